Background: an optimization exercise with open tools, aiming at small area, a short achievable clock period and few clock cycles. Do not read the settings as production practice.
Where RTL was checked, it was by simulation tests only, not by an equivalence proof against the original.
The runs stand in the order in which they began. Some may have run side by side, so a run need not build on the results above it, and the first need not be the original design.
Not every run is shown, and edits may drop behaviour that the tests do not exercise.
Only the layout flow was run in runs 1 to 3; the RTL was not checked for function there.
No activity file was given, so power comes from the tool's default toggle rates.

[flow/config.mk]
export PLATFORM = sky130hd
export DESIGN_NAME = mips_pipeline
export DESIGN_NICKNAME = mips_pipeline
export VERILOG_FILES = /design/flow/design.v
export SDC_FILE = /design/flow/constraint.sdc
export NUM_CORES = 8
export LEC_CHECK = 0
export CAP_MARGIN = 20
export CORE_MARGIN = 2
export CORE_UTILIZATION = 40
export SLEW_MARGIN = 20
[flow/run.sh]
#!/bin/bash
# synth_recipe.tcl (not shown) runs the flow's synth.tcl, then flattens the netlist and writes it again
# the make line also repeats each setting of config.mk as NAME=value (left out here)
make -C /OpenROAD-flow-scripts/flow DESIGN_CONFIG=/design/flow/config.mk WORK_HOME=/design/flow/orfs CLKGATE_MAP_FILE= SYNTH_SCRIPT=/design/flow/synth_recipe.tcl finish
[flow/design.v]
module Adder (out ,in1, in2);
input wire signed [31:0] in1, in2;
output wire [31:0] out;
assign out = in1 + in2;
endmodule 
module ShiftLeft2(out, in);
input [31:0]in;
output [31:0]out;
assign out = in << 2;
endmodule
module SignExtend(in ,out);
input  [15:0] in;
output [31:0] out;
assign out =  (in[15] == 1)? {16'hffff , in} : 
              (in[15] == 0)? {16'h0000 ,in}  : 16'hxxxx;
endmodule
module mux_3input_out1 #(parameter integer LENGTH = 8) (
    input wire [LENGTH-1:0] in1,
    input wire [LENGTH-1:0] in2,
    input wire [LENGTH-1:0] in3,
    input wire [1:0] sel,
    output reg [LENGTH-1:0] out
);
    always @* begin
        case (sel)
            2'b00: out = in1;
            2'b01: out = in2;
            2'b10: out = in3;
            default: out = in1;  
        endcase
    end
endmodule  
module ALU32Bit(data1, data2, ALUControl, shiftAmount, ALUResult);
input wire signed [31:0] data1,data2;
input wire [3:0] ALUControl;
input wire [4:0] shiftAmount;
output reg signed [31:0] ALUResult;
wire [31:0] neg_data2;
assign neg_data2 = -data2;
parameter ADD = 4'b0000;
parameter SUB = 4'b0001;
parameter AND = 4'b0010;
parameter OR = 4'b0011;
parameter SHFT_L = 4'b0100;
parameter SHFT_R_L = 4'b0101;
parameter SHFT_R_A = 4'b0110;
parameter GREATER = 4'b0111;
parameter LESS = 4'b1000;
parameter NOR = 4'b1001;
always @(*)
begin
case(ALUControl)
ADD: 
	ALUResult = data1 + data2;
SUB:
	ALUResult = data1 + neg_data2;
AND:
	ALUResult = data1 & data2;
OR:
	ALUResult = data1 | data2;
SHFT_L:
	ALUResult = data2 << shiftAmount;
SHFT_R_L:
	ALUResult = data2 >> shiftAmount;
SHFT_R_A:
	ALUResult = data2 >>> shiftAmount;
GREATER:
	begin
	if(data1 > data2)
	ALUResult = 1;
	else
	ALUResult = 0;
	end
LESS:
	begin
	if(data1 < data2)
	ALUResult = 1;
	else
	ALUResult = 0;
	end
NOR:
	begin
	ALUResult = ~(data1 | data2);
	end
default:
	ALUResult = data1 + data2;
endcase
end
endmodule
module ALUControl(clk, ALUControl, ALUOp, funct);
input clk;
input [3:0] ALUOp;
input [5:0] funct;
output [3:0] ALUControl;
assign ALUControl = 	(ALUOp == 4'b0000) ? 4'b0000:
			(ALUOp == 4'b0001) ? 4'b0001:
			(ALUOp == 4'b0011) ? 4'b0010:
			(ALUOp == 4'b0100) ? 4'b0011:
			(ALUOp == 4'b0101) ? 4'b1000:
			(ALUOp == 4'b0010) ? 
				((funct == 6'b100000) ? 4'b0000:
				 (funct == 6'b100010) ? 4'b0001:
				 (funct == 6'b100100) ? 4'b0010:
				 (funct == 6'b100101) ? 4'b0011:
				 (funct == 6'b100111) ? 4'b1001:
				 (funct == 6'b101010) ? 4'b1000:
				 (funct == 6'b000000) ? 4'b0100:
				 (funct == 6'b000010) ? 4'b0101 : 4'b0000): 4'b0000;
endmodule
module PC (
    input wire clk,           
    input wire rst,           
    input wire hold,          
    input wire [31:0] pc_in,  
    output wire [31:0] pc_out  
);
    reg [31:0] current_pc;
    always @(posedge clk or posedge rst) begin
        if (rst)
            current_pc <= 32'h00000000;  
        else if (!hold)
            current_pc <= pc_in;         
    end
    assign pc_out = current_pc;
endmodule
module IF_ID_reg(PCplus4 ,instrIn ,instrOut ,clk ,hold,PCplus4Out,IF_flush,reset);
  input wire [31:0] instrIn,PCplus4;
  input clk ,hold,IF_flush,reset;
  output reg [31:0] instrOut, PCplus4Out;
  always @(posedge clk or posedge reset)
    begin
      if (reset)
        begin
      instrOut <= 32'b0;
        end
      else if (hold==1'b0)
        begin
          if (IF_flush==1'b1)
            instrOut <= 32'b0;
          else
            instrOut <= instrIn;
        end
    end
  always @(posedge clk)
    begin
      if (hold==1'b0)
        PCplus4Out<=PCplus4;
    end
endmodule
module ID_EX_reg (
    input wire clk,           
    input wire reset,         
    input wire RegWrite, MemtoReg, MemWrite, MemRead, ALUSrc, RegDst,
    input wire [3:0] ALUOp,
    input wire [31:0] rs,     
    input wire [31:0] rt,     
    input wire [31:0] imm,    
    input wire [14:0] regs,   
    output reg RegWriteOut, MemtoRegOut, MemWriteOut, MemReadOut, ALUSrcOut, RegDstOut,
    output reg [3:0] ALUOpOut,
    output reg [31:0] rs_out,
    output reg [31:0] rt_out,
    output reg [31:0] imm_out,
    output reg [4:0] rsNum, rtNum, rdNum
);
    always @(posedge clk or posedge reset) begin
        if (reset) begin
            RegWriteOut <= 1'b0;
            MemWriteOut <= 1'b0;
            MemReadOut <= 1'b0;
        end else begin
            RegWriteOut <= RegWrite;
            MemWriteOut <= MemWrite;
            MemReadOut <= MemRead;
        end
    end
    always @(posedge clk) begin
        MemtoRegOut <= MemtoReg;
        ALUSrcOut <= ALUSrc;
        RegDstOut <= RegDst;
        ALUOpOut <= ALUOp;
        rs_out <= rs;
        rt_out <= rt;
        imm_out <= imm;
        rsNum <= regs[14:10];
        rtNum <= regs[9:5];
        rdNum <= regs[4:0];
    end
endmodule
module EX_MemReg (clk,reset,RegWrite, MemtoReg,MemWrite, MemRead,ALUresult,writedata,writeReg,RegWriteOut, MemtoRegOut,MemWriteOut
			,MemReadOut,ALUresultOut,writedataOut,writeRegOut);
  input clk, reset;
  input RegWrite, MemtoReg;
  input MemWrite, MemRead; 
  input [31:0] ALUresult,writedata;
  input [4:0] writeReg;
  output reg RegWriteOut, MemtoRegOut ,MemWriteOut, MemReadOut;
  output reg [31:0] ALUresultOut,writedataOut;
  output reg [4:0] writeRegOut;
  always@(posedge clk or posedge reset)
    begin
      if (reset)
        begin
      RegWriteOut <= 1'b0;
      MemWriteOut <= 1'b0;
      MemReadOut <= 1'b0;
        end
      else
        begin
      RegWriteOut <= RegWrite;
      MemWriteOut <= MemWrite;
      MemReadOut <= MemRead;
        end
    end
  always@(posedge clk)
    begin
      MemtoRegOut <= MemtoReg;
      ALUresultOut<=ALUresult;
      writedataOut<=writedata;
      writeRegOut<=writeReg;
    end
endmodule
module Mem_WbReg (
    input wire clk,
    input wire reset,
    input wire RegWrite, MemtoReg,
    input wire [31:0] ALUresult,
    input wire [31:0] readData,
    input wire [4:0] writeReg,
    output reg RegWriteOut, MemtoRegOut,
    output reg [31:0] readDataOut,
    output reg [31:0] ALUresultOut,
    output reg [4:0] writeRegOut
);
    always @(posedge clk or posedge reset) begin
        if (reset)
            RegWriteOut <= 1'b0;
        else
            RegWriteOut <= RegWrite;
    end
    always @(posedge clk) begin
        MemtoRegOut <= MemtoReg;
        readDataOut <= readData;
        ALUresultOut <= ALUresult;
        writeRegOut <= writeReg;
    end
endmodule
module ForwardingUnit (EX_MemRegwrite,EX_MemWriteReg,EX_MemMemRead,Mem_WbRegwrite,Mem_WbWriteReg,ID_Ex_Rs,ID_Ex_Rt,IF_ID_Rs,IF_ID_Rt,upperMux_sel,lowerMux_sel, comparatorMux1Selector,comparatorMux2Selector);
  input EX_MemRegwrite, EX_MemMemRead, Mem_WbRegwrite;
  input [4:0] EX_MemWriteReg , Mem_WbWriteReg, ID_Ex_Rs, ID_Ex_Rt, IF_ID_Rs, IF_ID_Rt;
  output reg [1:0] upperMux_sel, lowerMux_sel;
  output reg comparatorMux1Selector,comparatorMux2Selector;
  always@(*)
    begin
      if (EX_MemRegwrite && (EX_MemWriteReg != 5'd0) && (EX_MemWriteReg == ID_Ex_Rs))
        upperMux_sel = 2'b10;
      else if (Mem_WbRegwrite && (Mem_WbWriteReg != 5'd0) && (Mem_WbWriteReg == ID_Ex_Rs))
        upperMux_sel = 2'b01;
      else  
        upperMux_sel = 2'b00;
      if (EX_MemRegwrite && (EX_MemWriteReg != 5'd0) && (EX_MemWriteReg == ID_Ex_Rt))
        lowerMux_sel = 2'b10;
      else if (Mem_WbRegwrite && (Mem_WbWriteReg != 5'd0) && (Mem_WbWriteReg == ID_Ex_Rt))
        lowerMux_sel = 2'b01;
      else  
        lowerMux_sel = 2'b00;
      comparatorMux1Selector = EX_MemRegwrite && !EX_MemMemRead && (EX_MemWriteReg != 5'd0) && (EX_MemWriteReg == IF_ID_Rs);
      comparatorMux2Selector = EX_MemRegwrite && !EX_MemMemRead && (EX_MemWriteReg != 5'd0) && (EX_MemWriteReg == IF_ID_Rt);
    end
endmodule
module HazardDetectionUnit(ID_ExMemRead,EX_MemMemRead,ID_Ex_Rt,EX_MemWriteReg,IF_ID_Instr,beqWaited,holdPC,holdIF_ID,muxSelector);
  input ID_ExMemRead,EX_MemMemRead,beqWaited;
  input [4:0] ID_Ex_Rt, EX_MemWriteReg;
  input [31:0] IF_ID_Instr;
  output reg holdPC, holdIF_ID, muxSelector;
  parameter beqOPcode=6'b000100;
  reg stall;
  always@(*)
    begin
      stall = 1'b0;
      if (ID_ExMemRead && (ID_Ex_Rt==IF_ID_Instr[25:21] || ID_Ex_Rt==IF_ID_Instr[20:16]))
        stall = 1'b1;
      if ((IF_ID_Instr[31:26]==beqOPcode) && !beqWaited)
        stall = 1'b1;
      if ((IF_ID_Instr[31:26]==beqOPcode) && EX_MemMemRead && (EX_MemWriteReg != 5'd0)
          && (EX_MemWriteReg==IF_ID_Instr[25:21] || EX_MemWriteReg==IF_ID_Instr[20:16]))
        stall = 1'b1;
      holdPC = stall;
      holdIF_ID = stall;
      muxSelector = stall;
    end
endmodule
module register_file (
    input wire [4:0] rs,  
    input wire [4:0] rt,  
    input wire [4:0] rd,  
    input wire [31:0] writeData,  
    input wire RegWrite,  
    input wire clk,  
    output wire [31:0] readData1,  
    output wire [31:0] readData2  
);
reg [31:0] registers [1:31];  
always @(posedge clk) begin
    if (RegWrite && (rd != 5'd0)) begin
        registers[rd] <= writeData;
    end
end
assign readData1 = (rs == 5'd0) ? 32'd0 : (RegWrite && (rd == rs)) ? writeData : registers[rs];
assign readData2 = (rt == 5'd0) ? 32'd0 : (RegWrite && (rd == rt)) ? writeData : registers[rt];
endmodule
module ControlUnit(
    input [5:0] Opcode,
    input [5:0] Funct,
    output reg RegDst, Branch, MemRead, MemtoReg,
    output reg [3:0] ALUOp,
    output reg MemWrite, ALUSrc, RegWrite
);
always @(*)
begin
    RegDst    = 1'b0;
    Branch    = 1'b0;
    MemRead   = 1'b0;
    MemtoReg  = 1'b0;
    ALUOp     = 4'b0000;
    MemWrite  = 1'b0;
    ALUSrc    = 1'b0;
    RegWrite  = 1'b0;
    case(Opcode)
        6'b000000: begin  
            RegDst    = 1'b1;
            ALUOp     = 4'b0010;
            case(Funct)
                6'b100000, 6'b100010, 6'b100100, 6'b100101,
                6'b100111, 6'b101010, 6'b000000, 6'b000010: RegWrite = 1'b1;
                default: RegWrite = 1'b0;
            endcase
        end
        6'b100011: begin  
            RegWrite  = 1'b1;
            ALUSrc    = 1'b1;
            MemtoReg  = 1'b1;
            MemRead   = 1'b1;
        end
        6'b101011: begin  
            ALUSrc    = 1'b1;
            MemWrite  = 1'b1;
        end
        6'b000100: begin  
            Branch    = 1'b1;
            ALUOp     = 4'b0001;
        end
        6'b001000: begin  
            RegWrite  = 1'b1;
            ALUSrc    = 1'b1;
        end
        6'b001100: begin  
            RegWrite  = 1'b1;
            ALUSrc    = 1'b1;
            ALUOp     = 4'b0011;
        end
        6'b001101: begin  
            RegWrite  = 1'b1;
            ALUSrc    = 1'b1;
            ALUOp     = 4'b0100;
        end
        6'b001010: begin  
            RegWrite  = 1'b1;
            ALUSrc    = 1'b1;
            ALUOp     = 4'b0101;
        end
        default: begin  
        end
    endcase
end
endmodule
module mips_pipeline (
    input  wire        clk,
    input  wire        reset,
    output wire [31:0] imem_addr,
    input  wire [31:0] imem_rdata,
    output wire [31:0] dmem_addr,
    output wire [31:0] dmem_wdata,
    output wire        dmem_we,
    output wire        dmem_re,
    input  wire [31:0] dmem_rdata
);
wire [31:0] nextPC, readPC, PCPlus4IF, PCPlus4ID;
wire [31:0] branchAddress;
wire [31:0] instructionID;
wire [31:0] registerData1ID, registerData2ID, registerData1EX, registerData2EX;
wire [31:0] signExtendOutID, signExtendOutEX;
wire [31:0] shiftOut;
wire [3:0] ALUOpID, ALUOpEX;
wire [4:0] rsEX ,rtEX ,rdEX;
wire [31:0] ALUData1, ALUData2;
wire [31:0] ALUData2Mux_1Out;
wire [4:0] regDstMuxOut;
wire [31:0] ALUResultEX, ALUResultMEM, ALUResultWB;
wire [31:0] memoryWriteDataMEM;
wire [4:0] writeRegMEM, writeRegWB;
wire [1:0] upperMux_sel, lowerMux_sel;
wire comparatorMux1Selector,comparatorMux2Selector;
wire [31:0] comparatorMux1Out, comparatorMux2Out;
wire [31:0] memoryReadDataWB;
wire [31:0] regWriteDataMEM;
wire [3:0] ALUControl;
wire holdPC, holdIF_ID, hazardMuxSelector;
wire RegDstID, branchID, MemReadID, MemtoRegID, MemWriteID, ALUSrcID, RegWriteID;
wire RegDstEX, MemReadEX, MemtoRegEX, MemWriteEX, ALUSrcEX, RegWriteEX;
wire RegWriteMEM, MemtoRegMEM, MemWriteMEM, MemReadMEM;
wire RegWriteWB, MemtoRegWB;
wire equalFlag, PCMuxSel;
reg beqWaited;
PC PCRegister(.clk(clk), .rst(reset), .hold(holdPC), .pc_in(nextPC), .pc_out(readPC));
assign imem_addr = readPC;
Adder PCAdder(PCPlus4IF ,readPC, 32'h00000004);
assign nextPC = PCMuxSel ? branchAddress : PCPlus4IF;
assign PCMuxSel = branchID & equalFlag & ~holdPC;
IF_ID_reg IF_ID(PCPlus4IF, imem_rdata, instructionID, clk, holdIF_ID, PCPlus4ID, PCMuxSel, reset);
ControlUnit controlUnit(.Opcode(instructionID[31:26]), .Funct(instructionID[5:0]), .RegDst(RegDstID), .Branch(branchID),
			.MemRead(MemReadID), .MemtoReg(MemtoRegID), .ALUOp(ALUOpID), .MemWrite(MemWriteID), .ALUSrc(ALUSrcID),
			.RegWrite(RegWriteID));
register_file registerFile(.rs(instructionID[25:21]), .rt(instructionID[20:16]), .rd(writeRegWB), .writeData(regWriteDataMEM),
			.RegWrite(RegWriteWB), .clk(clk), .readData1(registerData1ID), .readData2(registerData2ID));
assign comparatorMux1Out = comparatorMux1Selector ? ALUResultMEM : registerData1ID;
assign comparatorMux2Out = comparatorMux2Selector ? ALUResultMEM : registerData2ID;
assign equalFlag = (comparatorMux1Out == comparatorMux2Out);
SignExtend signExtend(instructionID[15:0], signExtendOutID);
ShiftLeft2 shiftLeft2(shiftOut, signExtendOutID);
Adder branchAdder(branchAddress, shiftOut, PCPlus4ID);
HazardDetectionUnit hazardUnit(.ID_ExMemRead(MemReadEX), .EX_MemMemRead(MemReadMEM), .ID_Ex_Rt(rtEX), .EX_MemWriteReg(writeRegMEM),
			.IF_ID_Instr(instructionID), .beqWaited(beqWaited), .holdPC(holdPC), .holdIF_ID(holdIF_ID),
			.muxSelector(hazardMuxSelector));
always @(posedge clk or posedge reset)
  if (reset)
    beqWaited <= 1'b0;
  else
    beqWaited <= holdIF_ID & branchID;
ID_EX_reg ID_EX(.clk(clk), .reset(reset),
		.RegWrite(RegWriteID & ~hazardMuxSelector), .MemtoReg(MemtoRegID), .MemWrite(MemWriteID & ~hazardMuxSelector),
		.MemRead(MemReadID & ~hazardMuxSelector), .ALUSrc(ALUSrcID), .RegDst(RegDstID), .ALUOp(ALUOpID),
		.rs(registerData1ID), .rt(registerData2ID), .imm(signExtendOutID), .regs(instructionID[25:11]),
		.RegWriteOut(RegWriteEX), .MemtoRegOut(MemtoRegEX), .MemWriteOut(MemWriteEX), .MemReadOut(MemReadEX),
		.ALUSrcOut(ALUSrcEX), .RegDstOut(RegDstEX), .ALUOpOut(ALUOpEX),
		.rs_out(registerData1EX), .rt_out(registerData2EX), .imm_out(signExtendOutEX),
		.rsNum(rsEX), .rtNum(rtEX), .rdNum(rdEX));
mux_3input_out1 #(32) ALUData1Mux(.in1(registerData1EX), .in2(regWriteDataMEM), .in3(ALUResultMEM), .sel(upperMux_sel), .out(ALUData1));
mux_3input_out1 #(32) ALUData2Mux_1(.in1(registerData2EX), .in2(regWriteDataMEM), .in3(ALUResultMEM), .sel(lowerMux_sel), .out(ALUData2Mux_1Out));
assign ALUData2 = ALUSrcEX ? signExtendOutEX : ALUData2Mux_1Out;
ALUControl AluControl(clk, ALUControl, ALUOpEX, signExtendOutEX[5:0]);
ALU32Bit ALU(.data1(ALUData1), .data2(ALUData2), .ALUControl(ALUControl), .shiftAmount(signExtendOutEX[10:6]), .ALUResult(ALUResultEX));
assign regDstMuxOut = RegDstEX ? rdEX : rtEX;
EX_MemReg EX_MEM(clk, reset, RegWriteEX, MemtoRegEX, MemWriteEX, MemReadEX, ALUResultEX, ALUData2Mux_1Out
		,regDstMuxOut, RegWriteMEM, MemtoRegMEM, MemWriteMEM, MemReadMEM, ALUResultMEM, memoryWriteDataMEM, writeRegMEM);
ForwardingUnit forwardingUnit(.EX_MemRegwrite(RegWriteMEM), .EX_MemWriteReg(writeRegMEM), .EX_MemMemRead(MemReadMEM),
			.Mem_WbRegwrite(RegWriteWB), .Mem_WbWriteReg(writeRegWB), .ID_Ex_Rs(rsEX), .ID_Ex_Rt(rtEX),
			.IF_ID_Rs(instructionID[25:21]), .IF_ID_Rt(instructionID[20:16]),
			.upperMux_sel(upperMux_sel), .lowerMux_sel(lowerMux_sel),
			.comparatorMux1Selector(comparatorMux1Selector), .comparatorMux2Selector(comparatorMux2Selector));
assign dmem_addr  = ALUResultMEM;
assign dmem_wdata = memoryWriteDataMEM;
assign dmem_we    = MemWriteMEM;
assign dmem_re    = MemReadMEM;
Mem_WbReg MEM_WB(.clk(clk), .reset(reset), .RegWrite(RegWriteMEM), .MemtoReg(MemtoRegMEM), .ALUresult(ALUResultMEM),
		.readData(dmem_rdata), .writeReg(writeRegMEM), .RegWriteOut(RegWriteWB), .MemtoRegOut(MemtoRegWB),
		.readDataOut(memoryReadDataWB), .ALUresultOut(ALUResultWB), .writeRegOut(writeRegWB));
assign regWriteDataMEM = MemtoRegWB ? memoryReadDataWB : ALUResultWB;
endmodule
[flow/constraint.sdc]
create_clock -name core_clock -period 7.5 [get_ports {clk}]
set_input_delay 1.5000 -clock core_clock [delete_from_list [all_inputs] [get_ports {clk}]]
set_output_delay 1.5000 -clock core_clock [all_outputs]
set_load 0.01 [all_outputs]
==> results of run 1 <==
[stage by stage]
step	hold slack (ps)	std cells	power [mW]	worst slack, ps	cell area [um2]
2_1_floorplan	310	5600	12.6	2010	72000
3_3_place_gp	312	7961	15.4	920	76800
3_5_place_dp	314	7961	15.4	816	76800
4_1_cts	326	8231	22.7	758	81600
5_1_grt	337	8237	23.4	213	81600
6_report	335	8246	22.8	362	81700
[layout make-up]
cell class              count  area (um2)  area share, %
clock buffers             185        3870           4.74
repair buffers            425        3860           4.73
well taps                2355        2950           3.61
multi-input cells        3652       31900           39.1
flip-flops and latches   1332       37300           45.7
inverters                 197         742          0.909
diodes                     15        37.5         0.0460
clock inverters            85         978           1.20
[layer usage]
layer	track usage, %	share of wire, %	up-vias
met2	47.0	45	3602
met1	40.0	38	27800
met5	0	0.034	-
met3	7.32	11	811
li1	-	-	22500
met4	17.3	6.2	14
[cells by family after synthesis]
logic type	count (synthesis)	synth area share (%)
XOR/XNOR	145	1.76
flip-flops	1332	51.8
adder cells (fa/ha/maj)	129	2.27
multiplexers	754	18.3
AO/OA/AOI/OAI	1328	12.8
buffers and inverters	616	4.44
AND/OR/NAND/NOR	1296	8.65
[Yosys cell counts (all sizes together), types with 57 or more instances]
master     n  area, um2
a31oi     82        513
dfxtp    236       4720
buf      223       1710
o211ai    58        440
nand3    104        521
dfrtp     72       1800
mux2i    237       2370
nand4     57        357
nand2    433       1630
xnor2    109        955
mux4     441       9940
inv      193        724
nor4      63        407
a211oi    87        671
nor2     301       1130
a21oi    204       1030
edfxtp  1024      30700
o22ai     73        457
nor3      73        370
o21ai    280       1430
mux2      76        856
ha       126       1580
clkbuf   195        734
[critical path: cells and delay by family, from the launching register on]
family | cells | cell delay (ps)
AOI/OAI and AO/OA | 10 | 2490
buffers and inverters | 3 | 1470
muxes | 2 | 1190
and+or+nand+nor | 3 | 1000
DFF | 1 | 520
adders and majority gates | 1 | 310
[power by group through the flow]
stage	Combinational (mW)	Clock [mW]	Sequential, mW
floorplan	3.09	0	9.53
global placement	5.66	0	9.71
detailed placement	5.70	0	9.71
CTS	5.72	7.43	9.56
global route	6.13	7.70	9.58
finish	5.89	7.37	9.56
[how the worst max path moves through the flow]
stage / startpoint / endpoint / slack, ps / depth (start not counted)
after floorplan: MEM_WB.writeRegOut[3]$_DFF_P_ / EX_MEM.ALUresultOut[23]$_DFF_P_ / 2010 / 22
after global placement: MEM_WB.writeRegOut[3]$_DFF_P_ / EX_MEM.ALUresultOut[0]$_DFF_P_ / 920 / 19
after detailed placement: MEM_WB.writeRegOut[2]$_DFF_P_ / EX_MEM.ALUresultOut[30]$_DFF_P_ / 820 / 18
after CTS: MEM_WB.writeRegOut[2]$_DFF_P_ / EX_MEM.ALUresultOut[30]$_DFF_P_ / 760 / 18
after global routing: MEM_WB.MemtoRegOut$_DFF_P_ / EX_MEM.ALUresultOut[23]$_DFF_P_ / 210 / 21
final: MEM_WB.MemtoRegOut$_DFF_P_ / EX_MEM.ALUresultOut[0]$_DFF_P_ / 360 / 19
==> impl_table.tex, run 1 <==
\begin{tabular}{lr}
\hline
Metric & Value \\
\hline
\multicolumn{2}{l}{\textbf{Worst setup path}} \\
Setup crit start kind & register \\
Most numerous cell on the critical path & sky130\_fd\_sc\_hd\_\_o21ai\_0 \\
Worst Reg-to-Reg Cells & 19 \\
Critical path capture point type & register \\
Origin of the critical flop-to-flop path & MEM\_WB.MemtoRegOut\$\_DFF\_P\_ \\
Critical path class & register to register \\
Worst endpoint required time & 8170 ps \\
Worst-path cell with the longest stage delay & sky130\_fd\_sc\_hd\_\_clkinv\_1 \\
Capture point of the worst reg-to-reg path & EX\_MEM.ALUresultOut[0]\$\_DFF\_P\_ \\
Max incr delay on CP & 1040 ps \\
Slack of the worst reg-to-reg path & 360 ps \\
CP Max Fanout & 34 \\
Arrival time of the worst setup path & 7810 ps \\
Cell Chain, Critical Path & buf\_4 -> mux2i\_1 -> clkinv\_1 -> nor4\_1 -> o31a\_1 -> inv\_1 -> mux2i\_1 -> ha\_1 -> o21ai\_0 -> nand2b\_1 -> o31ai\_1 -> o21ai\_0 -> a21oi\_1 -> o31a\_1 -> o21ai\_0 -> a31oi\_1 -> or3\_1 -> a41oi\_1 -> o211ai\_1 \\
\multicolumn{2}{l}{\textbf{Global routing}} \\
Pin count of the biggest net entering global routing & 73 \\
All-Layer GR Usage & 30.7\% \\
Gr ovfl total & 0 \\
First-pass GRT wire length & 402 mm \\
Number of global-route vias before repair & 52800 \\
Number of antenna violations at the first check in global routing & 22 \\
\multicolumn{2}{l}{\textbf{Clock tree}} \\
Clk slew on worst S/H paths & 60 ps \\
Total of hold buffers inserted after clock tree synthesis & 0 \\
CTS tree & built \\
Number of CTS-inserted buffers & 145 \\
Buffers from clock root to sink, at most & 3 \\
Setup Buffers After CTS & 0 \\
Clock tree sinks & 1332 \\
Clock H-tree levels & 4 \\
Cells resized by post-CTS repair & 0 \\
Clock latency on the worst-skew pair & 840 ps \\
CTS Root Buffer Type & sky130\_fd\_sc\_hd\_\_clkbuf\_16 \\
\multicolumn{2}{l}{\textbf{Placed design}} \\
I/O Buffers & 163 \\
RD Place Congestion & 1.00 \\
Detailed-placement wirelength estimate & 196 mm \\
\multicolumn{2}{l}{\textbf{Route}} \\
Per-cell routed wire length & 35.1 um \\
DRC violation count after routing & 0 \\
Initial DRC Count & 8093 \\
Drt pass-1 iters & 6 \\
Total Routed Length & 289 mm \\
Post-DR vias/cell & 6.63 \\
Residual antenna-violating net count after detailed routing & 0 \\
Vias after detailed routing & 54700 \\
\multicolumn{2}{l}{\textbf{STA}} \\
Time the final worst path needs with I/O delays and setup & 7140 ps \\
Max-slew violation count & 0 \\
Final period util & 95.2\% \\
Final setup violating endpoints & 0 \\
Slew at the pin closest to its max-slew limit & 1320 ps \\
Tightest slew margin relative to the limit & 11.6\% \\
Unrepaired setup endpoints after global routing & no \\
Number of hold violations in the final report & 0 \\
Highest clock rate & 0.140 GHz \\
Clock skew after layout & 55.9 ps \\
Total negative slack & 0 ps \\
\multicolumn{2}{l}{\textbf{Yosys}} \\
Cells after Synth & 5600 \\
Sequential-to-total area share from yosys stat & 51.8\% \\
Distinct cells, synth & 114 \\
Synthesized area per cell & 12.9 um2 \\
Number of synthesized flops with an enable pin & 1024 \\
Ys Warns & 12 \\
Async set-reset flop share out of synthesis & 5.41\% \\
Ys flop type & sky130\_fd\_sc\_hd\_\_edfxtp\_1 \\
Netlist area before placement & 0.0720 mm2 \\
Number of synthesized register bits & 1332 \\
\multicolumn{2}{l}{\textbf{Floorplanning}} \\
Die span in y & 428 um \\
I/O pin total & 164 \\
Starting utilization of the core area & 40.3\% \\
Placeable Area & 0.179 mm2 \\
Number of placement rows & 155 \\
Full die area & 0.183 mm2 \\
Width of the die & 428 um \\
\multicolumn{2}{l}{\textbf{Power}} \\
NetSw & 7.65 mW \\
Share of total power consumed by net switching & 33.5\% \\
Power density over the cells & 279 mW/mm2 \\
Share of total power in the clock network & 32.3\% \\
Portion of total power attributed to combinational logic & 25.8\% \\
Max rail drop VDD & 0.000259 V \\
Pint & 15.2 mW \\
Static leakage & 28.3 nW \\
Share of total power in sequential cells & 41.9\% \\
\multicolumn{2}{l}{\textbf{Worst hold path}} \\
Instance count along the most critical hold path & 0 \\
Worst Hold Path EP & MEM\_WB.MemtoRegOut\$\_DFF\_P\_ \\
Hold Path Origin & EX\_MEM.MemtoRegOut\$\_DFF\_P\_ \\
Worst Hold Class & register to register \\
\multicolumn{2}{l}{\textbf{Finish}} \\
Count of fill cells added during filler insertion & 15900 \\
Register with the most flip-flops & registerFile.registers \\
P\&R area growth vs syn & 13.4\% \\
Most common library cell in the layout ignoring fill and taps & sky130\_fd\_sc\_hd\_\_edfxtp\_1 \\
Most used cells in the layout excluding fill and tap cells & 1024 x sky130\_fd\_sc\_hd\_\_edfxtp\_1, 438 x sky130\_fd\_sc\_hd\_\_mux4\_2, 433 x sky130\_fd\_sc\_hd\_\_nand2\_1 \\
Share of post-route cells with drive strength above 1 & 19.3\% \\
Number of flip-flops in the largest register & 992 \\
Share of the core filled with cells in the final layout & 45.7\% \\
Number of nets in the final layout & 5948 \\
\multicolumn{2}{l}{\textbf{Outcome}} \\
Status & timing/DRC/antenna clean \\
\multicolumn{2}{l}{\textbf{Run}} \\
Max-cap check violation count & 0 \\
\hline
\end{tabular}
==> inputs of run 2 (changes only) <==
==> flow/design.v (replaced) <==
module mips_pipeline (
    input  wire        clk,
    input  wire        reset,
    output wire [31:0] imem_addr,
    input  wire [31:0] imem_rdata,
    output wire [31:0] dmem_addr,
    output wire [31:0] dmem_wdata,
    output wire        dmem_we,
    output wire        dmem_re,
    input  wire [31:0] dmem_rdata
);
reg  [9:0]  pc;
reg  [31:0] x_a, x_b;
reg  [15:0] x_imm;
reg  [9:0]  x_target;
reg  [4:0]  x_dst;
reg         x_fa, x_fb;
reg         x_alusrc;
reg         x_add, x_sub, x_and, x_or, x_nor, x_slt, x_sll, x_srl;
reg         x_regwrite, x_load, x_store, x_br;
reg  [31:0] m_res, m_wdata;
reg  [4:0]  m_dst;
reg         m_regwrite, m_load, m_we;
wire [31:0] ins = imem_rdata;
wire [5:0]  op  = ins[31:26];
wire [4:0]  rs  = ins[25:21];
wire [4:0]  rt  = ins[20:16];
wire [4:0]  rd  = ins[15:11];
wire [5:0]  fn  = ins[5:0];
wire f_r    = (op == 6'h00);
wire f_radd = f_r & (fn == 6'h20);
wire f_rsub = f_r & (fn == 6'h22);
wire f_rand = f_r & (fn == 6'h24);
wire f_ror  = f_r & (fn == 6'h25);
wire f_rnor = f_r & (fn == 6'h27);
wire f_rslt = f_r & (fn == 6'h2a);
wire f_rsll = f_r & (fn == 6'h00);
wire f_rsrl = f_r & (fn == 6'h02);
wire f_addi = (op == 6'h08);
wire f_andi = (op == 6'h0c);
wire f_ori  = (op == 6'h0d);
wire f_slti = (op == 6'h0a);
wire f_lw   = (op == 6'h23);
wire f_sw   = (op == 6'h2b);
wire f_beq  = (op == 6'h04);
wire f_same = (rs == rt);
wire f_rknown = f_radd | f_rsub | f_rand | f_ror | f_rnor | f_rslt | f_rsll | f_rsrl;
wire [4:0] f_dst = f_r ? rd : rt;
wire f_regwrite = (f_rknown | f_addi | f_andi | f_ori | f_slti | f_lw) & (f_dst != 5'd0);
wire [9:0] pc1      = pc + 10'd1;
wire [9:0] f_target = pc1 + ins[9:0];
wire       x_taken;
wire [9:0] pc_next  = x_taken ? x_target : (f_beq & f_same) ? f_target : pc1;
always @(posedge clk or posedge reset)
  if (reset) pc <= 10'd0;
  else       pc <= pc_next;
assign imem_addr = {20'd0, pc, 2'b00};
wire [31:0] m_val = m_load ? dmem_rdata : m_res;
wire [31:0] rf [0:31];
assign rf[0] = 32'd0;
genvar gi;
generate
  for (gi = 1; gi < 32; gi = gi + 1) begin : g_rf
    reg [31:0] r;
    always @(posedge clk)
      if (m_regwrite && (m_dst == gi)) r <= m_val;
    assign rf[gi] = r;
  end
endgenerate
wire byp_a = m_regwrite & (m_dst == rs);
wire byp_b = m_regwrite & (m_dst == rt);
reg [31:0] rd_a, rd_b;
integer k;
always @(*) begin
  rd_a = byp_a ? m_val : 32'd0;
  rd_b = byp_b ? m_val : 32'd0;
  for (k = 1; k < 32; k = k + 1) begin
    rd_a = rd_a | ({32{(rs == k) & ~byp_a}} & rf[k]);
    rd_b = rd_b | ({32{(rt == k) & ~byp_b}} & rf[k]);
  end
end
wire f_fa = x_regwrite & (x_dst == rs);
wire f_fb = x_regwrite & (x_dst == rt);
always @(posedge clk) begin
  x_a      <= rd_a;
  x_b      <= rd_b;
  x_imm    <= ins[15:0];
  x_target <= f_target;
  x_dst    <= f_dst;
  x_fa     <= f_fa;
  x_fb     <= f_fb;
  x_alusrc <= ~f_r;
  x_add    <= f_radd | f_addi | f_lw | f_sw;
  x_sub    <= f_rsub;
  x_and    <= f_rand | f_andi;
  x_or     <= f_ror | f_ori;
  x_nor    <= f_rnor;
  x_slt    <= f_rslt | f_slti;
  x_sll    <= f_rsll;
  x_srl    <= f_rsrl;
end
always @(posedge clk or posedge reset)
  if (reset) begin
    x_regwrite <= 1'b0;
    x_load     <= 1'b0;
    x_store    <= 1'b0;
    x_br       <= 1'b0;
  end else begin
    x_regwrite <= f_regwrite & ~x_taken;
    x_load     <= f_lw & ~x_taken;
    x_store    <= f_sw & ~x_taken;
    x_br       <= f_beq & ~f_same & ~x_taken;
  end
wire [31:0] a   = x_fa ? m_val : x_a;
wire [31:0] bv  = x_fb ? m_val : x_b;
wire [31:0] b   = x_alusrc ? {{16{x_imm[15]}}, x_imm} : bv;
wire        sub = x_sub | x_slt;
wire [31:0] sum = a + (sub ? ~b : b) + {31'd0, sub};
wire        lt  = (a[31] ^ b[31]) ? a[31] : sum[31];
wire [4:0]  sh  = x_imm[10:6];
reg [31:0] res;
always @(*) begin
  res = 32'd0;
  if (x_add | x_sub) res = res | sum;
  if (x_and)         res = res | (a & b);
  if (x_or)          res = res | (a | b);
  if (x_nor)         res = res | ~(a | b);
  if (x_slt)         res = res | {31'd0, lt};
  if (x_sll)         res = res | (bv << sh);
  if (x_srl)         res = res | (bv >> sh);
end
assign x_taken = x_br & (a == bv);
always @(posedge clk) begin
  m_res   <= res;
  m_wdata <= bv;
  m_dst   <= x_dst;
end
always @(posedge clk or posedge reset)
  if (reset) begin
    m_regwrite <= 1'b0;
    m_load     <= 1'b0;
    m_we       <= 1'b0;
  end else begin
    m_regwrite <= x_regwrite;
    m_load     <= x_load;
    m_we       <= x_store;
  end
assign dmem_addr  = m_res;
assign dmem_wdata = m_wdata;
assign dmem_we    = m_we;
assign dmem_re    = m_load;
endmodule
==> run 2 against run 1 <==
Synthesized area down 22%. Clock skew down 23 ps. Clock power down 8.4%. Register-to-register slack better by 1300 ps. Final area down 19%. Die area down 22%. Total power down 27%. Sequential power down 22%. Largest cell class unchanged.
==> impl_table.tex, run 2 <==
\begin{tabular}{lr}
\hline
Metric & Value \\
\hline
\multicolumn{2}{l}{\textbf{STA}} \\
Clock skew after layout & 32.9 ps (was 55.9 ps) \\
Final setup violating endpoints & 0 (unchanged) \\
Number of hold violations in the final report & 0 (unchanged) \\
Slew at the pin closest to its max-slew limit & 1340 ps (was 1320 ps) \\
Unrepaired setup endpoints after global routing & no (unchanged) \\
Highest clock rate & 0.168 GHz (was 0.140 GHz) \\
Total negative slack & 0 ps (unchanged) \\
Max-slew violation count & 0 (unchanged) \\
Tightest slew margin relative to the limit & 10.2\% (was 11.6\%) \\
Final period util & 79.2\% (was 95.2\%) \\
Time the final worst path needs with I/O delays and setup & 5940 ps (was 7140 ps) \\
\multicolumn{2}{l}{\textbf{Floorplanning}} \\
Width of the die & 379 um (was 428 um) \\
Full die area & 0.144 mm2 (was 0.183 mm2) \\
I/O pin total & 164 (unchanged) \\
Die span in y & 379 um (was 428 um) \\
Number of placement rows & 137 (was 155) \\
Starting utilization of the core area & 40.3\% (about the same) \\
Placeable Area & 0.140 mm2 (was 0.179 mm2) \\
\multicolumn{2}{l}{\textbf{Yosys}} \\
Ranking of synthesized cells by instance count & 992 x sky130\_fd\_sc\_hd\_\_edfxtp\_1, 513 x sky130\_fd\_sc\_hd\_\_a22oi\_1, 262 x sky130\_fd\_sc\_hd\_\_nor2\_1, 240 x sky130\_fd\_sc\_hd\_\_clkbuf\_1, 208 x sky130\_fd\_sc\_hd\_\_a221oi\_1 (was 1024 x sky130\_fd\_sc\_hd\_\_edfxtp\_1, 438 x sky130\_fd\_sc\_hd\_\_mux4\_2, 433 x sky130\_fd\_sc\_hd\_\_nand2\_1, 301 x sky130\_fd\_sc\_hd\_\_nor2\_1, 257 x sky130\_fd\_sc\_hd\_\_o21ai\_0) \\
Largest family of logic cells by synthesized area & compound AO/OA/AOI/OAI gates (was multiplexers) \\
Ys flop type & sky130\_fd\_sc\_hd\_\_edfxtp\_1 (unchanged) \\
Share of Yosys cell area claimed by the top area cell type & 53.0\% (was 42.7\%) \\
Synth Area in Compound Gates & 19.1\% (was 12.8\%) \\
Largest area contributor in the netlist & sky130\_fd\_sc\_hd\_\_edfxtp\_1 (unchanged) \\
Sequential-to-total area share from yosys stat & 60.0\% (was 51.8\%) \\
Synthesized area per cell & 12.8 um2 (was 12.9 um2) \\
Netlist area before placement & 0.0562 mm2 (was 0.0720 mm2) \\
Distinct cells, synth & 85 (was 114) \\
Ys Warns & 1 (was 12) \\
Synthesized-area fraction occupied by xor and xnor cells & 1.90\% (was 1.76\%) \\
Simple logic cell fraction of the synthesized area & 8.43\% (was 8.65\%) \\
Number of synthesized register bits & 1184 (was 1332) \\
Library cell with the highest instance count after synthesis & sky130\_fd\_sc\_hd\_\_edfxtp\_1 (unchanged) \\
Multiplexer fraction of the synthesized cell area & 6.33\% (was 18.3\%) \\
Post-Synth Adder-Cell Area & 1.02\% (was 2.27\%) \\
Dominant cells by area after synthesis & sky130\_fd\_sc\_hd\_\_edfxtp\_1 53\%, sky130\_fd\_sc\_hd\_\_a22oi\_1 6.9\%, sky130\_fd\_sc\_hd\_\_dfxtp\_1 6.2\% (was sky130\_fd\_sc\_hd\_\_edfxtp\_1 43\%, sky130\_fd\_sc\_hd\_\_mux4\_2 14\%, sky130\_fd\_sc\_hd\_\_dfxtp\_1 6.6\%) \\
Cells after Synth & 4406 (was 5600) \\
Async set-reset flop share out of synthesis & 1.44\% (was 5.41\%) \\
Number of synthesized flops with an enable pin & 992 (was 1024) \\
\multicolumn{2}{l}{\textbf{Finish}} \\
Number of flip-flops in the largest register & 992 (unchanged) \\
Final cell count without fillers & 6610 (was 8246) \\
Register with the most flip-flops & g\_rf.r (was registerFile.registers) \\
Footprint of the multi-input gates & 0.0216 mm2 (was 0.0319 mm2) \\
Count of fill cells added during filler insertion & 12400 (was 15900) \\
Sequential cell area & 0.0337 mm2 (was 0.0373 mm2) \\
Number of nets in the final layout & 4709 (was 5948) \\
P\&R area growth vs syn & 17.1\% (was 13.4\%) \\
Most common library cell in the layout ignoring fill and taps & sky130\_fd\_sc\_hd\_\_edfxtp\_1 (unchanged) \\
Share of post-route cells with drive strength above 1 & 14.8\% (was 19.3\%) \\
Most used cells in the layout excluding fill and tap cells & 992 x sky130\_fd\_sc\_hd\_\_edfxtp\_1, 513 x sky130\_fd\_sc\_hd\_\_a22oi\_1, 224 x sky130\_fd\_sc\_hd\_\_buf\_4 (was 1024 x sky130\_fd\_sc\_hd\_\_edfxtp\_1, 438 x sky130\_fd\_sc\_hd\_\_mux4\_2, 433 x sky130\_fd\_sc\_hd\_\_nand2\_1) \\
\multicolumn{2}{l}{\textbf{Worst setup path}} \\
Worst Path Buf+Inv & 1 (was 3) \\
Critical path class & input pin to register (was register to register) \\
CP Max Fanout & 36 (was 34) \\
Setup crit start kind & input pin (was register) \\
Worst endpoint required time & 8160 ps (was 8170 ps) \\
Most numerous cell on the critical path & sky130\_fd\_sc\_hd\_\_o21ai\_0 (unchanged) \\
Worst-path cell with the longest stage delay & sky130\_fd\_sc\_hd\_\_mux2\_2 (was sky130\_fd\_sc\_hd\_\_clkinv\_1) \\
Max incr delay on CP & 810 ps (was 1040 ps) \\
Arrival time of the worst setup path & 6600 ps (was 7810 ps) \\
Largest delay share family, worst path & compound AO/OA/AOI/OAI gates (unchanged) \\
Cell Chain, Critical Path & clkdlybuf4s50\_1 -> mux2\_2 -> mux2i\_4 -> o21ai\_0 -> xnor2\_1 -> ha\_1 -> and2\_1 -> a221o\_1 -> or3\_1 -> o221a\_2 -> a211o\_1 -> a21oi\_1 -> xor2\_1 -> o21ai\_0 (was buf\_4 -> mux2i\_1 -> clkinv\_1 -> nor4\_1 -> o31a\_1 -> inv\_1 -> mux2i\_1 -> ha\_1 -> o21ai\_0 -> nand2b\_1 -> o31ai\_1 -> o21ai\_0 -> a21oi\_1 -> o31a\_1 -> o21ai\_0 -> a31oi\_1 -> or3\_1 -> a41oi\_1 -> o211ai\_1) \\
Critical path capture point type & register (unchanged) \\
\multicolumn{2}{l}{\textbf{Run}} \\
Max-cap check violation count & 0 (unchanged) \\
\multicolumn{2}{l}{\textbf{Placed design}} \\
Detailed-placement wirelength estimate & 195 mm (was 196 mm) \\
Total placed cells including tap cells & 6338 (was 7961) \\
I/O Buffers & 141 (was 163) \\
RD Place Congestion & 1.05 (was 1.00) \\
\multicolumn{2}{l}{\textbf{Clock tree}} \\
Clk slew on worst S/H paths & 60 ps (about the same) \\
Buffers from clock root to sink, at most & 3 (unchanged) \\
Total of hold buffers inserted after clock tree synthesis & 0 (unchanged) \\
CTS Root Buffer Type & sky130\_fd\_sc\_hd\_\_clkbuf\_16 (unchanged) \\
Number of CTS-inserted buffers & 131 (was 145) \\
Clock tree sinks & 1184 (was 1332) \\
Clock latency on the worst-skew pair & 810 ps (was 840 ps) \\
Clock H-tree levels & 4 (unchanged) \\
Cells resized by post-CTS repair & 0 (unchanged) \\
Setup Buffers After CTS & 0 (unchanged) \\
CTS tree & built (unchanged) \\
\multicolumn{2}{l}{\textbf{Global routing}} \\
Pin count of the biggest net entering global routing & 42 (was 73) \\
Gr ovfl total & 0 (unchanged) \\
Number of global-route vias before repair & 46400 (was 52800) \\
All-Layer GR Usage & 41.6\% (was 30.7\%) \\
Number of antenna violations at the first check in global routing & 23 (was 22) \\
First-pass GRT wire length & 401 mm (was 402 mm) \\
\multicolumn{2}{l}{\textbf{Route}} \\
DRC violation count after routing & 0 (unchanged) \\
Per-cell routed wire length & 46.4 um (was 35.1 um) \\
Vias after detailed routing & 51000 (was 54700) \\
Total Routed Length & 306 mm (was 289 mm) \\
Residual antenna-violating net count after detailed routing & 0 (unchanged) \\
Post-DR vias/cell & 7.71 (was 6.63) \\
Drt pass-1 iters & 17 (was 6) \\
Initial DRC Count & 10900 (was 8093) \\
\multicolumn{2}{l}{\textbf{Power}} \\
Power density over the cells & 252 mW/mm2 (was 279 mW/mm2) \\
Max rail drop VDD & 0.000237 V (was 0.000259 V) \\
Static leakage & 22.2 nW (was 28.3 nW) \\
\multicolumn{2}{l}{\textbf{Worst hold path}} \\
Worst Hold Class & register to register (unchanged) \\
\multicolumn{2}{l}{\textbf{Outcome}} \\
Status & timing/DRC/antenna clean (unchanged) \\
\hline
\end{tabular}
run 2: metal layers:
layer	vias to the layer above	track usage [%]	share of wire, %
met3	2001	21.4	17
li1	18400	-	-
met5	-	1.03	0.069
met1	24500	47.4	32
met4	18	34.0	11
met2	5977	57.8	40
run 2: worst paths after layout:
kind,from,end,cells past startpoint,slack [ps]
worst max-delay path,dmem_rdata[11],m_res[23]$_DFF_P_,14,1560
min in group asynchronous,reset,pc[3]$_DFF_PP0_,2,1170
worst max register to register,m_load$_DFF_PP0_,m_res[7]$_DFF_P_,15,1700
worst min-delay path,x_store$_DFF_PP0_,m_we$_DFF_PP0_,0,360
worst min register to register,x_store$_DFF_PP0_,m_we$_DFF_PP0_,0,360
max in group asynchronous,reset,m_load$_DFF_PP0_,2,5760
run 2: where the power goes:
| group | internal (mW) | switching [mW] | total (mW) |
|---|---|---|---|
| registers | 7.29 | 0.206 | 7.50 |
| logic | 0.793 | 1.55 | 2.34 |
| clock network | 3.92 | 2.83 | 6.75 |
| total | 12.0 | 4.59 | 16.6 |
run 2: metrics by stage:
stage	setup slack (ps)	hold slack, ps	utilization [%]	power (mW)	cell area [um2]
floorplan	2210	331	-	8.77	56300
CTS	1710	366	47.0	16.4	65600
finish	1560	359	47.2	16.6	65800
global route	1420	369	47.1	16.9	65700
global placement	878	333	43.8	9.83	61200
detailed placement	890	351	43.9	9.82	61200
run 2: worst reg2reg max path, cell delays in order (launching register included):
cell	delay (ps)
sky130_fd_sc_hd__dfrtp_2	940
sky130_fd_sc_hd__buf_4	320
sky130_fd_sc_hd__mux2i_1	580
sky130_fd_sc_hd__inv_2	460
sky130_fd_sc_hd__mux2i_4	460
sky130_fd_sc_hd__o21ai_0	220
sky130_fd_sc_hd__xnor2_1	190
sky130_fd_sc_hd__ha_1	380
sky130_fd_sc_hd__nand3_1	150
sky130_fd_sc_hd__a211oi_1	70
sky130_fd_sc_hd__mux2_2	340
sky130_fd_sc_hd__nor3b_1	400
sky130_fd_sc_hd__o21ai_0	160
sky130_fd_sc_hd__xor2_1	240
sky130_fd_sc_hd__a221oi_1	540
sky130_fd_sc_hd__nand2_1	220
run 2: kinds of logic (layout without fill, tap and decap cells):
kind of cell,after synthesis,count (layout)
buffers and inverters,429,704
adders and majority gates,45,45
other,1,54
AOI/OAI and AO/OA,1396,1396
xor gates and xnor gates,122,122
DFF,1184,1184
and+or+nand+nor,959,959
muxes,270,270
run 2: area by class of cell:
class	instances	area share, %
flip-flops and latches	1184	51.3
multi-input cells	2814	32.8
clock buffers	160	5.31
repair buffers	377	5.06
well taps	1876	3.57
clock inverters	76	1.37
inverters	91	0.519
diodes	32	0.122
==> inputs of run 3 (changes only) <==
==> flow/design.v (replaced) <==
module mips_pipeline (
    input  wire        clk,
    input  wire        reset,
    output wire [31:0] imem_addr,
    input  wire [31:0] imem_rdata,
    output wire [31:0] dmem_addr,
    output wire [31:0] dmem_wdata,
    output wire        dmem_we,
    output wire        dmem_re,
    input  wire [31:0] dmem_rdata
);
reg  [9:0]  pc;
reg  [31:0] x_a;         
reg  [31:0] x_b;         
reg  [15:0] x_imm;       
reg  [9:0]  x_target;    
reg  [4:0]  x_dst;
reg         x_useimm, x_inv;
reg         x_sum, x_and, x_or, x_nor, x_slt, x_sll, x_srl;
reg         x_wr_alu, x_wr_ld, x_load, x_store, x_br;
reg  [31:0] m_res;       
reg  [31:0] m_addr;      
reg  [31:0] m_wdata;
reg  [4:0]  m_dst;
reg         m_regwrite;  
reg         m_load;      
reg         m_re, m_we;
wire [31:0] ins = imem_rdata;
wire [5:0]  op  = ins[31:26];
wire [4:0]  rs  = ins[25:21];
wire [4:0]  rt  = ins[20:16];
wire [4:0]  rd  = ins[15:11];
wire [5:0]  fn  = ins[5:0];
wire f_r    = (op == 6'h00);
wire f_radd = f_r & (fn == 6'h20);
wire f_rsub = f_r & (fn == 6'h22);
wire f_rand = f_r & (fn == 6'h24);
wire f_ror  = f_r & (fn == 6'h25);
wire f_rnor = f_r & (fn == 6'h27);
wire f_rslt = f_r & (fn == 6'h2a);
wire f_rsll = f_r & (fn == 6'h00);
wire f_rsrl = f_r & (fn == 6'h02);
wire f_addi = (op == 6'h08);
wire f_andi = (op == 6'h0c);
wire f_ori  = (op == 6'h0d);
wire f_slti = (op == 6'h0a);
wire f_lw   = (op == 6'h23);
wire f_sw   = (op == 6'h2b);
wire f_beq  = (op == 6'h04);
wire f_same = (rs == rt);
wire f_bc   = f_beq & ~f_same;               
wire f_ialu   = f_addi | f_andi | f_ori | f_slti;
wire f_rknown = f_radd | f_rsub | f_rand | f_ror | f_rnor | f_rslt | f_rsll | f_rsrl;
wire [4:0] f_dst = f_r ? rd : rt;
wire f_nz     = (f_dst != 5'd0);
wire f_wr_alu = (f_rknown | f_ialu) & f_nz;
wire f_wr_ld  = f_lw & f_nz;
wire stall = x_wr_ld & ((x_dst == rs) | (x_dst == rt));
wire [9:0] pc1      = pc + 10'd1;
wire [9:0] f_target = pc1 + ins[9:0];
wire       x_taken;
wire [9:0] pc_next  = x_taken ? x_target :
                      stall   ? pc :
                      (f_beq & f_same) ? f_target : pc1;
always @(posedge clk or posedge reset)
  if (reset) pc <= 10'd0;
  else       pc <= pc_next;
assign imem_addr = {20'd0, pc, 2'b00};
wire [31:0] m_val = m_load ? dmem_rdata : m_res;
wire [31:0] rf [0:31];
assign rf[0] = 32'd0;
genvar gi;
generate
  for (gi = 1; gi < 32; gi = gi + 1) begin : g_rf
    reg [31:0] r;
    always @(posedge clk)
      if (m_regwrite && (m_dst == gi)) r <= m_val;
    assign rf[gi] = r;
  end
endgenerate
wire [31:0] res;
wire fwd_a = x_wr_alu & (x_dst == rs);
wire fwd_b = x_wr_alu & (x_dst == rt);
wire byp_a = ~fwd_a & m_regwrite & (m_dst == rs);
wire byp_b = ~fwd_b & m_regwrite & (m_dst == rt);
reg [31:0] rd_a, rd_b;
integer k;
always @(*) begin
  rd_a = ({32{fwd_a}} & res) | ({32{byp_a}} & m_val);
  rd_b = ({32{fwd_b}} & res) | ({32{byp_b}} & m_val);
  for (k = 1; k < 32; k = k + 1) begin
    rd_a = rd_a | ({32{(rs == k) & ~fwd_a & ~byp_a}} & rf[k]);
    rd_b = rd_b | ({32{(rt == k) & ~fwd_b & ~byp_b}} & rf[k]);
  end
end
wire f_inv = f_rsub | f_rslt | f_slti;      
always @(posedge clk) begin
  x_a      <= rd_a;
  x_b      <= rd_b;
  x_imm    <= f_slti ? ~ins[15:0] : ins[15:0];
  x_target <= f_target;
  x_dst    <= f_dst;
  x_useimm <= ~f_r;
  x_inv    <= f_inv;
  x_sum    <= f_radd | f_rsub | f_addi | f_lw | f_sw;
  x_and    <= f_rand | f_andi;
  x_or     <= f_ror | f_ori;
  x_nor    <= f_rnor;
  x_slt    <= f_rslt | f_slti;
  x_sll    <= f_rsll;
  x_srl    <= f_rsrl;
end
wire f_ok = ~x_taken & ~stall;
always @(posedge clk or posedge reset)
  if (reset) begin
    x_wr_alu <= 1'b0;
    x_wr_ld  <= 1'b0;
    x_load   <= 1'b0;
    x_store  <= 1'b0;
    x_br     <= 1'b0;
  end else begin
    x_wr_alu <= f_wr_alu & f_ok;
    x_wr_ld  <= f_wr_ld & f_ok;
    x_load   <= f_lw & f_ok;
    x_store  <= f_sw & f_ok;
    x_br     <= f_bc & f_ok;
  end
wire [31:0] a = x_a;
wire [31:0] b = x_useimm ? {{16{x_imm[15]}}, x_imm} : (x_inv ? ~x_b : x_b);
wire [31:0] p0 = a ^ b;
wire [31:0] g0 = a & b;
reg  [31:0] gk, pk, gn, pn;
integer j, d;
always @(*) begin
  gk = g0; pk = p0;
  gk[0] = g0[0] | (p0[0] & x_inv);
  for (d = 1; d < 32; d = d * 2) begin
    gn = gk; pn = pk;
    for (j = d; j < 32; j = j + 1) begin
      gn[j] = gk[j] | (pk[j] & gk[j-d]);
      pn[j] = pk[j] & pk[j-d];
    end
    gk = gn; pk = pn;
  end
end
wire [31:0] c   = {gk[30:0], x_inv};
wire [31:0] sum = p0 ^ c;
wire        lt  = (a[31] == b[31]) ? a[31] : ~c[31];
function [31:0] rev(input [31:0] v);
  integer i;
  for (i = 0; i < 32; i = i + 1) rev[i] = v[31-i];
endfunction
wire [31:0] shin = x_sll ? rev(x_b) : x_b;
wire [31:0] shr  = shin >> x_imm[10:6];
reg [31:0] r;
always @(*) begin
  r = 32'd0;
  if (x_sum) r = r | sum;
  if (x_and) r = r | (a & b);
  if (x_or)  r = r | (a | b);
  if (x_nor) r = r | ~(a | b);
  if (x_slt) r = r | {31'd0, lt};
  if (x_sll) r = r | rev(shr);
  if (x_srl) r = r | shr;
end
assign res = r;
assign x_taken = x_br & (x_a == x_b);
always @(posedge clk) begin
  m_res   <= res;
  m_addr  <= sum;
  m_wdata <= x_b;
  m_dst   <= x_dst;
end
always @(posedge clk or posedge reset)
  if (reset) begin
    m_regwrite <= 1'b0;
    m_load     <= 1'b0;
    m_re       <= 1'b0;
    m_we       <= 1'b0;
  end else begin
    m_regwrite <= x_wr_alu | x_wr_ld;
    m_load     <= x_wr_ld;
    m_re       <= x_load;
    m_we       <= x_store;
  end
assign dmem_addr  = m_addr;
assign dmem_wdata = m_wdata;
assign dmem_we    = m_we;
assign dmem_re    = m_re;
endmodule
--- a/flow/config.mk
+++ b/flow/config.mk
@@ -7,5 +7,7 @@
 export LEC_CHECK = 0
 export CAP_MARGIN = 20
 export CORE_MARGIN = 2
-export CORE_UTILIZATION = 40
+export CORE_UTILIZATION = 35
+export SETUP_SLACK_MARGIN = 4.5
 export SLEW_MARGIN = 20
+export TNS_END_PERCENT = 0
==> run 3 against run 2 <==
Largest cell class unchanged. Final area rose by 4.7%. Highest routed layer unchanged. Register-to-register slack gained 1700 ps. Core utilization decreased by 4.1 points. Clock skew grew 6.9 ps. Clock power rose by 0.6%. Worst setup slack better by 1800 ps. Sequential share of layout area shrank 1.3 points. Sequential power increased by 5.2%.
==> impl_table.tex, run 3 <==
\begin{tabular}{lr}
\hline
Metric & Value \\
\hline
\multicolumn{2}{l}{\textbf{Worst setup path}} \\
Slack of the worst reg-to-reg path & 3360 ps (was 1700 ps) \\
Launch point of the critical path & x\_a[8]\$\_DFF\_P\_ (was dmem\_rdata[11]) \\
Critical path capture point type & register (unchanged) \\
Setup crit start kind & register (was input pin) \\
Origin of the critical flop-to-flop path & x\_a[8]\$\_DFF\_P\_ (was m\_load\$\_DFF\_PP0\_) \\
Cell Chain, Critical Path & inv\_1 -> ha\_4 -> o211ai\_1 -> or2\_4 -> or3\_1 -> o211ai\_1 -> buf\_4 -> nand2\_1 -> xnor2\_2 -> a211oi\_4 -> o211ai\_1 (was clkdlybuf4s50\_1 -> mux2\_2 -> mux2i\_4 -> o21ai\_0 -> xnor2\_1 -> ha\_1 -> and2\_1 -> a221o\_1 -> or3\_1 -> o221a\_2 -> a211o\_1 -> a21oi\_1 -> xor2\_1 -> o21ai\_0) \\
Arrival time of the worst setup path & 4710 ps (was 6600 ps) \\
Worst-path cell with the longest stage delay & sky130\_fd\_sc\_hd\_\_dfxtp\_1 (was sky130\_fd\_sc\_hd\_\_mux2\_2) \\
Worst Reg-to-Reg Cells & 11 (was 15) \\
Most numerous cell on the critical path & sky130\_fd\_sc\_hd\_\_o211ai\_1 (was sky130\_fd\_sc\_hd\_\_o21ai\_0) \\
Worst endpoint required time & 8060 ps (was 8160 ps) \\
CP Max Fanout & 6 (was 36) \\
Max incr delay on CP & 910 ps (was 810 ps) \\
Capture point of the worst reg-to-reg path & x\_b[23]\$\_DFF\_P\_ (was m\_res[7]\$\_DFF\_P\_) \\
Critical path class & register to register (was input pin to register) \\
\multicolumn{2}{l}{\textbf{Clock tree}} \\
CTS Root Buffer Type & sky130\_fd\_sc\_hd\_\_clkbuf\_16 (unchanged) \\
Clock tree sinks & 1216 (was 1184) \\
Number of CTS-inserted buffers & 133 (was 131) \\
Buffers from clock root to sink, at most & 3 (unchanged) \\
Clk slew on worst S/H paths & 60 ps (about the same) \\
Clock H-tree levels & 4 (unchanged) \\
CTS tree & built (unchanged) \\
Clock latency on the worst-skew pair & 820 ps (was 810 ps) \\
Total of hold buffers inserted after clock tree synthesis & 0 (unchanged) \\
\multicolumn{2}{l}{\textbf{Global routing}} \\
Met1 track demand over resource in global routing & 44.2\% (was 47.4\%) \\
Gr ovfl total & 0 (unchanged) \\
Met2 Resource Use GR & 52.5\% (was 57.8\%) \\
Number of global-route vias before repair & 47700 (was 46400) \\
Pin count of the biggest net entering global routing & 40 (was 42) \\
First-pass GRT wire length & 424 mm (was 401 mm) \\
All-Layer GR Usage & 38.3\% (was 41.6\%) \\
Number of antenna violations at the first check in global routing & 36 (was 23) \\
Met3 track demand over resource in global routing & 21.3\% (was 21.4\%) \\
Layer carrying the most global-route usage & met2 (unchanged) \\
\multicolumn{2}{l}{\textbf{Power}} \\
Power density over the cells & 251 mW/mm2 (was 252 mW/mm2) \\
Pint & 12.4 mW (was 12.0 mW) \\
Portion of total power attributed to combinational logic & 15.2\% (was 14.1\%) \\
Max rail drop VDD & 0.000260 V (was 0.000237 V) \\
Share of total power in sequential cells & 45.6\% (was 45.2\%) \\
Share of total power in the clock network & 39.2\% (was 40.7\%) \\
Overall Power & 17.3 mW (was 16.6 mW) \\
Static leakage & 23.7 nW (was 22.2 nW) \\
Share of total power consumed by net switching & 28.3\% (was 27.6\%) \\
NetSw & 4.90 mW (was 4.59 mW) \\
\multicolumn{2}{l}{\textbf{STA}} \\
Tightest slew margin relative to the limit & 17.6\% (was 10.2\%) \\
Time the final worst path needs with I/O delays and setup & 4140 ps (was 5940 ps) \\
Highest clock rate & 0.241 GHz (was 0.168 GHz) \\
Final setup violating endpoints & 0 (unchanged) \\
Total negative slack & 0 ps (unchanged) \\
Slew at the pin closest to its max-slew limit & 1230 ps (was 1340 ps) \\
Number of hold violations in the final report & 0 (unchanged) \\
Clock skew after layout & 39.8 ps (was 32.9 ps) \\
Final period util & 55.2\% (was 79.2\%) \\
Max-slew violation count & 0 (unchanged) \\
Unrepaired setup endpoints after global routing & yes (was no) \\
\multicolumn{2}{l}{\textbf{Floorplanning}} \\
Full die area & 0.164 mm2 (was 0.144 mm2) \\
Number of placement rows & 147 (was 137) \\
I/O pin total & 164 (unchanged) \\
Starting utilization of the core area & 35.2\% (was 40.3\%) \\
Die span in y & 405 um (was 379 um) \\
Placeable Area & 0.160 mm2 (was 0.140 mm2) \\
Width of the die & 405 um (was 379 um) \\
\multicolumn{2}{l}{\textbf{Finish}} \\
Most used cells in the layout excluding fill and tap cells & 992 x sky130\_fd\_sc\_hd\_\_edfxtp\_1, 725 x sky130\_fd\_sc\_hd\_\_a22oi\_1, 343 x sky130\_fd\_sc\_hd\_\_nand2\_1 (was 992 x sky130\_fd\_sc\_hd\_\_edfxtp\_1, 513 x sky130\_fd\_sc\_hd\_\_a22oi\_1, 224 x sky130\_fd\_sc\_hd\_\_buf\_4) \\
Share of post-route cells with drive strength above 1 & 19.9\% (was 14.8\%) \\
Number of nets in the final layout & 5016 (was 4709) \\
P\&R area growth vs syn & 22.3\% (was 17.1\%) \\
Register with the most flip-flops & g\_rf.r (unchanged) \\
Most common library cell in the layout ignoring fill and taps & sky130\_fd\_sc\_hd\_\_edfxtp\_1 (unchanged) \\
Number of flip-flops in the largest register & 992 (unchanged) \\
\multicolumn{2}{l}{\textbf{Worst hold path}} \\
Hold Path Origin & x\_load\$\_DFF\_PP0\_ (was x\_store\$\_DFF\_PP0\_) \\
Worst Hold Class & register to register (unchanged) \\
Instance count along the most critical hold path & 0 (unchanged) \\
Worst Hold Path EP & m\_re\$\_DFF\_PP0\_ (was m\_we\$\_DFF\_PP0\_) \\
\multicolumn{2}{l}{\textbf{Yosys}} \\
Sequential-to-total area share from yosys stat & 61.0\% (was 60.0\%) \\
Async set-reset flop share out of synthesis & 1.56\% (was 1.44\%) \\
Dominant cells by area after synthesis & sky130\_fd\_sc\_hd\_\_edfxtp\_1 53\%, sky130\_fd\_sc\_hd\_\_a22oi\_1 9.7\%, sky130\_fd\_sc\_hd\_\_dfxtp\_1 7.3\% (was sky130\_fd\_sc\_hd\_\_edfxtp\_1 53\%, sky130\_fd\_sc\_hd\_\_a22oi\_1 6.9\%, sky130\_fd\_sc\_hd\_\_dfxtp\_1 6.2\%) \\
Largest area contributor in the netlist & sky130\_fd\_sc\_hd\_\_edfxtp\_1 (unchanged) \\
Number of synthesized register bits & 1216 (was 1184) \\
Ys flop type & sky130\_fd\_sc\_hd\_\_edfxtp\_1 (unchanged) \\
Cells after Synth & 4516 (was 4406) \\
Synthesized area per cell & 12.5 um2 (was 12.8 um2) \\
Ranking of synthesized cells by instance count & 992 x sky130\_fd\_sc\_hd\_\_edfxtp\_1, 728 x sky130\_fd\_sc\_hd\_\_a22oi\_1, 351 x sky130\_fd\_sc\_hd\_\_nand2\_1, 225 x sky130\_fd\_sc\_hd\_\_nor2\_1 (was 992 x sky130\_fd\_sc\_hd\_\_edfxtp\_1, 513 x sky130\_fd\_sc\_hd\_\_a22oi\_1, 262 x sky130\_fd\_sc\_hd\_\_nor2\_1, 240 x sky130\_fd\_sc\_hd\_\_clkbuf\_1, 208 x sky130\_fd\_sc\_hd\_\_a221oi\_1) \\
Distinct cells, synth & 91 (was 85) \\
Library cell with the highest instance count after synthesis & sky130\_fd\_sc\_hd\_\_edfxtp\_1 (unchanged) \\
Ys Warns & 1 (unchanged) \\
Share of Yosys cell area claimed by the top area cell type & 52.9\% (was 53.0\%) \\
Number of synthesized flops with an enable pin & 992 (unchanged) \\
Netlist area before placement & 0.0564 mm2 (was 0.0562 mm2) \\
\multicolumn{2}{l}{\textbf{Placed design}} \\
I/O Buffers & 141 (unchanged) \\
RD Place Congestion & 1.04 (was 1.05) \\
Detailed-placement wirelength estimate & 193 mm (was 195 mm) \\
\multicolumn{2}{l}{\textbf{Run}} \\
Max-cap check violation count & 0 (unchanged) \\
\multicolumn{2}{l}{\textbf{Route}} \\
DRC violation count after routing & 0 (unchanged) \\
Post-DR vias/cell & 7.27 (was 7.71) \\
Vias after detailed routing & 52100 (was 51000) \\
Initial DRC Count & 11300 (was 10900) \\
Per-cell routed wire length & 45.0 um (was 46.4 um) \\
Total Routed Length & 322 mm (was 306 mm) \\
Residual antenna-violating net count after detailed routing & 0 (unchanged) \\
Drt pass-1 iters & 12 (was 17) \\
\multicolumn{2}{l}{\textbf{Outcome}} \\
Status & timing/DRC/antenna clean (unchanged) \\
\hline
\end{tabular}
-- run 3: routing by layer --
layer  vias up  wire, um
met3      1993     56600
met1     25500    106000
met2      5753    126000
li1      18900         -
met4        50     32000
met5         -      1150
-- run 3: layout make-up --
| class | count | area [um2] |
|---|---|---|
| tap | 2160 | 2700 |
| inverter | 119 | 447 |
| timing repair buffer | 523 | 5050 |
| sequential | 1216 | 34400 |
| fill | 14700 | 91300 |
| clock inverter | 65 | 723 |
| clock buffer | 179 | 3750 |
| multi-input combinational | 2880 | 21800 |
| antenna | 26 | 65.1 |
-- run 3: repair_timing --
item	in CTS	in global routing
pin swaps	106	14
setup buffers	171	2
endpoints found under the setup margin	264	307
gates resized for setup	341	13
cloned	14	0
-- run 3: stage by stage --
step | utilization [%] | cell area, um2 | worst slack (ps) | cells | hold WS (ps)
CTS | 42.9 | 68700 | 3670 | 7138 | 350
finish | 43.0 | 68900 | 3360 | 7168 | 347
global route | 43.0 | 68800 | 3430 | 7142 | 367
detailed placement | 38.3 | 61300 | 1640 | 6709 | 338
global placement | 38.3 | 61300 | 1670 | 6707 | 343
floorplan | - | 56600 | 3710 | 4537 | 329
-- run 3: worst max path at each step --
stage / to / depth (start not counted)
4_1_cts: x_b[28]$_DFF_P_ / 16
5_1_grt: x_b[25]$_DFF_P_ / 15
2_1_floorplan: x_a[5]$_DFF_P_ / 10
6_report: x_b[23]$_DFF_P_ / 11
3_3_place_gp: x_b[13]$_DFF_P_ / 11
3_5_place_dp: x_a[5]$_DFF_P_ / 10
-- run 3: kinds of logic (layout without fill, tap and decap cells) --
logic type,after synthesis,in the layout,synth area share [%]
buf+inv,450,886,3.37
compound gates,1346,1346,18.1
mux,162,162,3.80
flops,1216,1216,61.0
fa+ha+maj,77,77,1.75
simple gates,1117,1126,9.71
xor+xnor,147,147,2.32
other cells,1,48,0.00665
-- run 3: critical path, delay by kind of cell, from the launching register on --
family	cells	cell delay, ps
compound gates	4	1320
flops	1	910
simple gates	3	700
buf+inv	2	390
fa+ha+maj	1	360
xor+xnor	1	210
-- run 3: power by group through the flow --
| stage | registers (mW) | clock network (mW) | logic, mW |
|---|---|---|---|
| 3_3_place_gp | 8.00 | 0 | 2.27 |
| 2_1_floorplan | 7.87 | 0 | 1.21 |
| 5_1_grt | 7.89 | 7.07 | 2.72 |
| 6_report | 7.89 | 6.79 | 2.62 |
| 4_1_cts | 7.86 | 6.78 | 2.50 |
| 3_5_place_dp | 8.00 | 0 | 2.27 |
==> inputs of run 4 (changes only) <==
--- a/flow/design.v
+++ b/flow/design.v
@@ -12,10 +12,11 @@
 reg  [9:0]  pc;
 reg  [31:0] x_a;         
 reg  [31:0] x_b;         
-reg  [15:0] x_imm;       
+reg  [31:0] x_sd;        
+reg  [4:0]  x_sh;        
 reg  [9:0]  x_target;    
 reg  [4:0]  x_dst;
-reg         x_useimm, x_inv;
+reg         x_inv;
 reg         x_sum, x_and, x_or, x_nor, x_slt, x_sll, x_srl;
 reg         x_wr_alu, x_wr_ld, x_load, x_store, x_br;
 reg  [31:0] m_res;       
@@ -81,26 +82,28 @@
 wire [31:0] res;
 wire fwd_a = x_wr_alu & (x_dst == rs);
 wire fwd_b = x_wr_alu & (x_dst == rt);
-wire byp_a = ~fwd_a & m_regwrite & (m_dst == rs);
-wire byp_b = ~fwd_b & m_regwrite & (m_dst == rt);
-reg [31:0] rd_a, rd_b;
+wire byp_a = m_regwrite & (m_dst == rs);
+wire byp_b = m_regwrite & (m_dst == rt);
+reg [31:0] rf_a, rf_b;
 integer k;
 always @(*) begin
-  rd_a = ({32{fwd_a}} & res) | ({32{byp_a}} & m_val);
-  rd_b = ({32{fwd_b}} & res) | ({32{byp_b}} & m_val);
+  rf_a = 32'd0;
+  rf_b = 32'd0;
   for (k = 1; k < 32; k = k + 1) begin
-    rd_a = rd_a | ({32{(rs == k) & ~fwd_a & ~byp_a}} & rf[k]);
-    rd_b = rd_b | ({32{(rt == k) & ~fwd_b & ~byp_b}} & rf[k]);
+    rf_a = rf_a | ({32{rs == k}} & rf[k]);
+    rf_b = rf_b | ({32{rt == k}} & rf[k]);
   end
 end
+wire [31:0] rd_a = fwd_a ? res : byp_a ? m_val : rf_a;
+wire [31:0] rd_b = fwd_b ? res : byp_b ? m_val : rf_b;
 wire f_inv = f_rsub | f_rslt | f_slti;      
 always @(posedge clk) begin
   x_a      <= rd_a;
-  x_b      <= rd_b;
-  x_imm    <= f_slti ? ~ins[15:0] : ins[15:0];
+  x_b      <= (f_r | f_beq ? rd_b : {{16{ins[15]}}, ins[15:0]}) ^ {32{f_inv}};
+  x_sd     <= rd_b;
+  x_sh     <= ins[10:6];
   x_target <= f_target;
   x_dst    <= f_dst;
-  x_useimm <= ~f_r;
   x_inv    <= f_inv;
   x_sum    <= f_radd | f_rsub | f_addi | f_lw | f_sw;
   x_and    <= f_rand | f_andi;
@@ -126,7 +129,7 @@
     x_br     <= f_bc & f_ok;
   end
 wire [31:0] a = x_a;
-wire [31:0] b = x_useimm ? {{16{x_imm[15]}}, x_imm} : (x_inv ? ~x_b : x_b);
+wire [31:0] b = x_b;
 wire [31:0] p0 = a ^ b;
 wire [31:0] g0 = a & b;
 reg  [31:0] gk, pk, gn, pn;
@@ -151,7 +154,7 @@
   for (i = 0; i < 32; i = i + 1) rev[i] = v[31-i];
 endfunction
 wire [31:0] shin = x_sll ? rev(x_b) : x_b;
-wire [31:0] shr  = shin >> x_imm[10:6];
+wire [31:0] shr  = shin >> x_sh;
 reg [31:0] r;
 always @(*) begin
   r = 32'd0;
@@ -168,7 +171,7 @@
 always @(posedge clk) begin
   m_res   <= res;
   m_addr  <= sum;
-  m_wdata <= x_b;
+  m_wdata <= x_sd;
   m_dst   <= x_dst;
 end
 always @(posedge clk or posedge reset)
--- a/flow/config.mk
+++ b/flow/config.mk
@@ -7,7 +7,7 @@
 export LEC_CHECK = 0
 export CAP_MARGIN = 20
 export CORE_MARGIN = 2
-export CORE_UTILIZATION = 35
-export SETUP_SLACK_MARGIN = 4.5
+export CORE_UTILIZATION = 40
+export SETUP_SLACK_MARGIN = 4.4
 export SLEW_MARGIN = 20
-export TNS_END_PERCENT = 0
+export TNS_END_PERCENT = 20
==> run 4 against run 3 <==
Still clean on timing, DRC and antenna. Routed wire length rose by 0.44%. Core utilization up 9.4 points. Maximum frequency rose by 19%. Synthesized cell count increased by 2.7%. Synthesized area is 1.9% higher. Global-route usage grew 4.7 points. Critical endpoint is now x_b[16]$_DFF_P_. Largest cell class unchanged. Highest routed layer unchanged.
==> impl_table.tex, run 4 <==
\begin{tabular}{lr}
\hline
Metric & Value \\
\hline
\multicolumn{2}{l}{\textbf{Worst setup path}} \\
Worst-path cell with the longest stage delay & sky130\_fd\_sc\_hd\_\_a2111oi\_2 (was sky130\_fd\_sc\_hd\_\_dfxtp\_1) \\
Setup crit start kind & input pin (was register) \\
CP Max Fanout & 11 (was 6) \\
Slack of the worst reg-to-reg path & 4200 ps (was 3360 ps) \\
Most numerous cell on the critical path & sky130\_fd\_sc\_hd\_\_o21ai\_2 (was sky130\_fd\_sc\_hd\_\_o211ai\_1) \\
Capture point of the worst reg-to-reg path & x\_a[31]\$\_DFF\_P\_ (was x\_b[23]\$\_DFF\_P\_) \\
Max incr delay on CP & 510 ps (was 910 ps) \\
Worst Path Buf+Inv & 2 (unchanged) \\
Critical path class & input pin to register (was register to register) \\
Origin of the critical flop-to-flop path & x\_b[22]\$\_DFF\_P\_ (was x\_a[8]\$\_DFF\_P\_) \\
Worst endpoint required time & 8180 ps (was 8060 ps) \\
Arrival time of the worst setup path & 4150 ps (was 4710 ps) \\
Largest delay share family, worst path & simple AND/OR/NAND/NOR gates (was compound AO/OA/AOI/OAI gates) \\
Critical path capture point type & register (unchanged) \\
Worst Reg-to-Reg Cells & 10 (was 11) \\
Cell Chain, Critical Path & buf\_16 -> and3b\_2 -> buf\_12 -> and2\_4 -> a2111oi\_2 -> nand3\_2 -> nor4\_4 -> a211o\_1 -> o21ai\_2 -> o21ai\_2 -> xnor2\_1 (was inv\_1 -> ha\_4 -> o211ai\_1 -> or2\_4 -> or3\_1 -> o211ai\_1 -> buf\_4 -> nand2\_1 -> xnor2\_2 -> a211oi\_4 -> o211ai\_1) \\
\multicolumn{2}{l}{\textbf{Global routing}} \\
Number of global-route vias before repair & 50000 (was 47700) \\
Number of antenna violations at the first check in global routing & 21 (was 36) \\
Pin count of the biggest net entering global routing & 52 (was 40) \\
Gr ovfl total & 0 (unchanged) \\
All-Layer GR Usage & 43.0\% (was 38.3\%) \\
First-pass GRT wire length & 429 mm (was 424 mm) \\
\multicolumn{2}{l}{\textbf{Route}} \\
DRC violation count after routing & 0 (unchanged) \\
Residual antenna-violating net count after detailed routing & 0 (unchanged) \\
Per-cell routed wire length & 44.6 um (was 45.0 um) \\
Drt pass-1 iters & 17 (was 12) \\
Vias after detailed routing & 54500 (was 52100) \\
Post-DR vias/cell & 7.49 (was 7.27) \\
Initial DRC Count & 12300 (was 11300) \\
Total Routed Length & 324 mm (was 322 mm) \\
\multicolumn{2}{l}{\textbf{Yosys}} \\
Library cell with the highest instance count after synthesis & sky130\_fd\_sc\_hd\_\_edfxtp\_1 (unchanged) \\
Share of Yosys cell area claimed by the top area cell type & 51.9\% (was 52.9\%) \\
Ranking of synthesized cells by instance count & 992 x sky130\_fd\_sc\_hd\_\_edfxtp\_1, 764 x sky130\_fd\_sc\_hd\_\_a22oi\_1, 408 x sky130\_fd\_sc\_hd\_\_nand2\_1, 242 x sky130\_fd\_sc\_hd\_\_clkbuf\_1, 225 x sky130\_fd\_sc\_hd\_\_dfxtp\_1 (was 992 x sky130\_fd\_sc\_hd\_\_edfxtp\_1, 728 x sky130\_fd\_sc\_hd\_\_a22oi\_1, 351 x sky130\_fd\_sc\_hd\_\_nand2\_1, 225 x sky130\_fd\_sc\_hd\_\_nor2\_1) \\
Cells after Synth & 4640 (was 4516) \\
Sequential-to-total area share from yosys stat & 60.5\% (was 61.0\%) \\
Dominant cells by area after synthesis & sky130\_fd\_sc\_hd\_\_edfxtp\_1 52\%, sky130\_fd\_sc\_hd\_\_a22oi\_1 10\%, sky130\_fd\_sc\_hd\_\_dfxtp\_1 7.8\% (was sky130\_fd\_sc\_hd\_\_edfxtp\_1 53\%, sky130\_fd\_sc\_hd\_\_a22oi\_1 9.7\%, sky130\_fd\_sc\_hd\_\_dfxtp\_1 7.3\%) \\
Number of synthesized register bits & 1236 (was 1216) \\
Largest area contributor in the netlist & sky130\_fd\_sc\_hd\_\_edfxtp\_1 (unchanged) \\
Number of synthesized flops with an enable pin & 992 (unchanged) \\
Async set-reset flop share out of synthesis & 1.54\% (was 1.56\%) \\
Netlist area before placement & 0.0574 mm2 (was 0.0564 mm2) \\
Ys Warns & 1 (unchanged) \\
Ys flop type & sky130\_fd\_sc\_hd\_\_edfxtp\_1 (unchanged) \\
Distinct cells, synth & 98 (was 91) \\
Synthesized area per cell & 12.4 um2 (was 12.5 um2) \\
\multicolumn{2}{l}{\textbf{Placed design}} \\
I/O Buffers & 141 (unchanged) \\
Detailed-placement wirelength estimate & 177 mm (was 193 mm) \\
RD Place Congestion & 1.05 (was 1.04) \\
\multicolumn{2}{l}{\textbf{Finish}} \\
Most common library cell in the layout ignoring fill and taps & sky130\_fd\_sc\_hd\_\_edfxtp\_1 (unchanged) \\
Most used cells in the layout excluding fill and tap cells & 992 x sky130\_fd\_sc\_hd\_\_edfxtp\_1, 711 x sky130\_fd\_sc\_hd\_\_a22oi\_1, 421 x sky130\_fd\_sc\_hd\_\_buf\_4 (was 992 x sky130\_fd\_sc\_hd\_\_edfxtp\_1, 725 x sky130\_fd\_sc\_hd\_\_a22oi\_1, 343 x sky130\_fd\_sc\_hd\_\_nand2\_1) \\
P\&R area growth vs syn & 30.5\% (was 22.3\%) \\
Number of flip-flops in the largest register & 992 (unchanged) \\
Share of the core filled with cells in the final layout & 52.4\% (was 43.0\%) \\
Share of post-route cells with drive strength above 1 & 28.5\% (was 19.9\%) \\
Register with the most flip-flops & g\_rf.r (unchanged) \\
Number of nets in the final layout & 5375 (was 5016) \\
\multicolumn{2}{l}{\textbf{Clock tree}} \\
CTS Root Buffer Type & sky130\_fd\_sc\_hd\_\_clkbuf\_16 (unchanged) \\
Clock latency on the worst-skew pair & 800 ps (was 820 ps) \\
Total of hold buffers inserted after clock tree synthesis & 0 (unchanged) \\
Number of CTS-inserted buffers & 131 (was 133) \\
Clk slew on worst S/H paths & 70 ps (was 60 ps) \\
Clock H-tree levels & 4 (unchanged) \\
CTS tree & built (unchanged) \\
Buffers from clock root to sink, at most & 3 (unchanged) \\
Clock tree sinks & 1236 (was 1216) \\
\multicolumn{2}{l}{\textbf{STA}} \\
Number of hold violations in the final report & 0 (unchanged) \\
Slew at the pin closest to its max-slew limit & 1280 ps (was 1230 ps) \\
Clock skew after layout & 37.1 ps (was 39.8 ps) \\
Time the final worst path needs with I/O delays and setup & 3470 ps (was 4140 ps) \\
Total negative slack & 0 ps (unchanged) \\
Tightest slew margin relative to the limit & 14.6\% (was 17.6\%) \\
Highest clock rate & 0.288 GHz (was 0.241 GHz) \\
Post-Route Hold Slack & 327 ps (was 347 ps) \\
Max-slew violation count & 0 (unchanged) \\
Final period util & 46.3\% (was 55.2\%) \\
Final setup violating endpoints & 0 (unchanged) \\
Unrepaired setup endpoints after global routing & yes (unchanged) \\
\multicolumn{2}{l}{\textbf{Floorplanning}} \\
Width of the die & 383 um (was 405 um) \\
I/O pin total & 164 (unchanged) \\
Placeable Area & 0.143 mm2 (was 0.160 mm2) \\
Full die area & 0.147 mm2 (was 0.164 mm2) \\
Number of placement rows & 139 (was 147) \\
Starting utilization of the core area & 40.1\% (was 35.2\%) \\
Die span in y & 383 um (was 405 um) \\
\multicolumn{2}{l}{\textbf{Run}} \\
Max-cap check violation count & 0 (unchanged) \\
\multicolumn{2}{l}{\textbf{Power}} \\
Power density over the cells & 237 mW/mm2 (was 251 mW/mm2) \\
Static leakage & 27.8 nW (was 23.7 nW) \\
Max rail drop VDD & 0.000223 V (was 0.000260 V) \\
\multicolumn{2}{l}{\textbf{Worst hold path}} \\
Worst Hold Path EP & m\_wdata[10]\$\_DFF\_P\_ (was m\_re\$\_DFF\_PP0\_) \\
Hold Path Origin & x\_sd[10]\$\_DFF\_P\_ (was x\_load\$\_DFF\_PP0\_) \\
Instance count along the most critical hold path & 0 (unchanged) \\
Worst Hold Class & register to register (unchanged) \\
\multicolumn{2}{l}{\textbf{Outcome}} \\
Status & timing/DRC/antenna clean (unchanged) \\
\hline
\end{tabular}
==> run 4: changes by cell type after synthesis, sizes merged, moves of 18 or more <==
cell	previous run	this run
nand2	351	408
nor4	46	64
and3	25	116
clkbuf	206	242
xnor2	101	62
a22oi	728	764
dfxtp	205	225
nand4	177	47
mux4	34	62
nand3	81	156
a222oi	99	63
nor3	73	48
a21oi	76	94
a2111oi	9	32
==> run 4: logic make-up after synthesis <==
kind of cell               count (synthesis)  share of synthesized area [%]
buffers and inverters                    474                           3.49
other                                      1                        0.00653
DFF                                     1236                           60.5
and+or+nand+nor                         1190                           9.89
adders and majority gates                 77                           1.72
muxes                                    192                           5.02
xor gates and xnor gates                  93                           1.42
AOI/OAI and AO/OA                       1377                           17.9
==> run 4: worst max-delay path by stage <==
stage	startpoint	endpoint	slack, ps	depth (start not counted)
after floorplan	imem_rdata[17]	x_b[4]$_DFF_P_	3850	12
after global placement	imem_rdata[20]	x_b[0]$_DFF_P_	1490	10
after detailed placement	imem_rdata[20]	x_b[0]$_DFF_P_	1510	10
after CTS	imem_rdata[1]	pc[9]$_DFFE_PP0P_	4140	11
after global routing	imem_rdata[17]	x_b[17]$_DFF_P_	4040	13
final	imem_rdata[20]	x_b[16]$_DFF_P_	4030	11
==> run 4: stage by stage <==
step           power [mW]  area [um2]  std cells  setup WS (ps)
2_1_floorplan        9.29       58600       4661           3850
3_3_place_gp         10.4       62200       6533           1490
3_5_place_dp         10.4       62200       6534           1510
4_1_cts              17.4       73200       7174           4140
5_1_grt              18.1       74900       7248           4040
6_report             17.8       75000       7266           4030
==> run 4: repair_timing <==
item,4_1_cts,5_1_grt
pin swaps,221,95
buffers inserted,369,59
resized for setup,655,235
setup endpoints to repair,233,335
cloned,36,4
==> run 4: area by class of cell <==
class,count,area (um2)
diodes,29,72.6
clock buffers,155,3510
clock inverters,80,915
fillers,11800,68200
inverters,112,440
multi-input cells,2967,24200
flip-flops and latches,1236,34900
well taps,1903,2380
repair buffers,782,8540
repair inverters,2,27.5
==> run 4: routing by layer <==
layer | vias to the layer above | track usage (%) | wire length, um
met2 | 6534 | 59.0 | 125000
met3 | 2545 | 23.4 | 56900
met4 | 22 | 38.8 | 43200
li1 | 19700 | - | -
met1 | 25700 | 47.1 | 97900
met5 | - | 4.17 | 910
==> run 4: report_power, final <==
| part | switching, mW | leakage [nW] | internal, mW |
|---|---|---|---|
| Combinational | 1.79 | 14.3 | 1.27 |
| Clock | 2.90 | 2.15 | 3.92 |
| Sequential | 0.211 | 11.3 | 7.67 |
==> run 4: worst reg2reg max path, stage by stage (launching register included) <==
cell                      delay (ps)
sky130_fd_sc_hd__dfxtp_4         490
sky130_fd_sc_hd__inv_1            80
sky130_fd_sc_hd__ha_1            470
sky130_fd_sc_hd__nand4_1         210
sky130_fd_sc_hd__or3_1           360
sky130_fd_sc_hd__a211o_1         350
sky130_fd_sc_hd__and2_1          210
sky130_fd_sc_hd__o21ai_2         300
sky130_fd_sc_hd__xor2_1          200
sky130_fd_sc_hd__a21bo_2         280
sky130_fd_sc_hd__mux2_2          260
Testbench counts for the RTL of run 4, summed over its fixed seeds: cycles 23,348.
==> inputs of run 5 (changes only) <==
==> flow/flow/run.sh (new file) <==
#!/bin/bash
# Standard layout, with the ports buffered by buf_4 cells instead of the
# default delay-cell buffers.
set -e
export BUFFER_PORTS_ARGS="-buffer_cell sky130_fd_sc_hd__buf_4"
bash standard.sh > standard.log 2>&1
==> flow/standard.sh (new file) <==
#!/bin/bash
# synth_recipe.tcl (not shown) runs the flow's synth.tcl, then flattens the netlist and writes it again
# the make line also repeats each setting of config.mk as NAME=value (left out here)
make -C /OpenROAD-flow-scripts/flow DESIGN_CONFIG=/design/flow/config.mk WORK_HOME=/design/flow/orfs CLKGATE_MAP_FILE= SYNTH_SCRIPT=/design/flow/synth_recipe.tcl "${@:-finish}"
--- a/flow/config.mk
+++ b/flow/config.mk
@@ -8,6 +8,6 @@
 export CAP_MARGIN = 20
 export CORE_MARGIN = 2
 export CORE_UTILIZATION = 40
-export SETUP_SLACK_MARGIN = 4.4
+export SETUP_SLACK_MARGIN = 4.6
 export SLEW_MARGIN = 20
 export TNS_END_PERCENT = 20
removed: flow/run.sh
==> run 5 against run 4 <==
Non-clock buffer count increased by 56. Largest cell class unchanged. Total power grew 0.83%. Core utilization up 0.84 points. Critical endpoint is now x_b[22]$_DFF_P_. Clock power about the same. Clock skew increased by 4.5 ps. Sequential share of layout area shrank 0.69 points. Highest routed layer unchanged. First-iteration DRC count up 2.1%. Final cell count rose by 0.87%. Worst setup slack improved by 37 ps. Sequential power about the same.
==> impl_table.tex, run 5 <==
\begin{tabular}{lr}
\hline
Metric & Value \\
\hline
\multicolumn{2}{l}{\textbf{Outcome}} \\
Status & timing/DRC/antenna clean (unchanged) \\
\multicolumn{2}{l}{\textbf{Worst setup path}} \\
Max incr delay on CP & 550 ps (was 510 ps) \\
Critical path class & input pin to register (unchanged) \\
CP Max Fanout & 12 (was 11) \\
Largest delay share family, worst path & simple AND/OR/NAND/NOR gates (unchanged) \\
Setup crit start kind & input pin (unchanged) \\
Critical path capture point type & register (unchanged) \\
Worst Path Buf+Inv & 3 (was 2) \\
Worst-path cell with the longest stage delay & sky130\_fd\_sc\_hd\_\_nor4\_4 (was sky130\_fd\_sc\_hd\_\_a2111oi\_2) \\
Worst endpoint required time & 8220 ps (was 8180 ps) \\
Arrival time of the worst setup path & 4160 ps (was 4150 ps) \\
Cell Chain, Critical Path & buf\_16 -> buf\_4 -> and3\_2 -> and3\_1 -> a2111oi\_4 -> nand3\_2 -> nor4\_4 -> buf\_4 -> a211o\_1 -> o21ai\_2 -> o21ai\_2 -> xnor2\_1 (was buf\_16 -> and3b\_2 -> buf\_12 -> and2\_4 -> a2111oi\_2 -> nand3\_2 -> nor4\_4 -> a211o\_1 -> o21ai\_2 -> o21ai\_2 -> xnor2\_1) \\
\multicolumn{2}{l}{\textbf{Yosys}} \\
Async set-reset flop share out of synthesis & 1.54\% (unchanged) \\
Ys Warns & 1 (unchanged) \\
Synthesized area per cell & 12.4 um2 (unchanged) \\
Ranking of synthesized cells by instance count & 992 x sky130\_fd\_sc\_hd\_\_edfxtp\_1, 764 x sky130\_fd\_sc\_hd\_\_a22oi\_1, 408 x sky130\_fd\_sc\_hd\_\_nand2\_1, 242 x sky130\_fd\_sc\_hd\_\_clkbuf\_1, 225 x sky130\_fd\_sc\_hd\_\_dfxtp\_1 (unchanged) \\
Distinct cells, synth & 98 (unchanged) \\
Sequential-to-total area share from yosys stat & 60.5\% (unchanged) \\
Cells after Synth & 4640 (unchanged) \\
Library cell with the highest instance count after synthesis & sky130\_fd\_sc\_hd\_\_edfxtp\_1 (unchanged) \\
Largest area contributor in the netlist & sky130\_fd\_sc\_hd\_\_edfxtp\_1 (unchanged) \\
Number of synthesized register bits & 1236 (unchanged) \\
Ys flop type & sky130\_fd\_sc\_hd\_\_edfxtp\_1 (unchanged) \\
Dominant cells by area after synthesis & sky130\_fd\_sc\_hd\_\_edfxtp\_1 52\%, sky130\_fd\_sc\_hd\_\_a22oi\_1 10\%, sky130\_fd\_sc\_hd\_\_dfxtp\_1 7.8\% (unchanged) \\
Number of synthesized flops with an enable pin & 992 (unchanged) \\
Share of Yosys cell area claimed by the top area cell type & 51.9\% (unchanged) \\
Netlist area before placement & 0.0574 mm2 (unchanged) \\
\multicolumn{2}{l}{\textbf{Placed design}} \\
I/O Buffers & 141 (unchanged) \\
Placement Cell Area & 0.0615 mm2 (was 0.0622 mm2) \\
Detailed-placement wirelength estimate & 173 mm (was 177 mm) \\
RD Place Congestion & 1.03 (was 1.05) \\
\multicolumn{2}{l}{\textbf{Power}} \\
Overall Power & 17.9 mW (was 17.8 mW) \\
Static leakage & 28.4 nW (was 27.8 nW) \\
Power density over the cells & 235 mW/mm2 (was 237 mW/mm2) \\
Max rail drop VDD & 0.000213 V (was 0.000223 V) \\
\multicolumn{2}{l}{\textbf{Route}} \\
DRC violation count after routing & 0 (unchanged) \\
Post-DR vias/cell & 7.52 (was 7.49) \\
Initial DRC Count & 12500 (was 12300) \\
Per-cell routed wire length & 44.2 um (was 44.6 um) \\
Total Routed Length & 324 mm (about the same) \\
Vias after detailed routing & 55100 (was 54500) \\
Residual antenna-violating net count after detailed routing & 0 (unchanged) \\
Drt pass-1 iters & 21 (was 17) \\
\multicolumn{2}{l}{\textbf{Finish}} \\
Finished Cell Area & 0.0762 mm2 (was 0.0750 mm2) \\
Most used cells in the layout excluding fill and tap cells & 992 x sky130\_fd\_sc\_hd\_\_edfxtp\_1, 692 x sky130\_fd\_sc\_hd\_\_a22oi\_1, 570 x sky130\_fd\_sc\_hd\_\_buf\_4 (was 992 x sky130\_fd\_sc\_hd\_\_edfxtp\_1, 711 x sky130\_fd\_sc\_hd\_\_a22oi\_1, 421 x sky130\_fd\_sc\_hd\_\_buf\_4) \\
P\&R area growth vs syn & 32.6\% (was 30.5\%) \\
Number of flip-flops in the largest register & 992 (unchanged) \\
Most common library cell in the layout ignoring fill and taps & sky130\_fd\_sc\_hd\_\_edfxtp\_1 (unchanged) \\
Share of post-route cells with drive strength above 1 & 32.8\% (was 28.5\%) \\
Count of fill cells added during filler insertion & 11600 (was 11800) \\
Register with the most flip-flops & g\_rf.r (unchanged) \\
Number of nets in the final layout & 5431 (was 5375) \\
\multicolumn{2}{l}{\textbf{STA}} \\
Final setup violating endpoints & 0 (unchanged) \\
Clock skew after layout & 41.6 ps (was 37.1 ps) \\
Slew at the pin closest to its max-slew limit & 1230 ps (was 1280 ps) \\
Highest clock rate & 0.291 GHz (was 0.288 GHz) \\
Time the final worst path needs with I/O delays and setup & 3430 ps (was 3470 ps) \\
Number of hold violations in the final report & 0 (unchanged) \\
Final period util & 45.8\% (was 46.3\%) \\
Total negative slack & 0 ps (unchanged) \\
Tightest slew margin relative to the limit & 18.1\% (was 14.6\%) \\
Unrepaired setup endpoints after global routing & yes (unchanged) \\
Max-slew violation count & 0 (unchanged) \\
\multicolumn{2}{l}{\textbf{Global routing}} \\
First-pass GRT wire length & 424 mm (was 429 mm) \\
Number of antenna violations at the first check in global routing & 27 (was 21) \\
All-Layer GR Usage & 42.3\% (was 43.0\%) \\
Number of global-route vias before repair & 50100 (was 50000) \\
Pin count of the biggest net entering global routing & 60 (was 52) \\
Gr ovfl total & 0 (unchanged) \\
\multicolumn{2}{l}{\textbf{Floorplanning}} \\
Width of the die & 383 um (unchanged) \\
Starting utilization of the core area & 40.1\% (unchanged) \\
Placeable Area & 0.143 mm2 (unchanged) \\
I/O pin total & 164 (unchanged) \\
Number of placement rows & 139 (unchanged) \\
Full die area & 0.147 mm2 (unchanged) \\
Die span in y & 383 um (unchanged) \\
\multicolumn{2}{l}{\textbf{Clock tree}} \\
Clock H-tree levels & 4 (unchanged) \\
Clock tree sinks & 1236 (unchanged) \\
CTS Root Buffer Type & sky130\_fd\_sc\_hd\_\_clkbuf\_16 (unchanged) \\
CTS tree & built (unchanged) \\
Number of CTS-inserted buffers & 132 (was 131) \\
Clk slew on worst S/H paths & 60 ps (was 70 ps) \\
Clock latency on the worst-skew pair & 840 ps (was 800 ps) \\
Buffers from clock root to sink, at most & 3 (unchanged) \\
\multicolumn{2}{l}{\textbf{Worst hold path}} \\
Worst Hold Class & register to register (unchanged) \\
\multicolumn{2}{l}{\textbf{Run}} \\
Max-cap check violation count & 0 (unchanged) \\
\hline
\end{tabular}
==> run 5: cell counts after synthesis <==
No cell type changed its count.
==> run 5: timing repair <==
action / CTS / global route
buffers inserted: 368 / 147
pin swaps: 211 / 152
cloned: 30 / 11
gates resized for setup: 648 / 277
endpoints found under the setup margin: 253 / 243
endpoints found under the hold margin: 0 / 0
hold buffers: 0 / 0
==> run 5: where the power goes <==
group	internal, mW	switching [mW]
clock	3.94	2.90
combinational	1.32	1.86
sequential	7.67	0.216
total	12.9	4.98
==> run 5: through the flow <==
step	hold slack (ps)	std cells	setup slack, ps	utilization [%]
after floorplan	310	4661	3850	-
after global placement	313	6501	1970	43.0
after detailed placement	312	6501	2000	43.0
after CTS	327	7138	4320	51.1
after global routing	340	7304	4150	53.2
final	327	7329	4070	53.2
==> run 5: cells by family after synthesis <==
group	synth area share, %
other	0.00653
buffers and inverters	3.49
XOR/XNOR	1.42
AO/OA/AOI/OAI	17.9
adder cells (fa/ha/maj)	1.72
AND/OR/NAND/NOR	9.89
flip-flops	60.5
multiplexers	5.02
==> run 5: path summary, 6_finish.rpt <==
| kind | depth (start not counted) | end | slack [ps] | start |
|---|---|---|---|---|
| max | 12 | x_b[22]$_DFF_P_ | 4070 | imem_rdata[18] |
| min | 0 | m_wdata[10]$_DFF_P_ | 330 | x_sd[10]$_DFF_P_ |
| max reg2reg | 4 | g_rf[4].r[7]$_DFFE_PP_ | 4160 | m_regwrite$_DFF_PP0_ |
| min reg2reg | 0 | m_wdata[10]$_DFF_P_ | 330 | x_sd[10]$_DFF_P_ |
| max in group asynchronous | 2 | m_load$_DFF_PP0_ | 6070 | reset |
| min in group asynchronous | 2 | pc[9]$_DFFE_PP0P_ | 850 | reset |
==> run 5: cell type report <==
type                       count  area [um2]  area share (%)
sequential                  1236       34900            45.8
inverter                     112         449           0.590
timing repair buffer         838        9140            12.0
multi-input combinational   2968       24800            32.6
tap                         1903        2380            3.13
clock buffer                 172        3680            4.84
clock inverter                67         754           0.990
antenna                       33        82.6           0.108
==> run 5: metal layers <==
| metal | GRT usage [%] | part of all wire (%) |
|---|---|---|
| met2 | 59.3 | 39 |
| met3 | 22.7 | 17 |
| met4 | 37.2 | 13 |
| met1 | 46.1 | 30 |
| met5 | 2.91 | 0.32 |
==> inputs of run 6 (changes only) <==
--- a/flow/design.v
+++ b/flow/design.v
@@ -96,10 +96,20 @@
 end
 wire [31:0] rd_a = fwd_a ? res : byp_a ? m_val : rf_a;
 wire [31:0] rd_b = fwd_b ? res : byp_b ? m_val : rf_b;
+wire f_useb  = f_r | f_beq;
+wire s_fwd_p = f_useb & fwd_b & ~f_inv;
+wire s_fwd_n = f_useb & fwd_b &  f_inv;
+wire s_byp   = f_useb & ~fwd_b & byp_b;
+wire s_rf_p  = f_useb & ~fwd_b & ~byp_b & ~f_inv;
+wire s_rf_n  = f_useb & ~fwd_b & ~byp_b &  f_inv;
+wire [31:0] f_immx = {{16{ins[15]}}, ins[15:0]} ^ {32{f_inv}};
+wire [31:0] f_bop = ({32{s_fwd_p}} & res) | ({32{s_fwd_n}} & ~res) |
+                    ({32{s_rf_p}} & rf_b) | ({32{s_rf_n}} & ~rf_b) |
+                    ({32{s_byp}} & (m_val ^ {32{f_inv}})) | ({32{~f_useb}} & f_immx);
 wire f_inv = f_rsub | f_rslt | f_slti;      
 always @(posedge clk) begin
   x_a      <= rd_a;
-  x_b      <= (f_r | f_beq ? rd_b : {{16{ins[15]}}, ins[15:0]}) ^ {32{f_inv}};
+  x_b      <= f_bop;
   x_sd     <= rd_b;
   x_sh     <= ins[10:6];
   x_target <= f_target;
--- a/flow/config.mk
+++ b/flow/config.mk
@@ -8,6 +8,8 @@
 export CAP_MARGIN = 20
 export CORE_MARGIN = 2
 export CORE_UTILIZATION = 40
+export CTS_CLUSTER_DIAMETER = 60
+export CTS_CLUSTER_SIZE = 30
 export SETUP_SLACK_MARGIN = 4.6
 export SLEW_MARGIN = 20
 export TNS_END_PERCENT = 20
==> run 6 against run 5 <==
First-iteration DRC count down 5.5%. Routed wire length down 4.7%. Clock power down 11%. Worst hold slack worse by 11 ps. Sequential cell count unchanged. Via count down 2.1%. Clock skew up 19 ps. Worst setup slack better by 74 ps. Count of clock-buffer cells in the layout down 71. Largest power group unchanged. Register-to-register slack better by 30 ps. Die area up 1.1%. Still clean.
==> impl_table.tex, run 6 <==
\begin{tabular}{lr}
\hline
Metric & Value \\
\hline
\multicolumn{2}{l}{\textbf{Global routing}} \\
Pin count of the biggest net entering global routing & 65 (was 60) \\
Gr ovfl total & 0 (unchanged) \\
All-Layer GR Usage & 39.2\% (was 42.3\%) \\
Number of global-route vias before repair & 48400 (was 50100) \\
Number of antenna violations at the first check in global routing & 18 (was 27) \\
First-pass GRT wire length & 400 mm (was 424 mm) \\
\multicolumn{2}{l}{\textbf{Clock tree}} \\
Clock tree sinks & 1236 (unchanged) \\
Clock H-tree levels & 3 (was 4) \\
Buffers from clock root to sink, at most & 3 (unchanged) \\
Number of CTS-inserted buffers & 96 (was 132) \\
CTS tree & built (unchanged) \\
Clk slew on worst S/H paths & 100 ps (was 60 ps) \\
Total of hold buffers inserted after clock tree synthesis & 0 (unchanged) \\
Clock latency on the worst-skew pair & 780 ps (was 840 ps) \\
CTS Root Buffer Type & sky130\_fd\_sc\_hd\_\_clkbuf\_16 (unchanged) \\
\multicolumn{2}{l}{\textbf{Route}} \\
Initial DRC Count & 11800 (was 12500) \\
Post-DR vias/cell & 7.47 (was 7.52) \\
Residual antenna-violating net count after detailed routing & 0 (unchanged) \\
Vias after detailed routing & 54000 (was 55100) \\
Total Routed Length & 308 mm (was 324 mm) \\
DRC violation count after routing & 0 (unchanged) \\
Drt pass-1 iters & 13 (was 21) \\
Per-cell routed wire length & 42.6 um (was 44.2 um) \\
\multicolumn{2}{l}{\textbf{Yosys}} \\
Dominant cells by area after synthesis & sky130\_fd\_sc\_hd\_\_edfxtp\_1 51\%, sky130\_fd\_sc\_hd\_\_a22oi\_1 9.7\%, sky130\_fd\_sc\_hd\_\_dfxtp\_1 7.8\% (was sky130\_fd\_sc\_hd\_\_edfxtp\_1 52\%, sky130\_fd\_sc\_hd\_\_a22oi\_1 10\%, sky130\_fd\_sc\_hd\_\_dfxtp\_1 7.8\%) \\
Largest area contributor in the netlist & sky130\_fd\_sc\_hd\_\_edfxtp\_1 (unchanged) \\
Synthesized area per cell & 12.3 um2 (was 12.4 um2) \\
Library cell with the highest instance count after synthesis & sky130\_fd\_sc\_hd\_\_edfxtp\_1 (unchanged) \\
Ranking of synthesized cells by instance count & 992 x sky130\_fd\_sc\_hd\_\_edfxtp\_1, 754 x sky130\_fd\_sc\_hd\_\_a22oi\_1, 347 x sky130\_fd\_sc\_hd\_\_nand2\_1, 283 x sky130\_fd\_sc\_hd\_\_clkbuf\_1, 249 x sky130\_fd\_sc\_hd\_\_nor2\_1 (was 992 x sky130\_fd\_sc\_hd\_\_edfxtp\_1, 764 x sky130\_fd\_sc\_hd\_\_a22oi\_1, 408 x sky130\_fd\_sc\_hd\_\_nand2\_1, 242 x sky130\_fd\_sc\_hd\_\_clkbuf\_1, 225 x sky130\_fd\_sc\_hd\_\_dfxtp\_1) \\
Share of Yosys cell area claimed by the top area cell type & 51.3\% (was 51.9\%) \\
Distinct cells, synth & 93 (was 98) \\
Ys Warns & 1 (unchanged) \\
Ys flop type & sky130\_fd\_sc\_hd\_\_edfxtp\_1 (unchanged) \\
Cells after Synth & 4718 (was 4640) \\
Async set-reset flop share out of synthesis & 1.54\% (unchanged) \\
Number of synthesized register bits & 1236 (unchanged) \\
Netlist area before placement & 0.0581 mm2 (was 0.0574 mm2) \\
Number of synthesized flops with an enable pin & 992 (unchanged) \\
Sequential-to-total area share from yosys stat & 59.9\% (was 60.5\%) \\
\multicolumn{2}{l}{\textbf{Finish}} \\
Share of the core filled with cells in the final layout & 52.4\% (was 53.2\%) \\
Number of nets in the final layout & 5366 (was 5431) \\
Count of fill cells added during filler insertion & 11800 (was 11600) \\
P\&R area growth vs syn & 29.7\% (was 32.6\%) \\
Sequential cell area & 0.0349 mm2 (about the same) \\
Most used cells in the layout excluding fill and tap cells & 992 x sky130\_fd\_sc\_hd\_\_edfxtp\_1, 693 x sky130\_fd\_sc\_hd\_\_a22oi\_1, 467 x sky130\_fd\_sc\_hd\_\_buf\_4 (was 992 x sky130\_fd\_sc\_hd\_\_edfxtp\_1, 692 x sky130\_fd\_sc\_hd\_\_a22oi\_1, 570 x sky130\_fd\_sc\_hd\_\_buf\_4) \\
Most common library cell in the layout ignoring fill and taps & sky130\_fd\_sc\_hd\_\_edfxtp\_1 (unchanged) \\
Share of post-route cells with drive strength above 1 & 31.5\% (was 32.8\%) \\
Footprint of the multi-input gates & 0.0254 mm2 (was 0.0248 mm2) \\
Register with the most flip-flops & g\_rf.r (unchanged) \\
Number of flip-flops in the largest register & 992 (unchanged) \\
\multicolumn{2}{l}{\textbf{Power}} \\
Static leakage & 27.6 nW (was 28.4 nW) \\
Max rail drop VDD & 0.000186 V (was 0.000213 V) \\
Overall Power & 17.1 mW (was 17.9 mW) \\
Power density over the cells & 227 mW/mm2 (was 235 mW/mm2) \\
\multicolumn{2}{l}{\textbf{Worst setup path}} \\
CP Max Fanout & 10 (was 12) \\
Critical path class & input pin to register (unchanged) \\
Critical path capture point type & register (unchanged) \\
Setup crit start kind & input pin (unchanged) \\
Worst endpoint required time & 8090 ps (was 8220 ps) \\
Arrival time of the worst setup path & 3950 ps (was 4160 ps) \\
\multicolumn{2}{l}{\textbf{STA}} \\
Slack of the critical path & 4140 ps (was 4070 ps) \\
Highest clock rate & 0.298 GHz (was 0.291 GHz) \\
Tightest slew margin relative to the limit & 17.0\% (was 18.1\%) \\
Total negative slack & 0 ps (unchanged) \\
Final setup violating endpoints & 0 (unchanged) \\
Number of hold violations in the final report & 0 (unchanged) \\
Clock skew after layout & 60.3 ps (was 41.6 ps) \\
Unrepaired setup endpoints after global routing & yes (unchanged) \\
Final period util & 44.8\% (was 45.8\%) \\
Slew at the pin closest to its max-slew limit & 1240 ps (was 1230 ps) \\
Max-slew violation count & 0 (unchanged) \\
Post-Route Hold Slack & 316 ps (was 327 ps) \\
Time the final worst path needs with I/O delays and setup & 3360 ps (was 3430 ps) \\
\multicolumn{2}{l}{\textbf{Placed design}} \\
RD Place Congestion & 1.00 (was 1.03) \\
Detailed-placement wirelength estimate & 171 mm (was 173 mm) \\
Worst setup slack before clock tree synthesis & 2320 ps (was 2000 ps) \\
I/O Buffers & 141 (unchanged) \\
\multicolumn{2}{l}{\textbf{Floorplanning}} \\
Die span in y & 385 um (was 383 um) \\
Starting utilization of the core area & 40.4\% (was 40.1\%) \\
Number of placement rows & 139 (unchanged) \\
Full die area & 0.148 mm2 (was 0.147 mm2) \\
Placeable Area & 0.144 mm2 (was 0.143 mm2) \\
I/O pin total & 164 (unchanged) \\
Width of the die & 385 um (was 383 um) \\
\multicolumn{2}{l}{\textbf{Outcome}} \\
Status & timing/DRC/antenna clean (unchanged) \\
\multicolumn{2}{l}{\textbf{Worst hold path}} \\
Worst Hold Class & register to register (unchanged) \\
\multicolumn{2}{l}{\textbf{Run}} \\
Max-cap check violation count & 0 (unchanged) \\
\hline
\end{tabular}
-- run 6: cell count changes after synthesis, moves of 22 or more --
cell,before,now
sky130_fd_sc_hd__buf_2,48,22
sky130_fd_sc_hd__nand2_1,408,347
sky130_fd_sc_hd__clkbuf_1,242,283
sky130_fd_sc_hd__nor2_1,223,249
sky130_fd_sc_hd__and3_1,116,160
sky130_fd_sc_hd__and2_1,38,16
sky130_fd_sc_hd__a221o_1,5,30
sky130_fd_sc_hd__mux4_2,42,69
-- run 6: logic make-up (layout without fill, tap and decap cells) --
logic type               count (synthesis)  after routing  share of synthesized area (%)
other                                    1             45                        0.00646
flip-flops                            1236           1236                           59.9
AND/OR/NAND/NOR                       1226           1230                           10.3
AO/OA/AOI/OAI                         1397           1397                           18.1
XOR/XNOR                                98             98                           1.48
buffers and inverters                  483           1047                           3.40
multiplexers                           200            200                           5.12
adder cells (fa/ha/maj)                 77             77                           1.70
-- run 6: metal layers --
metal,up-vias,track usage (%),wire [um]
met5,-,0.195,464
li1,19900,-,-
met3,2170,18.4,53600
met4,18,29.3,36300
met2,6225,56.2,121000
met1,25700,45.5,96500
-- run 6: cell type report --
type                            instances  area share (%)
Antenna cell                           23          0.0764
Timing Repair Buffer                  750            11.0
Tap cell                             1903            3.16
Clock inverter                         81            1.81
Clock buffer                          101            3.31
Sequential cell                      1236            46.3
Inverter                              115           0.586
Multi-Input combinational cell       3024            33.8
-- run 6: metrics by stage --
step           cells  instance area (um2)
6_report        7233                75300
4_1_cts         7022                70900
2_1_floorplan   4739                59100
5_1_grt         7215                75300
3_5_place_dp    6571                62400
3_3_place_gp    6571                62400
-- run 6: final timing paths --
kind | slack [ps] | from | cells past startpoint | endpoint
setup / recovery | 4140 | imem_rdata[18] | 11 | x_b[31]$_DFF_P_
hold reg to reg | 320 | x_sd[18]$_DFF_P_ | 0 | m_wdata[18]$_DFF_P_
max in group asynchronous | 6000 | reset | 2 | pc[1]$_DFFE_PP0P_
min in group asynchronous | 900 | reset | 2 | x_load$_DFF_PP0_
setup reg to reg | 4190 | x_sh[0]$_DFF_P_ | 10 | x_b[12]$_DFF_P_
hold / removal | 320 | x_sd[18]$_DFF_P_ | 0 | m_wdata[18]$_DFF_P_
-- run 6: where the power goes --
| part | leakage (nW) | internal (mW) | total (mW) | switching, mW |
|---|---|---|---|---|
| combinational | 14.4 | 1.29 | 3.12 | 1.83 |
| clock | 1.85 | 2.84 | 6.09 | 3.26 |
| sequential | 11.3 | 7.66 | 7.87 | 0.216 |
-- run 6: repair_timing --
action / in CTS / in global routing
pin swaps: 126 / 182
gates cloned: 8 / 22
resized for setup: 470 / 517
endpoints found under the setup margin: 170 / 621
setup buffers: 261 / 166
-- run 6: critical path, cell delays in order --
cell	delay [ps]
sky130_fd_sc_hd__buf_16	130
sky130_fd_sc_hd__or3_4	450
sky130_fd_sc_hd__nor2_4	310
sky130_fd_sc_hd__buf_4	280
sky130_fd_sc_hd__buf_6	240
sky130_fd_sc_hd__a22oi_1	120
sky130_fd_sc_hd__nand2_1	90
sky130_fd_sc_hd__nor3_2	60
sky130_fd_sc_hd__a31oi_4	360
sky130_fd_sc_hd__xnor2_2	200
sky130_fd_sc_hd__o221ai_1	170
Testbench counts for the RTL of run 6, summed over its fixed seeds: cycles 23,348.
==> inputs of run 7 (changes only) <==
--- a/flow/design.v
+++ b/flow/design.v
@@ -17,6 +17,7 @@
 reg  [9:0]  x_target;    
 reg  [4:0]  x_dst;
 reg         x_inv;
+reg         x_fsd;       
 reg         x_sum, x_and, x_or, x_nor, x_slt, x_sll, x_srl;
 reg         x_wr_alu, x_wr_ld, x_load, x_store, x_br;
 reg  [31:0] m_res;       
@@ -56,6 +57,7 @@
 wire f_nz     = (f_dst != 5'd0);
 wire f_wr_alu = (f_rknown | f_ialu) & f_nz;
 wire f_wr_ld  = f_lw & f_nz;
+wire f_inv    = f_rsub | f_rslt | f_slti;    
 wire stall = x_wr_ld & ((x_dst == rs) | (x_dst == rt));
 wire [9:0] pc1      = pc + 10'd1;
 wire [9:0] f_target = pc1 + ins[9:0];
@@ -95,7 +97,6 @@
   end
 end
 wire [31:0] rd_a = fwd_a ? res : byp_a ? m_val : rf_a;
-wire [31:0] rd_b = fwd_b ? res : byp_b ? m_val : rf_b;
 wire f_useb  = f_r | f_beq;
 wire s_fwd_p = f_useb & fwd_b & ~f_inv;
 wire s_fwd_n = f_useb & fwd_b &  f_inv;
@@ -106,11 +107,11 @@
 wire [31:0] f_bop = ({32{s_fwd_p}} & res) | ({32{s_fwd_n}} & ~res) |
                     ({32{s_rf_p}} & rf_b) | ({32{s_rf_n}} & ~rf_b) |
                     ({32{s_byp}} & (m_val ^ {32{f_inv}})) | ({32{~f_useb}} & f_immx);
-wire f_inv = f_rsub | f_rslt | f_slti;      
 always @(posedge clk) begin
   x_a      <= rd_a;
   x_b      <= f_bop;
-  x_sd     <= rd_b;
+  x_sd     <= byp_b ? m_val : rf_b;
+  x_fsd    <= fwd_b;
   x_sh     <= ins[10:6];
   x_target <= f_target;
   x_dst    <= f_dst;
@@ -181,7 +182,7 @@
 always @(posedge clk) begin
   m_res   <= res;
   m_addr  <= sum;
-  m_wdata <= x_sd;
+  m_wdata <= x_fsd ? m_res : x_sd;
   m_dst   <= x_dst;
 end
 always @(posedge clk or posedge reset)
==> run 7 against run 6 <==
Still clean on timing, DRC and antenna. Total power down 0.70%. Worst setup slack worse by 88 ps. Final cell count up 1.5%. Routed wire length up 4.4%. Final area up 1.6%. Sequential share of layout area down 0.67 points. Register-to-register slack about the same. Clock skew up 2.0 ps. Global-route usage up 2.8 points. Combinational power down 1%. Synthesized area down 1.2%. Worst hold slack better by 76 ps. Critical path type unchanged. Largest cell class unchanged.
==> impl_table.tex, run 7 <==
\begin{tabular}{lr}
\hline
Metric & Value \\
\hline
\multicolumn{2}{l}{\textbf{Outcome}} \\
Status & timing/DRC/antenna clean (unchanged) \\
\multicolumn{2}{l}{\textbf{Clock tree}} \\
Buffers from clock root to sink, at most & 3 (unchanged) \\
Number of CTS-inserted buffers & 104 (was 96) \\
Clk slew on worst S/H paths & 70 ps (was 100 ps) \\
Clock H-tree levels & 3 (unchanged) \\
CTS Root Buffer Type & sky130\_fd\_sc\_hd\_\_clkbuf\_16 (unchanged) \\
Clock tree sinks & 1237 (was 1236) \\
Clock latency on the worst-skew pair & 800 ps (was 780 ps) \\
CTS tree & built (unchanged) \\
\multicolumn{2}{l}{\textbf{Yosys}} \\
Sequential-to-total area share from yosys stat & 60.6\% (was 59.9\%) \\
Largest area contributor in the netlist & sky130\_fd\_sc\_hd\_\_edfxtp\_1 (unchanged) \\
Ys Warns & 1 (unchanged) \\
Async set-reset flop share out of synthesis & 1.54\% (about the same) \\
Cells after Synth & 4627 (was 4718) \\
Synthesized area per cell & 12.4 um2 (was 12.3 um2) \\
Largest family of logic cells by synthesized area & compound AO/OA/AOI/OAI gates (unchanged) \\
Library cell with the highest instance count after synthesis & sky130\_fd\_sc\_hd\_\_edfxtp\_1 (unchanged) \\
Simple logic cell fraction of the synthesized area & 9.05\% (was 10.3\%) \\
Number of synthesized flops with an enable pin & 992 (unchanged) \\
Distinct cells, synth & 95 (was 93) \\
Synthesized-area fraction occupied by xor and xnor cells & 1.57\% (was 1.48\%) \\
Multiplexer fraction of the synthesized cell area & 5.29\% (was 5.12\%) \\
Dominant cells by area after synthesis & sky130\_fd\_sc\_hd\_\_edfxtp\_1 52\%, sky130\_fd\_sc\_hd\_\_a22oi\_1 11\%, sky130\_fd\_sc\_hd\_\_dfxtp\_1 7.9\% (was sky130\_fd\_sc\_hd\_\_edfxtp\_1 51\%, sky130\_fd\_sc\_hd\_\_a22oi\_1 9.7\%, sky130\_fd\_sc\_hd\_\_dfxtp\_1 7.8\%) \\
Netlist area before placement & 0.0574 mm2 (was 0.0581 mm2) \\
Synth Area in Compound Gates & 18.4\% (was 18.1\%) \\
Ys flop type & sky130\_fd\_sc\_hd\_\_edfxtp\_1 (unchanged) \\
Post-Synth Adder-Cell Area & 1.72\% (was 1.70\%) \\
Share of Yosys cell area claimed by the top area cell type & 51.9\% (was 51.3\%) \\
Number of synthesized register bits & 1237 (was 1236) \\
Ranking of synthesized cells by instance count & 992 x sky130\_fd\_sc\_hd\_\_edfxtp\_1, 822 x sky130\_fd\_sc\_hd\_\_a22oi\_1, 386 x sky130\_fd\_sc\_hd\_\_nand2\_1, 260 x sky130\_fd\_sc\_hd\_\_clkbuf\_1, 256 x sky130\_fd\_sc\_hd\_\_nor2\_1 (was 992 x sky130\_fd\_sc\_hd\_\_edfxtp\_1, 754 x sky130\_fd\_sc\_hd\_\_a22oi\_1, 347 x sky130\_fd\_sc\_hd\_\_nand2\_1, 283 x sky130\_fd\_sc\_hd\_\_clkbuf\_1, 249 x sky130\_fd\_sc\_hd\_\_nor2\_1) \\
\multicolumn{2}{l}{\textbf{Worst setup path}} \\
Cell Chain, Critical Path & buf\_16 -> buf\_12 -> nand3b\_1 -> buf\_4 -> nor2\_4 -> buf\_12 -> buf\_12 -> buf\_4 -> a221oi\_2 -> nand4\_1 -> nor3\_4 -> a21oi\_2 -> xnor2\_1 -> o221ai\_1 (was buf\_16 -> or3\_4 -> nor2\_4 -> buf\_4 -> buf\_6 -> a22oi\_1 -> nand2\_1 -> nor3\_2 -> a31oi\_4 -> xnor2\_2 -> o221ai\_1) \\
CP Max Fanout & 9 (was 10) \\
Most numerous cell on the critical path & sky130\_fd\_sc\_hd\_\_buf\_12 \\
Max incr delay on CP & 540 ps (was 450 ps) \\
Critical path capture point type & register (unchanged) \\
Critical path class & input pin to register (unchanged) \\
Setup crit start kind & input pin (unchanged) \\
Origin of the critical flop-to-flop path & x\_sh[0]\$\_DFF\_P\_ (unchanged) \\
Worst endpoint required time & 8120 ps (was 8090 ps) \\
Arrival time of the worst setup path & 4060 ps (was 3950 ps) \\
Launch point of the critical path & imem\_rdata[20] (was imem\_rdata[18]) \\
Worst-path cell with the longest stage delay & sky130\_fd\_sc\_hd\_\_nor3\_4 (was sky130\_fd\_sc\_hd\_\_or3\_4) \\
Worst Reg-to-Reg Cells & 13 (was 10) \\
\multicolumn{2}{l}{\textbf{STA}} \\
Max-slew violation count & 0 (unchanged) \\
Slew at the pin closest to its max-slew limit & 1250 ps (was 1240 ps) \\
Unrepaired setup endpoints after global routing & yes (unchanged) \\
Highest clock rate & 0.290 GHz (was 0.298 GHz) \\
Number of hold violations in the final report & 0 (unchanged) \\
Clock skew after layout & 62.3 ps (was 60.3 ps) \\
Time the final worst path needs with I/O delays and setup & 3450 ps (was 3360 ps) \\
Tightest slew margin relative to the limit & 16.8\% (was 17.0\%) \\
Final period util & 46.0\% (was 44.8\%) \\
Final setup violating endpoints & 0 (unchanged) \\
Total negative slack & 0 ps (unchanged) \\
\multicolumn{2}{l}{\textbf{Worst hold path}} \\
Worst Hold Class & register to register (unchanged) \\
Instance count along the most critical hold path & 0 (unchanged) \\
Hold Path Origin & x\_store\$\_DFF\_PP0\_ (was x\_sd[18]\$\_DFF\_P\_) \\
\multicolumn{2}{l}{\textbf{Floorplanning}} \\
Starting utilization of the core area & 40.4\% (about the same) \\
Die span in y & 383 um (was 385 um) \\
Placeable Area & 0.142 mm2 (was 0.144 mm2) \\
I/O pin total & 164 (unchanged) \\
Full die area & 0.146 mm2 (was 0.148 mm2) \\
Width of the die & 383 um (was 385 um) \\
Number of placement rows & 138 (was 139) \\
\multicolumn{2}{l}{\textbf{Finish}} \\
Register with the most flip-flops & g\_rf.r (unchanged) \\
Footprint of the multi-input gates & 0.0250 mm2 (was 0.0254 mm2) \\
Share of the core filled with cells in the final layout & 53.9\% (was 52.4\%) \\
Number of nets in the final layout & 5476 (was 5366) \\
Number of flip-flops in the largest register & 992 (unchanged) \\
Sequential cell area & 0.0349 mm2 (about the same) \\
Most common library cell in the layout ignoring fill and taps & sky130\_fd\_sc\_hd\_\_edfxtp\_1 (unchanged) \\
Share of post-route cells with drive strength above 1 & 35.4\% (was 31.5\%) \\
Most used cells in the layout excluding fill and tap cells & 992 x sky130\_fd\_sc\_hd\_\_edfxtp\_1, 757 x sky130\_fd\_sc\_hd\_\_a22oi\_1, 610 x sky130\_fd\_sc\_hd\_\_buf\_4 (was 992 x sky130\_fd\_sc\_hd\_\_edfxtp\_1, 693 x sky130\_fd\_sc\_hd\_\_a22oi\_1, 467 x sky130\_fd\_sc\_hd\_\_buf\_4) \\
Count of fill cells added during filler insertion & 11600 (was 11800) \\
P\&R area growth vs syn & 33.4\% (was 29.7\%) \\
\multicolumn{2}{l}{\textbf{Route}} \\
Drt pass-1 iters & 14 (was 13) \\
Residual antenna-violating net count after detailed routing & 0 (unchanged) \\
Initial DRC Count & 11800 (about the same) \\
Total Routed Length & 322 mm (was 308 mm) \\
Post-DR vias/cell & 7.43 (was 7.47) \\
DRC violation count after routing & 0 (unchanged) \\
Per-cell routed wire length & 43.9 um (was 42.6 um) \\
Vias after detailed routing & 54500 (was 54000) \\
\multicolumn{2}{l}{\textbf{Global routing}} \\
Number of global-route vias before repair & 50000 (was 48400) \\
First-pass GRT wire length & 421 mm (was 400 mm) \\
Number of antenna violations at the first check in global routing & 20 (was 18) \\
Gr ovfl total & 0 (unchanged) \\
Pin count of the biggest net entering global routing & 48 (was 65) \\
All-Layer GR Usage & 42.0\% (was 39.2\%) \\
\multicolumn{2}{l}{\textbf{Power}} \\
Power density over the cells & 222 mW/mm2 (was 227 mW/mm2) \\
Static leakage & 28.0 nW (was 27.6 nW) \\
Max rail drop VDD & 0.000193 V (was 0.000186 V) \\
\multicolumn{2}{l}{\textbf{Placed design}} \\
RD Place Congestion & 1.01 (was 1.00) \\
Detailed-placement wirelength estimate & 182 mm (was 171 mm) \\
I/O Buffers & 141 (unchanged) \\
\multicolumn{2}{l}{\textbf{Run}} \\
Max-cap check violation count & 0 (unchanged) \\
\hline
\end{tabular}
==> run 7: cell types whose count changed in the layout (fill, tap and decap cells not counted), sizes merged, moves of 21 or more <==
cell,before,now
and3,160,60
nand3,167,115
buf,726,915
nor3,43,77
mux2,71,121
nand2,347,386
a2111oi,43,8
a31oi,19,42
a22oi,754,822
mux4,70,49
nor4,69,46
==> run 7: cells by family (layout without fill, tap and decap cells) <==
kind of cell / Yosys count / count (layout)
compound gates: 1405 / 1405
flops: 1237 / 1237
simple gates: 1117 / 1123
buf+inv: 464 / 1234
mux: 224 / 224
xor+xnor: 102 / 102
fa+ha+maj: 77 / 77
other cells: 1 / 47
==> run 7: routing by layer <==
metal	GRT usage [%]	wire, um
met4	38.4	40900
met3	20.9	55300
met2	59.2	128000
met1	45.8	97300
met5	3.14	498
==> run 7: layout make-up <==
cell class / count / share of cell area, %
repair inverters: 2 / 0.0131
clock inverters: 86 / 1.46
clock buffers: 111 / 3.52
inverters: 116 / 0.615
flip-flops and latches: 1237 / 45.6
diodes: 25 / 0.0817
multi-input cells: 2953 / 32.6
repair buffers: 919 / 13.0
well taps: 1890 / 3.09
==> run 7: through the flow <==
step	std cells	power, mW	area (um2)	setup slack (ps)	hold WS (ps)
after floorplan	4648	9.18	58900	4180	331
after global routing	7315	17.3	76500	4070	401
after global placement	6505	10.2	61800	1860	371
after CTS	7140	16.6	73200	4130	394
final	7339	17.0	76500	4050	392
after detailed placement	6505	10.2	61800	1920	383
==> run 7: final timing paths <==
check                           slack, ps           endpoint
worst max-delay path                 4050    x_b[28]$_DFF_P_
worst min-delay path                  390     m_we$_DFF_PP0_
worst max register to register       4180    x_b[23]$_DFF_P_
worst min register to register        390     m_we$_DFF_PP0_
max in group asynchronous            6330   m_load$_DFF_PP0_
min in group asynchronous             840  pc[0]$_DFFE_PP0P_
==> run 7: where the power goes <==
group          internal [mW]  switching [mW]  total (mW)
sequential              7.66           0.198        7.85
clock                   2.87            3.17        6.03
combinational           1.27            1.80        3.08
==> run 7: worst max-delay path: cells and delay by family <==
family	cells	cell delay, ps
AO/OA/AOI/OAI	3	570
XOR/XNOR	1	180
buffers and inverters	6	870
AND/OR/NAND/NOR	4	910
==> run 7: repair_timing <==
item	4_1_cts	5_1_grt
buffers inserted	418	172
cloned	20	2
resized for setup	659	371
pin swaps	203	201
setup endpoints to repair	225	689
hold buffers	0	0
Testbench counts for the RTL of run 7, summed over its fixed seeds: cycles 23,348.
==> inputs of run 8 (changes only) <==
--- a/flow/config.mk
+++ b/flow/config.mk
@@ -5,11 +5,12 @@
 export SDC_FILE = /design/flow/constraint.sdc
 export NUM_CORES = 8
 export LEC_CHECK = 0
+export ABC_AREA = 1
 export CAP_MARGIN = 20
 export CORE_MARGIN = 2
 export CORE_UTILIZATION = 40
 export CTS_CLUSTER_DIAMETER = 60
 export CTS_CLUSTER_SIZE = 30
-export SETUP_SLACK_MARGIN = 4.6
+export SETUP_SLACK_MARGIN = 4.8
 export SLEW_MARGIN = 20
 export TNS_END_PERCENT = 20
==> run 8 against run 7 <==
Die area grew 8.0%. Sequential power is essentially flat. Worst setup slack gained 370 ps. Synthesized cell count grew 51%. First-iteration DRC count grew 18%. Worst hold slack lost 38 ps. Synthesized area grew 8.1%. Now fails the layout checks on max-capacitance violations, max-slew violations. Highest routed layer unchanged. Maximum frequency grew 12%.
==> impl_table.tex, run 8 <==
\begin{tabular}{lr}
\hline
Metric & Value \\
\hline
\multicolumn{2}{l}{\textbf{Route}} \\
Vias after detailed routing & 63500 (was 54500) \\
Total Routed Length & 371 mm (was 322 mm) \\
Per-cell routed wire length & 38.2 um (was 43.9 um) \\
Drt pass-1 iters & 23 (was 14) \\
Metal-1 WL & 118 mm (was 97.3 mm) \\
Post-DR vias/cell & 6.54 (was 7.43) \\
Residual antenna-violating net count after detailed routing & 0 (unchanged) \\
DR WL met3 & 63.5 mm (was 55.3 mm) \\
Highest routed layer & met5 (unchanged) \\
Initial DRC Count & 13900 (was 11800) \\
Length of routed met2 wiring & 145 mm (was 128 mm) \\
DRC violation count after routing & 0 (unchanged) \\
\multicolumn{2}{l}{\textbf{Yosys}} \\
Cells after Synth & 6996 (was 4627) \\
Ys Warns & 1 (unchanged) \\
Library cell with the highest instance count after synthesis & sky130\_fd\_sc\_hd\_\_nand2\_1 (was sky130\_fd\_sc\_hd\_\_edfxtp\_1) \\
Netlist area before placement & 0.0620 mm2 (was 0.0574 mm2) \\
Multiplexer fraction of the synthesized cell area & 0.581\% (was 5.29\%) \\
Dominant cells by area after synthesis & sky130\_fd\_sc\_hd\_\_edfxtp\_1 48\%, sky130\_fd\_sc\_hd\_\_nand2\_1 10\%, sky130\_fd\_sc\_hd\_\_dfxtp\_1 7.3\% (was sky130\_fd\_sc\_hd\_\_edfxtp\_1 52\%, sky130\_fd\_sc\_hd\_\_a22oi\_1 11\%, sky130\_fd\_sc\_hd\_\_dfxtp\_1 7.9\%) \\
Share of Yosys cell area claimed by the top area cell type & 48.0\% (was 51.9\%) \\
Largest area contributor in the netlist & sky130\_fd\_sc\_hd\_\_edfxtp\_1 (unchanged) \\
Number of synthesized register bits & 1237 (unchanged) \\
Number of synthesized flops with an enable pin & 992 (unchanged) \\
Ranking of synthesized cells by instance count & 1653 x sky130\_fd\_sc\_hd\_\_nand2\_1, 992 x sky130\_fd\_sc\_hd\_\_edfxtp\_1, 940 x sky130\_fd\_sc\_hd\_\_inv\_1, 731 x sky130\_fd\_sc\_hd\_\_nor2\_1, 559 x sky130\_fd\_sc\_hd\_\_nand3\_1 (was 992 x sky130\_fd\_sc\_hd\_\_edfxtp\_1, 822 x sky130\_fd\_sc\_hd\_\_a22oi\_1, 386 x sky130\_fd\_sc\_hd\_\_nand2\_1, 260 x sky130\_fd\_sc\_hd\_\_clkbuf\_1, 256 x sky130\_fd\_sc\_hd\_\_nor2\_1) \\
Distinct cells, synth & 59 (was 95) \\
Async set-reset flop share out of synthesis & 1.54\% (unchanged) \\
Largest family of logic cells by synthesized area & simple AND/OR/NAND/NOR gates (was compound AO/OA/AOI/OAI gates) \\
Synthesized-area fraction occupied by xor and xnor cells & 0.452\% (was 1.57\%) \\
Post-Synth Adder-Cell Area & 1.59\% (was 1.72\%) \\
Synthesized area per cell & 8.86 um2 (was 12.4 um2) \\
Synth Area in Compound Gates & 10.4\% (was 18.4\%) \\
Sequential-to-total area share from yosys stat & 56.1\% (was 60.6\%) \\
Simple logic cell fraction of the synthesized area & 22.4\% (was 9.05\%) \\
Ys flop type & sky130\_fd\_sc\_hd\_\_edfxtp\_1 (unchanged) \\
\multicolumn{2}{l}{\textbf{Outcome}} \\
Status & complete, but fails checks (was timing/DRC/antenna clean) \\
SO Faults & max-capacitance violations, max-slew violations \\
\multicolumn{2}{l}{\textbf{Worst hold path}} \\
Worst Hold Class & register to register (unchanged) \\
\multicolumn{2}{l}{\textbf{Power}} \\
Share of total power consumed by net switching & 31.8\% (was 30.5\%) \\
Power density over the cells & 221 mW/mm2 (was 222 mW/mm2) \\
Pint & 11.7 mW (was 11.8 mW) \\
Share of total power in sequential cells & 45.7\% (was 46.3\%) \\
Max rail drop VDD & 0.000181 V (was 0.000193 V) \\
Static leakage & 31.9 nW (was 28.0 nW) \\
Portion of total power attributed to combinational logic & 17.0\% (was 18.1\%) \\
NetSw & 5.48 mW (was 5.17 mW) \\
Share of total power in the clock network & 37.2\% (was 35.6\%) \\
\multicolumn{2}{l}{\textbf{Finish}} \\
Most common library cell in the layout ignoring fill and taps & sky130\_fd\_sc\_hd\_\_nand2\_1 (was sky130\_fd\_sc\_hd\_\_edfxtp\_1) \\
Number of flip-flops in the largest register & 992 (unchanged) \\
Count of fill cells added during filler insertion & 14000 (was 11600) \\
P\&R area growth vs syn & 25.4\% (was 33.4\%) \\
Share of the core filled with cells in the final layout & 50.5\% (was 53.9\%) \\
Register with the most flip-flops & g\_rf.r (unchanged) \\
Share of post-route cells with drive strength above 1 & 19.3\% (was 35.4\%) \\
Most used cells in the layout excluding fill and tap cells & 1578 x sky130\_fd\_sc\_hd\_\_nand2\_1, 992 x sky130\_fd\_sc\_hd\_\_edfxtp\_1, 879 x sky130\_fd\_sc\_hd\_\_inv\_1 (was 992 x sky130\_fd\_sc\_hd\_\_edfxtp\_1, 757 x sky130\_fd\_sc\_hd\_\_a22oi\_1, 610 x sky130\_fd\_sc\_hd\_\_buf\_4) \\
Number of nets in the final layout & 7666 (was 5476) \\
Footprint of the multi-input gates & 0.0244 mm2 (was 0.0250 mm2) \\
Sequential cell area & 0.0348 mm2 (was 0.0349 mm2) \\
\multicolumn{2}{l}{\textbf{STA}} \\
Tightest slew margin relative to the limit & -7.51\% (was 16.8\%) \\
Unrepaired setup endpoints after global routing & yes (unchanged) \\
Slew at the pin closest to its max-slew limit & 1600 ps (was 1250 ps) \\
Highest clock rate & 0.325 GHz (was 0.290 GHz) \\
Number of hold violations in the final report & 0 (unchanged) \\
Clock skew after layout & 64.1 ps (was 62.3 ps) \\
Total negative slack & 0 ps (unchanged) \\
Time the final worst path needs with I/O delays and setup & 3080 ps (was 3450 ps) \\
Final setup violating endpoints & 0 (unchanged) \\
Final period util & 41.1\% (was 46.0\%) \\
Max-slew violation count & 6 (was 0) \\
Post-Route Hold Slack & 354 ps (was 392 ps) \\
\multicolumn{2}{l}{\textbf{Floorplanning}} \\
Full die area & 0.158 mm2 (was 0.146 mm2) \\
I/O pin total & 164 (unchanged) \\
Number of placement rows & 144 (was 138) \\
Placeable Area & 0.154 mm2 (was 0.142 mm2) \\
Starting utilization of the core area & 40.3\% (was 40.4\%) \\
Width of the die & 398 um (was 383 um) \\
Die span in y & 398 um (was 383 um) \\
\multicolumn{2}{l}{\textbf{Global routing}} \\
Gr ovfl total & 0 (unchanged) \\
Number of antenna violations at the first check in global routing & 39 (was 20) \\
Number of global-route vias before repair & 56200 (was 50000) \\
First-pass GRT wire length & 484 mm (was 421 mm) \\
Pin count of the biggest net entering global routing & 66 (was 48) \\
All-Layer GR Usage & 45.3\% (was 42.0\%) \\
\multicolumn{2}{l}{\textbf{Placed design}} \\
I/O Buffers & 141 (unchanged) \\
RD Place Congestion & 1.07 (was 1.01) \\
Detailed-placement wirelength estimate & 213 mm (was 182 mm) \\
\multicolumn{2}{l}{\textbf{Worst setup path}} \\
Critical path capture point type & register (unchanged) \\
Critical path class & input pin to register (unchanged) \\
Max incr delay on CP & 260 ps (was 540 ps) \\
Most numerous cell on the critical path & sky130\_fd\_sc\_hd\_\_nand2\_1 (was sky130\_fd\_sc\_hd\_\_buf\_12) \\
Arrival time of the worst setup path & 3730 ps (was 4060 ps) \\
Largest delay share family, worst path & simple AND/OR/NAND/NOR gates (unchanged) \\
Worst Path Buf+Inv & 3 (was 6) \\
CP Max Fanout & 10 (was 9) \\
Worst-path cell with the longest stage delay & sky130\_fd\_sc\_hd\_\_nand2\_1 (was sky130\_fd\_sc\_hd\_\_nor3\_4) \\
Setup crit start kind & input pin (unchanged) \\
Cell Chain, Critical Path & buf\_16 -> nand2\_8 -> inv\_2 -> nand3\_4 -> inv\_4 -> nand2\_1 -> nand2\_1 -> a21oi\_1 -> nand2\_1 -> nor2\_4 -> nand2\_1 -> nand2\_1 -> nand3b\_1 -> nor2\_1 -> nand3\_1 (was buf\_16 -> buf\_12 -> nand3b\_1 -> buf\_4 -> nor2\_4 -> buf\_12 -> buf\_12 -> buf\_4 -> a221oi\_2 -> nand4\_1 -> nor3\_4 -> a21oi\_2 -> xnor2\_1 -> o221ai\_1) \\
Worst endpoint required time & 8150 ps (was 8120 ps) \\
\multicolumn{2}{l}{\textbf{Clock tree}} \\
CTS Root Buffer Type & sky130\_fd\_sc\_hd\_\_clkbuf\_16 (unchanged) \\
Clock latency on the worst-skew pair & 820 ps (was 800 ps) \\
Buffers from clock root to sink, at most & 3 (unchanged) \\
Clock tree sinks & 1237 (unchanged) \\
Clock H-tree levels & 3 (unchanged) \\
CTS tree & built (unchanged) \\
Number of CTS-inserted buffers & 108 (was 104) \\
Clk slew on worst S/H paths & 70 ps (about the same) \\
\multicolumn{2}{l}{\textbf{Run}} \\
Max-cap check violation count & 1 (was 0) \\
\hline
\end{tabular}
run 8: cell count changes in the layout (fill, tap and decap cells not counted), moves of 54 or more:
cell	delta
sky130_fd_sc_hd__a21oi_1	+54
sky130_fd_sc_hd__a222oi_1	-66
sky130_fd_sc_hd__a22oi_1	-721
sky130_fd_sc_hd__a22oi_2	-63
sky130_fd_sc_hd__and3_1	-55
sky130_fd_sc_hd__buf_4	-158
sky130_fd_sc_hd__buf_6	-71
sky130_fd_sc_hd__inv_1	+781
sky130_fd_sc_hd__mux2_2	-72
sky130_fd_sc_hd__nand2_1	+1205
sky130_fd_sc_hd__nand3_1	+421
sky130_fd_sc_hd__nor2_1	+484
sky130_fd_sc_hd__o21ai_0	+304
sky130_fd_sc_hd__o22ai_1	+402
run 8: power groups by stage:
stage / clock network [mW] / registers (mW) / logic (mW)
after floorplan: 0 / 8.01 / 1.29
after global placement: 0 / 8.02 / 2.38
after detailed placement: 0 / 8.03 / 2.39
after CTS: 6.36 / 7.87 / 2.73
after global routing: 6.61 / 7.89 / 3.03
final: 6.41 / 7.88 / 2.93
run 8: layout make-up:
type | instances | area share, %
Clock inverter | 93 | 1.65
Multi-Input combinational cell | 4509 | 31.4
Inverter | 976 | 5.29
Tap cell | 2044 | 3.29
Timing Repair Buffer | 663 | 9.64
Timing Repair inverter | 28 | 0.236
Sequential cell | 1237 | 44.8
Clock buffer | 113 | 3.57
Antenna cell | 47 | 0.151
run 8: worst paths after layout:
path                                        from  slack, ps                       to  cells past startpoint
worst max-delay path              imem_rdata[19]       4420           x_b[8]$_DFF_P_                     15
min in group asynchronous                  reset        890           m_we$_DFF_PP0_                      2
max in group asynchronous                  reset       6090        pc[9]$_DFFE_PP0P_                      2
worst min register to register  x_load$_DFF_PP0_        350           m_re$_DFF_PP0_                      0
worst min-delay path            x_load$_DFF_PP0_        350           m_re$_DFF_PP0_                      0
worst max register to register  m_dst[2]$_DFF_P_       4500  g_rf[21].r[4]$_DFFE_PP_                      5
run 8: timing repair:
| item | in CTS | in global routing |
|---|---|---|
| hold buffers | 0 | 0 |
| buffers inserted | 311 | 49 |
| cloned | 46 | 5 |
| setup endpoints to repair | 1121 | 623 |
| resized for setup | 754 | 64 |
| pin swaps | 115 | 26 |
run 8: logic make-up (layout without fill, tap and decap cells):
group,Yosys count,count (layout)
buffers and inverters,1279,1873
adders and majority gates,77,77
and+or+nand+nor,3244,3252
xor gates and xnor gates,32,32
muxes,32,32
DFF,1237,1237
AOI/OAI and AO/OA,1094,1094
other,1,69
run 8: through the flow:
step | total power [mW] | instance area [um2] | worst slack (ps) | std cells
after floorplan | 9.30 | 62800 | 4570 | 7017
after global placement | 10.4 | 65900 | 2800 | 9044
after detailed placement | 10.4 | 65900 | 2800 | 9045
after CTS | 17.0 | 76800 | 4540 | 9608
after global routing | 17.5 | 77700 | 4480 | 9673
final | 17.2 | 77800 | 4420 | 9710
run 8: per-layer routing:
layer	up-vias	global-route usage, %
li1	24800	-
met1	29600	51.2
met2	6745	62.5
met3	2338	23.1
met4	42	38.9
met5	-	3.69
==> inputs of run 9 (changes only) <==
--- a/flow/design.v
+++ b/flow/design.v
@@ -10,6 +10,7 @@
     input  wire [31:0] dmem_rdata
 );
 reg  [9:0]  pc;
+reg  [9:0]  pc_o;        
 reg  [31:0] x_a;         
 reg  [31:0] x_b;         
 reg  [31:0] x_sd;        
@@ -24,6 +25,7 @@
 reg  [31:0] m_addr;      
 reg  [31:0] m_wdata;
 reg  [4:0]  m_dst;
+reg  [31:1] m_we_oh;     
 reg         m_regwrite;  
 reg         m_load;      
 reg         m_re, m_we;
@@ -68,7 +70,9 @@
 always @(posedge clk or posedge reset)
   if (reset) pc <= 10'd0;
   else       pc <= pc_next;
-assign imem_addr = {20'd0, pc, 2'b00};
+always @(posedge clk)
+  pc_o <= reset ? 10'd0 : pc_next;
+assign imem_addr = {20'd0, pc_o, 2'b00};
 wire [31:0] m_val = m_load ? dmem_rdata : m_res;
 wire [31:0] rf [0:31];
 assign rf[0] = 32'd0;
@@ -77,7 +81,7 @@
   for (gi = 1; gi < 32; gi = gi + 1) begin : g_rf
     reg [31:0] r;
     always @(posedge clk)
-      if (m_regwrite && (m_dst == gi)) r <= m_val;
+      if (m_we_oh[gi]) r <= m_val;
     assign rf[gi] = r;
   end
 endgenerate
@@ -188,11 +192,13 @@
 always @(posedge clk or posedge reset)
   if (reset) begin
     m_regwrite <= 1'b0;
+    m_we_oh    <= 31'd0;
     m_load     <= 1'b0;
     m_re       <= 1'b0;
     m_we       <= 1'b0;
   end else begin
     m_regwrite <= x_wr_alu | x_wr_ld;
+    for (k = 1; k < 32; k = k + 1) m_we_oh[k] <= (x_wr_alu | x_wr_ld) & (x_dst == k);
     m_load     <= x_wr_ld;
     m_re       <= x_load;
     m_we       <= x_store;
==> run 9 against run 8 <==
The layout still fails its checks (max-capacitance violations, max-slew violations). Final cell count is 0.84% higher. Routed wire length shrank 0.19%. Global-route usage decreased by 1.4 points. Via count down 0.34%. Synthesized area grew 2.4%. Critical endpoint is now x_a[28]$_DFF_P_. Highest routed layer unchanged.
==> impl_table.tex, run 9 <==
\begin{tabular}{lr}
\hline
Metric & Value \\
\hline
\multicolumn{2}{l}{\textbf{Outcome}} \\
Status & complete, but fails checks (unchanged) \\
SO Faults & max-capacitance violations, max-slew violations (unchanged) \\
\multicolumn{2}{l}{\textbf{Power}} \\
Power density over the cells & 227 mW/mm2 (was 221 mW/mm2) \\
Static leakage & 32.2 nW (was 31.9 nW) \\
Max rail drop VDD & 0.000202 V (was 0.000181 V) \\
\multicolumn{2}{l}{\textbf{Global routing}} \\
Number of antenna violations at the first check in global routing & 42 (was 39) \\
All-Layer GR Usage & 44.0\% (was 45.3\%) \\
Number of global-route vias before repair & 56100 (was 56200) \\
First-pass GRT wire length & 481 mm (was 484 mm) \\
Gr ovfl total & 0 (unchanged) \\
Pin count of the biggest net entering global routing & 66 (unchanged) \\
\multicolumn{2}{l}{\textbf{Clock tree}} \\
Clock latency on the worst-skew pair & 810 ps (was 820 ps) \\
Number of CTS-inserted buffers & 114 (was 108) \\
Buffers from clock root to sink, at most & 3 (unchanged) \\
CTS tree & built (unchanged) \\
Clock H-tree levels & 3 (unchanged) \\
Clk slew on worst S/H paths & 70 ps (about the same) \\
CTS Root Buffer Type & sky130\_fd\_sc\_hd\_\_clkbuf\_16 (unchanged) \\
Clock tree sinks & 1278 (was 1237) \\
Total of hold buffers inserted after clock tree synthesis & 0 (unchanged) \\
\multicolumn{2}{l}{\textbf{Worst setup path}} \\
Origin of the critical flop-to-flop path & m\_load\$\_DFF\_PP0\_ (was m\_dst[2]\$\_DFF\_P\_) \\
Worst-path cell with the longest stage delay & sky130\_fd\_sc\_hd\_\_nand4\_1 (was sky130\_fd\_sc\_hd\_\_nand2\_1) \\
Arrival time of the worst setup path & 3780 ps (was 3730 ps) \\
Max incr delay on CP & 520 ps (was 260 ps) \\
CP Max Fanout & 20 (was 10) \\
Capture point of the worst reg-to-reg path & g\_rf[16].r[30]\$\_DFFE\_PP\_ (was g\_rf[21].r[4]\$\_DFFE\_PP\_) \\
Slack of the worst reg-to-reg path & 4430 ps (was 4500 ps) \\
Cell Chain, Critical Path & buf\_8 -> inv\_4 -> nand2\_4 -> nor2\_4 -> nand2\_2 -> buf\_8 -> o22ai\_1 -> inv\_1 -> nand4\_1 -> inv\_1 -> nand4\_1 -> nand3\_2 -> nand2\_1 (was buf\_16 -> nand2\_8 -> inv\_2 -> nand3\_4 -> inv\_4 -> nand2\_1 -> nand2\_1 -> a21oi\_1 -> nand2\_1 -> nor2\_4 -> nand2\_1 -> nand2\_1 -> nand3b\_1 -> nor2\_1 -> nand3\_1) \\
Critical path class & input pin to register (unchanged) \\
Setup crit start kind & input pin (unchanged) \\
Critical path capture point type & register (unchanged) \\
Worst Reg-to-Reg Cells & 4 (was 5) \\
Worst endpoint required time & 8150 ps (about the same) \\
\multicolumn{2}{l}{\textbf{Finish}} \\
Most used cells in the layout excluding fill and tap cells & 1747 x sky130\_fd\_sc\_hd\_\_nand2\_1, 992 x sky130\_fd\_sc\_hd\_\_edfxtp\_1, 879 x sky130\_fd\_sc\_hd\_\_inv\_1 (was 1578 x sky130\_fd\_sc\_hd\_\_nand2\_1, 992 x sky130\_fd\_sc\_hd\_\_edfxtp\_1, 879 x sky130\_fd\_sc\_hd\_\_inv\_1) \\
Number of nets in the final layout & 7713 (was 7666) \\
Register with the most flip-flops & g\_rf.r (unchanged) \\
P\&R area growth vs syn & 21.9\% (was 25.4\%) \\
Most common library cell in the layout ignoring fill and taps & sky130\_fd\_sc\_hd\_\_nand2\_1 (unchanged) \\
Number of flip-flops in the largest register & 992 (unchanged) \\
Share of post-route cells with drive strength above 1 & 17.1\% (was 19.3\%) \\
\multicolumn{2}{l}{\textbf{STA}} \\
Clock skew after layout & 47.1 ps (was 64.1 ps) \\
Time the final worst path needs with I/O delays and setup & 3140 ps (was 3080 ps) \\
Max-slew violation count & 18 (was 6) \\
Final setup violating endpoints & 0 (unchanged) \\
Number of hold violations in the final report & 0 (unchanged) \\
Unrepaired setup endpoints after global routing & yes (unchanged) \\
Tightest slew margin relative to the limit & -28.7\% (was -7.51\%) \\
Highest clock rate & 0.319 GHz (was 0.325 GHz) \\
Slew at the pin closest to its max-slew limit & 1910 ps (was 1600 ps) \\
Final period util & 41.8\% (was 41.1\%) \\
Post-Route Hold Slack & 355 ps (was 354 ps) \\
Total negative slack & 0 ps (unchanged) \\
\multicolumn{2}{l}{\textbf{Worst hold path}} \\
Hold Path Origin & x\_store\$\_DFF\_PP0\_ (was x\_load\$\_DFF\_PP0\_) \\
Worst Hold Path EP & m\_we\$\_DFF\_PP0\_ (was m\_re\$\_DFF\_PP0\_) \\
Instance count along the most critical hold path & 0 (unchanged) \\
Worst Hold Class & register to register (unchanged) \\
\multicolumn{2}{l}{\textbf{Route}} \\
Total Routed Length & 370 mm (was 371 mm) \\
DRC violation count after routing & 0 (unchanged) \\
Post-DR vias/cell & 6.46 (was 6.54) \\
Drt pass-1 iters & 13 (was 23) \\
Residual antenna-violating net count after detailed routing & 0 (unchanged) \\
Vias after detailed routing & 63300 (was 63500) \\
Initial DRC Count & 12500 (was 13900) \\
Per-cell routed wire length & 37.8 um (was 38.2 um) \\
\multicolumn{2}{l}{\textbf{Floorplanning}} \\
Starting utilization of the core area & 40.2\% (was 40.3\%) \\
I/O pin total & 164 (unchanged) \\
Width of the die & 402 um (was 398 um) \\
Full die area & 0.162 mm2 (was 0.158 mm2) \\
Placeable Area & 0.158 mm2 (was 0.154 mm2) \\
Number of placement rows & 146 (was 144) \\
Die span in y & 402 um (was 398 um) \\
\multicolumn{2}{l}{\textbf{Yosys}} \\
Netlist area before placement & 0.0635 mm2 (was 0.0620 mm2) \\
Number of synthesized register bits & 1278 (was 1237) \\
Ys flop type & sky130\_fd\_sc\_hd\_\_edfxtp\_1 (unchanged) \\
Ys Warns & 1 (unchanged) \\
Cells after Synth & 7195 (was 6996) \\
Largest area contributor in the netlist & sky130\_fd\_sc\_hd\_\_edfxtp\_1 (unchanged) \\
Share of Yosys cell area claimed by the top area cell type & 46.9\% (was 48.0\%) \\
Ranking of synthesized cells by instance count & 1815 x sky130\_fd\_sc\_hd\_\_nand2\_1, 992 x sky130\_fd\_sc\_hd\_\_edfxtp\_1, 923 x sky130\_fd\_sc\_hd\_\_inv\_1, 753 x sky130\_fd\_sc\_hd\_\_nor2\_1, 581 x sky130\_fd\_sc\_hd\_\_nand3\_1 (was 1653 x sky130\_fd\_sc\_hd\_\_nand2\_1, 992 x sky130\_fd\_sc\_hd\_\_edfxtp\_1, 940 x sky130\_fd\_sc\_hd\_\_inv\_1, 731 x sky130\_fd\_sc\_hd\_\_nor2\_1, 559 x sky130\_fd\_sc\_hd\_\_nand3\_1) \\
Sequential-to-total area share from yosys stat & 56.3\% (was 56.1\%) \\
Async set-reset flop share out of synthesis & 3.91\% (was 1.54\%) \\
Synthesized area per cell & 8.83 um2 (was 8.86 um2) \\
Library cell with the highest instance count after synthesis & sky130\_fd\_sc\_hd\_\_nand2\_1 (unchanged) \\
Distinct cells, synth & 56 (was 59) \\
Dominant cells by area after synthesis & sky130\_fd\_sc\_hd\_\_edfxtp\_1 47\%, sky130\_fd\_sc\_hd\_\_nand2\_1 11\%, sky130\_fd\_sc\_hd\_\_dfxtp\_1 7.4\% (was sky130\_fd\_sc\_hd\_\_edfxtp\_1 48\%, sky130\_fd\_sc\_hd\_\_nand2\_1 10\%, sky130\_fd\_sc\_hd\_\_dfxtp\_1 7.3\%) \\
Number of synthesized flops with an enable pin & 992 (unchanged) \\
\multicolumn{2}{l}{\textbf{Placed design}} \\
I/O Buffers & 141 (unchanged) \\
Detailed-placement wirelength estimate & 214 mm (was 213 mm) \\
RD Place Congestion & 1.08 (was 1.07) \\
\multicolumn{2}{l}{\textbf{Run}} \\
Max-cap check violation count & 3 (was 1) \\
\hline
\end{tabular}
[run 9: what timing repair did]
item                       CTS  global route
setup buffers              206            38
setup endpoints to repair  704           678
pin swaps                   78            29
resized for setup          598            89
gates cloned                27             9
[run 9: routing by layer]
| layer | global-route usage, % | wire, um |
|---|---|---|
| met3 | 19.6 | 60200 |
| met5 | 2.47 | 810 |
| met1 | 50.7 | 120000 |
| met2 | 61.7 | 148000 |
| met4 | 37.9 | 40700 |
[run 9: worst max path at each step]
stage                         endpoint              from  slack, ps
2_1_floorplan       pc_o[8]$_SDFF_PP0_     imem_rdata[0]       4580
3_3_place_gp           x_b[28]$_DFF_P_     imem_rdata[3]       2650
3_5_place_dp           x_b[28]$_DFF_P_     imem_rdata[3]       2580
4_1_cts                x_b[26]$_DFF_P_  m_load$_DFF_PP0_       4440
5_1_grt        g_rf[29].r[5]$_DFFE_PP_  m_load$_DFF_PP0_       4390
6_report               x_a[28]$_DFF_P_    imem_rdata[24]       4360
[run 9: area by class of cell]
type / instances / area (um2)
timing repair inverter: 14 / 83.8
timing repair buffer: 528 / 6100
sequential: 1278 / 35900
antenna: 48 / 120
clock buffer: 124 / 2930
fill: 14700 / 80600
multi-input combinational: 4668 / 24300
inverter: 966 / 4110
clock inverter: 94 / 1220
tap: 2072 / 2590
[run 9: kinds of logic after synthesis]
family | Yosys count | share of synthesized area, %
buffers and inverters | 1275 | 8.35
adders and majority gates | 77 | 1.55
other | 1 | 0.00590
DFF | 1278 | 56.3
AOI/OAI and AO/OA | 1046 | 9.60
xor gates and xnor gates | 31 | 0.428
and+or+nand+nor | 3455 | 23.2
muxes | 32 | 0.567
[run 9: where the power goes]
| part | internal (mW) | switching (mW) |
|---|---|---|
| logic | 0.916 | 1.99 |
| registers | 7.90 | 0.181 |
| clock network | 3.22 | 3.40 |
[run 9: worst max-delay path: cells and delay by family]
family | cells | cell delay [ps]
buf+inv | 5 | 720
simple gates | 7 | 1320
compound gates | 1 | 130
[run 9: per-stage QoR]
stage | instance area [um2] | power, mW | cells | worst slack (ps) | utilization (%)
3_3_place_gp | 67100 | 10.7 | 9241 | 2650 | 42.5
2_1_floorplan | 64500 | 9.58 | 7216 | 4580 | -
6_report | 77400 | 17.6 | 9792 | 4360 | 49.0
4_1_cts | 76400 | 17.4 | 9692 | 4440 | 48.3
3_5_place_dp | 67100 | 10.7 | 9241 | 2580 | 42.5
5_1_grt | 77300 | 18.0 | 9754 | 4390 | 48.9
Testbench counts for the RTL of run 9, summed over its fixed seeds: cycles 23,348.
==> inputs of run 10 (changes only) <==
--- a/flow/design.v
+++ b/flow/design.v
@@ -22,7 +22,6 @@
 reg         x_sum, x_and, x_or, x_nor, x_slt, x_sll, x_srl;
 reg         x_wr_alu, x_wr_ld, x_load, x_store, x_br;
 reg  [31:0] m_res;       
-reg  [31:0] m_addr;      
 reg  [31:0] m_wdata;
 reg  [4:0]  m_dst;
 reg  [31:1] m_we_oh;     
@@ -185,7 +184,6 @@
 assign x_taken = x_br & (x_a == x_b);
 always @(posedge clk) begin
   m_res   <= res;
-  m_addr  <= sum;
   m_wdata <= x_fsd ? m_res : x_sd;
   m_dst   <= x_dst;
 end
@@ -203,7 +201,7 @@
     m_re       <= x_load;
     m_we       <= x_store;
   end
-assign dmem_addr  = m_addr;
+assign dmem_addr  = m_res;
 assign dmem_wdata = m_wdata;
 assign dmem_we    = m_we;
 assign dmem_re    = m_re;
==> flow/flow/run.sh (replaced) <==
#!/bin/bash
# Standard layout, with the ports buffered by buf_4 cells instead of the
# default delay-cell buffers, and without gate cloning in timing repair
# (a clone can overload its driver after the last design repair).
set -e
export BUFFER_PORTS_ARGS="-buffer_cell sky130_fd_sc_hd__buf_4"
export SKIP_GATE_CLONING=1
bash standard.sh > standard.log 2>&1
==> run 10 against run 9 <==
Now clean on timing, DRC and antenna. Synthesized area fell by 1.2%. Total power is 3.2% lower. Critical path depth down 2. Non-clock buffer count increased by 216. Core utilization is 2.1 points higher. Final area up 2.9%. Clock skew grew 18 ps. Via count is 3.4% higher. Clock power decreased by 3.6%. Combinational power decreased by 3%. Global-route usage is 1.0 points higher. Critical path type unchanged. Largest power group unchanged.
==> impl_table.tex, run 10 <==
\begin{tabular}{lr}
\hline
Metric & Value \\
\hline
\multicolumn{2}{l}{\textbf{Floorplanning}} \\
Number of placement rows & 145 (was 146) \\
Placeable Area & 0.156 mm2 (was 0.158 mm2) \\
Width of the die & 400 um (was 402 um) \\
Full die area & 0.160 mm2 (was 0.162 mm2) \\
Starting utilization of the core area & 40.2\% (about the same) \\
I/O pin total & 164 (unchanged) \\
Die span in y & 400 um (was 402 um) \\
\multicolumn{2}{l}{\textbf{Power}} \\
NetSw & 5.40 mW (was 5.57 mW) \\
Static leakage & 33.3 nW (was 32.2 nW) \\
Share of total power in sequential cells & 46.0\% (was 45.9\%) \\
Share of total power in the clock network & 37.4\% (was 37.6\%) \\
Max rail drop VDD & 0.000189 V (was 0.000202 V) \\
Portion of total power attributed to combinational logic & 16.6\% (was 16.5\%) \\
Overall Power & 17.0 mW (was 17.6 mW) \\
Share of total power consumed by net switching & 31.7\% (about the same) \\
Power density over the cells & 214 mW/mm2 (was 227 mW/mm2) \\
Pint & 11.6 mW (was 12.0 mW) \\
\multicolumn{2}{l}{\textbf{Run}} \\
Max-cap check violation count & 0 (was 3) \\
\multicolumn{2}{l}{\textbf{Global routing}} \\
Gr ovfl total & 0 (unchanged) \\
Number of antenna violations at the first check in global routing & 52 (was 42) \\
All-Layer GR Usage & 45.0\% (was 44.0\%) \\
Number of global-route vias before repair & 57300 (was 56100) \\
First-pass GRT wire length & 485 mm (was 481 mm) \\
Pin count of the biggest net entering global routing & 67 (was 66) \\
\multicolumn{2}{l}{\textbf{Finish}} \\
Number of flip-flops in the largest register & 992 (unchanged) \\
Share of post-route cells with drive strength above 1 & 20.4\% (was 17.1\%) \\
Register with the most flip-flops & g\_rf.r (unchanged) \\
Most common library cell in the layout ignoring fill and taps & sky130\_fd\_sc\_hd\_\_nand2\_1 (unchanged) \\
Finished Cell Area & 0.0797 mm2 (was 0.0774 mm2) \\
Share of the core filled with cells in the final layout & 51.1\% (was 49.0\%) \\
Number of nets in the final layout & 7802 (was 7713) \\
P\&R area growth vs syn & 27.0\% (was 21.9\%) \\
Count of fill cells added during filler insertion & 14100 (was 14700) \\
Most used cells in the layout excluding fill and tap cells & 1554 x sky130\_fd\_sc\_hd\_\_nand2\_1, 992 x sky130\_fd\_sc\_hd\_\_edfxtp\_1, 956 x sky130\_fd\_sc\_hd\_\_inv\_1 (was 1747 x sky130\_fd\_sc\_hd\_\_nand2\_1, 992 x sky130\_fd\_sc\_hd\_\_edfxtp\_1, 879 x sky130\_fd\_sc\_hd\_\_inv\_1) \\
\multicolumn{2}{l}{\textbf{Yosys}} \\
Number of synthesized register bits & 1246 (was 1278) \\
Largest area contributor in the netlist & sky130\_fd\_sc\_hd\_\_edfxtp\_1 (unchanged) \\
Async set-reset flop share out of synthesis & 4.01\% (was 3.91\%) \\
Number of synthesized flops with an enable pin & 992 (unchanged) \\
Library cell with the highest instance count after synthesis & sky130\_fd\_sc\_hd\_\_nand2\_1 (unchanged) \\
Sequential-to-total area share from yosys stat & 56.0\% (was 56.3\%) \\
Ranking of synthesized cells by instance count & 1652 x sky130\_fd\_sc\_hd\_\_nand2\_1, 1015 x sky130\_fd\_sc\_hd\_\_inv\_1, 992 x sky130\_fd\_sc\_hd\_\_edfxtp\_1, 736 x sky130\_fd\_sc\_hd\_\_nor2\_1, 597 x sky130\_fd\_sc\_hd\_\_nand3\_1 (was 1815 x sky130\_fd\_sc\_hd\_\_nand2\_1, 992 x sky130\_fd\_sc\_hd\_\_edfxtp\_1, 923 x sky130\_fd\_sc\_hd\_\_inv\_1, 753 x sky130\_fd\_sc\_hd\_\_nor2\_1, 581 x sky130\_fd\_sc\_hd\_\_nand3\_1) \\
Cells after Synth & 7097 (was 7195) \\
Netlist area before placement & 0.0627 mm2 (was 0.0635 mm2) \\
Ys Warns & 1 (unchanged) \\
Dominant cells by area after synthesis & sky130\_fd\_sc\_hd\_\_edfxtp\_1 47\%, sky130\_fd\_sc\_hd\_\_nand2\_1 9.9\%, sky130\_fd\_sc\_hd\_\_dfxtp\_1 6.5\% (was sky130\_fd\_sc\_hd\_\_edfxtp\_1 47\%, sky130\_fd\_sc\_hd\_\_nand2\_1 11\%, sky130\_fd\_sc\_hd\_\_dfxtp\_1 7.4\%) \\
Share of Yosys cell area claimed by the top area cell type & 47.5\% (was 46.9\%) \\
Synthesized area per cell & 8.84 um2 (was 8.83 um2) \\
Ys flop type & sky130\_fd\_sc\_hd\_\_edfxtp\_1 (unchanged) \\
Distinct cells, synth & 59 (was 56) \\
\multicolumn{2}{l}{\textbf{Clock tree}} \\
Clock H-tree levels & 3 (unchanged) \\
Clk slew on worst S/H paths & 70 ps (about the same) \\
CTS Root Buffer Type & sky130\_fd\_sc\_hd\_\_clkbuf\_16 (unchanged) \\
Number of CTS-inserted buffers & 110 (was 114) \\
Clock tree sinks & 1246 (was 1278) \\
Buffers from clock root to sink, at most & 3 (unchanged) \\
Total of hold buffers inserted after clock tree synthesis & 0 (unchanged) \\
CTS tree & built (unchanged) \\
Clock latency on the worst-skew pair & 840 ps (was 810 ps) \\
\multicolumn{2}{l}{\textbf{Route}} \\
Vias after detailed routing & 65400 (was 63300) \\
Residual antenna-violating net count after detailed routing & 0 (unchanged) \\
Drt pass-1 iters & 22 (was 13) \\
DRC violation count after routing & 0 (unchanged) \\
Initial DRC Count & 13900 (was 12500) \\
Total Routed Length & 375 mm (was 370 mm) \\
Per-cell routed wire length & 37.9 um (was 37.8 um) \\
Post-DR vias/cell & 6.61 (was 6.46) \\
\multicolumn{2}{l}{\textbf{Worst setup path}} \\
Setup crit start kind & input pin (unchanged) \\
Max incr delay on CP & 660 ps (was 520 ps) \\
Launch point of the critical path & imem\_rdata[22] (was imem\_rdata[24]) \\
Critical path class & input pin to register (unchanged) \\
Arrival time of the worst setup path & 3960 ps (was 3780 ps) \\
CP Max Fanout & 11 (was 20) \\
Worst endpoint required time & 8250 ps (was 8150 ps) \\
Worst Reg-to-Reg Cells & 13 (was 4) \\
Critical path capture point type & register (unchanged) \\
Cell Chain, Critical Path & buf\_16 -> inv\_8 -> nor2\_1 -> nand3\_4 -> buf\_12 -> o22ai\_1 -> nor2\_1 -> nand4\_1 -> nand3b\_1 -> nand2\_1 -> nand2\_1 (was buf\_8 -> inv\_4 -> nand2\_4 -> nor2\_4 -> nand2\_2 -> buf\_8 -> o22ai\_1 -> inv\_1 -> nand4\_1 -> inv\_1 -> nand4\_1 -> nand3\_2 -> nand2\_1) \\
Largest delay share family, worst path & simple AND/OR/NAND/NOR gates (unchanged) \\
Worst Path Buf+Inv & 3 (was 5) \\
Worst-path cell with the longest stage delay & sky130\_fd\_sc\_hd\_\_nand3b\_1 (was sky130\_fd\_sc\_hd\_\_nand4\_1) \\
Capture point of the worst reg-to-reg path & x\_a[17]\$\_DFF\_P\_ (was g\_rf[16].r[30]\$\_DFFE\_PP\_) \\
Slack of the worst reg-to-reg path & 4680 ps (was 4430 ps) \\
Origin of the critical flop-to-flop path & x\_a[10]\$\_DFF\_P\_ (was m\_load\$\_DFF\_PP0\_) \\
\multicolumn{2}{l}{\textbf{STA}} \\
Max-slew violation count & 0 (was 18) \\
Final period util & 42.8\% (was 41.8\%) \\
Time the final worst path needs with I/O delays and setup & 3210 ps (was 3140 ps) \\
Final setup violating endpoints & 0 (unchanged) \\
Tightest slew margin relative to the limit & 17.2\% (was -28.7\%) \\
Unrepaired setup endpoints after global routing & yes (unchanged) \\
Number of hold violations in the final report & 0 (unchanged) \\
Highest clock rate & 0.312 GHz (was 0.319 GHz) \\
Clock skew after layout & 64.7 ps (was 47.1 ps) \\
Slew at the pin closest to its max-slew limit & 1240 ps (was 1910 ps) \\
Total negative slack & 0 ps (unchanged) \\
\multicolumn{2}{l}{\textbf{Placed design}} \\
Placement Cell Area & 0.0661 mm2 (was 0.0671 mm2) \\
RD Place Congestion & 1.05 (was 1.08) \\
I/O Buffers & 141 (unchanged) \\
Detailed-placement wirelength estimate & 210 mm (was 214 mm) \\
\multicolumn{2}{l}{\textbf{Worst hold path}} \\
Worst Hold Class & register to register (unchanged) \\
Instance count along the most critical hold path & 0 (unchanged) \\
Worst Hold Path EP & m\_we\$\_DFF\_PP0\_ (unchanged) \\
Hold Path Origin & x\_store\$\_DFF\_PP0\_ (unchanged) \\
\multicolumn{2}{l}{\textbf{Outcome}} \\
Status & timing/DRC/antenna clean (was complete, but fails checks) \\
\hline
\end{tabular}
run 10: what timing repair did:
item | in CTS | in global routing
pin swaps | 123 | 146
gates cloned | 0 | 0
buffers inserted | 360 | 113
gates resized for setup | 742 | 295
hold endpoints to repair | 0 | 0
endpoints found under the setup margin | 821 | 396
run 10: cell type report:
| type | instances | area (um2) | share of cell area (%) |
|---|---|---|---|
| timing repair buffer | 744 | 9000 | 11.3 |
| inverter | 1057 | 4450 | 5.59 |
| antenna | 81 | 203 | 0.254 |
| tap | 2058 | 2570 | 3.23 |
| sequential | 1246 | 35300 | 44.3 |
| clock inverter | 93 | 1150 | 1.45 |
| clock buffer | 117 | 2840 | 3.57 |
| multi-input combinational | 4500 | 24100 | 30.3 |
run 10: worst max path at each step:
stage / to / slack [ps] / cells past startpoint
final: x_a[3]$_DFF_P_ / 4290 / 11
after global routing: x_a[3]$_DFF_P_ / 4490 / 11
after CTS: g_rf[3].r[31]$_DFFE_PP_ / 4590 / 4
after detailed placement: x_b[8]$_DFF_P_ / 2570 / 14
after global placement: x_b[8]$_DFF_P_ / 2580 / 14
after floorplan: pc_o[6]$_SDFF_PP0_ / 4550 / 12
run 10: logic make-up (layout without fill, tap and decap cells):
group                      after synthesis  count (layout)  synth area share [%]
DFF                                   1246            1246                  56.0
adders and majority gates               77              77                  1.57
AOI/OAI and AO/OA                     1087            1087                  10.2
buffers and inverters                 1372            2011                  9.11
other                                    1             103               0.00598
and+or+nand+nor                       3263            3263                  22.3
xor gates and xnor gates                21              21                 0.293
muxes                                   30              30                 0.539
run 10: power groups by stage:
| stage | sequential, mW | clock, mW | combinational (mW) |
|---|---|---|---|
| floorplan | 7.91 | 0 | 1.31 |
| global placement | 7.99 | 0 | 2.14 |
| detailed placement | 7.99 | 0 | 2.16 |
| CTS | 7.83 | 6.31 | 2.47 |
| global route | 7.85 | 6.58 | 2.93 |
| finish | 7.84 | 6.38 | 2.82 |
run 10: routing by layer:
layer	global-route usage, %	part of all wire (%)	vias to the layer above
met3	22.4	17	2582
met4	39.3	12	45
met5	3.66	0.27	-
li1	-	-	25200
met2	62.3	39	7148
met1	50.7	32	30400
run 10: through the flow:
| stage | hold slack [ps] | worst slack, ps | cells |
|---|---|---|---|
| finish | 358 | 4290 | 9896 |
| global placement | 339 | 2580 | 9129 |
| CTS | 364 | 4590 | 9701 |
| global route | 365 | 4490 | 9826 |
| floorplan | 326 | 4550 | 7118 |
| detailed placement | 349 | 2570 | 9131 |
Testbench counts for the RTL of run 10, summed over its fixed seeds: cycles 23,348.
==> inputs of run 11 (changes only) <==
==> flow/flow/run.sh (replaced) <==
#!/bin/bash
# Standard layout with three changes:
#  - ports buffered by buf_4 cells instead of the default delay-cell buffers;
#  - no gate cloning in timing repair (a clone can overload its driver after
#    the last design repair);
#  - timing repair aims at a setup margin of 4.8 ns up to clock tree synthesis
#    and 4.65 ns after global routing.
set -e
export BUFFER_PORTS_ARGS="-buffer_cell sky130_fd_sc_hd__buf_4"
export SKIP_GATE_CLONING=1
SETUP_SLACK_MARGIN=4.8 bash standard.sh cts > standard_cts.log 2>&1
SETUP_SLACK_MARGIN=4.65 bash standard.sh > standard_finish.log 2>&1
--- a/flow/config.mk
+++ b/flow/config.mk
@@ -11,6 +11,5 @@
 export CORE_UTILIZATION = 40
 export CTS_CLUSTER_DIAMETER = 60
 export CTS_CLUSTER_SIZE = 30
-export SETUP_SLACK_MARGIN = 4.8
 export SLEW_MARGIN = 20
 export TNS_END_PERCENT = 20
==> run 11 against run 10 <==
Non-clock buffer count down 74. Sequential cell count did not move. Global-route usage unchanged. Combinational power fell by 5%. Final area shrank 2.1%. Clock power is essentially flat. Worst hold slack barely moved. First-iteration DRC count fell by 5.6%. Critical path type unchanged.
==> impl_table.tex, run 11 <==
\begin{tabular}{lr}
\hline
Metric & Value \\
\hline
\multicolumn{2}{l}{\textbf{Finish}} \\
Share of post-route cells with drive strength above 1 & 18.3\% (was 20.4\%) \\
Number of flip-flops in the largest register & 992 (unchanged) \\
Share of the core filled with cells in the final layout & 50.0\% (was 51.1\%) \\
Most common library cell in the layout ignoring fill and taps & sky130\_fd\_sc\_hd\_\_nand2\_1 (unchanged) \\
Register with the most flip-flops & g\_rf.r (unchanged) \\
Number of nets in the final layout & 7728 (was 7802) \\
Most used cells in the layout excluding fill and tap cells & 1581 x sky130\_fd\_sc\_hd\_\_nand2\_1, 992 x sky130\_fd\_sc\_hd\_\_edfxtp\_1, 959 x sky130\_fd\_sc\_hd\_\_inv\_1 (was 1554 x sky130\_fd\_sc\_hd\_\_nand2\_1, 992 x sky130\_fd\_sc\_hd\_\_edfxtp\_1, 956 x sky130\_fd\_sc\_hd\_\_inv\_1) \\
Count of fill cells added during filler insertion & 14400 (was 14100) \\
P\&R area growth vs syn & 24.3\% (was 27.0\%) \\
Final cell count without fillers & 9798 (was 9896) \\
\multicolumn{2}{l}{\textbf{Route}} \\
Initial DRC Count & 13100 (was 13900) \\
Post-DR vias/cell & 6.56 (was 6.61) \\
Total Routed Length & 368 mm (was 375 mm) \\
Drt pass-1 iters & 15 (was 22) \\
DRC violation count after routing & 0 (unchanged) \\
Residual antenna-violating net count after detailed routing & 0 (unchanged) \\
Per-cell routed wire length & 37.6 um (was 37.9 um) \\
Vias after detailed routing & 64200 (was 65400) \\
\multicolumn{2}{l}{\textbf{STA}} \\
Time the final worst path needs with I/O delays and setup & 3040 ps (was 3210 ps) \\
Unrepaired setup endpoints after global routing & yes (unchanged) \\
Clock skew after layout & 76.5 ps (was 64.7 ps) \\
Tightest slew margin relative to the limit & 17.7\% (was 17.2\%) \\
Slew at the pin closest to its max-slew limit & 1230 ps (was 1240 ps) \\
Number of hold violations in the final report & 0 (unchanged) \\
Final period util & 40.5\% (was 42.8\%) \\
Highest clock rate & 0.329 GHz (was 0.312 GHz) \\
Max-slew violation count & 0 (unchanged) \\
Total negative slack & 0 ps (unchanged) \\
Final setup violating endpoints & 0 (unchanged) \\
Post-Route Hold Slack & 358 ps (about the same) \\
\multicolumn{2}{l}{\textbf{Worst setup path}} \\
Worst endpoint required time & 8190 ps (was 8250 ps) \\
Critical path capture point type & register (unchanged) \\
Critical path class & input pin to register (unchanged) \\
Arrival time of the worst setup path & 3730 ps (was 3960 ps) \\
CP Max Fanout & 11 (unchanged) \\
Setup crit start kind & input pin (unchanged) \\
\multicolumn{2}{l}{\textbf{Yosys}} \\
Ys Warns & 1 (unchanged) \\
Ys flop type & sky130\_fd\_sc\_hd\_\_edfxtp\_1 (unchanged) \\
Sequential-to-total area share from yosys stat & 56.0\% (unchanged) \\
Ranking of synthesized cells by instance count & 1652 x sky130\_fd\_sc\_hd\_\_nand2\_1, 1015 x sky130\_fd\_sc\_hd\_\_inv\_1, 992 x sky130\_fd\_sc\_hd\_\_edfxtp\_1, 736 x sky130\_fd\_sc\_hd\_\_nor2\_1, 597 x sky130\_fd\_sc\_hd\_\_nand3\_1 (unchanged) \\
Synthesized area per cell & 8.84 um2 (unchanged) \\
Dominant cells by area after synthesis & sky130\_fd\_sc\_hd\_\_edfxtp\_1 47\%, sky130\_fd\_sc\_hd\_\_nand2\_1 9.9\%, sky130\_fd\_sc\_hd\_\_dfxtp\_1 6.5\% (unchanged) \\
Distinct cells, synth & 59 (unchanged) \\
Async set-reset flop share out of synthesis & 4.01\% (unchanged) \\
Cells after Synth & 7097 (unchanged) \\
Number of synthesized register bits & 1246 (unchanged) \\
Library cell with the highest instance count after synthesis & sky130\_fd\_sc\_hd\_\_nand2\_1 (unchanged) \\
Largest area contributor in the netlist & sky130\_fd\_sc\_hd\_\_edfxtp\_1 (unchanged) \\
Share of Yosys cell area claimed by the top area cell type & 47.5\% (unchanged) \\
Netlist area before placement & 0.0627 mm2 (unchanged) \\
Number of synthesized flops with an enable pin & 992 (unchanged) \\
\multicolumn{2}{l}{\textbf{Clock tree}} \\
CTS tree & built (unchanged) \\
Clock H-tree levels & 3 (unchanged) \\
Total of hold buffers inserted after clock tree synthesis & 0 (unchanged) \\
Number of CTS-inserted buffers & 110 (unchanged) \\
Clock tree sinks & 1246 (unchanged) \\
Clock latency on the worst-skew pair & 850 ps (was 840 ps) \\
Clk slew on worst S/H paths & 70 ps (about the same) \\
CTS Root Buffer Type & sky130\_fd\_sc\_hd\_\_clkbuf\_16 (unchanged) \\
Buffers from clock root to sink, at most & 3 (unchanged) \\
\multicolumn{2}{l}{\textbf{Power}} \\
Max rail drop VDD & 0.000185 V (was 0.000189 V) \\
Static leakage & 32.6 nW (was 33.3 nW) \\
Overall Power & 16.9 mW (was 17.0 mW) \\
Power density over the cells & 217 mW/mm2 (was 214 mW/mm2) \\
\multicolumn{2}{l}{\textbf{Global routing}} \\
Number of antenna violations at the first check in global routing & 43 (was 52) \\
First-pass GRT wire length & 485 mm (unchanged) \\
Pin count of the biggest net entering global routing & 67 (unchanged) \\
Gr ovfl total & 0 (unchanged) \\
All-Layer GR Usage & 45.0\% (unchanged) \\
Number of global-route vias before repair & 57300 (unchanged) \\
\multicolumn{2}{l}{\textbf{Placed design}} \\
Total placed cells including tap cells & 9131 (unchanged) \\
Detailed-placement wirelength estimate & 210 mm (unchanged) \\
RD Place Congestion & 1.05 (unchanged) \\
I/O Buffers & 141 (unchanged) \\
\multicolumn{2}{l}{\textbf{Worst hold path}} \\
Worst Hold Class & register to register (unchanged) \\
\multicolumn{2}{l}{\textbf{Floorplanning}} \\
Placeable Area & 0.156 mm2 (unchanged) \\
Number of placement rows & 145 (unchanged) \\
Full die area & 0.160 mm2 (unchanged) \\
Die span in y & 400 um (unchanged) \\
I/O pin total & 164 (unchanged) \\
Width of the die & 400 um (unchanged) \\
Starting utilization of the core area & 40.2\% (unchanged) \\
\multicolumn{2}{l}{\textbf{Run}} \\
Max-cap check violation count & 0 (unchanged) \\
\multicolumn{2}{l}{\textbf{Outcome}} \\
Status & timing/DRC/antenna clean (unchanged) \\
\hline
\end{tabular}
==> run 11: area by class of cell <==
cell class                      instances  area, um2  area share (%)
Tap cell                             2058       2570            3.30
Clock inverter                         93       1150            1.48
Multi-Input combinational cell       4500      23600            30.2
Antenna cell                           57        143           0.183
Clock buffer                          117       2840            3.64
Sequential cell                      1246      35300            45.3
Timing Repair Buffer                  670       7970            10.2
Inverter                             1057       4430            5.68
==> run 11: path summary, 6_finish.rpt <==
path | depth (start not counted) | slack [ps] | start | to
setup / recovery | 9 | 4460 | imem_rdata[25] | x_a[9]$_DFF_P_
hold / removal | 0 | 360 | x_store$_DFF_PP0_ | m_we$_DFF_PP0_
setup reg to reg | 7 | 4600 | m_load$_DFF_PP0_ | x_b[14]$_DFF_P_
hold reg to reg | 0 | 360 | x_store$_DFF_PP0_ | m_we$_DFF_PP0_
max in group asynchronous | 3 | 5980 | reset | m_we_oh[16]$_DFF_PP0_
min in group asynchronous | 2 | 630 | reset | m_re$_DFF_PP0_
==> run 11: cell families (layout without fill, tap and decap cells) <==
group                      count (synthesis)  after routing  share of synthesized area, %
DFF                                     1246           1246                          56.0
AOI/OAI and AO/OA                       1087           1087                          10.2
buffers and inverters                   1372           1937                          9.11
adders and majority gates                 77             77                          1.57
and+or+nand+nor                         3263           3263                          22.3
other                                      1             79                       0.00598
muxes                                     30             30                         0.539
xor gates and xnor gates                  21             21                         0.293
==> run 11: metrics by stage <==
step / setup slack [ps] / instance area [um2]
finish: 4460 / 78000
global route: 4520 / 77800
CTS: 4590 / 77000
detailed placement: 2570 / 66100
global placement: 2580 / 66000
floorplan: 4550 / 63200
==> run 11: critical path: stages <==
cell and delay (ps):
sky130_fd_sc_hd__buf_16 140, sky130_fd_sc_hd__buf_6 170, sky130_fd_sc_hd__nand3_2 240, sky130_fd_sc_hd__buf_8 260, sky130_fd_sc_hd__o22ai_1 130, sky130_fd_sc_hd__nor4_2 340
sky130_fd_sc_hd__nand4_1 540, sky130_fd_sc_hd__nand2_1 260, sky130_fd_sc_hd__nand2_1 70
==> run 11: report_power, final <==
part           switching [mW]  total, mW  internal, mW
sequential              0.184       7.84          7.66
clock                    3.30       6.37          3.06
combinational            1.83       2.68         0.850
==> run 11: layer usage <==
| layer | track usage [%] | routed length, um |
|---|---|---|
| met1 | 50.7 | 117000 |
| met2 | 62.3 | 145000 |
| met3 | 22.4 | 61600 |
| met4 | 39.3 | 43900 |
| met5 | 3.66 | 1100 |
==> run 11: repair_timing <==
item                                    in CTS  in global routing
endpoints found under the setup margin     821                221
pin swaps                                  123                 47
resized for setup                          742                100
gates cloned                                 0                  0
setup buffers                              360                 39
==> inputs of run 12 (changes only) <==
--- a/flow/design.v
+++ b/flow/design.v
@@ -22,6 +22,7 @@
 reg         x_sum, x_and, x_or, x_nor, x_slt, x_sll, x_srl;
 reg         x_wr_alu, x_wr_ld, x_load, x_store, x_br;
 reg  [31:0] m_res;       
+reg  [31:0] m_addr;      
 reg  [31:0] m_wdata;
 reg  [4:0]  m_dst;
 reg  [31:1] m_we_oh;     
@@ -184,6 +185,7 @@
 assign x_taken = x_br & (x_a == x_b);
 always @(posedge clk) begin
   m_res   <= res;
+  m_addr  <= sum;
   m_wdata <= x_fsd ? m_res : x_sd;
   m_dst   <= x_dst;
 end
@@ -201,7 +203,7 @@
     m_re       <= x_load;
     m_we       <= x_store;
   end
-assign dmem_addr  = m_res;
+assign dmem_addr  = m_addr;
 assign dmem_wdata = m_wdata;
 assign dmem_we    = m_we;
 assign dmem_re    = m_re;
==> run 12 against run 11 <==
Via count increased by 0.63%. First-iteration DRC count decreased by 1.8%. Combinational power increased by 14%. Largest cell class unchanged. Largest power group unchanged. Highest routed layer unchanged.
==> impl_table.tex, run 12 <==
\begin{tabular}{lr}
\hline
Metric & Value \\
\hline
\multicolumn{2}{l}{\textbf{Outcome}} \\
Status & timing/DRC/antenna clean (unchanged) \\
\multicolumn{2}{l}{\textbf{Yosys}} \\
Library cell with the highest instance count after synthesis & sky130\_fd\_sc\_hd\_\_nand2\_1 (unchanged) \\
Multiplexer fraction of the synthesized cell area & 0.567\% (was 0.539\%) \\
Dominant cells by area after synthesis & sky130\_fd\_sc\_hd\_\_edfxtp\_1 47\%, sky130\_fd\_sc\_hd\_\_nand2\_1 11\%, sky130\_fd\_sc\_hd\_\_dfxtp\_1 7.4\% (was sky130\_fd\_sc\_hd\_\_edfxtp\_1 47\%, sky130\_fd\_sc\_hd\_\_nand2\_1 9.9\%, sky130\_fd\_sc\_hd\_\_dfxtp\_1 6.5\%) \\
Largest area contributor in the netlist & sky130\_fd\_sc\_hd\_\_edfxtp\_1 (unchanged) \\
Simple logic cell fraction of the synthesized area & 23.2\% (was 22.3\%) \\
Ys Warns & 1 (unchanged) \\
Number of synthesized register bits & 1278 (was 1246) \\
Synth Area in Compound Gates & 9.60\% (was 10.2\%) \\
Netlist area before placement & 0.0635 mm2 (was 0.0627 mm2) \\
Cells after Synth & 7195 (was 7097) \\
Distinct cells, synth & 56 (was 59) \\
Number of synthesized flops with an enable pin & 992 (unchanged) \\
Largest family of logic cells by synthesized area & simple AND/OR/NAND/NOR gates (unchanged) \\
Sequential-to-total area share from yosys stat & 56.3\% (was 56.0\%) \\
Ys flop type & sky130\_fd\_sc\_hd\_\_edfxtp\_1 (unchanged) \\
Async set-reset flop share out of synthesis & 3.91\% (was 4.01\%) \\
Synthesized-area fraction occupied by xor and xnor cells & 0.428\% (was 0.293\%) \\
Synthesized area per cell & 8.83 um2 (was 8.84 um2) \\
Ranking of synthesized cells by instance count & 1815 x sky130\_fd\_sc\_hd\_\_nand2\_1, 992 x sky130\_fd\_sc\_hd\_\_edfxtp\_1, 923 x sky130\_fd\_sc\_hd\_\_inv\_1, 753 x sky130\_fd\_sc\_hd\_\_nor2\_1, 581 x sky130\_fd\_sc\_hd\_\_nand3\_1 (was 1652 x sky130\_fd\_sc\_hd\_\_nand2\_1, 1015 x sky130\_fd\_sc\_hd\_\_inv\_1, 992 x sky130\_fd\_sc\_hd\_\_edfxtp\_1, 736 x sky130\_fd\_sc\_hd\_\_nor2\_1, 597 x sky130\_fd\_sc\_hd\_\_nand3\_1) \\
Post-Synth Adder-Cell Area & 1.55\% (was 1.57\%) \\
Share of Yosys cell area claimed by the top area cell type & 46.9\% (was 47.5\%) \\
\multicolumn{2}{l}{\textbf{Placed design}} \\
Total placed cells including tap cells & 9241 (was 9131) \\
I/O Buffers & 141 (unchanged) \\
Placement Cell Area & 0.0671 mm2 (was 0.0661 mm2) \\
Detailed-placement wirelength estimate & 214 mm (was 210 mm) \\
RD Place Congestion & 1.08 (was 1.05) \\
\multicolumn{2}{l}{\textbf{Global routing}} \\
Gr ovfl total & 0 (unchanged) \\
First-pass GRT wire length & 494 mm (was 485 mm) \\
All-Layer GR Usage & 45.2\% (was 45.0\%) \\
Pin count of the biggest net entering global routing & 66 (was 67) \\
Number of global-route vias before repair & 57100 (was 57300) \\
Number of antenna violations at the first check in global routing & 48 (was 43) \\
\multicolumn{2}{l}{\textbf{Finish}} \\
Most common library cell in the layout ignoring fill and taps & sky130\_fd\_sc\_hd\_\_nand2\_1 (unchanged) \\
Count of fill cells added during filler insertion & 14400 (about the same) \\
Register with the most flip-flops & g\_rf.r (unchanged) \\
Number of nets in the final layout & 7862 (was 7728) \\
Footprint of the multi-input gates & 0.0244 mm2 (was 0.0236 mm2) \\
Final cell count without fillers & 9945 (was 9798) \\
Most used cells in the layout excluding fill and tap cells & 1747 x sky130\_fd\_sc\_hd\_\_nand2\_1, 992 x sky130\_fd\_sc\_hd\_\_edfxtp\_1, 864 x sky130\_fd\_sc\_hd\_\_inv\_1 (was 1581 x sky130\_fd\_sc\_hd\_\_nand2\_1, 992 x sky130\_fd\_sc\_hd\_\_edfxtp\_1, 959 x sky130\_fd\_sc\_hd\_\_inv\_1) \\
P\&R area growth vs syn & 25.5\% (was 24.3\%) \\
Finished Cell Area & 0.0797 mm2 (was 0.0780 mm2) \\
Sequential cell area & 0.0359 mm2 (was 0.0353 mm2) \\
Share of post-route cells with drive strength above 1 & 19.2\% (was 18.3\%) \\
Number of flip-flops in the largest register & 992 (unchanged) \\
\multicolumn{2}{l}{\textbf{Power}} \\
Share of total power consumed by net switching & 31.8\% (was 31.5\%) \\
Pint & 12.1 mW (was 11.6 mW) \\
Max rail drop VDD & 0.000201 V (was 0.000185 V) \\
Static leakage & 33.1 nW (was 32.6 nW) \\
Share of total power in the clock network & 37.3\% (was 37.7\%) \\
Overall Power & 17.8 mW (was 16.9 mW) \\
Share of total power in sequential cells & 45.5\% (was 46.4\%) \\
Power density over the cells & 223 mW/mm2 (was 217 mW/mm2) \\
NetSw & 5.64 mW (was 5.32 mW) \\
Portion of total power attributed to combinational logic & 17.2\% (was 15.9\%) \\
\multicolumn{2}{l}{\textbf{Worst setup path}} \\
Critical path capture point type & register (unchanged) \\
Cell Chain, Critical Path & buf\_16 -> clkinv\_16 -> buf\_6 -> nand2\_2 -> buf\_12 -> buf\_16 -> o22ai\_2 -> nor4\_2 -> nand4\_1 -> nand3\_2 -> nand2\_1 (was buf\_16 -> buf\_6 -> nand3\_2 -> buf\_8 -> o22ai\_1 -> nor4\_2 -> nand4\_1 -> nand2\_1 -> nand2\_1) \\
Max incr delay on CP & 610 ps (was 540 ps) \\
Largest delay share family, worst path & simple AND/OR/NAND/NOR gates (unchanged) \\
Worst Path Buf+Inv & 5 (was 3) \\
Setup crit start kind & input pin (unchanged) \\
Worst Reg-to-Reg Cells & 17 (was 7) \\
Arrival time of the worst setup path & 3710 ps (was 3730 ps) \\
Slack of the worst reg-to-reg path & 4630 ps (was 4600 ps) \\
Most numerous cell on the critical path & sky130\_fd\_sc\_hd\_\_buf\_16 (was sky130\_fd\_sc\_hd\_\_nand2\_1) \\
Origin of the critical flop-to-flop path & x\_b[0]\$\_DFF\_P\_ (was m\_load\$\_DFF\_PP0\_) \\
Worst-path cell with the longest stage delay & sky130\_fd\_sc\_hd\_\_nand4\_1 (unchanged) \\
Capture point of the worst reg-to-reg path & x\_a[14]\$\_DFF\_P\_ (was x\_b[14]\$\_DFF\_P\_) \\
Critical path class & input pin to register (unchanged) \\
Worst endpoint required time & 8130 ps (was 8190 ps) \\
CP Max Fanout & 11 (unchanged) \\
\multicolumn{2}{l}{\textbf{STA}} \\
Final setup violating endpoints & 0 (unchanged) \\
Unrepaired setup endpoints after global routing & yes (unchanged) \\
Slew at the pin closest to its max-slew limit & 1250 ps (was 1230 ps) \\
Highest clock rate & 0.325 GHz (was 0.329 GHz) \\
Total negative slack & 0 ps (unchanged) \\
Tightest slew margin relative to the limit & 16.7\% (was 17.7\%) \\
Final period util & 41.1\% (was 40.5\%) \\
Max-slew violation count & 0 (unchanged) \\
Time the final worst path needs with I/O delays and setup & 3080 ps (was 3040 ps) \\
Number of hold violations in the final report & 0 (unchanged) \\
Clock skew after layout & 60.9 ps (was 76.5 ps) \\
\multicolumn{2}{l}{\textbf{Route}} \\
Total Routed Length & 383 mm (was 368 mm) \\
Post-DR vias/cell & 6.50 (was 6.56) \\
Initial DRC Count & 12900 (was 13100) \\
Vias after detailed routing & 64600 (was 64200) \\
Residual antenna-violating net count after detailed routing & 0 (unchanged) \\
Per-cell routed wire length & 38.5 um (was 37.6 um) \\
DRC violation count after routing & 0 (unchanged) \\
Drt pass-1 iters & 14 (was 15) \\
\multicolumn{2}{l}{\textbf{Clock tree}} \\
Buffers from clock root to sink, at most & 3 (unchanged) \\
CTS Root Buffer Type & sky130\_fd\_sc\_hd\_\_clkbuf\_16 (unchanged) \\
Clock latency on the worst-skew pair & 810 ps (was 850 ps) \\
Number of CTS-inserted buffers & 114 (was 110) \\
CTS tree & built (unchanged) \\
Clock tree sinks & 1278 (was 1246) \\
Clock H-tree levels & 3 (unchanged) \\
Clk slew on worst S/H paths & 70 ps (about the same) \\
\multicolumn{2}{l}{\textbf{Worst hold path}} \\
Worst Hold Class & register to register (unchanged) \\
Worst Hold Path EP & m\_re\$\_DFF\_PP0\_ (was m\_we\$\_DFF\_PP0\_) \\
Instance count along the most critical hold path & 0 (unchanged) \\
Hold Path Origin & x\_load\$\_DFF\_PP0\_ (was x\_store\$\_DFF\_PP0\_) \\
\multicolumn{2}{l}{\textbf{Floorplanning}} \\
Number of placement rows & 146 (was 145) \\
Starting utilization of the core area & 40.2\% (about the same) \\
I/O pin total & 164 (unchanged) \\
Full die area & 0.162 mm2 (was 0.160 mm2) \\
Die span in y & 402 um (was 400 um) \\
Placeable Area & 0.158 mm2 (was 0.156 mm2) \\
Width of the die & 402 um (was 400 um) \\
\multicolumn{2}{l}{\textbf{Run}} \\
Max-cap check violation count & 0 (unchanged) \\
\hline
\end{tabular}
[run 12: cell count changes after synthesis, moves of 11 or more]
| cell | delta |
|---|---|
| sky130_fd_sc_hd__a211oi_1 | +24 |
| sky130_fd_sc_hd__a221oi_1 | +11 |
| sky130_fd_sc_hd__buf_2 | -16 |
| sky130_fd_sc_hd__o21ai_1 | +11 |
| sky130_fd_sc_hd__and2_1 | +12 |
| sky130_fd_sc_hd__nor2_1 | +17 |
| sky130_fd_sc_hd__or2_2 | +37 |
| sky130_fd_sc_hd__nand2_1 | +163 |
| sky130_fd_sc_hd__dfxtp_1 | +32 |
| sky130_fd_sc_hd__o22ai_1 | -111 |
| sky130_fd_sc_hd__nand3_1 | -16 |
| sky130_fd_sc_hd__o21ai_0 | +43 |
| sky130_fd_sc_hd__inv_1 | -92 |
[run 12: cells by family after synthesis]
kind of cell / Yosys count
AOI/OAI and AO/OA: 1046
buffers and inverters: 1275
and+or+nand+nor: 3455
muxes: 32
xor gates and xnor gates: 31
other: 1
adders and majority gates: 77
DFF: 1278
[run 12: worst max-delay path by stage]
stage	from	to	slack [ps]	cells after the start
2_1_floorplan	imem_rdata[0]	pc_o[8]$_SDFF_PP0_	4580	12
3_3_place_gp	imem_rdata[3]	x_b[28]$_DFF_P_	2650	12
3_5_place_dp	imem_rdata[3]	x_b[28]$_DFF_P_	2580	12
4_1_cts	m_wdata[15]$_DFF_P_	dmem_wdata[15]	4660	1
5_1_grt	imem_rdata[18]	x_b[4]$_DFF_P_	4480	18
6_report	imem_rdata[25]	x_a[28]$_DFF_P_	4420	11
[run 12: worst register-to-register path, cell delays in order (launching register included)]
cell and delay (ps):
sky130_fd_sc_hd__dfxtp_4 400, sky130_fd_sc_hd__fa_2 260, sky130_fd_sc_hd__inv_1 60, sky130_fd_sc_hd__fa_1 420, sky130_fd_sc_hd__inv_2 100, sky130_fd_sc_hd__nand3_1 60
sky130_fd_sc_hd__nand2_1 140, sky130_fd_sc_hd__nand2_1 80, sky130_fd_sc_hd__nand2_2 110, sky130_fd_sc_hd__nand2_1 90, sky130_fd_sc_hd__nand2_2 110, sky130_fd_sc_hd__nand2_1 110
sky130_fd_sc_hd__nand3_4 130, sky130_fd_sc_hd__nand3_1 100, sky130_fd_sc_hd__inv_1 120, sky130_fd_sc_hd__nand3_2 160, sky130_fd_sc_hd__nand2_1 170, sky130_fd_sc_hd__nand2_1 120
[run 12: repair_timing]
item	in CTS	in global routing
pin swaps	97	45
setup endpoints to repair	704	95
hold buffers	0	0
gates resized for setup	691	123
setup buffers	338	96
[run 12: area by class of cell]
class	instances	area share (%)
Sequential cell	1278	45.0
Multi-Input combinational cell	4663	30.7
Timing Repair Buffer	696	10.3
Clock inverter	94	1.53
Inverter	966	5.32
Antenna cell	52	0.163
Clock buffer	124	3.68
Tap cell	2072	3.25
[run 12: power groups by stage]
stage	logic, mW	clock network (mW)	registers [mW]
after floorplan	1.37	0	8.21
after global placement	2.46	0	8.23
after detailed placement	2.46	0	8.23
after CTS	2.81	6.57	8.07
after global routing	3.17	6.84	8.10
final	3.05	6.61	8.08
[run 12: metrics by stage]
stage               utilization (%)  hold WS (ps)  setup WS (ps)
finish                         50.4           356           4420
global route                   50.4           363           4480
CTS                            49.4           357           4660
detailed placement             42.5           347           2580
global placement               42.5           337           2650
floorplan                         -           326           4580
[run 12: metal layers]
metal,global-route usage (%),part of all wire (%),up-vias
li1,-,-,25300
met1,51.7,32,30400
met2,62.3,39,6623
met3,21.8,17,2292
met4,39.5,12,43
met5,3.45,0.25,-
Testbench counts for the RTL of run 12, summed over its fixed seeds: cycles 23,348.
==> inputs of run 13 (changes only) <==
--- a/flow/design.v
+++ b/flow/design.v
@@ -22,7 +22,6 @@
 reg         x_sum, x_and, x_or, x_nor, x_slt, x_sll, x_srl;
 reg         x_wr_alu, x_wr_ld, x_load, x_store, x_br;
 reg  [31:0] m_res;       
-reg  [31:0] m_addr;      
 reg  [31:0] m_wdata;
 reg  [4:0]  m_dst;
 reg  [31:1] m_we_oh;     
@@ -81,8 +80,8 @@
   for (gi = 1; gi < 32; gi = gi + 1) begin : g_rf
     reg [31:0] r;
     always @(posedge clk)
-      if (m_we_oh[gi]) r <= m_val;
-    assign rf[gi] = r;
+      if (m_we_oh[gi]) r <= ~m_val;    
+    assign rf[gi] = ~r;
   end
 endgenerate
 wire [31:0] res;
@@ -185,7 +184,6 @@
 assign x_taken = x_br & (x_a == x_b);
 always @(posedge clk) begin
   m_res   <= res;
-  m_addr  <= sum;
   m_wdata <= x_fsd ? m_res : x_sd;
   m_dst   <= x_dst;
 end
@@ -203,7 +201,7 @@
     m_re       <= x_load;
     m_we       <= x_store;
   end
-assign dmem_addr  = m_addr;
+assign dmem_addr  = m_res;
 assign dmem_wdata = m_wdata;
 assign dmem_we    = m_we;
 assign dmem_re    = m_re;
==> run 13 against run 12 <==
Routed wire length shrank 11%. Clock power shrank 9.8%. First-iteration DRC count grew 3.2%. Synthesized area shrank 6.5%. Sequential cell count shrank 32. Register-to-register slack gained 20 ps. Sequential share of layout area grew 2.6 points. Synthesized cell count shrank 14%. Final area shrank 7.1%. Total power shrank 6.3%. Critical path depth grew 1. Highest routed layer unchanged.
==> impl_table.tex, run 13 <==
\begin{tabular}{lr}
\hline
Metric & Value \\
\hline
\multicolumn{2}{l}{\textbf{Worst setup path}} \\
CP Max Fanout & 12 (was 11) \\
Worst endpoint required time & 8150 ps (was 8130 ps) \\
Worst Path Buf+Inv & 3 (was 5) \\
Cell Chain, Critical Path & buf\_12 -> nand2\_8 -> clkinvlp\_4 -> nand3\_4 -> buf\_12 -> o22ai\_1 -> nor2\_1 -> nand2\_1 -> nor2\_1 -> nand4\_1 -> o211ai\_1 -> nand2\_1 (was buf\_16 -> clkinv\_16 -> buf\_6 -> nand2\_2 -> buf\_12 -> buf\_16 -> o22ai\_2 -> nor4\_2 -> nand4\_1 -> nand3\_2 -> nand2\_1) \\
Largest delay share family, worst path & simple AND/OR/NAND/NOR gates (unchanged) \\
Arrival time of the worst setup path & 3780 ps (was 3710 ps) \\
Critical path class & input pin to register (unchanged) \\
Setup crit start kind & input pin (unchanged) \\
Max incr delay on CP & 390 ps (was 610 ps) \\
Critical path capture point type & register (unchanged) \\
Worst-path cell with the longest stage delay & sky130\_fd\_sc\_hd\_\_nand4\_1 (unchanged) \\
\multicolumn{2}{l}{\textbf{STA}} \\
Post-Route Hold Slack & 355 ps (was 356 ps) \\
Total negative slack & 0 ps (unchanged) \\
Time the final worst path needs with I/O delays and setup & 3120 ps (was 3080 ps) \\
Clock skew after layout & 57.5 ps (was 60.9 ps) \\
Number of hold violations in the final report & 0 (unchanged) \\
Unrepaired setup endpoints after global routing & yes (unchanged) \\
Highest clock rate & 0.320 GHz (was 0.325 GHz) \\
Final period util & 41.7\% (was 41.1\%) \\
Tightest slew margin relative to the limit & 18.4\% (was 16.7\%) \\
Final setup violating endpoints & 0 (unchanged) \\
Slack of the critical path & 4380 ps (was 4420 ps) \\
Slew at the pin closest to its max-slew limit & 1220 ps (was 1250 ps) \\
Max-slew violation count & 0 (unchanged) \\
\multicolumn{2}{l}{\textbf{Power}} \\
Share of total power consumed by net switching & 32.0\% (was 31.8\%) \\
Share of total power in sequential cells & 47.4\% (was 45.5\%) \\
Power density over the cells & 225 mW/mm2 (was 223 mW/mm2) \\
NetSw & 5.32 mW (was 5.64 mW) \\
Portion of total power attributed to combinational logic & 16.8\% (was 17.2\%) \\
Max rail drop VDD & 0.000209 V (was 0.000201 V) \\
Static leakage & 30.5 nW (was 33.1 nW) \\
Share of total power in the clock network & 35.8\% (was 37.3\%) \\
Overall Power & 16.6 mW (was 17.8 mW) \\
Pint & 11.3 mW (was 12.1 mW) \\
\multicolumn{2}{l}{\textbf{Route}} \\
Total Routed Length & 341 mm (was 383 mm) \\
Vias after detailed routing & 60600 (was 64600) \\
DRC violation count after routing & 0 (unchanged) \\
Post-DR vias/cell & 6.97 (was 6.50) \\
Residual antenna-violating net count after detailed routing & 0 (unchanged) \\
Initial DRC Count & 13300 (was 12900) \\
Drt pass-1 iters & 23 (was 14) \\
Per-cell routed wire length & 39.2 um (was 38.5 um) \\
\multicolumn{2}{l}{\textbf{Floorplanning}} \\
I/O pin total & 164 (unchanged) \\
Full die area & 0.152 mm2 (was 0.162 mm2) \\
Starting utilization of the core area & 40.3\% (was 40.2\%) \\
Die span in y & 389 um (was 402 um) \\
Placeable Area & 0.147 mm2 (was 0.158 mm2) \\
Width of the die & 389 um (was 402 um) \\
Number of placement rows & 141 (was 146) \\
\multicolumn{2}{l}{\textbf{Yosys}} \\
Ys flop type & sky130\_fd\_sc\_hd\_\_edfxtp\_1 (unchanged) \\
Ranking of synthesized cells by instance count & 1127 x sky130\_fd\_sc\_hd\_\_nand2\_1, 992 x sky130\_fd\_sc\_hd\_\_edfxtp\_1, 815 x sky130\_fd\_sc\_hd\_\_nor2\_1, 707 x sky130\_fd\_sc\_hd\_\_o22ai\_1, 516 x sky130\_fd\_sc\_hd\_\_nand3\_1 (was 1815 x sky130\_fd\_sc\_hd\_\_nand2\_1, 992 x sky130\_fd\_sc\_hd\_\_edfxtp\_1, 923 x sky130\_fd\_sc\_hd\_\_inv\_1, 753 x sky130\_fd\_sc\_hd\_\_nor2\_1, 581 x sky130\_fd\_sc\_hd\_\_nand3\_1) \\
Sequential-to-total area share from yosys stat & 59.2\% (was 56.3\%) \\
Synthesized area per cell & 9.57 um2 (was 8.83 um2) \\
Number of synthesized flops with an enable pin & 992 (unchanged) \\
Async set-reset flop share out of synthesis & 4.01\% (was 3.91\%) \\
Largest area contributor in the netlist & sky130\_fd\_sc\_hd\_\_edfxtp\_1 (unchanged) \\
Netlist area before placement & 0.0594 mm2 (was 0.0635 mm2) \\
Cells after Synth & 6204 (was 7195) \\
Dominant cells by area after synthesis & sky130\_fd\_sc\_hd\_\_edfxtp\_1 50\%, sky130\_fd\_sc\_hd\_\_o22ai\_1 7.4\%, sky130\_fd\_sc\_hd\_\_nand2\_1 7.1\% (was sky130\_fd\_sc\_hd\_\_edfxtp\_1 47\%, sky130\_fd\_sc\_hd\_\_nand2\_1 11\%, sky130\_fd\_sc\_hd\_\_dfxtp\_1 7.4\%) \\
Ys Warns & 1 (unchanged) \\
Number of synthesized register bits & 1246 (was 1278) \\
Share of Yosys cell area claimed by the top area cell type & 50.2\% (was 46.9\%) \\
Distinct cells, synth & 52 (was 56) \\
Library cell with the highest instance count after synthesis & sky130\_fd\_sc\_hd\_\_nand2\_1 (unchanged) \\
\multicolumn{2}{l}{\textbf{Global routing}} \\
Number of global-route vias before repair & 53700 (was 57100) \\
All-Layer GR Usage & 43.2\% (was 45.2\%) \\
Pin count of the biggest net entering global routing & 67 (was 66) \\
Number of antenna violations at the first check in global routing & 40 (was 48) \\
Gr ovfl total & 0 (unchanged) \\
First-pass GRT wire length & 448 mm (was 494 mm) \\
\multicolumn{2}{l}{\textbf{Placed design}} \\
Worst setup slack before clock tree synthesis & 2560 ps (was 2580 ps) \\
Placement Cell Area & 0.0636 mm2 (was 0.0671 mm2) \\
I/O Buffers & 141 (unchanged) \\
RD Place Congestion & 1.03 (was 1.08) \\
Detailed-placement wirelength estimate & 184 mm (was 214 mm) \\
\multicolumn{2}{l}{\textbf{Finish}} \\
Number of nets in the final layout & 6773 (was 7862) \\
Register with the most flip-flops & g\_rf.r (unchanged) \\
Share of post-route cells with drive strength above 1 & 21.0\% (was 19.2\%) \\
Number of flip-flops in the largest register & 992 (unchanged) \\
Most common library cell in the layout ignoring fill and taps & sky130\_fd\_sc\_hd\_\_nand2\_1 (unchanged) \\
Finished Cell Area & 0.0740 mm2 (was 0.0797 mm2) \\
Most used cells in the layout excluding fill and tap cells & 1045 x sky130\_fd\_sc\_hd\_\_nand2\_1, 992 x sky130\_fd\_sc\_hd\_\_edfxtp\_1, 744 x sky130\_fd\_sc\_hd\_\_nor2\_1 (was 1747 x sky130\_fd\_sc\_hd\_\_nand2\_1, 992 x sky130\_fd\_sc\_hd\_\_edfxtp\_1, 864 x sky130\_fd\_sc\_hd\_\_inv\_1) \\
P\&R area growth vs syn & 24.6\% (was 25.5\%) \\
\multicolumn{2}{l}{\textbf{Clock tree}} \\
Buffers from clock root to sink, at most & 3 (unchanged) \\
CTS Root Buffer Type & sky130\_fd\_sc\_hd\_\_clkbuf\_16 (unchanged) \\
Clock latency on the worst-skew pair & 790 ps (was 810 ps) \\
Number of CTS-inserted buffers & 97 (was 114) \\
Clock H-tree levels & 3 (unchanged) \\
Clock tree sinks & 1246 (was 1278) \\
Total of hold buffers inserted after clock tree synthesis & 0 (unchanged) \\
CTS tree & built (unchanged) \\
Clk slew on worst S/H paths & 90 ps (was 70 ps) \\
\multicolumn{2}{l}{\textbf{Outcome}} \\
Status & timing/DRC/antenna clean (unchanged) \\
\multicolumn{2}{l}{\textbf{Run}} \\
Max-cap check violation count & 0 (unchanged) \\
\multicolumn{2}{l}{\textbf{Worst hold path}} \\
Worst Hold Class & register to register (unchanged) \\
\hline
\end{tabular}
[run 13: cells by family (layout without fill, tap and decap cells)]
kind of cell	Yosys count	in the layout	share of synthesized area, %
xor+xnor	28	28	0.413
buf+inv	821	1309	5.69
fa+ha+maj	77	77	1.66
other cells	1	83	0.00632
compound gates	1234	1234	12.6
mux	41	41	0.759
flops	1246	1246	59.2
simple gates	2756	2756	19.7
[run 13: per-stage QoR]
stage | std cells | utilization [%]
floorplan | 6225 | -
global placement | 8087 | 43.1
detailed placement | 8089 | 43.1
CTS | 8552 | 49.2
global route | 8652 | 50.1
finish | 8704 | 50.2
[run 13: path summary, 6_finish.rpt]
path	slack, ps	cells after the start	to	startpoint
worst max-delay path	4380	12	x_a[25]$_DFF_P_	imem_rdata[23]
worst min-delay path	350	0	m_we$_DFF_PP0_	x_store$_DFF_PP0_
worst max register to register	4650	12	x_b[25]$_DFF_P_	x_b[8]$_DFF_P_
worst min register to register	350	0	m_we$_DFF_PP0_	x_store$_DFF_PP0_
max in group asynchronous	5890	3	m_we_oh[14]$_DFF_PP0_	reset
min in group asynchronous	700	2	pc[5]$_DFF_PP0_	reset
[run 13: layer usage]
| layer | up-vias | part of all wire [%] | GRT usage (%) |
|---|---|---|---|
| met5 | - | 0.31 | 4.69 |
| met4 | 36 | 12 | 37.3 |
| met3 | 2494 | 17 | 21.7 |
| met2 | 7004 | 39 | 59.4 |
| met1 | 28100 | 31 | 49.1 |
| li1 | 23000 | - | - |
[run 13: power groups by stage]
stage / clock network [mW] / registers [mW] / logic (mW)
global route: 6.14 / 7.89 / 2.94
global placement: 0 / 8.03 / 2.32
CTS: 5.89 / 7.87 / 2.58
finish: 5.96 / 7.88 / 2.80
floorplan: 0 / 7.95 / 1.45
detailed placement: 0 / 8.02 / 2.33
[run 13: timing repair]
action | in CTS | in global routing
pin swaps | 129 | 60
buffers inserted | 281 | 90
endpoints found under the hold margin | 0 | 0
resized for setup | 535 | 75
setup endpoints to repair | 269 | 91
[run 13: area by class of cell]
| cell class | count | area, um2 |
|---|---|---|
| clock inverters | 80 | 1160 |
| diodes | 61 | 153 |
| flip-flops and latches | 1246 | 35300 |
| clock buffers | 102 | 2490 |
| fillers | 13100 | 73500 |
| multi-input cells | 4158 | 23400 |
| repair buffers | 636 | 7020 |
| well taps | 1930 | 2410 |
| inverters | 491 | 2030 |
Testbench counts for the RTL of run 13, summed over its fixed seeds: cycles 23,348.
==> inputs of run 14 (changes only) <==
--- a/flow/design.v
+++ b/flow/design.v
@@ -186,17 +186,16 @@
   m_res   <= res;
   m_wdata <= x_fsd ? m_res : x_sd;
   m_dst   <= x_dst;
+  for (k = 1; k < 32; k = k + 1) m_we_oh[k] <= (x_wr_alu | x_wr_ld) & (x_dst == k);
 end
 always @(posedge clk or posedge reset)
   if (reset) begin
     m_regwrite <= 1'b0;
-    m_we_oh    <= 31'd0;
     m_load     <= 1'b0;
     m_re       <= 1'b0;
     m_we       <= 1'b0;
   end else begin
     m_regwrite <= x_wr_alu | x_wr_ld;
-    for (k = 1; k < 32; k = k + 1) m_we_oh[k] <= (x_wr_alu | x_wr_ld) & (x_dst == k);
     m_load     <= x_wr_ld;
     m_re       <= x_load;
     m_we       <= x_store;
--- a/flow/config.mk
+++ b/flow/config.mk
@@ -8,7 +8,7 @@
 export ABC_AREA = 1
 export CAP_MARGIN = 20
 export CORE_MARGIN = 2
-export CORE_UTILIZATION = 40
+export CORE_UTILIZATION = 45
 export CTS_CLUSTER_DIAMETER = 60
 export CTS_CLUSTER_SIZE = 30
 export SLEW_MARGIN = 20
==> run 14 against run 13 <==
Still clean. Routed wire length down 1.4%. Synthesized cell count unchanged. Clock skew up 16 ps. Non-clock buffer count up 6. Maximum frequency down 1.2%. Total power up 1.8%. First-iteration DRC count down 12%. Sequential cell count unchanged. Global-route usage up 4.7 points. Sequential power about the same. Critical path type unchanged. Critical endpoint is now x_a[15]$_DFF_P_. Highest routed layer unchanged.
==> impl_table.tex, run 14 <==
\begin{tabular}{lr}
\hline
Metric & Value \\
\hline
\multicolumn{2}{l}{\textbf{Clock tree}} \\
Total of hold buffers inserted after clock tree synthesis & 0 (unchanged) \\
Clk slew on worst S/H paths & 80 ps (was 90 ps) \\
CTS Root Buffer Type & sky130\_fd\_sc\_hd\_\_clkbuf\_16 (unchanged) \\
Number of CTS-inserted buffers & 106 (was 97) \\
Clock latency on the worst-skew pair & 790 ps (about the same) \\
Clock tree sinks & 1246 (unchanged) \\
CTS tree & built (unchanged) \\
Buffers from clock root to sink, at most & 3 (unchanged) \\
Clock H-tree levels & 3 (unchanged) \\
\multicolumn{2}{l}{\textbf{Route}} \\
Drt pass-1 iters & 41 (was 23) \\
DRC violation count after routing & 0 (unchanged) \\
Post-DR vias/cell & 6.97 (about the same) \\
Residual antenna-violating net count after detailed routing & 0 (unchanged) \\
Per-cell routed wire length & 39.5 um (was 39.2 um) \\
Initial DRC Count & 11800 (was 13300) \\
Vias after detailed routing & 59400 (was 60600) \\
Total Routed Length & 336 mm (was 341 mm) \\
\multicolumn{2}{l}{\textbf{Yosys}} \\
Ys flop type & sky130\_fd\_sc\_hd\_\_edfxtp\_1 (unchanged) \\
Synthesized area per cell & 9.55 um2 (was 9.57 um2) \\
Ranking of synthesized cells by instance count & 1127 x sky130\_fd\_sc\_hd\_\_nand2\_1, 992 x sky130\_fd\_sc\_hd\_\_edfxtp\_1, 815 x sky130\_fd\_sc\_hd\_\_nor2\_1, 707 x sky130\_fd\_sc\_hd\_\_o22ai\_1, 516 x sky130\_fd\_sc\_hd\_\_nand3\_1 (unchanged) \\
Async set-reset flop share out of synthesis & 1.52\% (was 4.01\%) \\
Library cell with the highest instance count after synthesis & sky130\_fd\_sc\_hd\_\_nand2\_1 (unchanged) \\
Number of synthesized register bits & 1246 (unchanged) \\
Dominant cells by area after synthesis & sky130\_fd\_sc\_hd\_\_edfxtp\_1 50\%, sky130\_fd\_sc\_hd\_\_dfxtp\_1 7.9\%, sky130\_fd\_sc\_hd\_\_o22ai\_1 7.5\% (was sky130\_fd\_sc\_hd\_\_edfxtp\_1 50\%, sky130\_fd\_sc\_hd\_\_o22ai\_1 7.4\%, sky130\_fd\_sc\_hd\_\_nand2\_1 7.1\%) \\
Distinct cells, synth & 52 (unchanged) \\
Sequential-to-total area share from yosys stat & 59.0\% (was 59.2\%) \\
Netlist area before placement & 0.0592 mm2 (was 0.0594 mm2) \\
Cells after Synth & 6204 (unchanged) \\
Ys Warns & 1 (unchanged) \\
Share of Yosys cell area claimed by the top area cell type & 50.3\% (was 50.2\%) \\
Number of synthesized flops with an enable pin & 992 (unchanged) \\
Largest area contributor in the netlist & sky130\_fd\_sc\_hd\_\_edfxtp\_1 (unchanged) \\
\multicolumn{2}{l}{\textbf{Floorplanning}} \\
Number of placement rows & 133 (was 141) \\
Width of the die & 367 um (was 389 um) \\
Die span in y & 367 um (was 389 um) \\
I/O pin total & 164 (unchanged) \\
Starting utilization of the core area & 45.2\% (was 40.3\%) \\
Full die area & 0.135 mm2 (was 0.152 mm2) \\
Placeable Area & 0.131 mm2 (was 0.147 mm2) \\
\multicolumn{2}{l}{\textbf{Worst setup path}} \\
Critical path capture point type & register (unchanged) \\
Most numerous cell on the critical path & sky130\_fd\_sc\_hd\_\_nand2\_1 \\
Arrival time of the worst setup path & 3840 ps (was 3780 ps) \\
Worst Reg-to-Reg Cells & 19 (was 12) \\
Worst Path Buf+Inv & 4 (was 3) \\
CP Max Fanout & 7 (was 12) \\
Critical path class & input pin to register (unchanged) \\
Worst-path cell with the longest stage delay & sky130\_fd\_sc\_hd\_\_nand4\_1 (unchanged) \\
Cell Chain, Critical Path & buf\_16 -> inv\_8 -> nor2\_2 -> nand3\_4 -> clkinvlp\_4 -> buf\_12 -> nand2\_1 -> o21ai\_0 -> nor2\_1 -> nand2\_1 -> nor2\_1 -> nand4\_1 -> nand2\_2 -> nand2\_1 (was buf\_12 -> nand2\_8 -> clkinvlp\_4 -> nand3\_4 -> buf\_12 -> o22ai\_1 -> nor2\_1 -> nand2\_1 -> nor2\_1 -> nand4\_1 -> o211ai\_1 -> nand2\_1) \\
Setup crit start kind & input pin (unchanged) \\
Largest delay share family, worst path & simple AND/OR/NAND/NOR gates (unchanged) \\
Worst endpoint required time & 8170 ps (was 8150 ps) \\
Max incr delay on CP & 540 ps (was 390 ps) \\
Levels on crit path & 14 (was 12) \\
\multicolumn{2}{l}{\textbf{Global routing}} \\
All-Layer GR Usage & 47.9\% (was 43.2\%) \\
Number of global-route vias before repair & 53900 (was 53700) \\
First-pass GRT wire length & 443 mm (was 448 mm) \\
Met2 Resource Use GR & 68.2\% (was 59.4\%) \\
Gr ovfl total & 0 (unchanged) \\
Met1 track demand over resource in global routing & 54.6\% (was 49.1\%) \\
Number of antenna violations at the first check in global routing & 28 (was 40) \\
Layer carrying the most global-route usage & met2 (unchanged) \\
Pin count of the biggest net entering global routing & 49 (was 67) \\
Met3 track demand over resource in global routing & 21.8\% (was 21.7\%) \\
\multicolumn{2}{l}{\textbf{Finish}} \\
Number of flip-flops in the largest register & 992 (unchanged) \\
Most used cells in the layout excluding fill and tap cells & 1041 x sky130\_fd\_sc\_hd\_\_nand2\_1, 992 x sky130\_fd\_sc\_hd\_\_edfxtp\_1, 743 x sky130\_fd\_sc\_hd\_\_nor2\_1 (was 1045 x sky130\_fd\_sc\_hd\_\_nand2\_1, 992 x sky130\_fd\_sc\_hd\_\_edfxtp\_1, 744 x sky130\_fd\_sc\_hd\_\_nor2\_1) \\
Number of nets in the final layout & 6788 (was 6773) \\
Share of the core filled with cells in the final layout & 56.6\% (was 50.2\%) \\
P\&R area growth vs syn & 25.2\% (was 24.6\%) \\
Share of post-route cells with drive strength above 1 & 21.4\% (was 21.0\%) \\
Count of fill cells added during filler insertion & 11000 (was 13100) \\
Footprint of the multi-input gates & 0.0235 mm2 (was 0.0234 mm2) \\
Most common library cell in the layout ignoring fill and taps & sky130\_fd\_sc\_hd\_\_nand2\_1 (unchanged) \\
Register with the most flip-flops & g\_rf.r (unchanged) \\
Sequential cell area & 0.0351 mm2 (was 0.0353 mm2) \\
Final cell count without fillers & 8518 (was 8704) \\
\multicolumn{2}{l}{\textbf{Power}} \\
Power density over the cells & 228 mW/mm2 (was 225 mW/mm2) \\
Max rail drop VDD & 0.000212 V (was 0.000209 V) \\
Share of total power in the clock network & 36.6\% (was 35.8\%) \\
Static leakage & 30.7 nW (was 30.5 nW) \\
Portion of total power attributed to combinational logic & 17.0\% (was 16.8\%) \\
NetSw & 5.30 mW (was 5.32 mW) \\
Share of total power in sequential cells & 46.4\% (was 47.4\%) \\
Share of total power consumed by net switching & 31.3\% (was 32.0\%) \\
Overall Power & 16.9 mW (was 16.6 mW) \\
Pint & 11.6 mW (was 11.3 mW) \\
\multicolumn{2}{l}{\textbf{STA}} \\
Total negative slack & 0 ps (unchanged) \\
Final period util & 42.2\% (was 41.7\%) \\
Highest clock rate & 0.316 GHz (was 0.320 GHz) \\
Max-slew violation count & 0 (unchanged) \\
Tightest slew margin relative to the limit & 16.2\% (was 18.4\%) \\
Slew at the pin closest to its max-slew limit & 1260 ps (was 1220 ps) \\
Clock skew after layout & 73.3 ps (was 57.5 ps) \\
Final setup violating endpoints & 0 (unchanged) \\
Unrepaired setup endpoints after global routing & yes (unchanged) \\
Number of hold violations in the final report & 0 (unchanged) \\
Time the final worst path needs with I/O delays and setup & 3160 ps (was 3120 ps) \\
\multicolumn{2}{l}{\textbf{Run}} \\
Max-cap check violation count & 0 (unchanged) \\
\multicolumn{2}{l}{\textbf{Worst hold path}} \\
Instance count along the most critical hold path & 0 (unchanged) \\
Worst Hold Class & register to register (unchanged) \\
\multicolumn{2}{l}{\textbf{Placed design}} \\
RD Place Congestion & 1.06 (was 1.03) \\
Detailed-placement wirelength estimate & 180 mm (was 184 mm) \\
I/O Buffers & 141 (unchanged) \\
Total placed cells including tap cells & 7923 (was 8089) \\
\multicolumn{2}{l}{\textbf{Outcome}} \\
Status & timing/DRC/antenna clean (unchanged) \\
\hline
\end{tabular}
-- run 14: cell count changes after synthesis, sizes merged --
cell,delta
dfxtp,+31
dfrtp,-31
-- run 14: cell families (layout without fill, tap and decap cells) --
kind of cell               after synthesis  after routing  synth area share [%]
AOI/OAI and AO/OA                     1234           1234                  12.6
xor gates and xnor gates                28             28                 0.414
adders and majority gates               77             77                  1.66
buffers and inverters                  821           1334                  5.70
DFF                                   1246           1246                  59.0
muxes                                   41             41                 0.761
other                                    1             47               0.00633
and+or+nand+nor                       2756           2756                  19.8
-- run 14: cell type report --
class / count / area share [%]
multi-input cells: 4158 / 31.7
repair buffers: 642 / 9.90
well taps: 1755 / 2.96
diodes: 25 / 0.0844
clock buffers: 112 / 3.66
inverters: 491 / 2.73
flip-flops and latches: 1246 / 47.4
clock inverters: 89 / 1.56
-- run 14: power by group through the flow --
stage               clock [mW]  combinational (mW)  sequential, mW
floorplan                    0                1.45            7.94
global placement             0                2.36            8.01
detailed placement           0                2.37            8.01
CTS                       6.16                2.63            7.85
global route              6.41                3.02            7.87
finish                    6.20                2.87            7.86
-- run 14: worst paths after layout --
path | start | to | slack, ps
max | imem_rdata[23] | x_a[15]$_DFF_P_ | 4340
min | x_load$_DFF_PP0_ | m_re$_DFF_PP0_ | 360
max reg2reg | x_a[0]$_DFF_P_ | x_a[14]$_DFF_P_ | 4700
min reg2reg | x_load$_DFF_PP0_ | m_re$_DFF_PP0_ | 360
max in group asynchronous | reset | m_load$_DFF_PP0_ | 6090
min in group asynchronous | reset | pc[8]$_DFF_PP0_ | 900
-- run 14: what timing repair did --
| item | CTS | global route |
|---|---|---|
| pin swaps | 116 | 70 |
| setup buffers | 297 | 70 |
| hold endpoints to repair | 0 | 0 |
| resized for setup | 532 | 92 |
| setup endpoints to repair | 252 | 88 |
-- run 14: per-layer routing --
metal | share of wire, % | vias up
met1 | 31 | 27800
met5 | 0.21 | -
met3 | 17 | 2261
met4 | 12 | 26
met2 | 40 | 6293
li1 | - | 23000
-- run 14: per-stage QoR --
stage / hold slack, ps / worst slack, ps / instance area (um2)
finish: 356 / 4340 / 74200
global route: 369 / 4410 / 74100
CTS: 357 / 4690 / 73000
detailed placement: 340 / 2570 / 63300
global placement: 332 / 2490 / 63200
floorplan: 326 / 4580 / 61300
Testbench counts for the RTL of run 14, summed over its fixed seeds: cycles 23,348.
==> inputs of run 15 (changes only) <==
--- a/flow/config.mk
+++ b/flow/config.mk
@@ -8,7 +8,7 @@
 export ABC_AREA = 1
 export CAP_MARGIN = 20
 export CORE_MARGIN = 2
-export CORE_UTILIZATION = 45
+export CORE_UTILIZATION = 35
 export CTS_CLUSTER_DIAMETER = 60
 export CTS_CLUSTER_SIZE = 30
 export SLEW_MARGIN = 20
==> run 15 against run 14 <==
Synthesized area unchanged. Count of clock-buffer cells in the layout grew 4. Non-clock buffer count decreased by 25. Critical path type unchanged. Combinational power shrank 3%. Sequential share of layout area fell by 0.11 points. Final cell count is 5.2% higher. Final area is 0.14% higher. Core utilization fell by 12 points. Highest routed layer unchanged.
==> impl_table.tex, run 15 <==
\begin{tabular}{lr}
\hline
Metric & Value \\
\hline
\multicolumn{2}{l}{\textbf{Route}} \\
Residual antenna-violating net count after detailed routing & 0 (unchanged) \\
Drt pass-1 iters & 17 (was 41) \\
Post-DR vias/cell & 6.68 (was 6.97) \\
Initial DRC Count & 13200 (was 11800) \\
Vias after detailed routing & 59900 (was 59400) \\
DRC violation count after routing & 0 (unchanged) \\
Per-cell routed wire length & 37.7 um (was 39.5 um) \\
Total Routed Length & 338 mm (was 336 mm) \\
\multicolumn{2}{l}{\textbf{Global routing}} \\
Pin count of the biggest net entering global routing & 52 (was 49) \\
Met2 Resource Use GR & 51.8\% (was 68.2\%) \\
Met1 track demand over resource in global routing & 43.2\% (was 54.6\%) \\
Number of antenna violations at the first check in global routing & 40 (was 28) \\
Gr ovfl total & 0 (unchanged) \\
Number of global-route vias before repair & 53600 (was 53900) \\
All-Layer GR Usage & 37.7\% (was 47.9\%) \\
Layer carrying the most global-route usage & met2 (unchanged) \\
First-pass GRT wire length & 449 mm (was 443 mm) \\
Met3 track demand over resource in global routing & 20.7\% (was 21.8\%) \\
\multicolumn{2}{l}{\textbf{Floorplanning}} \\
I/O pin total & 164 (unchanged) \\
Number of placement rows & 150 (was 133) \\
Width of the die & 415 um (was 367 um) \\
Placeable Area & 0.168 mm2 (was 0.131 mm2) \\
Full die area & 0.173 mm2 (was 0.135 mm2) \\
Die span in y & 415 um (was 367 um) \\
Starting utilization of the core area & 35.3\% (was 45.2\%) \\
\multicolumn{2}{l}{\textbf{Yosys}} \\
Synthesized area per cell & 9.55 um2 (unchanged) \\
Library cell with the highest instance count after synthesis & sky130\_fd\_sc\_hd\_\_nand2\_1 (unchanged) \\
Netlist area before placement & 0.0592 mm2 (unchanged) \\
Share of Yosys cell area claimed by the top area cell type & 50.3\% (unchanged) \\
Largest family of logic cells by synthesized area & simple AND/OR/NAND/NOR gates (unchanged) \\
Simple logic cell fraction of the synthesized area & 19.8\% (unchanged) \\
Synthesized-area fraction occupied by xor and xnor cells & 0.414\% (unchanged) \\
Synth Area in Compound Gates & 12.6\% (unchanged) \\
Distinct cells, synth & 52 (unchanged) \\
Multiplexer fraction of the synthesized cell area & 0.761\% (unchanged) \\
Ys flop type & sky130\_fd\_sc\_hd\_\_edfxtp\_1 (unchanged) \\
Sequential-to-total area share from yosys stat & 59.0\% (unchanged) \\
Number of synthesized flops with an enable pin & 992 (unchanged) \\
Dominant cells by area after synthesis & sky130\_fd\_sc\_hd\_\_edfxtp\_1 50\%, sky130\_fd\_sc\_hd\_\_dfxtp\_1 7.9\%, sky130\_fd\_sc\_hd\_\_o22ai\_1 7.5\% (unchanged) \\
Number of synthesized register bits & 1246 (unchanged) \\
Ranking of synthesized cells by instance count & 1127 x sky130\_fd\_sc\_hd\_\_nand2\_1, 992 x sky130\_fd\_sc\_hd\_\_edfxtp\_1, 815 x sky130\_fd\_sc\_hd\_\_nor2\_1, 707 x sky130\_fd\_sc\_hd\_\_o22ai\_1, 516 x sky130\_fd\_sc\_hd\_\_nand3\_1 (unchanged) \\
Post-Synth Adder-Cell Area & 1.66\% (unchanged) \\
Largest area contributor in the netlist & sky130\_fd\_sc\_hd\_\_edfxtp\_1 (unchanged) \\
Async set-reset flop share out of synthesis & 1.52\% (unchanged) \\
Cells after Synth & 6204 (unchanged) \\
Ys Warns & 1 (unchanged) \\
\multicolumn{2}{l}{\textbf{Worst hold path}} \\
Worst Hold Path EP & m\_re\$\_DFF\_PP0\_ (unchanged) \\
Worst Hold Class & register to register (unchanged) \\
Instance count along the most critical hold path & 0 (unchanged) \\
Hold Path Origin & x\_load\$\_DFF\_PP0\_ (unchanged) \\
\multicolumn{2}{l}{\textbf{Clock tree}} \\
Number of CTS-inserted buffers & 104 (was 106) \\
CTS tree & built (unchanged) \\
CTS Root Buffer Type & sky130\_fd\_sc\_hd\_\_clkbuf\_16 (unchanged) \\
Clock H-tree levels & 3 (unchanged) \\
Buffers from clock root to sink, at most & 3 (unchanged) \\
Clk slew on worst S/H paths & 80 ps (about the same) \\
Clock latency on the worst-skew pair & 840 ps (was 790 ps) \\
Clock tree sinks & 1246 (unchanged) \\
\multicolumn{2}{l}{\textbf{Worst setup path}} \\
Origin of the critical flop-to-flop path & x\_b[30]\$\_DFF\_P\_ (was x\_a[0]\$\_DFF\_P\_) \\
Capture point of the worst reg-to-reg path & pc[0]\$\_DFF\_PP0\_ (was x\_a[14]\$\_DFF\_P\_) \\
Slack of the worst reg-to-reg path & 4630 ps (was 4700 ps) \\
Worst Reg-to-Reg Cells & 11 (was 19) \\
Arrival time of the worst setup path & 3980 ps (was 3840 ps) \\
Worst-path cell with the longest stage delay & sky130\_fd\_sc\_hd\_\_nand4\_1 (unchanged) \\
Max incr delay on CP & 590 ps (was 540 ps) \\
CP Max Fanout & 8 (was 7) \\
Worst endpoint required time & 8170 ps (about the same) \\
Critical path class & input pin to register (unchanged) \\
Setup crit start kind & input pin (unchanged) \\
Critical path capture point type & register (unchanged) \\
Cell Chain, Critical Path & buf\_12 -> nand2\_4 -> inv\_1 -> nand3\_4 -> buf\_12 -> buf\_6 -> o22ai\_1 -> nor4\_1 -> nand4\_1 -> nand2\_1 -> nand2\_1 (was buf\_16 -> inv\_8 -> nor2\_2 -> nand3\_4 -> clkinvlp\_4 -> buf\_12 -> nand2\_1 -> o21ai\_0 -> nor2\_1 -> nand2\_1 -> nor2\_1 -> nand4\_1 -> nand2\_2 -> nand2\_1) \\
\multicolumn{2}{l}{\textbf{Power}} \\
Power density over the cells & 227 mW/mm2 (was 228 mW/mm2) \\
Static leakage & 30.6 nW (was 30.7 nW) \\
Max rail drop VDD & 0.000204 V (was 0.000212 V) \\
Overall Power & 16.9 mW (about the same) \\
\multicolumn{2}{l}{\textbf{Finish}} \\
Share of post-route cells with drive strength above 1 & 20.5\% (was 21.4\%) \\
Count of fill cells added during filler insertion & 15300 (was 11000) \\
Final cell count without fillers & 8958 (was 8518) \\
Number of flip-flops in the largest register & 992 (unchanged) \\
Number of nets in the final layout & 6761 (was 6788) \\
P\&R area growth vs syn & 25.4\% (was 25.2\%) \\
Most common library cell in the layout ignoring fill and taps & sky130\_fd\_sc\_hd\_\_nand2\_1 (unchanged) \\
Register with the most flip-flops & g\_rf.r (unchanged) \\
Most used cells in the layout excluding fill and tap cells & 1044 x sky130\_fd\_sc\_hd\_\_nand2\_1, 992 x sky130\_fd\_sc\_hd\_\_edfxtp\_1, 738 x sky130\_fd\_sc\_hd\_\_nor2\_1 (was 1041 x sky130\_fd\_sc\_hd\_\_nand2\_1, 992 x sky130\_fd\_sc\_hd\_\_edfxtp\_1, 743 x sky130\_fd\_sc\_hd\_\_nor2\_1) \\
Finished Cell Area & 0.0743 mm2 (was 0.0742 mm2) \\
\multicolumn{2}{l}{\textbf{Placed design}} \\
RD Place Congestion & 1.05 (was 1.06) \\
Placement Cell Area & 0.0638 mm2 (was 0.0633 mm2) \\
I/O Buffers & 141 (unchanged) \\
Total placed cells including tap cells & 8367 (was 7923) \\
Worst setup slack before clock tree synthesis & 2640 ps (was 2570 ps) \\
Detailed-placement wirelength estimate & 183 mm (was 180 mm) \\
\multicolumn{2}{l}{\textbf{STA}} \\
Slew at the pin closest to its max-slew limit & 1210 ps (was 1260 ps) \\
Slack of the critical path & 4190 ps (was 4340 ps) \\
Final setup violating endpoints & 0 (unchanged) \\
Tightest slew margin relative to the limit & 19.4\% (was 16.2\%) \\
Clock skew after layout & 98.1 ps (was 73.3 ps) \\
Max-slew violation count & 0 (unchanged) \\
Time the final worst path needs with I/O delays and setup & 3310 ps (was 3160 ps) \\
Final period util & 44.2\% (was 42.2\%) \\
Number of hold violations in the final report & 0 (unchanged) \\
Unrepaired setup endpoints after global routing & yes (unchanged) \\
Total negative slack & 0 ps (unchanged) \\
Highest clock rate & 0.302 GHz (was 0.316 GHz) \\
\multicolumn{2}{l}{\textbf{Run}} \\
Max-cap check violation count & 0 (unchanged) \\
\multicolumn{2}{l}{\textbf{Outcome}} \\
Status & timing/DRC/antenna clean (unchanged) \\
\hline
\end{tabular}
-- run 15: cell count changes in the layout (fill, tap and decap cells not counted), moves of 7 or more --
cell,before,now
sky130_fd_sc_hd__inv_1,444,454
sky130_fd_sc_hd__clkinvlp_4,24,17
sky130_fd_sc_hd__dfxtp_4,20,11
sky130_fd_sc_hd__nor2_2,28,36
sky130_fd_sc_hd__diode_2,25,44
sky130_fd_sc_hd__buf_6,41,25
-- run 15: kinds of logic after synthesis --
family / after synthesis
mux: 41
xor+xnor: 28
simple gates: 2756
compound gates: 1234
flops: 1246
other cells: 1
buf+inv: 821
fa+ha+maj: 77
-- run 15: worst max-delay path by stage --
stage,cells after the start,start,slack [ps],endpoint
6_report,11,imem_rdata[24],4190,x_a[19]$_DFF_P_
5_1_grt,12,imem_rdata[24],4390,x_a[22]$_DFF_P_
2_1_floorplan,12,imem_rdata[0],4580,pc_o[8]$_SDFF_PP0_
3_5_place_dp,12,imem_rdata[31],2640,x_b[19]$_DFF_P_
3_3_place_gp,12,imem_rdata[31],2580,x_b[19]$_DFF_P_
4_1_cts,1,m_we$_DFF_PP0_,4690,dmem_we
-- run 15: layout make-up --
class / instances / area (um2) / share of cell area [%]
Sequential cell: 1246 / 35100 / 47.3
Tap cell: 2204 / 2760 / 3.71
Multi-Input combinational cell: 4158 / 23400 / 31.5
Clock inverter: 82 / 1200 / 1.62
Clock buffer: 116 / 2700 / 3.64
Inverter: 491 / 2000 / 2.69
Antenna cell: 44 / 110 / 0.148
Timing Repair Buffer: 617 / 7010 / 9.45
-- run 15: power breakdown --
part           switching [mW]  internal, mW
combinational            1.90         0.886
clock                    3.18          3.05
sequential              0.192          7.68
total                    5.27          11.6
-- run 15: timing repair --
item | in CTS | in global routing
hold endpoints to repair | 0 | 0
buffers inserted | 310 | 38
hold buffers | 0 | 0
pin swaps | 118 | 53
resized for setup | 458 | 87
setup endpoints to repair | 278 | 90
-- run 15: per-layer routing --
| layer | vias up | wire (um) |
|---|---|---|
| met2 | 6684 | 132000 |
| li1 | 23000 | - |
| met4 | 32 | 38000 |
| met1 | 27900 | 108000 |
| met3 | 2210 | 59800 |
| met5 | - | 640 |
-- run 15: worst max-delay path: cells and delay by family --
family                 cells  cell delay [ps]
AOI/OAI and AO/OA          1               90
buffers and inverters      4              690
and+or+nand+nor            6             1670
-- run 15: stage by stage --
step	utilization [%]	hold WS [ps]
after floorplan	-	326
after detailed placement	38.1	346
after global routing	44.3	368
after CTS	43.8	360
final	44.3	357
after global placement	38.1	335
==> inputs of run 16 (changes only) <==
--- a/flow/design.v
+++ b/flow/design.v
@@ -89,16 +89,19 @@
 wire fwd_b = x_wr_alu & (x_dst == rt);
 wire byp_a = m_regwrite & (m_dst == rs);
 wire byp_b = m_regwrite & (m_dst == rt);
-reg [31:0] rf_a, rf_b;
+function [31:0] rdport(input [4:0] sl);
+  reg [31:0] t [0:31];
+  integer i, w;
+  begin
+    for (i = 0; i < 32; i = i + 1) t[i] = {32{sl == i}} & rf[i];
+    for (w = 16; w >= 1; w = w / 2)
+      for (i = 0; i < w; i = i + 1) t[i] = t[2*i] | t[2*i+1];
+    rdport = t[0];
+  end
+endfunction
+wire [31:0] rf_a = rdport(rs);
+wire [31:0] rf_b = rdport(rt);
 integer k;
-always @(*) begin
-  rf_a = 32'd0;
-  rf_b = 32'd0;
-  for (k = 1; k < 32; k = k + 1) begin
-    rf_a = rf_a | ({32{rs == k}} & rf[k]);
-    rf_b = rf_b | ({32{rt == k}} & rf[k]);
-  end
-end
 wire [31:0] rd_a = fwd_a ? res : byp_a ? m_val : rf_a;
 wire f_useb  = f_r | f_beq;
 wire s_fwd_p = f_useb & fwd_b & ~f_inv;
--- a/flow/config.mk
+++ b/flow/config.mk
@@ -8,7 +8,7 @@
 export ABC_AREA = 1
 export CAP_MARGIN = 20
 export CORE_MARGIN = 2
-export CORE_UTILIZATION = 35
+export CORE_UTILIZATION = 40
 export CTS_CLUSTER_DIAMETER = 60
 export CTS_CLUSTER_SIZE = 30
 export SLEW_MARGIN = 20
==> run 16 against run 15 <==
Total power rose by 0.66%. Largest cell class unchanged. Final area fell by 2.0%. Die area fell by 13%. Worst hold slack got worse by 3.5 ps. Global-route usage rose by 3.8 points. Routed wire length fell by 3.9%. Critical path type unchanged. Still clean. Core utilization rose by 5.7 points.
==> impl_table.tex, run 16 <==
\begin{tabular}{lr}
\hline
Metric & Value \\
\hline
\multicolumn{2}{l}{\textbf{Outcome}} \\
Status & timing/DRC/antenna clean (unchanged) \\
\multicolumn{2}{l}{\textbf{STA}} \\
Unrepaired setup endpoints after global routing & yes (unchanged) \\
Post-Route Hold Slack & 353 ps (was 357 ps) \\
Time the final worst path needs with I/O delays and setup & 3150 ps (was 3310 ps) \\
Highest clock rate & 0.317 GHz (was 0.302 GHz) \\
Total negative slack & 0 ps (unchanged) \\
Slew at the pin closest to its max-slew limit & 1150 ps (was 1210 ps) \\
Max-slew violation count & 0 (unchanged) \\
Tightest slew margin relative to the limit & 23.3\% (was 19.4\%) \\
Final setup violating endpoints & 0 (unchanged) \\
Clock skew after layout & 72.2 ps (was 98.1 ps) \\
Final period util & 42.0\% (was 44.2\%) \\
Number of hold violations in the final report & 0 (unchanged) \\
\multicolumn{2}{l}{\textbf{Power}} \\
Power density over the cells & 234 mW/mm2 (was 227 mW/mm2) \\
Static leakage & 30.2 nW (was 30.6 nW) \\
Overall Power & 17.0 mW (was 16.9 mW) \\
Max rail drop VDD & 0.000174 V (was 0.000204 V) \\
\multicolumn{2}{l}{\textbf{Clock tree}} \\
Clk slew on worst S/H paths & 80 ps (about the same) \\
Clock H-tree levels & 3 (unchanged) \\
CTS tree & built (unchanged) \\
Clock latency on the worst-skew pair & 800 ps (was 840 ps) \\
Buffers from clock root to sink, at most & 3 (unchanged) \\
Number of CTS-inserted buffers & 103 (was 104) \\
CTS Root Buffer Type & sky130\_fd\_sc\_hd\_\_clkbuf\_16 (unchanged) \\
Clock tree sinks & 1246 (unchanged) \\
\multicolumn{2}{l}{\textbf{Placed design}} \\
Total placed cells including tap cells & 7866 (was 8367) \\
RD Place Congestion & 0.998 (was 1.05) \\
Detailed-placement wirelength estimate & 176 mm (was 183 mm) \\
I/O Buffers & 141 (unchanged) \\
\multicolumn{2}{l}{\textbf{Route}} \\
Drt pass-1 iters & 14 (was 17) \\
Total Routed Length & 325 mm (was 338 mm) \\
Vias after detailed routing & 57700 (was 59900) \\
Per-cell routed wire length & 38.5 um (was 37.7 um) \\
DRC violation count after routing & 0 (unchanged) \\
Initial DRC Count & 10700 (was 13200) \\
Post-DR vias/cell & 6.83 (was 6.68) \\
Residual antenna-violating net count after detailed routing & 0 (unchanged) \\
\multicolumn{2}{l}{\textbf{Yosys}} \\
Netlist area before placement & 0.0586 mm2 (was 0.0592 mm2) \\
Ys Warns & 3 (was 1) \\
Number of synthesized flops with an enable pin & 992 (unchanged) \\
Ranking of synthesized cells by instance count & 1030 x sky130\_fd\_sc\_hd\_\_nand2\_1, 992 x sky130\_fd\_sc\_hd\_\_edfxtp\_1, 824 x sky130\_fd\_sc\_hd\_\_o22ai\_1, 741 x sky130\_fd\_sc\_hd\_\_nor2\_1, 528 x sky130\_fd\_sc\_hd\_\_nand3\_1 (was 1127 x sky130\_fd\_sc\_hd\_\_nand2\_1, 992 x sky130\_fd\_sc\_hd\_\_edfxtp\_1, 815 x sky130\_fd\_sc\_hd\_\_nor2\_1, 707 x sky130\_fd\_sc\_hd\_\_o22ai\_1, 516 x sky130\_fd\_sc\_hd\_\_nand3\_1) \\
Distinct cells, synth & 58 (was 52) \\
Number of synthesized register bits & 1246 (unchanged) \\
Library cell with the highest instance count after synthesis & sky130\_fd\_sc\_hd\_\_nand2\_1 (unchanged) \\
Largest area contributor in the netlist & sky130\_fd\_sc\_hd\_\_edfxtp\_1 (unchanged) \\
Sequential-to-total area share from yosys stat & 59.7\% (was 59.0\%) \\
Synthesized area per cell & 9.78 um2 (was 9.55 um2) \\
Async set-reset flop share out of synthesis & 1.52\% (unchanged) \\
Share of Yosys cell area claimed by the top area cell type & 50.8\% (was 50.3\%) \\
Cells after Synth & 5991 (was 6204) \\
Dominant cells by area after synthesis & sky130\_fd\_sc\_hd\_\_edfxtp\_1 51\%, sky130\_fd\_sc\_hd\_\_o22ai\_1 8.8\%, sky130\_fd\_sc\_hd\_\_dfxtp\_1 8.0\% (was sky130\_fd\_sc\_hd\_\_edfxtp\_1 50\%, sky130\_fd\_sc\_hd\_\_dfxtp\_1 7.9\%, sky130\_fd\_sc\_hd\_\_o22ai\_1 7.5\%) \\
Ys flop type & sky130\_fd\_sc\_hd\_\_edfxtp\_1 (unchanged) \\
\multicolumn{2}{l}{\textbf{Global routing}} \\
First-pass GRT wire length & 429 mm (was 449 mm) \\
Gr ovfl total & 0 (unchanged) \\
Number of antenna violations at the first check in global routing & 24 (was 40) \\
Pin count of the biggest net entering global routing & 72 (was 52) \\
All-Layer GR Usage & 41.6\% (was 37.7\%) \\
Number of global-route vias before repair & 52200 (was 53600) \\
\multicolumn{2}{l}{\textbf{Floorplanning}} \\
Number of placement rows & 140 (was 150) \\
Starting utilization of the core area & 40.2\% (was 35.3\%) \\
Placeable Area & 0.146 mm2 (was 0.168 mm2) \\
Die span in y & 387 um (was 415 um) \\
Width of the die & 387 um (was 415 um) \\
I/O pin total & 164 (unchanged) \\
Full die area & 0.150 mm2 (was 0.173 mm2) \\
\multicolumn{2}{l}{\textbf{Worst setup path}} \\
Worst Reg-to-Reg Cells & 13 (was 11) \\
Origin of the critical flop-to-flop path & x\_b[0]\$\_DFF\_P\_ (was x\_b[30]\$\_DFF\_P\_) \\
CP Max Fanout & 19 (was 8) \\
Critical path capture point type & register (unchanged) \\
Capture point of the worst reg-to-reg path & x\_b[26]\$\_DFF\_P\_ (was pc[0]\$\_DFF\_PP0\_) \\
Critical path class & input pin to register (unchanged) \\
Slack of the worst reg-to-reg path & 4650 ps (was 4630 ps) \\
Arrival time of the worst setup path & 3840 ps (was 3980 ps) \\
Setup crit start kind & input pin (unchanged) \\
Worst endpoint required time & 8190 ps (was 8170 ps) \\
\multicolumn{2}{l}{\textbf{Worst hold path}} \\
Instance count along the most critical hold path & 0 (unchanged) \\
Worst Hold Path EP & m\_re\$\_DFF\_PP0\_ (unchanged) \\
Worst Hold Class & register to register (unchanged) \\
Hold Path Origin & x\_load\$\_DFF\_PP0\_ (unchanged) \\
\multicolumn{2}{l}{\textbf{Finish}} \\
Count of fill cells added during filler insertion & 12800 (was 15300) \\
Register with the most flip-flops & g\_rf.r (unchanged) \\
Most common library cell in the layout ignoring fill and taps & sky130\_fd\_sc\_hd\_\_edfxtp\_1 (was sky130\_fd\_sc\_hd\_\_nand2\_1) \\
P\&R area growth vs syn & 24.2\% (was 25.4\%) \\
Number of flip-flops in the largest register & 992 (unchanged) \\
Share of the core filled with cells in the final layout & 50.0\% (was 44.3\%) \\
Number of nets in the final layout & 6546 (was 6761) \\
Share of post-route cells with drive strength above 1 & 21.0\% (was 20.5\%) \\
Final cell count without fillers & 8440 (was 8958) \\
Most used cells in the layout excluding fill and tap cells & 992 x sky130\_fd\_sc\_hd\_\_edfxtp\_1, 960 x sky130\_fd\_sc\_hd\_\_nand2\_1, 807 x sky130\_fd\_sc\_hd\_\_o22ai\_1 (was 1044 x sky130\_fd\_sc\_hd\_\_nand2\_1, 992 x sky130\_fd\_sc\_hd\_\_edfxtp\_1, 738 x sky130\_fd\_sc\_hd\_\_nor2\_1) \\
\multicolumn{2}{l}{\textbf{Run}} \\
Max-cap check violation count & 0 (unchanged) \\
\hline
\end{tabular}
[run 16: worst max-delay path by stage]
stage,cells past startpoint,slack (ps),end,start
finish,10,4350,x_a[19]$_DFF_P_,imem_rdata[21]
global route,10,4450,x_a[19]$_DFF_P_,imem_rdata[21]
CTS,1,4700,dmem_addr[14],m_res[14]$_DFF_P_
detailed placement,11,2530,x_b[2]$_DFF_P_,imem_rdata[20]
global placement,12,2550,x_b[28]$_DFF_P_,imem_rdata[4]
floorplan,12,4580,pc_o[8]$_SDFF_PP0_,imem_rdata[0]
[run 16: kinds of logic (layout without fill, tap and decap cells)]
family,Yosys count,in the layout,synth area share [%]
buffers and inverters,737,1219,5.50
muxes,34,34,0.649
and+or+nand+nor,2626,2626,19.3
adders and majority gates,77,77,1.68
other,1,51,0.00640
xor gates and xnor gates,23,23,0.344
AOI/OAI and AO/OA,1247,1247,12.8
DFF,1246,1246,59.7
[run 16: per-stage QoR]
| step | instance area, um2 | worst slack (ps) |
|---|---|---|
| floorplan | 60000 | 4580 |
| global placement | 62400 | 2550 |
| detailed placement | 62400 | 2530 |
| CTS | 71500 | 4700 |
| global route | 72700 | 4450 |
| finish | 72800 | 4350 |
[run 16: final cells by class]
class / count / area, um2 / area share (%)
inverters: 400 / 1650 / 2.27
clock inverters: 87 / 1090 / 1.49
diodes: 29 / 72.6 / 0.0997
well taps: 1917 / 2400 / 3.30
multi-input cells: 4029 / 22800 / 31.3
clock buffers: 109 / 2670 / 3.66
repair buffers: 623 / 7020 / 9.65
flip-flops and latches: 1246 / 35100 / 48.3
[run 16: timing repair]
action,4_1_cts,5_1_grt
cloned,0,0
hold buffers,0,0
pin swaps,97,68
setup endpoints to repair,224,86
gates resized for setup,477,85
setup buffers,268,81
[run 16: worst max-delay path: stages]
cell                      delay [ps]
sky130_fd_sc_hd__buf_12          140
sky130_fd_sc_hd__nor2_4           80
sky130_fd_sc_hd__buf_6           130
sky130_fd_sc_hd__nand3_4         250
sky130_fd_sc_hd__buf_8           320
sky130_fd_sc_hd__o22ai_1         170
sky130_fd_sc_hd__nor4_1          530
sky130_fd_sc_hd__nand4_1         390
sky130_fd_sc_hd__nand2_1         220
sky130_fd_sc_hd__nand2_1          60
[run 16: report_power, final]
part / total [mW] / leakage, nW / internal [mW] / switching (mW)
Clock: 6.03 / 1.82 / 2.87 / 3.17
Combinational: 3.03 / 15.2 / 0.961 / 2.07
Sequential: 7.93 / 13.2 / 7.71 / 0.218
Total: 17.0 / 30.2 / 11.5 / 5.45
[run 16: per-layer routing]
metal | wire length (um) | vias up | track usage [%] | share of wire, %
li1 | - | 22500 | - | -
met1 | 103000 | 27300 | 46.8 | 32
met2 | 134000 | 5882 | 60.1 | 41
met3 | 51400 | 1972 | 17.5 | 16
met4 | 36300 | 28 | 36.4 | 11
met5 | 662 | - | 3.41 | 0.20
Testbench counts for the RTL of run 16, summed over its fixed seeds: cycles 23,348.
==> inputs of run 17 (changes only) <==
==> flow/flow/run.sh (replaced) <==
#!/bin/bash
set -e
export BUFFER_PORTS_ARGS="-buffer_cell sky130_fd_sc_hd__buf_4"
export SKIP_GATE_CLONING=1
W=$PWD
sed 's/^set_input_delay 1\.5000 /set_input_delay 1.7000 /' constraint.sdc > flow/opt.sdc
sed "s|^export SDC_FILE = .*|export SDC_FILE = $W/flow/opt.sdc|" config.mk > flow/opt_config.mk
sed "s|DESIGN_CONFIG=[^ ]*|DESIGN_CONFIG=$W/flow/opt_config.mk|" standard.sh > flow/opt_standard.sh
SETUP_SLACK_MARGIN=4.7 bash flow/opt_standard.sh cts > standard_cts.log 2>&1
SETUP_SLACK_MARGIN=4.6 bash flow/opt_standard.sh > standard_finish.log 2>&1
==> run 17 against run 16 <==
Still clean. Clock skew fell by 37 ps. Clock power increased by 2%. Core utilization increased by 1.3 points. Sequential cell count unchanged. Final cell count increased by 1.3%. Critical path depth is 3 higher. Total power increased by 0.68%. Synthesized area stayed put. Combinational power hardly changed. Maximum frequency is 4.9% lower. Sequential share of layout area decreased by 1.3 points. Count of clock-buffer cells in the layout is the same. Critical endpoint is now x_b[19]$_DFF_P_. Largest power group unchanged. Highest routed layer unchanged.
==> impl_table.tex, run 17 <==
\begin{tabular}{lr}
\hline
Metric & Value \\
\hline
\multicolumn{2}{l}{\textbf{Outcome}} \\
Status & timing/DRC/antenna clean (unchanged) \\
\multicolumn{2}{l}{\textbf{Floorplanning}} \\
Die span in y & 387 um (unchanged) \\
Placeable Area & 0.146 mm2 (unchanged) \\
Width of the die & 387 um (unchanged) \\
Full die area & 0.150 mm2 (unchanged) \\
Number of placement rows & 140 (unchanged) \\
I/O pin total & 164 (unchanged) \\
Starting utilization of the core area & 40.2\% (unchanged) \\
\multicolumn{2}{l}{\textbf{Placed design}} \\
Total placed cells including tap cells & 7870 (was 7866) \\
Placement Cell Area & 0.0625 mm2 (was 0.0624 mm2) \\
RD Place Congestion & 1.08 (was 0.998) \\
I/O Buffers & 141 (unchanged) \\
Detailed-placement wirelength estimate & 174 mm (was 176 mm) \\
\multicolumn{2}{l}{\textbf{STA}} \\
Final period util & 44.2\% (was 42.0\%) \\
Number of hold violations in the final report & 0 (unchanged) \\
Unrepaired setup endpoints after global routing & yes (unchanged) \\
Highest clock rate & 0.302 GHz (was 0.317 GHz) \\
Slew at the pin closest to its max-slew limit & 1210 ps (was 1150 ps) \\
Max-slew violation count & 0 (unchanged) \\
Time the final worst path needs with I/O delays and setup & 3310 ps (was 3150 ps) \\
Clock skew after layout & 35.2 ps (was 72.2 ps) \\
Total negative slack & 0 ps (unchanged) \\
Tightest slew margin relative to the limit & 19.6\% (was 23.3\%) \\
Final setup violating endpoints & 0 (unchanged) \\
\multicolumn{2}{l}{\textbf{Worst setup path}} \\
Origin of the critical flop-to-flop path & x\_a[26]\$\_DFF\_P\_ (was x\_b[0]\$\_DFF\_P\_) \\
CP Max Fanout & 16 (was 19) \\
Max incr delay on CP & 450 ps (was 530 ps) \\
Worst Path Buf+Inv & 3 (unchanged) \\
Critical path class & input pin to register (unchanged) \\
Arrival time of the worst setup path & 3980 ps (was 3840 ps) \\
Largest delay share family, worst path & simple AND/OR/NAND/NOR gates (unchanged) \\
Setup crit start kind & input pin (unchanged) \\
Critical path capture point type & register (unchanged) \\
Launch point of the critical path & imem\_rdata[17] (was imem\_rdata[21]) \\
Cell Chain, Critical Path & buf\_12 -> inv\_6 -> nor2\_2 -> nand3\_4 -> buf\_12 -> o22ai\_1 -> nor2\_1 -> nand2\_1 -> nor2\_2 -> nand3\_2 -> nand3\_1 -> nor2\_1 -> nand3\_1 (was buf\_12 -> nor2\_4 -> buf\_6 -> nand3\_4 -> buf\_8 -> o22ai\_1 -> nor4\_1 -> nand4\_1 -> nand2\_1 -> nand2\_1) \\
Worst-path cell with the longest stage delay & sky130\_fd\_sc\_hd\_\_nor2\_2 (was sky130\_fd\_sc\_hd\_\_nor4\_1) \\
Worst endpoint required time & 8170 ps (was 8190 ps) \\
\multicolumn{2}{l}{\textbf{Power}} \\
Overall Power & 17.1 mW (was 17.0 mW) \\
Static leakage & 31.0 nW (was 30.2 nW) \\
Power density over the cells & 229 mW/mm2 (was 234 mW/mm2) \\
Max rail drop VDD & 0.000189 V (was 0.000174 V) \\
\multicolumn{2}{l}{\textbf{Yosys}} \\
Ys Warns & 3 (unchanged) \\
Share of Yosys cell area claimed by the top area cell type & 50.8\% (unchanged) \\
Largest area contributor in the netlist & sky130\_fd\_sc\_hd\_\_edfxtp\_1 (unchanged) \\
Number of synthesized flops with an enable pin & 992 (unchanged) \\
Distinct cells, synth & 58 (unchanged) \\
Number of synthesized register bits & 1246 (unchanged) \\
Cells after Synth & 5991 (unchanged) \\
Netlist area before placement & 0.0586 mm2 (unchanged) \\
Synthesized area per cell & 9.78 um2 (unchanged) \\
Sequential-to-total area share from yosys stat & 59.7\% (unchanged) \\
Ys flop type & sky130\_fd\_sc\_hd\_\_edfxtp\_1 (unchanged) \\
Dominant cells by area after synthesis & sky130\_fd\_sc\_hd\_\_edfxtp\_1 51\%, sky130\_fd\_sc\_hd\_\_o22ai\_1 8.8\%, sky130\_fd\_sc\_hd\_\_dfxtp\_1 8.0\% (unchanged) \\
Library cell with the highest instance count after synthesis & sky130\_fd\_sc\_hd\_\_nand2\_1 (unchanged) \\
Async set-reset flop share out of synthesis & 1.52\% (unchanged) \\
Ranking of synthesized cells by instance count & 1030 x sky130\_fd\_sc\_hd\_\_nand2\_1, 992 x sky130\_fd\_sc\_hd\_\_edfxtp\_1, 824 x sky130\_fd\_sc\_hd\_\_o22ai\_1, 741 x sky130\_fd\_sc\_hd\_\_nor2\_1, 528 x sky130\_fd\_sc\_hd\_\_nand3\_1 (unchanged) \\
\multicolumn{2}{l}{\textbf{Route}} \\
Residual antenna-violating net count after detailed routing & 0 (unchanged) \\
DRC violation count after routing & 0 (unchanged) \\
Initial DRC Count & 12100 (was 10700) \\
Drt pass-1 iters & 23 (was 14) \\
Post-DR vias/cell & 6.93 (was 6.83) \\
Total Routed Length & 335 mm (was 325 mm) \\
Vias after detailed routing & 59300 (was 57700) \\
Per-cell routed wire length & 39.2 um (was 38.5 um) \\
\multicolumn{2}{l}{\textbf{Clock tree}} \\
Clk slew on worst S/H paths & 80 ps (about the same) \\
Number of CTS-inserted buffers & 101 (was 103) \\
Buffers from clock root to sink, at most & 3 (unchanged) \\
CTS tree & built (unchanged) \\
Clock tree sinks & 1246 (unchanged) \\
Clock H-tree levels & 3 (unchanged) \\
CTS Root Buffer Type & sky130\_fd\_sc\_hd\_\_clkbuf\_16 (unchanged) \\
Clock latency on the worst-skew pair & 790 ps (was 800 ps) \\
\multicolumn{2}{l}{\textbf{Finish}} \\
Final cell count without fillers & 8552 (was 8440) \\
Most common library cell in the layout ignoring fill and taps & sky130\_fd\_sc\_hd\_\_edfxtp\_1 (unchanged) \\
P\&R area growth vs syn & 27.4\% (was 24.2\%) \\
Count of fill cells added during filler insertion & 12600 (was 12800) \\
Finished Cell Area & 0.0746 mm2 (was 0.0728 mm2) \\
Share of the core filled with cells in the final layout & 51.3\% (was 50.0\%) \\
Share of post-route cells with drive strength above 1 & 22.0\% (was 21.0\%) \\
Number of nets in the final layout & 6654 (was 6546) \\
Register with the most flip-flops & g\_rf.r (unchanged) \\
Number of flip-flops in the largest register & 992 (unchanged) \\
Most used cells in the layout excluding fill and tap cells & 992 x sky130\_fd\_sc\_hd\_\_edfxtp\_1, 962 x sky130\_fd\_sc\_hd\_\_nand2\_1, 798 x sky130\_fd\_sc\_hd\_\_o22ai\_1 (was 992 x sky130\_fd\_sc\_hd\_\_edfxtp\_1, 960 x sky130\_fd\_sc\_hd\_\_nand2\_1, 807 x sky130\_fd\_sc\_hd\_\_o22ai\_1) \\
\multicolumn{2}{l}{\textbf{Worst hold path}} \\
Worst Hold Class & register to register (unchanged) \\
Hold Path Origin & x\_store\$\_DFF\_PP0\_ (was x\_load\$\_DFF\_PP0\_) \\
\multicolumn{2}{l}{\textbf{Global routing}} \\
Number of antenna violations at the first check in global routing & 28 (was 24) \\
First-pass GRT wire length & 440 mm (was 429 mm) \\
Pin count of the biggest net entering global routing & 66 (was 72) \\
All-Layer GR Usage & 42.7\% (was 41.6\%) \\
Number of global-route vias before repair & 53100 (was 52200) \\
Gr ovfl total & 0 (unchanged) \\
\multicolumn{2}{l}{\textbf{Run}} \\
Max-cap check violation count & 0 (unchanged) \\
\hline
\end{tabular}
run 17: changes by cell type in the layout (fill, tap and decap cells not counted), moves of 8 or more:
cell / before / now
sky130_fd_sc_hd__buf_12: 134 / 171
sky130_fd_sc_hd__buf_16: 21 / 37
sky130_fd_sc_hd__buf_4: 422 / 474
sky130_fd_sc_hd__bufinv_16: 1 / 9
sky130_fd_sc_hd__dfxtp_1: 153 / 179
sky130_fd_sc_hd__dfxtp_2: 71 / 52
sky130_fd_sc_hd__nand2_8: 37 / 45
sky130_fd_sc_hd__nor2_1: 682 / 670
sky130_fd_sc_hd__nor2_4: 42 / 50
sky130_fd_sc_hd__o22ai_1: 807 / 798
sky130_fd_sc_hd__o22ai_2: 16 / 24
run 17: cell families (layout without fill, tap and decap cells):
kind of cell,Yosys count,count (layout),share of synthesized area (%)
other,1,58,0.00640
AO/OA/AOI/OAI,1247,1247,12.8
multiplexers,34,34,0.649
buffers and inverters,737,1324,5.50
flip-flops,1246,1246,59.7
XOR/XNOR,23,23,0.344
adder cells (fa/ha/maj),77,77,1.68
AND/OR/NAND/NOR,2626,2626,19.3
run 17: per-stage QoR:
step           hold slack (ps)  worst slack (ps)
2_1_floorplan              326              4380
3_3_place_gp               334              2480
3_5_place_dp               336              2380
4_1_cts                    352              4600
5_1_grt                    358              4210
6_report                   354              4190
run 17: area by class of cell:
type / count / area (um2) / share of cell area [%]
Clock buffer: 109 / 2630 / 3.52
Antenna cell: 36 / 90.1 / 0.121
Sequential cell: 1246 / 35100 / 47.0
Timing Repair Buffer: 733 / 8640 / 11.6
Clock inverter: 82 / 1190 / 1.59
Multi-Input combinational cell: 4029 / 23000 / 30.8
Inverter: 400 / 1630 / 2.19
Tap cell: 1917 / 2400 / 3.21
run 17: final timing paths:
check                      cells past startpoint  slack, ps               end
hold / removal                                 0        350    m_we$_DFF_PP0_
setup reg to reg                              13       4510   x_b[31]$_DFF_P_
hold reg to reg                                0        350    m_we$_DFF_PP0_
min in group asynchronous                      2        940   pc[4]$_DFF_PP0_
max in group asynchronous                      3       6090  m_load$_DFF_PP0_
setup / recovery                              13       4190   x_b[19]$_DFF_P_
run 17: power by group:
group          internal (mW)  leakage (nW)  switching, mW
sequential              7.71          13.1          0.219
combinational          0.966          16.0           2.05
clock                   3.06          1.85           3.11
run 17: repair_timing:
| action | 4_1_cts | 5_1_grt |
|---|---|---|
| pin swaps | 142 | 91 |
| hold buffers | 0 | 0 |
| buffers inserted | 357 | 97 |
| resized for setup | 463 | 123 |
| setup endpoints to repair | 178 | 119 |
run 17: metal layers:
| metal | vias to the layer above | GRT usage (%) | part of all wire [%] |
|---|---|---|---|
| li1 | 22700 | - | - |
| met1 | 27800 | 46.5 | 30 |
| met2 | 6423 | 60.8 | 40 |
| met3 | 2276 | 21.4 | 17 |
| met4 | 43 | 37.8 | 12 |
| met5 | - | 3.13 | 0.32 |

## afterwards: timing with drivers on the ports
How much do the figures lean on ideal ports? The routed layouts below were timed once more, with nothing changed but the port constraints.
Step 1: set_driving_cell puts a clkbuf_16 on clk and a buf_2 on each other input, an assumption about the parent block.
Step 2 moves the port delays by t, midway between the first and last clock arrival at a register: inputs arrive t later, outputs are due t later. That takes back most of the time a late clock gives input paths.
a / b / c = ideal / step 1 / step 2; a / b = the first two.
run | shift t [ns] | slack for setup (ns) | worst setup path after step 2 | slew at the worst register clock pin (ns) | worst slew at a driven data input, ns
run 1 | 0.899 | 0.362 / 0.362 / 0.362 | register to register | 0.08 / 0.08 | 0.12
run 2 | 0.875 | 1.563 / 1.618 / 0.742 | input to register | 0.07 / 0.07 | 0.13
run 3 | 0.877 | 3.357 / 3.357 / 2.542 | input to register | 0.07 / 0.07 | 0.19
run 4 | 0.867 | 4.030 / 3.969 / 3.102 | input to register | 0.07 / 0.07 | 0.18
run 5 | 0.897 | 4.067 / 4.054 / 3.157 | input to register | 0.07 / 0.07 | 0.17
run 6 | 0.826 | 4.141 / 3.943 / 3.117 | input to register | 0.11 / 0.11 | 0.33
run 7 | 0.834 | 4.053 / 4.029 / 3.196 | input to register | 0.10 / 0.10 | 0.18
run 8 | 0.871 | 4.419 / 4.384 / 3.512 | input to register | 0.10 / 0.10 | 0.29
run 9 | 0.867 | 4.362 / 4.350 / 3.484 | input to register | 0.11 / 0.11 | 0.18
run 10 | 0.894 | 4.290 / 4.267 / 3.373 | input to register | 0.10 / 0.10 | 0.10
run 11 | 0.894 | 4.463 / 4.470 / 3.579 | input to register | 0.10 / 0.10 | 0.09
run 12 | 0.877 | 4.419 / 4.414 / 3.536 | input to register | 0.10 / 0.10 | 0.10
run 13 | 0.852 | 4.375 / 4.372 / 3.520 | input to register | 0.11 / 0.11 | 0.11
run 14 | 0.832 | 4.338 / 4.342 / 3.510 | input to register | 0.10 / 0.10 | 0.11
run 15 | 0.870 | 4.186 / 4.208 / 3.338 | input to register | 0.12 / 0.12 | 0.11
run 16 | 0.861 | 4.349 / 4.366 / 3.505 | input to register | 0.10 / 0.10 | 0.09
The setup slack of run 6, which loses most, moves by -0.198 ns with the drivers and by -1.024 ns with both steps.
